What follows belongs to an exercise in optimizing a design on an open flow for small area, a short achievable clock period and few clock cycles; a production flow would make more cautious choices. At most, simulation tests tie the RTL to the original design; equivalence was not proved. Runs are listed by start time; runs that overlapped did not see each other's results, and the first one shown may already differ from the original design. Not every run is shown, and edits may drop behaviour that the tests do not exercise. The RTL of runs 2 to 6 was laid out without a check of its function. Power and IR drop assume default switching activity.

`config.mk`:
```
export PLATFORM = sky130hd
export DESIGN_NAME = pipeline_6
export DESIGN_NICKNAME = pipeline_6
export VERILOG_FILES = /design/flow/design.v
export SDC_FILE = /design/flow/constraint.sdc
export NUM_CORES = 4
export LEC_CHECK = 0
export CAP_MARGIN = 20
export CORE_MARGIN = 2
export CORE_UTILIZATION = 40
export PLACE_DENSITY = 0.6
export SLEW_MARGIN = 20
```
`constraint.sdc`:
```
create_clock -name core_clock -period 10.0 [get_ports {clk}]
set_input_delay 2.0000 -clock core_clock [delete_from_list [all_inputs] [get_ports {clk}]]
set_output_delay 2.0000 -clock core_clock [all_outputs]
set_load 0.01 [all_outputs]
```
`design.v`:
```
`timescale 1ns / 1ps
module ALU(
    in1,
    in2,
    out,
    sel
    );
input [3:0] sel;
input [31:0] in1, in2;
output [31:0] out;
reg [31:0] out;
parameter ADD = 4'd0;
parameter SUB = 4'd1;
parameter XOR = 4'd2;
parameter OR  = 4'd3;
parameter AND = 4'd4;
parameter SLL = 4'd5;
parameter SRL = 4'd6;
parameter SRA = 4'd7;
parameter USLT= 4'd8;
parameter SLT = 4'd9;
parameter COPYB = 4'd10;
always @(*) 
begin
    out <= 32'd0;
    case (sel)
    ADD:
        out <= in1 + in2;
    SUB:
        out <= in1 - in2;
    XOR:
        out <= in1 ^ in2;
    OR:
        out <= in1 | in2;
    AND:
        out <= in1 & in2;
    SLL:
        out <= in1 << in2[4:0];
    SRL:
        out <= in1 >> in2[4:0];
    SRA:
        out <= $signed(in1) >>> in2[4:0];
    USLT:
        out <= ( in1 < in2) ? 32'd1 : 32'd0;
    SLT:
        out <= ( $signed(in1) < $signed(in2)) ? 32'd1 : 32'd0;
    COPYB:
        out <= in2;
    endcase
end
endmodule
`timescale 1ns / 1ps
module add_4(
    in,
    out
    );
input [31:0] in;
output [31:0] out;
reg [31:0] out;
always @(*)
begin
    out = in + 32'd4;
end
endmodule
`timescale 1ns / 1ps
module branch_comp(
    inA,
    inB,
    BrUn,
    BrEq,
    BrLT
    );
input [31:0] inA, inB;
input BrUn;
output BrEq, BrLT;
reg BrEq, BrLT;
always @(*)
begin
case (BrUn)
    1'b0:
        begin
            BrEq = (inA == inB) ? 1'b1 : 1'b0;
            BrLT = ($signed(inA) < $signed(inB)) ? 1'b1 : 1'b0;
        end
    1'b1:
        begin
            BrEq = (inA == inB) ? 1'b1 : 1'b0;
            BrLT = (inA <  inB) ? 1'b1 : 1'b0;
        end
endcase
end
endmodule
`timescale 1ns / 1ps
module control(
    inst,
    BrEq,
    BrLT,
    PCSel,
    ImmSel,
    RegWen,
    BrUn,
    BSel,
    ASel,
    ALUSel,
    MemRW,
    WBSel,
    RSel,
    WSel
    );
input [31:0] inst;
input BrEq, BrLT;
output reg PCSel, ASel, BSel, MemRW, BrUn, RegWen;
output reg [1:0] WSel, WBSel;
output reg [2:0] RSel, ImmSel;
output reg [3:0] ALUSel;
parameter IMM_R_TYPE = 3'd5;
parameter IMM_B_TYPE = 3'd2;
parameter IMM_I_TYPE = 3'd0;
parameter IMM_S_TYPE = 3'd1;
parameter IMM_U_TYPE = 3'd3;
parameter IMM_J_TYPE = 3'd4;
parameter BEQ = 3'b000;
parameter BNE = 3'b001;
parameter BLT = 3'b100;
parameter BGE = 3'b101;
parameter BLTU = 3'b110;
parameter BGEU = 3'b111;
parameter SB = 3'b000;
parameter SH = 3'b001;
parameter SW = 3'b010;
parameter LB = 3'b000;
parameter LH = 3'b001;
parameter LW = 3'b010;
parameter LBU = 3'b100;
parameter LHU = 3'b101;
parameter R_TYPE = 5'b01100;
parameter B_TYPE = 5'b11000;
parameter I_CAL = 5'b00100;
parameter I_LOAD = 5'b00000;
parameter S_TYPE = 5'b01000;
parameter LUI_TYPE = 5'b01101;
parameter AUIPC_TYPE = 5'b00101;
parameter JAL_TYPE = 5'b11011;
parameter JALR_TYPE = 5'b11001;
parameter ADD = 4'd0;
parameter SUB = 4'd1;
parameter XOR = 4'd2;
parameter OR  = 4'd3;
parameter AND = 4'd4;
parameter SLL = 4'd5;
parameter SRL = 4'd6;
parameter SRA = 4'd7;
parameter USLT= 4'd8;
parameter SLT = 4'd9;
parameter COPYB = 4'd10;
always @(*)
begin
PCSel <= 1'b0;
ASel <= 1'b0;
BSel <= 1'b0;
MemRW <= 1'b0;
BrUn <= 1'b0;
RegWen <= 1'b0;
WSel <= 2'd0;
WBSel <= 2'd0;
RSel <= 3'd0;
ImmSel <= 3'd0;
ALUSel <= 4'd0;
case (inst[6:2])
    R_TYPE:
    begin
        PCSel <= 1'b0; 
        ImmSel <= IMM_R_TYPE;
        RegWen <= 1'b1;
        BSel <= 1'b0;
        ASel <= 1'b0;
        MemRW <= 1'b0;
        WBSel <= 2'd1;
        case (inst[14:12])
        3'b000:  
            case (inst[30])
            1'b0: ALUSel <= ADD;  
            1'b1: ALUSel <= SUB;  
            endcase
        3'b001: ALUSel <= SLL;  
        3'b010: ALUSel <= SLT;  
        3'b011: ALUSel <= USLT;  
        3'b100: ALUSel <= XOR;  
        3'b101: 
            case(inst[30])
            1'b0: ALUSel <= SRL;   
            1'b1: ALUSel <= SRA;  
            endcase
        3'b110: ALUSel <= OR;  
        3'b111: ALUSel <= AND;  
        endcase
    end
    I_CAL:
    begin
        PCSel <= 1'b0;
        ImmSel <= IMM_I_TYPE;
        RegWen <= 1'b1;
        BSel <= 1'b1;
        ASel <= 1'b0;
        MemRW <= 1'b0;
        WBSel <= 2'd1;
        case (inst[14:12])
        3'b000: ALUSel <= ADD;  
        3'b010: ALUSel <= SLT;  
        3'b011: ALUSel <= USLT;  
        3'b100: ALUSel <= XOR;  
        3'b110: ALUSel <= OR;  
        3'b101: 
            case(inst[30])
            1'b0: ALUSel <= SRL;  
            1'b1: ALUSel <= SRA;  
            endcase
        3'b001: ALUSel <= SLL;  
        3'b111: ALUSel <= AND;  
        endcase
    end
    B_TYPE:
    begin
        MemRW <= 1'b0;
        ALUSel <= ADD;
        ASel <= 1'b1;
        BSel <= 1'b1;
        RegWen <= 1'b0;
        ImmSel <= IMM_B_TYPE;
        case (inst[14:12])
        BEQ:
        begin
            BrUn <= 1'b0;
            PCSel <= BrEq;
        end
        BNE:
        begin
            BrUn <= 1'b0;
            PCSel <= ~BrEq;
        end
        BLT:
        begin
            BrUn <= 1'b0;
            PCSel <= BrLT;
        end
        BGE:
        begin
            BrUn <= 1'b0;
            PCSel <= ~BrLT;
        end
        BLTU:
        begin
            BrUn <= 1'b1;
            PCSel <= BrLT;
        end
        BGEU:
        begin
            BrUn <= 1'b1;
            PCSel <= ~BrLT;
        end
        endcase
    end
    I_LOAD:
    begin
        PCSel <= 1'b0;
        ImmSel <= IMM_I_TYPE;
        RegWen <= 1'b1;
        BSel <= 1'b1;
        ASel <= 1'b0;
        MemRW <= 1'b0;
        WBSel <= 2'd0;
        ALUSel <= ADD;
        case (inst[14:12])
        LB: RSel <= 3'd2;
        LH: RSel <= 3'd1;
        LW: RSel <= 3'd0;
        LBU: RSel <= 3'd4;
        LHU: RSel <= 3'd3;
        endcase
    end
    S_TYPE:
    begin
        PCSel <= 1'b0;
        ImmSel <= IMM_S_TYPE;
        RegWen <= 1'b0;
        BSel <= 1'b1;
        ASel <= 1'b0;
        MemRW <= 1'b1;
        ALUSel <= ADD;
        case (inst[14:12])
        SB: WSel <= 2'd2;
        SH: WSel <= 2'd1;
        SW: WSel <= 2'd0;
        endcase
    end
    LUI_TYPE:
    begin
        ImmSel <= IMM_U_TYPE;
        RegWen <= 1'b1;
        BSel <= 1'b1;
        WBSel <= 2'd1;
        ALUSel <= COPYB;
    end
    AUIPC_TYPE:
    begin
        ImmSel <= IMM_U_TYPE;
        RegWen <= 1'b1;
        BSel <= 1'b1;
        ASel <= 1'b1;
        WBSel <= 2'd1;
        ALUSel <= ADD;
    end
    JAL_TYPE:
    begin
        PCSel <= 1'b1;
        ImmSel <= IMM_J_TYPE;
        RegWen <= 1'b1;
        BSel <= 1'b1;
        ASel <= 1'b1;
        MemRW <= 1'b0;
        WBSel <= 2'd2;
        ALUSel <= ADD;
    end
    JALR_TYPE:
    begin
        PCSel <= 1'b1;
        ImmSel <= IMM_I_TYPE;
        RegWen <= 1'b1;
        BSel <= 1'b1;
        ASel <= 1'b0;
        MemRW <= 1'b0;
        WBSel <= 2'd2;
        ALUSel <= ADD;
    end
    default:
    begin
        MemRW <= 1'b0;
    end
endcase
end
endmodule
`timescale 1ns / 1ps
module forwarding_pipeline6(
    instF,
    instD,
    instD2,
    instX,
    instM,
    instW,
    validF,
    validD,
    validD2,
    validX,
    validM,
    validW,
    Abypass_sel,
    Bbypass_sel,
    stallF_req
    );
input [31:0] instD, instD2, instX, instM, instW, instF;
input validF, validD, validD2, validX, validM, validW;
output reg stallF_req;
output reg [1:0] Abypass_sel, Bbypass_sel;
wire we_bypassF, we_stallF, re1F, re2F;
wire [4:0] rs1F, rs2F, wsF;
w   wF(.inst(instF), .we_bypass(we_bypassF), .we_stall(we_stallF), .ws(wsF));
r   rF(.inst(instF), .re1(re1F), .re2(re2F), .rs1(rs1F), .rs2(rs2F));
wire we_bypassD, we_stallD, re1D, re2D;
wire [4:0] rs1D, rs2D, wsD;
w   wD(.inst(instD), .we_bypass(we_bypassD), .we_stall(we_stallD), .ws(wsD));
r   rD(.inst(instD), .re1(re1D), .re2(re2D), .rs1(rs1D), .rs2(rs2D));
wire we_bypassD2, we_stallD2, re1D2, re2D2;
wire [4:0] rs1D2, rs2D2, wsD2;
w   wD2(.inst(instD2), .we_bypass(we_bypassD2), .we_stall(we_stallD2), .ws(wsD2));
r   rD2(.inst(instD2), .re1(re1D2), .re2(re2D2), .rs1(rs1D2), .rs2(rs2D2));
wire we_bypassX, we_stallX, re1X, re2X;
wire [4:0] rs1X, rs2X, wsX;
w   wX(.inst(instX), .we_bypass(we_bypassX), .we_stall(we_stallX), .ws(wsX));
r   rX(.inst(instX), .re1(re1X), .re2(re2X), .rs1(rs1X), .rs2(rs2X));
wire we_bypassM, we_stallM, re1M, re2M;
wire [4:0] rs1M, rs2M, wsM;
w   wM(.inst(instM), .we_bypass(we_bypassM), .we_stall(we_stallM), .ws(wsM));
r   rM(.inst(instM), .re1(re1M), .re2(re2M), .rs1(rs1M), .rs2(rs2M));
wire we_bypassW, we_stallW, re1W, re2W;
wire [4:0] rs1W, rs2W, wsW;
w   wW(.inst(instW), .we_bypass(we_bypassW), .we_stall(we_stallW), .ws(wsW));
r   rW(.inst(instW), .re1(re1W), .re2(re2W), .rs1(rs1W), .rs2(rs2W));
wire Abypass_XD2, Abypass_MD2, Abypass_WD2;
wire Bbypass_XD2, Bbypass_MD2, Bbypass_WD2;
assign Abypass_XD2 = (rs1D2 == wsX) && (we_bypassX == 1'b1) && (re1D2 == 1'b1) && (wsX != 5'd0) && (validX == 1'b1) && (validD2 == 1'b1);
assign Bbypass_XD2 = (rs2D2 == wsX) && (we_bypassX == 1'b1) && (re2D2 == 1'b1) && (wsX != 5'd0) && (validX == 1'b1) && (validD2 == 1'b1);
assign Abypass_MD2 = (rs1D2 == wsM) && (we_bypassM == 1'b1) && (re1D2 == 1'b1) && (wsM != 5'd0) && (validM == 1'b1) && (validD2 == 1'b1);
assign Bbypass_MD2 = (rs2D2 == wsM) && (we_bypassM == 1'b1) && (re2D2 == 1'b1) && (wsM != 5'd0) && (validM == 1'b1) && (validD2 == 1'b1);
assign Abypass_WD2 = (rs1D2 == wsW) && (we_bypassW == 1'b1) && (re1D2 == 1'b1) && (wsW != 5'd0) && (validW == 1'b1) && (validD2 == 1'b1);
assign Bbypass_WD2 = (rs2D2 == wsW) && (we_bypassW == 1'b1) && (re2D2 == 1'b1) && (wsW != 5'd0) && (validW == 1'b1) && (validD2 == 1'b1);
wire stall_load_A, stall_load_B, stall_load;
assign stall_load_B = (rs2F == wsD) && (we_stallD == 1'b1) && (re2F == 1'b1) && (wsD != 5'd0) && (validF == 1'b1) && (validD == 1'b1) ;
assign stall_load_A = (rs1F == wsD) && (we_stallD == 1'b1) && (re1F == 1'b1) && (wsD != 5'd0) && (validF == 1'b1) && (validD == 1'b1) ;
assign stall_load = stall_load_A | stall_load_B;
always @(*)
begin
    if (Abypass_XD2 == 1'b1) begin
        Abypass_sel = 2'd1;
    end else begin 
        if (Abypass_MD2 == 1'b1) begin
            Abypass_sel = 2'd2;        
        end else begin
            if (Abypass_WD2 == 1'b1) begin
                Abypass_sel = 2'd3;
            end else begin
                Abypass_sel = 2'd0;
            end
        end
    end
    if (Bbypass_XD2 == 1'b1) begin
        Bbypass_sel = 2'd1;
    end else begin 
        if (Bbypass_MD2 == 1'b1) begin
            Bbypass_sel = 2'd2;        
        end else begin
            if (Bbypass_WD2 == 1'b1) begin
                Bbypass_sel = 2'd3;
            end else begin
                Bbypass_sel = 2'd0;
            end
        end
    end
    if (stall_load == 1'b1)
    begin
        stallF_req = 1'b1;
    end else begin
        stallF_req = 1'b0;
    end
end
endmodule
`timescale 1ns / 1ps
module r(
    inst,
    re1,
    re2,
    rs1,
    rs2
    );
input [31:0] inst;
output reg [4:0] rs1, rs2;
output reg re1, re2;
parameter R_TYPE = 5'b01100;
parameter B_TYPE = 5'b11000;
parameter I_CAL = 5'b00100;
parameter I_LOAD = 5'b00000;
parameter S_TYPE = 5'b01000;
parameter LUI_TYPE = 5'b01101;
parameter AUIPC_TYPE = 5'b00101;
parameter JAL_TYPE = 5'b11011;
parameter JALR_TYPE = 5'b11001;
always @(*)
begin
    re1 = 1'b0;
    case (inst[6:2])
    R_TYPE: re1 = 1'b1; 
    I_CAL:  re1 = 1'b1;
    I_LOAD: re1 = 1'b1;
    S_TYPE: re1 = 1'b1;
    B_TYPE: re1 = 1'b1;
    LUI_TYPE: re1 = 1'b0;
    AUIPC_TYPE: re1 = 1'b0;
    JAL_TYPE: re1 = 1'b0;
    JALR_TYPE: re1 = 1'b1;
    endcase
end
always @(*)
begin
    re2 = 1'b0;
    case (inst[6:2])
    R_TYPE: re2 = 1'b1; 
    I_CAL:  re2 = 1'b0;
    I_LOAD: re2 = 1'b0;
    S_TYPE: re2 = 1'b1;
    B_TYPE: re2 = 1'b1;
    LUI_TYPE: re2 = 1'b0;
    AUIPC_TYPE: re2 = 1'b0;
    JAL_TYPE: re2 = 1'b0;
    JALR_TYPE: re2 = 1'b0;
    endcase
end
always @(*)
begin
    rs1 = inst[19:15];
    rs2 = inst[24:20];
end
endmodule
`timescale 1ns / 1ps
module w(
    inst,
    we_bypass,
    we_stall,
    ws
    );
input [31:0] inst;
output reg we_bypass, we_stall;
output reg [4:0] ws;
parameter R_TYPE = 5'b01100;
parameter B_TYPE = 5'b11000;
parameter I_CAL = 5'b00100;
parameter I_LOAD = 5'b00000;
parameter S_TYPE = 5'b01000;
parameter LUI_TYPE = 5'b01101;
parameter AUIPC_TYPE = 5'b00101;
parameter JAL_TYPE = 5'b11011;
parameter JALR_TYPE = 5'b11001;
always @(*)
begin
    we_bypass = 1'b0;
    case (inst[6:2])
    R_TYPE: we_bypass = 1'b1; 
    I_CAL:  we_bypass = 1'b1;
    I_LOAD: we_bypass = 1'b1;
    S_TYPE: we_bypass = 1'b0;
    B_TYPE: we_bypass = 1'b0;
    LUI_TYPE: we_bypass = 1'b1;  
    AUIPC_TYPE: we_bypass = 1'b1;  
    JAL_TYPE: we_bypass = 1'b1;
    JALR_TYPE: we_bypass = 1'b1;  
    endcase
end
always @(*)
begin
    we_stall = 1'b0;
    case (inst[6:2])
    R_TYPE: we_stall = 1'b0; 
    I_CAL:  we_stall = 1'b0;
    I_LOAD: we_stall = 1'b1;
    S_TYPE: we_stall = 1'b0;
    B_TYPE: we_stall = 1'b0;
    LUI_TYPE: we_stall = 1'b0;  
    AUIPC_TYPE: we_stall = 1'b0;  
    JAL_TYPE: we_stall = 1'b1; 
    JALR_TYPE: we_stall = 1'b1; 
    endcase
end
always @(*)
begin
    ws = inst[11:7];
end
endmodule
`timescale 1ns / 1ps
module imm_gen(
    ImmSel,
    inst,
    imm
    );
input [31:0] inst;
input [2:0] ImmSel;
output [31:0] imm;
reg [31:0] imm;
parameter R_TYPE = 3'd5;
parameter B_TYPE = 3'd2;
parameter I_TYPE = 3'd0;
parameter S_TYPE = 3'd1;
parameter U_TYPE = 3'd3;
parameter J_TYPE = 3'd4;
always @(*)
begin
imm = 32'd0;
case (ImmSel)
    R_TYPE: imm[31:0] = {31'd0}; 
    B_TYPE: imm[31:0] = {{20{inst[31]}}, {inst[7]}, {inst[30:25]}, {inst[11:8]}, {1'b0}};
    I_TYPE: imm[31:0] = {{20{inst[31]}}, {inst[31:20]}};
    S_TYPE: imm[31:0] = {{20{inst[31]}}, {inst[31:25]}, {inst[11:7]}};
    U_TYPE: imm[31:0] = {inst[31:12], {12'd0}};
    J_TYPE: imm[31:0] = {{12{inst[31]}}, inst[19:12], inst[20], inst[30:21], {1'b0}};
endcase
end
endmodule
`timescale 1ns / 1ps
module mux(
    in0,
    in1,
    sel,
    out
    );
input [31:0] in1, in0;
output [31:0] out;
input sel;
reg [31:0] out;
always @(*)
begin
    case (sel)
    0: out <= in0;
    1: out <= in1;
    endcase
end
endmodule
`timescale 1ns / 1ps
module mux4(
    in0,
    in1,
    in2,
    in3,
    sel,
    out
    );
input [31:0] in0, in1, in2, in3;
input [1:0] sel;
output [31:0] out;
reg [31:0] out;
always @(*)
begin
case (sel)
    2'd0: out <= in0;
    2'd1: out <= in1;
    2'd2: out <= in2;
    2'd3: out <= in3;
endcase
end
endmodule
`timescale 1ns / 1ps
module mux8(
    in0,
    in1,
    in2,
    in3,
    in4,
    in5,
    in6,
    in7,
    sel,
    out
    );
input [31:0] in0, in1, in2, in3, in4, in5, in6, in7;
input [2:0] sel;
output reg [31:0] out;
always @(*)
begin
    case (sel)
    3'd0: out <= in0;
    3'd1: out <= in1;
    3'd2: out <= in2;
    3'd3: out <= in3;
    3'd4: out <= in4;
    3'd5: out <= in5;
    3'd6: out <= in6;
    3'd7: out <= in7;
    endcase
end
endmodule
`timescale 1ns / 1ps
module pipeline6_branch(
    clk,
    rst,
    pnjD2,
    predict_not_jump,
    instF,
    instD,
    instD2,
    instX,
    validF,
    validD,
    validD2,
    validX,
    killD_req_next,
    killD2_req_next,
    killX_req_next,
    PCSel_F,
    PCSel_D2,
    PCSel_F_out
);
input [31:0] instF, instD, instD2, instX;
input validF, validD, validD2, validX, PCSel_F, PCSel_D2, clk, rst, pnjD2;
output reg killD_req_next, killD2_req_next;
output reg killX_req_next;
output reg [2:0] PCSel_F_out;
parameter R_TYPE = 5'b01100;
parameter B_TYPE = 5'b11000;
parameter I_CAL = 5'b00100;
parameter I_LOAD = 5'b00000;
parameter S_TYPE = 5'b01000;
parameter LUI_TYPE = 5'b01101;
parameter AUIPC_TYPE = 5'b00101;
parameter JAL_TYPE = 5'b11011;
parameter JALR_TYPE = 5'b11001;
reg [1:0] state;
output reg predict_not_jump;
reg return_jump;
reg return_valid;
always @(*)
begin
return_jump = 1'b0;
return_valid = 1'b0;
killD_req_next = 1'b0;
killD2_req_next = 1'b0;
killX_req_next = 1'b0;
PCSel_F_out = 3'd0;
case ({{validD2}, {validX}})
2'b00: begin
    return_valid = 1'b0;
    case (instF[6:2])
    JAL_TYPE: begin
        killD_req_next = 1'b0;
        killD2_req_next = 1'b0;
        killX_req_next = 1'b0;
        PCSel_F_out = 3'd1;  
    end
    JALR_TYPE: begin
        killD_req_next = 1'b0;
        killD2_req_next = 1'b0;
        killX_req_next = 1'b0;
        PCSel_F_out = 3'd0;  
    end
    B_TYPE: begin
        PCSel_F_out = {{2'd0}, ~predict_not_jump}; 
        killD_req_next = 1'b0;
        killD2_req_next = 1'b0;
        killX_req_next = 1'b0;
    end
    default: begin
        killD_req_next = 1'b0;
        killD2_req_next = 1'b0;
        killX_req_next = 1'b0;
        if (PCSel_F == 1'b0) begin
            PCSel_F_out = 3'd0; 
        end else begin
            PCSel_F_out = 3'd1; 
        end
    end
    endcase
end
2'b01: begin
    return_valid = 1'b0;
    case (instX[6:2])
    JALR_TYPE: begin
        killD_req_next = 1'b1;
        killD2_req_next = 1'b1;
        killX_req_next = 1'b1;
        PCSel_F_out = 3'd2;  
    end
    default: begin
        case (instF[6:2])
        JAL_TYPE: begin
            killD_req_next = 1'b0;
            killD2_req_next = 1'b0;
            killX_req_next = 1'b0;
            PCSel_F_out = 3'd1;  
        end
        JALR_TYPE: begin
            killD_req_next = 1'b0;
            killD2_req_next = 1'b0;
            killX_req_next = 1'b0;
            PCSel_F_out = 3'd0;  
        end
        B_TYPE: begin
            PCSel_F_out = {{2'd0}, ~predict_not_jump}; 
            killD_req_next = 1'b0;
            killD2_req_next = 1'b0;
            killX_req_next = 1'b0;
        end
        default: begin
            killD_req_next = 1'b0;
            killD2_req_next = 1'b0;
            killX_req_next = 1'b0;
            if (PCSel_F == 1'b0) begin
                PCSel_F_out = 3'd0; 
            end else begin
                PCSel_F_out = 3'd1; 
            end
        end
        endcase
    end
    endcase
end
2'b10: begin
    case (instD2[6:2])
    B_TYPE: begin
        return_valid = 1'b1;
        if (PCSel_D2 == 1'b1) begin  
            return_jump = 1'b1;
            if (pnjD2 == 1'b1) begin 
                killD_req_next = 1'b1;
                killD2_req_next = 1'b1;
                killX_req_next = 1'b0;
                PCSel_F_out = 3'd3;  
            end else begin
                case (instF[6:2])
                JAL_TYPE: begin
                    killD_req_next = 1'b0;
                    killD2_req_next = 1'b0;
                    killX_req_next = 1'b0;
                    PCSel_F_out = 3'd1;  
                end
                JALR_TYPE: begin
                    killD_req_next = 1'b0;
                    killD2_req_next = 1'b0;
                    killX_req_next = 1'b0;
                    PCSel_F_out = 3'd0;  
                end
                B_TYPE: begin
                    PCSel_F_out = {{2'd0}, ~predict_not_jump}; 
                    killD_req_next = 1'b0;
                    killD2_req_next = 1'b0;
                    killX_req_next = 1'b0;
                end
                default: begin
                    killD_req_next = 1'b0;
                    killD2_req_next = 1'b0;
                    killX_req_next = 1'b0;
                    if (PCSel_F == 1'b0) begin
                        PCSel_F_out = 3'd0; 
                    end else begin
                        PCSel_F_out = 3'd1; 
                    end
                end
                endcase 
            end
        end else begin  
            return_jump = 1'b0;
            if (pnjD2 == 1'b1) begin
                case (instF[6:2])
                JAL_TYPE: begin
                    killD_req_next = 1'b0;
                    killD2_req_next = 1'b0;
                    killX_req_next = 1'b0;
                    PCSel_F_out = 3'd1;  
                end
                JALR_TYPE: begin
                    killD_req_next = 1'b0;
                    killD2_req_next = 1'b0;
                    killX_req_next = 1'b0;
                    PCSel_F_out = 3'd0;  
                end
                B_TYPE: begin
                    PCSel_F_out = {{2'd0}, ~predict_not_jump}; 
                    killD_req_next = 1'b0;
                    killD2_req_next = 1'b0;
                    killX_req_next = 1'b0;
                end
                default: begin
                    killD_req_next = 1'b0;
                    killD2_req_next = 1'b0;
                    killX_req_next = 1'b0;
                    if (PCSel_F == 1'b0) begin
                        PCSel_F_out = 3'd0; 
                    end else begin
                        PCSel_F_out = 3'd1; 
                    end
                end
                endcase
            end else begin  
                killD_req_next = 1'b1;
                killD2_req_next = 1'b1;
                killX_req_next = 1'b0;
                PCSel_F_out = 3'd4;  
            end
        end
    end
    default: begin
        return_valid = 1'b0;
        case (instF[6:2])
        JAL_TYPE: begin
            killD_req_next = 1'b0;
            killD2_req_next = 1'b0;
            killX_req_next = 1'b0;
            PCSel_F_out = 3'd1;  
        end
        JALR_TYPE: begin
            killD_req_next = 1'b0;
            killD2_req_next = 1'b0;
            killX_req_next = 1'b0;
            PCSel_F_out = 3'd0;  
        end
        B_TYPE: begin
            PCSel_F_out = {{2'd0}, ~predict_not_jump}; 
            killD_req_next = 1'b0;
            killD2_req_next = 1'b0;
            killX_req_next = 1'b0;
        end
        default: begin
            killD_req_next = 1'b0;
            killD2_req_next = 1'b0;
            killX_req_next = 1'b0;
            if (PCSel_F == 1'b0) begin
                PCSel_F_out = 3'd0; 
            end else begin
                PCSel_F_out = 3'd1; 
            end
        end
        endcase
    end
    endcase
end
2'b11: begin
case (instX[6:2])
    JALR_TYPE: begin
        return_valid = 1'b0;
        killD_req_next = 1'b1;
        killD2_req_next = 1'b1;
        killX_req_next = 1'b1;
        PCSel_F_out = 3'd2;  
    end
    default: begin
        case (instD2[6:2])
        B_TYPE: begin
            return_valid = 1'b1;
            if (PCSel_D2 == 1'b1) begin  
                return_jump = 1'b1;
                if (pnjD2 == 1'b1) begin
                    killD_req_next = 1'b1;
                    killD2_req_next = 1'b1;
                    killX_req_next = 1'b0;
                    PCSel_F_out = 3'd3;  
                end else begin
                    case (instF[6:2])
                    JAL_TYPE: begin
                        killD_req_next = 1'b0;
                        killD2_req_next = 1'b0;
                        killX_req_next = 1'b0;
                        PCSel_F_out = 3'd1;  
                    end
                    JALR_TYPE: begin
                        killD_req_next = 1'b0;
                        killD2_req_next = 1'b0;
                        killX_req_next = 1'b0;
                        PCSel_F_out = 3'd0;  
                    end
                    B_TYPE: begin
                        PCSel_F_out = {{2'd0}, ~predict_not_jump}; 
                        killD_req_next = 1'b0;
                        killD2_req_next = 1'b0;
                        killX_req_next = 1'b0;
                    end
                    default: begin
                        killD_req_next = 1'b0;
                        killD2_req_next = 1'b0;
                        killX_req_next = 1'b0;
                        if (PCSel_F == 1'b0) begin
                            PCSel_F_out = 3'd0; 
                        end else begin
                            PCSel_F_out = 3'd1; 
                        end
                    end
                    endcase
                end
            end else begin  
                return_jump = 1'b0;
                if (pnjD2 == 1'b1) begin
                    case (instF[6:2])
                    JAL_TYPE: begin
                        killD_req_next = 1'b0;
                        killD2_req_next = 1'b0;
                        killX_req_next = 1'b0;
                        PCSel_F_out = 3'd1;  
                    end
                    JALR_TYPE: begin
                        killD_req_next = 1'b0;
                        killD2_req_next = 1'b0;
                        killX_req_next = 1'b0;
                        PCSel_F_out = 3'd0;  
                    end
                    B_TYPE: begin
                        PCSel_F_out = {{2'd0}, ~predict_not_jump}; 
                        killD_req_next = 1'b0;
                        killD2_req_next = 1'b0;
                        killX_req_next = 1'b0;
                    end
                    default: begin
                        killD_req_next = 1'b0;
                        killD2_req_next = 1'b0;
                        killX_req_next = 1'b0;
                        if (PCSel_F == 1'b0) begin
                            PCSel_F_out = 3'd0; 
                        end else begin
                            PCSel_F_out = 3'd1; 
                        end
                    end
                    endcase
                end else begin
                    killD_req_next = 1'b1;
                    killD2_req_next = 1'b1;
                    killX_req_next = 1'b0;
                    PCSel_F_out = 3'd4;  
                end
            end
        end
        default: begin
            return_valid = 1'b0;
            case (instF[6:2])
            JAL_TYPE: begin
                killD_req_next = 1'b0;
                killD2_req_next = 1'b0;
                killX_req_next = 1'b0;
                PCSel_F_out = 3'd1;  
            end
            JALR_TYPE: begin
                killD_req_next = 1'b0;
                killD2_req_next = 1'b0;
                killX_req_next = 1'b0;
                PCSel_F_out = 3'd0;  
            end
            B_TYPE: begin
                PCSel_F_out = {{2'd0}, ~predict_not_jump}; 
                killD_req_next = 1'b0;
                killD2_req_next = 1'b0;
                killX_req_next = 1'b0;
            end
            default: begin
                killD_req_next = 1'b0;
                killD2_req_next = 1'b0;
                killX_req_next = 1'b0;
                if (PCSel_F == 1'b0) begin
                    PCSel_F_out = 3'd0; 
                end else begin
                    PCSel_F_out = 3'd1; 
                end
            end
            endcase
        end
        endcase
    end
endcase
end
endcase
end
always @(posedge clk)
begin
if (rst == 1'b1) begin
    state <= 2'd0;
    predict_not_jump <= 1'b0;
end else if (return_valid == 1'b1) begin
    case (state)
    2'd0: begin
        if (return_jump == 1'b1) begin
            state <= 2'd0;
            predict_not_jump <= 0;
        end else begin
            state <= 2'd1;
            predict_not_jump <= 0;
        end
    end
    2'd1: begin
        if (return_jump == 1'b1) begin
            state <= 2'd0;
            predict_not_jump <= 0;
        end else begin
            state <= 2'd2;
            predict_not_jump <= 1;
        end    
    end
    2'd2: begin
        if (return_jump == 1'b1) begin
            state <= 2'd3;
            predict_not_jump <= 1;
        end else begin
            state <= 2'd2;
            predict_not_jump <= 1;
        end    
    end
    2'd3: begin
        if (return_jump == 1'b1) begin
            state <= 2'd0;
            predict_not_jump <= 0;
        end else begin
            state <= 2'd2;
            predict_not_jump <= 1;
        end    
    end
    endcase
end
end
endmodule
`timescale 1ns / 1ps
module pipeline_reg(
    clk,
    rst,
    in,
    out,
    stall
    );
input clk, rst, stall;
input [31:0] in;
output reg [31:0] out;
always @(posedge clk)
begin
    if (rst == 1'b1)
    out <= 32'd0;
    else if (stall == 1'b0)
    out <= in;
end
endmodule
`timescale 1ns / 1ps
module regs(
    data_D,
    addr_D,
    addr_A,
    addr_B,
    Wen,
    clk,
    data_A,
    data_B
    );
input [31:0] data_D;
input [4:0] addr_D, addr_A, addr_B;
input Wen, clk;
output [31:0] data_A, data_B;
reg [31:0] rd_A, rd_B;
reg [31:0] reg_file [31:0];
integer i;
always @(*)
begin
    case (addr_A)
        5'd00: rd_A <= reg_file[00];
        5'd01: rd_A <= reg_file[01];
        5'd02: rd_A <= reg_file[02];
        5'd03: rd_A <= reg_file[03];
        5'd04: rd_A <= reg_file[04];
        5'd05: rd_A <= reg_file[05];
        5'd06: rd_A <= reg_file[06];
        5'd07: rd_A <= reg_file[07];
        5'd08: rd_A <= reg_file[08];
        5'd09: rd_A <= reg_file[09];
        5'd10: rd_A <= reg_file[10];
        5'd11: rd_A <= reg_file[11];
        5'd12: rd_A <= reg_file[12];
        5'd13: rd_A <= reg_file[13];
        5'd14: rd_A <= reg_file[14];
        5'd15: rd_A <= reg_file[15];
        5'd16: rd_A <= reg_file[16];
        5'd17: rd_A <= reg_file[17];
        5'd18: rd_A <= reg_file[18];
        5'd19: rd_A <= reg_file[19];
        5'd20: rd_A <= reg_file[20];
        5'd21: rd_A <= reg_file[21];
        5'd22: rd_A <= reg_file[22];
        5'd23: rd_A <= reg_file[23];
        5'd24: rd_A <= reg_file[24];
        5'd25: rd_A <= reg_file[25];
        5'd26: rd_A <= reg_file[26];
        5'd27: rd_A <= reg_file[27];
        5'd28: rd_A <= reg_file[28];
        5'd29: rd_A <= reg_file[29];
        5'd30: rd_A <= reg_file[30];
        5'd31: rd_A <= reg_file[31];
    endcase
    case (addr_B)
        5'd00: rd_B <= reg_file[00];
        5'd01: rd_B <= reg_file[01];
        5'd02: rd_B <= reg_file[02];
        5'd03: rd_B <= reg_file[03];
        5'd04: rd_B <= reg_file[04];
        5'd05: rd_B <= reg_file[05];
        5'd06: rd_B <= reg_file[06];
        5'd07: rd_B <= reg_file[07];
        5'd08: rd_B <= reg_file[08];
        5'd09: rd_B <= reg_file[09];
        5'd10: rd_B <= reg_file[10];
        5'd11: rd_B <= reg_file[11];
        5'd12: rd_B <= reg_file[12];
        5'd13: rd_B <= reg_file[13];
        5'd14: rd_B <= reg_file[14];
        5'd15: rd_B <= reg_file[15];
        5'd16: rd_B <= reg_file[16];
        5'd17: rd_B <= reg_file[17];
        5'd18: rd_B <= reg_file[18];
        5'd19: rd_B <= reg_file[19];
        5'd20: rd_B <= reg_file[20];
        5'd21: rd_B <= reg_file[21];
        5'd22: rd_B <= reg_file[22];
        5'd23: rd_B <= reg_file[23];
        5'd24: rd_B <= reg_file[24];
        5'd25: rd_B <= reg_file[25];
        5'd26: rd_B <= reg_file[26];
        5'd27: rd_B <= reg_file[27];
        5'd28: rd_B <= reg_file[28];
        5'd29: rd_B <= reg_file[29];
        5'd30: rd_B <= reg_file[30];
        5'd31: rd_B <= reg_file[31];
    endcase
end
assign data_A = (addr_A == 5'd0) ? 32'd0 : ((Wen == 1'b1) && (addr_D == addr_A)) ? data_D : rd_A;
assign data_B = (addr_B == 5'd0) ? 32'd0 : ((Wen == 1'b1) && (addr_D == addr_B)) ? data_D : rd_B;
always @(posedge clk)
begin
    if (Wen == 1'b1)
        begin
            case (addr_D)
                5'd00: ; 
                5'd01: reg_file[01]  <= data_D[31:0]; 
                5'd02: reg_file[02]  <= data_D[31:0]; 
                5'd03: reg_file[03]  <= data_D[31:0]; 
                5'd04: reg_file[04]  <= data_D[31:0]; 
                5'd05: reg_file[05]  <= data_D[31:0]; 
                5'd06: reg_file[06]  <= data_D[31:0]; 
                5'd07: reg_file[07]  <= data_D[31:0]; 
                5'd08: reg_file[08]  <= data_D[31:0]; 
                5'd09: reg_file[09]  <= data_D[31:0]; 
                5'd10: reg_file[10]  <= data_D[31:0]; 
                5'd11: reg_file[11]  <= data_D[31:0]; 
                5'd12: reg_file[12]  <= data_D[31:0]; 
                5'd13: reg_file[13]  <= data_D[31:0]; 
                5'd14: reg_file[14]  <= data_D[31:0]; 
                5'd15: reg_file[15]  <= data_D[31:0]; 
                5'd16: reg_file[16]  <= data_D[31:0]; 
                5'd17: reg_file[17]  <= data_D[31:0]; 
                5'd18: reg_file[18]  <= data_D[31:0]; 
                5'd19: reg_file[19]  <= data_D[31:0]; 
                5'd20: reg_file[20]  <= data_D[31:0]; 
                5'd21: reg_file[21]  <= data_D[31:0]; 
                5'd22: reg_file[22]  <= data_D[31:0]; 
                5'd23: reg_file[23]  <= data_D[31:0]; 
                5'd24: reg_file[24]  <= data_D[31:0]; 
                5'd25: reg_file[25]  <= data_D[31:0]; 
                5'd26: reg_file[26]  <= data_D[31:0]; 
                5'd27: reg_file[27]  <= data_D[31:0]; 
                5'd28: reg_file[28]  <= data_D[31:0]; 
                5'd29: reg_file[29]  <= data_D[31:0]; 
                5'd30: reg_file[30]  <= data_D[31:0]; 
                5'd31: reg_file[31]  <= data_D[31:0]; 
            endcase
        end
end
endmodule
`timescale 1ps / 1ps
module pipeline_6(
    clk,
    rst,
    imem_addr,
    imem_rdata,
    dmem_addr,
    dmem_wdata,
    dmem_wmask,
    dmem_we,
    dmem_rdata
);
input clk, rst;
output [31:0] imem_addr;
input  [31:0] imem_rdata;
output [31:0] dmem_addr;
output [31:0] dmem_wdata;
output [3:0]  dmem_wmask;
output        dmem_we;
input  [31:0] dmem_rdata;
wire [31:0] instF, instD, instD2, instX, instM, instW;
wire [31:0] pc_in, pcF, pcD, pcD2, pcX, pcM, pcW;
parameter ADD = 4'd0;
wire stallF_req, PCSel_F;
wire [31:0] pc_plus4_out, immF, PC_Imm_F;
wire [2:0] imm_sel;
wire [2:0] PCSel_F_out;
wire [4:0] rsAD, rsBD;
wire [31:0] rsA_out, rsB_out, PC_Imm_D, pcD_4, immD;
wire stallD = 1'b0;
wire br_eq_D2, br_lt_D2, br_un_D2, BSel, ASel, PCSel_D2;
wire stallD2 = 1'b0;
wire [31:0] Bout_D2, Aout_D2, Bbypass_out, Abypass_out, PC_Imm_D2, immD2, rsB_out_D2, rsA_out_D2, pcD2_4;
wire [1:0] Abypass_sel, Bbypass_sel;
wire [31:0] Aout_X, Bout_X, ALUout_X, Bbypass_out_X, pcX_4;
wire [3:0] ALUSel;
wire stallX = 1'b0;
wire [31:0] wbout_M, dmem_out_M, Bbypass_out_M, ALUout_M, pcM_4;
wire [1:0] WBSel, WSel;
wire DMEM_Wen;
wire [2:0] RSel ;
wire stallM = 1'b0;
wire [31:0] wbout_W;
wire [4:0] rdW;
wire RegWen;
wire stallW = 1'b0;
wire predict_not_jump;
reg pnjD, pnjD2;
reg validF, validD, validD2, validX, validM, validW;
wire killD_req_next, killD2_req_next, killX_req_next;
mux8 PCmux(
    .in0(pc_plus4_out),
    .in1(PC_Imm_F),
    .in2(ALUout_X),
    .in3(PC_Imm_D2),
    .in4(pcD2_4),
    .in5(32'd0),
    .in6(32'd0),
    .in7(32'd0),
    .sel(PCSel_F_out),
    .out(pc_in)
);
wire stallF = stallF_req & ~killD_req_next;
pipeline_reg   PCF   (.clk(clk), .rst(rst), .in(pc_in), .out(pcF), .stall(stallF));   
add_4          PC_F4(.in(pcF), .out(pc_plus4_out));
assign imem_addr = pcF;
assign instF = imem_rdata;
imm_gen        IMM_G( .ImmSel(imm_sel), .inst(instF), .imm(immF));
ALU            ALU_J(.in1(pcF), .in2(immF), .out(PC_Imm_F), .sel(ADD)); 
pipeline_reg   branchD_reg(.clk(clk), .rst(rst), .in(PC_Imm_F),      .out(PC_Imm_D),  .stall(stallD));
pipeline_reg   ImmD_reg   (.clk(clk), .rst(rst), .in(pc_plus4_out),  .out(pcD_4),     .stall(stallD));
pipeline_reg   PCD_reg    (.clk(clk), .rst(rst), .in(pcF),           .out(pcD),       .stall(stallD));   
pipeline_reg   instD_reg  (.clk(clk), .rst(rst), .in(instF),         .out(instD),     .stall(stallD));   
pipeline_reg   immD_reg   (.clk(clk), .rst(rst), .in(immF),          .out(immD),      .stall(stallD));   
assign rsAD = instD[19:15];
assign rsBD = instD[24:20];
regs      REG_FILES (.addr_D(rdW), .data_D(wbout_W),  
                    .addr_A(rsAD), .data_A(rsA_out),
                    .addr_B(rsBD), .data_B(rsB_out),
                    .Wen(RegWen & validW), 
                    .clk(clk) );
pipeline_reg   branch_reg(.clk(clk), .rst(rst), .in(PC_Imm_D),  .out(PC_Imm_D2),   .stall(stallD2));
pipeline_reg   Imm_reg_D2(.clk(clk), .rst(rst), .in(pcD_4),     .out(pcD2_4),      .stall(stallD2));
pipeline_reg   rsA_outD2 (.clk(clk), .rst(rst), .in(rsA_out),   .out(rsA_out_D2),  .stall(stallD2));
pipeline_reg   rsB_outD2 (.clk(clk), .rst(rst), .in(rsB_out),   .out(rsB_out_D2),  .stall(stallD2));
pipeline_reg   ImmD2_reg (.clk(clk), .rst(rst), .in(immD),      .out(immD2),       .stall(stallD2));   
pipeline_reg   PCD2_reg  (.clk(clk), .rst(rst), .in(pcD),       .out(pcD2),        .stall(stallD2));   
pipeline_reg   instD2_reg(.clk(clk), .rst(rst), .in(instD),     .out(instD2),      .stall(stallD2));   
mux4 Abypass_mux (
    .in0(rsA_out_D2),
    .in1(ALUout_X),
    .in2(wbout_M),
    .in3(wbout_W),
    .sel(Abypass_sel),
    .out(Abypass_out)
);
mux4 Bbypass_mux (
    .in0(rsB_out_D2),
    .in1(ALUout_X),
    .in2(wbout_M),
    .in3(wbout_W),
    .sel(Bbypass_sel),
    .out(Bbypass_out)
);
mux Aout(
    .in0(Abypass_out),
    .in1(pcD2),
    .sel(ASel),
    .out(Aout_D2)
);
mux Bout(
    .in0(Bbypass_out),
    .in1(immD2),
    .sel(BSel),
    .out(Bout_D2)
);
branch_comp branch_comp(.inA(Abypass_out), .inB(Bbypass_out), 
                        .BrEq(br_eq_D2), .BrLT(br_lt_D2), .BrUn(br_un_D2));
pipeline_reg   PCX_4_reg (.clk(clk), .rst(rst), .in(pcD2_4),        .out(pcX_4),          .stall(stallX));  
pipeline_reg   Aout_X_reg(.clk(clk), .rst(rst), .in(Aout_D2),       .out(Aout_X),         .stall(stallX));
pipeline_reg   Bout_X_reg(.clk(clk), .rst(rst), .in(Bout_D2),       .out(Bout_X),         .stall(stallX));
pipeline_reg   rsB_outX  (.clk(clk), .rst(rst), .in(Bbypass_out),   .out(Bbypass_out_X),  .stall(stallX));
pipeline_reg   PCX_reg   (.clk(clk), .rst(rst), .in(pcD2),          .out(pcX),            .stall(stallX));   
pipeline_reg   instX_reg (.clk(clk), .rst(rst), .in(instD2),        .out(instX),          .stall(stallX));   
ALU            ALU(.in1(Aout_X), .in2(Bout_X), .out(ALUout_X), .sel(ALUSel));
pipeline_reg   Imm_reg_M (.clk(clk), .rst(rst), .in(pcX_4),         .out(pcM_4),          .stall(stallM));
pipeline_reg   rsA_outM  (.clk(clk), .rst(rst), .in(ALUout_X),      .out(ALUout_M),       .stall(stallM));
pipeline_reg   rsB_outM  (.clk(clk), .rst(rst), .in(Bbypass_out_X), .out(Bbypass_out_M),  .stall(stallM));
pipeline_reg   PCM_reg   (.clk(clk), .rst(rst), .in(pcX),           .out(pcM),            .stall(stallM));   
pipeline_reg   instM_reg (.clk(clk), .rst(rst), .in(instX),         .out(instM),          .stall(stallM));   
assign dmem_addr  = ALUout_M;
assign dmem_we    = DMEM_Wen & validM;
assign dmem_wdata = (WSel == 2'd2) ? {4{Bbypass_out_M[7:0]}} :
                    (WSel == 2'd1) ? {2{Bbypass_out_M[15:0]}} : Bbypass_out_M;
assign dmem_wmask = (WSel == 2'd2) ? (4'b0001 << ALUout_M[1:0]) :
                    (WSel == 2'd1) ? (ALUout_M[1] ? 4'b1100 : 4'b0011) : 4'b1111;
wire [15:0] ld_half = ALUout_M[1] ? dmem_rdata[31:16] : dmem_rdata[15:0];
wire [7:0]  ld_byte = ALUout_M[1] ? (ALUout_M[0] ? dmem_rdata[31:24] : dmem_rdata[23:16])
                                  : (ALUout_M[0] ? dmem_rdata[15:8]  : dmem_rdata[7:0]);
assign dmem_out_M = (RSel == 3'd1) ? {{16{ld_half[15]}}, ld_half} :
                    (RSel == 3'd2) ? {{24{ld_byte[7]}}, ld_byte} :
                    (RSel == 3'd3) ? {16'd0, ld_half} :
                    (RSel == 3'd4) ? {24'd0, ld_byte} : dmem_rdata;
mux4      Wbmux(.in0(dmem_out_M), .in1(ALUout_M), .in2(pcM_4), .in3(32'd0), .out(wbout_M), .sel(WBSel));
pipeline_reg   instW_reg (.clk(clk), .rst(rst), .in(wbout_M),       .out(wbout_W),          .stall(stallW));   
pipeline_reg   rsB_outW  (.clk(clk), .rst(rst), .in(instM),         .out(instW),            .stall(stallW));
assign rdW = instW[11:7];
control   ControlF(
    .BrEq(1'b0),
    .BrLT(1'b0),
    .PCSel(PCSel_F),  
    .inst(instF),
    .ImmSel(imm_sel)
    );
control   ControlD2(
    .PCSel(PCSel_D2),
    .inst(instD2),
    .BrEq(br_eq_D2),
    .BrLT(br_lt_D2),
    .BrUn(br_un_D2),
    .BSel(BSel),
    .ASel(ASel)
    );
control   ControlX(
    .BrEq(1'b0),
    .BrLT(1'b0),
    .inst(instX),
    .ALUSel(ALUSel)
    );
control   ControlM(
    .BrEq(1'b0),
    .BrLT(1'b0),
    .inst(instM),
    .MemRW(DMEM_Wen),
    .RSel(RSel),
    .WSel(WSel),
    .WBSel(WBSel)
    );
control   ControlW(
    .BrEq(1'b0),
    .BrLT(1'b0),
    .inst(instW),
    .RegWen(RegWen)
    );
pipeline6_branch pipeline_branch(
    .clk(clk),
    .rst(rst),
    .pnjD2(pnjD2),
    .predict_not_jump(predict_not_jump),
    .instF(instF),
    .instD(instD),
    .instD2(instD2),
    .instX(instX),
    .validF(validF),
    .validD(validD),
    .validD2(validD2),
    .validX(validX),
    .killD_req_next(killD_req_next),
    .killD2_req_next(killD2_req_next),
    .killX_req_next(killX_req_next),
    .PCSel_F(PCSel_F),
    .PCSel_D2(PCSel_D2),
    .PCSel_F_out(PCSel_F_out)
    );
forwarding_pipeline6 forwarding_pipeline6(
    .instF(instF),
    .instD(instD),
    .instD2(instD2),
    .instX(instX),
    .instM(instM),
    .instW(instW),
    .validF(validF),
    .validD(validD),
    .validD2(validD2),
    .validX(validX),
    .validM(validM),
    .validW(validW),
    .Abypass_sel(Abypass_sel),
    .Bbypass_sel(Bbypass_sel),
    .stallF_req(stallF_req)
    );
always @(posedge clk) begin
  if (rst == 1'b1) begin
    pnjD  <= 1'b0;
    pnjD2 <= 1'b0;
  end else begin
    pnjD  <= predict_not_jump;
    pnjD2 <= pnjD;
  end
end
always @(posedge clk) begin
  if (rst == 1'b1) begin
    validF <= 1'b1;
    validD <= 1'b0;
    validD2 <= 1'b0;
    validX <= 1'b0;
    validM <= 1'b0;
    validW <= 1'b0;
  end else begin
    validF <= 1'b1;
    if ((stallF == 1'b1) || (killD_req_next == 1'b1))
    begin
        validD <= 1'b0;
    end else begin
        validD <= validF;
    end
    if (killD2_req_next == 1'b1) begin
        validD2 <= 1'b0;
    end else begin
        validD2 <= validD;
    end
    if (killX_req_next == 1'b1) begin
        validX <= 1'b0;
    end else begin
        validX <= validD2;
    end
    validM <= validX;
    validW <= validM;
  end
end
endmodule
```
`run.sh`:
```
#!/bin/bash
# synth_recipe.tcl (not shown) runs the flow's synth.tcl, then flattens the netlist and writes it again
# the make line also repeats each setting of config.mk as NAME=value (left out here)
make -C /OpenROAD-flow-scripts/flow DESIGN_CONFIG=/design/flow/config.mk WORK_HOME=/design/flow/orfs CLKGATE_MAP_FILE= SYNTH_SCRIPT=/design/flow/synth_recipe.tcl finish
```
==> results of run 1 <==
==> kinds of logic after synthesis <==
family,count (synthesis)
xor+xnor,119
flops,1696
compound gates,2116
simple gates,2216
mux,251
buf+inv,673
fa+ha+maj,166
==> path summary, 6_finish.rpt <==
| kind | endpoint | slack [ns] |
|---|---|---|
| worst max-delay path | PCF.out[2]$_SDFFE_PP0N_ | 0.67 |
| worst min-delay path | Imm_reg_D2.out[17]$_SDFF_PP0_ | 0.43 |
| worst max register to register | PCF.out[2]$_SDFFE_PP0N_ | 0.67 |
| worst min register to register | Imm_reg_D2.out[17]$_SDFF_PP0_ | 0.43 |
==> worst max-delay path, delay by kind of cell (launching register included) <==
family	cells	cell delay [ns]
buffers and inverters	5	1.27
flip-flops	1	0.84
AND/OR/NAND/NOR	12	2.75
AO/OA/AOI/OAI	9	3.16
adder cells (fa/ha/maj)	3	1.18
==> power by group <==
group | switching, mW | internal (mW)
combinational | 1.31 | 0.615
sequential | 0.214 | 7.60
clock | 2.96 | 3.84
total | 4.48 | 12.1
==> placed cells by master, fill, tap and decap left out, types with 23 or more instances in the layout <==
cell             count
clkbuf_16          173
clkdlybuf4s50_1    163
nand2_1            437
a22oi_1            463
a221oi_1           256
xor2_1              55
nand2b_1            39
o31ai_1             23
buf_4              266
or3_1               23
ha_1               163
o32a_1              43
o211ai_1            64
and3_1              57
a21oi_1            295
edfxtp_1           992
clkinv_2            27
mux2_2              42
a211oi_1            75
and2_1              96
dfxtp_1            688
nor4_1              26
nor2b_1            365
a21o_1              54
mux4_2              53
o21a_1              34
xnor2_1             64
o21ai_0            173
clkbuf_1            27
a222oi_1            72
a31oi_1             63
a22o_1             198
inv_1              124
nor2_1             537
nand3_1            175
nor2_4              83
nand4_1            167
o22ai_1             57
nor3_1              93
mux2i_1            156
==> routing by layer <==
| metal | vias up | share of wire, % |
|---|---|---|
| li1 | 28100 | - |
| met1 | 34500 | 37 |
| met2 | 6700 | 40 |
| met3 | 1667 | 16 |
| met4 | 16 | 7.4 |
| met5 | - | 0.055 |
==> cells in the mapped netlist, types with 35 or more instances <==
cell / instances / share of area (%)
edfxtp_1: 992 / 37
dfxtp_1: 704 / 18
nor2_1: 621 / 2.9
a22oi_1: 464 / 4.4
clkbuf_1: 437 / 2.1
nand2_1: 437 / 2.1
nor2b_1: 365 / 2.9
a21oi_1: 296 / 1.9
a221oi_1: 256 / 2.8
a22o_1: 198 / 2.2
nand3_1: 175 / 1.1
o21ai_0: 173 / 1.1
nand4_1: 167 / 1.3
ha_1: 163 / 2.6
mux2i_1: 156 / 2.0
inv_1: 126 / 0.59
nor3_1: 103 / 0.65
and2_1: 96 / 0.75
a211oi_1: 75 / 0.70
a222oi_1: 72 / 0.90
o211ai_1: 64 / 0.60
xnor2_1: 64 / 0.70
a31oi_1: 63 / 0.49
and3_1: 57 / 0.45
o22ai_1: 57 / 0.45
xor2_1: 55 / 0.60
a21o_1: 54 / 0.51
mux4_2: 53 / 1.5
buf_1: 45 / 0.21
o32a_1: 43 / 0.54
mux2_2: 42 / 0.59
nand2b_1: 40 / 0.31
buf_2: 35 / 0.22
==> layout make-up <==
class / instances / share of cell area (%)
Antenna cell: 19 / 0.0519
Multi-Input combinational cell: 4868 / 37.2
Timing Repair Buffer: 436 / 4.10
Sequential cell: 1696 / 48.0
Clock buffer: 217 / 5.09
Clock inverter: 102 / 1.42
Inverter: 128 / 0.525
Tap cell: 2656 / 3.63
==> results.toml, run 1 <==
[logic_synthesis]
post_synth.cell_area_avg_um2 = 11.0
synth_cells = 7237
synth_edf_count = 992
ys_seq_area_share_pct = 54.9
async_reset_ff_share_pct = 0
yosys.cell_types.count = 113
synth_warnings = 48
synth-simple-area-share_pct = 13.8
synth-compound-area-share_pct = 19.9
yosys_most_used_dff = "edfxtp_1"
synth_adder_area_share_pct = 2.63
synth_xor_area_share_pct = 1.30
yosys-mux-area-fraction_pct = 4.04
synth_top_family_by_area = "compound AO/OA/AOI/OAI gates"
netlist_area_um2 = 79900
ys_ff_latch = 1696

[power]
total_power_mw = 16.5
ir_drop_mv = 0.183
powerDensity_nw_per_um2 = 181
p_leak_nw = 31.9

[worst_setup_path]
critPathMostFrequentCell = "buf_4"
cp-start-kind = "flop"
worstPathRequired_ns = 10.73
path_class = "flop to flop"
cp_max_fo = 13
arrival_ns = 10.07
r2r_cells = 29
crit_start = "Aout_X_reg.out[11]$_SDFF_PP0_"
slowest_delay_ns = 0.84
cp-end-kind = "flop"
slowest_stage = "dfxtp_1"
r2r-start = "Aout_X_reg.out[11]$_SDFF_PP0_"

[cts]
postCtsSetupBuffers = 0
clock_latency_ns = 0.88
htreeDepth = 4
cts_hold_repair.buffers = 0
ctsRootBufferMaster = "clkbuf_16"
cts_buffers = 171
clock_path_buffers = 3
cts_tree = "done"
clock_sinks = 1696
ctsResizeCount = 0
clkSlewWorstSetupHoldPaths_ns = 0.07

[detailed_routing]
firstDrtPassIters = 12
num_vias = 71000
postRouteAntennaNets = 0
wl_per_cell_um = 38.3
via_per_inst = 7.01
drc_errors = 0
drtIter0Drc = 14200
drt_wl_total_mm = 387

[layout]
seqCellArea_um2 = 43900
max_flop_register = "REG_FILES.reg_file"
layout-drive-gt1-share_pct = 11.4
area_growth_pct = 14.6
stdcell_area_um2 = 91600
utilization_pct = 46.0
largest_reg_flops = 992
nNetsFinal = 7533
num-fill-cells = 18100
instances_no_fill = 10100
multi_input_area_um2 = 34100

[floorplan]
rows = 164
start_util_pct = 40.1
die_h_um = 451
die_area_um2 = 203000
core_um2 = 199000
chipWidth_um = 451
num_io_pins = 167

[sta]
hold_viol_final = 0
rsz0062_at_grt = "false"
worst_pin_slew_ns = 1.32
maxSlewHeadroom_pct = 11.6
setup_tns_ns = 0
report.final.slew_viol_count = 0
setup_violations = 0
holdWs_ns = 0.428
finalWorstSetupSlack_ns = 0.665
min_period_ns = 9.33
min_period_over_period_pct = 93.3
max_freq_mhz = 107
clock_skew_ns = 0.0784

[global_route]
grt_pass1_wl_mm = 528
grt.busiest_layer = "met2"
grt_overflow = 0
met3_usage_pct = 13.7
grt_use_met2_pct = 50.9
grtUsageTotal_pct = 36.6
grtUsageMet1_pct = 48.9
grt_start_max_net_pins = 94
grt_antenna_before_repair = 25
grt_pass1_vias = 66000

[place]
port_buffers = 164
place_hpwl_mm = 236
dp.cells = 9782
globalplace.congestion = 1.04
dpl_worst_slack_ns = 0.678
place_area_um2 = 85500

[worst_hold_path]
min_from = "ImmD_reg.out[17]$_SDFF_PP0_"
hold_depth = 1
hold_class = "flop to flop"

[run_status]
status = "finished clean"

[job]
cap_violations = 0
Testbench counts, summed over its fixed seeds: cycles 181,673.
==> inputs of run 2 (changes only) <==
==> design.v (replaced) <==
`timescale 1ns / 1ps
module pipeline_6(
    clk,
    rst,
    imem_addr,
    imem_rdata,
    dmem_addr,
    dmem_wdata,
    dmem_wmask,
    dmem_we,
    dmem_rdata
);
input clk, rst;
output [31:0] imem_addr;
input  [31:0] imem_rdata;
output [31:0] dmem_addr;
output [31:0] dmem_wdata;
output [3:0]  dmem_wmask;
output        dmem_we;
input  [31:0] dmem_rdata;
reg  [31:2] pcF;
reg         vD;
reg  [31:0] iD;
reg  [31:2] pcD;
reg         vE;
reg  [31:0] aE, bE, sE;
reg  [31:2] altE;
reg  [2:0]  f3E;
reg         subE, opE, brE, jlE, jrE, ldE, stE, wE, predE;
reg  [4:0]  rdE;
reg         wenM, stM, ldM;
reg  [31:0] resM, sdM;
reg  [3:0]  wmM;
reg  [2:0]  f3M;
reg  [4:0]  rdM;
reg  [31:0] rf [1:31];
wire [4:0] op = iD[6:2];
wire dJ    = op[4] &  op[1];                       
wire dJR   = op[4] & ~op[1] &  op[0];              
wire dBR   = op[4] & ~op[0];                       
wire dU    = ~op[4] & op[2] & op[0];               
wire dLUI  = dU & op[3];
wire dLD   = ~op[4] & ~op[2] & ~op[3];             
wire dST   = ~op[4] & ~op[2] &  op[3];             
wire dOPI  = ~op[4] &  op[2] & ~op[0] & ~op[3];    
wire dOP   = ~op[4] &  op[2] & ~op[0] &  op[3];    
wire [2:0] f3 = iD[14:12];
wire [4:0] rs1 = iD[19:15];
wire [4:0] rs2 = iD[24:20];
wire [4:0] rd  = iD[11:7];
wire use1 = ~dJ & ~dU;
wire use2 = dBR | dST | dOP;
wire dW   = ~dBR & ~dST & (rd != 5'd0);
wire [31:0] immI = {{20{iD[31]}}, iD[31:20]};
wire [31:0] immS = {{20{iD[31]}}, iD[31:25], iD[11:7]};
wire [31:0] immU = {iD[31:12], 12'd0};
wire [31:2] immB = {{20{iD[31]}}, iD[7], iD[30:25], iD[11:9]};
wire [31:2] immJ = {{12{iD[31]}}, iD[19:12], iD[20], iD[30:22]};
wire [31:2] tgtD  = pcD + (dJ ? immJ : immB);
wire        predD = dJ | (dBR & iD[31]);
wire stallD = vD & vE & ldE & wE &
              ((use1 & (rdE == rs1)) | (use2 & (rdE == rs2)));
wire [31:0] resE;
wire [31:0] wbM;
wire [31:0] rf1 = (rs1 == 5'd0) ? 32'd0 : rf[rs1];
wire [31:0] rf2 = (rs2 == 5'd0) ? 32'd0 : rf[rs2];
wire fE1 = vE & wE & (rdE == rs1);
wire fE2 = vE & wE & (rdE == rs2);
wire fM1 = wenM & (rdM == rs1);
wire fM2 = wenM & (rdM == rs2);
wire [31:0] r1 = fE1 ? resE : fM1 ? wbM : rf1;
wire [31:0] r2 = fE2 ? resE : fM2 ? wbM : rf2;
wire [31:0] aD = dU ? (dLUI ? 32'd0 : {pcD, 2'b00}) : r1;
wire [31:0] bD = (dOP | dBR) ? r2 : dST ? immS : dU ? immU : immI;
wire [31:0] bx   = bE ^ {32{subE}};
wire [32:0] sum  = {1'b0, aE} + {1'b0, bx} + {32'd0, subE};
wire        ltu  = ~sum[32];
wire        lt   = (aE[31] ^ bE[31]) ? aE[31] : sum[31];
wire        eq   = (aE == bE);
wire [31:0] sra  = $signed(aE) >>> bE[4:0];
wire [31:0] srl  = aE >> bE[4:0];
wire [31:0] sll  = aE << bE[4:0];
reg [31:0] alu;
always @(*) begin
    case (opE ? f3E : 3'd0)
    3'd0: alu = sum[31:0];
    3'd1: alu = sll;
    3'd2: alu = {31'd0, lt};
    3'd3: alu = {31'd0, ltu};
    3'd4: alu = aE ^ bE;
    3'd5: alu = subE ? sra : srl;
    3'd6: alu = aE | bE;
    default: alu = aE & bE;
    endcase
end
assign resE = jlE ? {altE, 2'b00} : alu;
wire taken = (f3E[2] ? (f3E[1] ? ltu : lt) : eq) ^ f3E[0];
wire redirE = vE & ((brE & (taken ^ predE)) | jrE);
wire [31:2] tgtE = jrE ? sum[31:2] : altE;
wire redirD = vD & predD & ~stallD & ~redirE;
wire [3:0] wm = f3E[1] ? 4'b1111 :
                f3E[0] ? (sum[1] ? 4'b1100 : 4'b0011) :
                         (4'b0001 << sum[1:0]);
wire [31:0] sd = f3E[1] ? sE : f3E[0] ? {2{sE[15:0]}} : {4{sE[7:0]}};
assign dmem_addr  = resM;
assign dmem_we    = stM;
assign dmem_wdata = sdM;
assign dmem_wmask = wmM;
wire [15:0] ldh = resM[1] ? dmem_rdata[31:16] : dmem_rdata[15:0];
wire [7:0]  ldb = resM[0] ? ldh[15:8] : ldh[7:0];
wire [31:0] ldv = f3M[1] ? dmem_rdata :
                  f3M[0] ? {{16{ldh[15] & ~f3M[2]}}, ldh} :
                           {{24{ldb[7] & ~f3M[2]}}, ldb};
assign wbM = ldM ? ldv : resM;
assign imem_addr = {pcF, 2'b00};
always @(posedge clk) begin
    if (rst)
        pcF <= 30'd0;
    else if (redirE)
        pcF <= tgtE;
    else if (stallD)
        pcF <= pcF;
    else if (redirD)
        pcF <= tgtD;
    else
        pcF <= pcF + 30'd1;
end
always @(posedge clk) begin
    if (rst)
        vD <= 1'b0;
    else if (!stallD)
        vD <= ~redirE & ~redirD;
    if (!stallD) begin
        iD  <= imem_rdata;
        pcD <= pcF;
    end
end
always @(posedge clk) begin
    if (rst)
        vE <= 1'b0;
    else
        vE <= vD & ~stallD & ~redirE;
    aE    <= aD;
    bE    <= bD;
    sE    <= r2;
    altE  <= (dBR & ~iD[31]) ? tgtD : pcF;
    f3E   <= dBR ? f3 : (dOP | dOPI) ? f3 : (dLD | dST) ? f3 : 3'd0;
    subE  <= dBR | (dOP & iD[30] & (f3 == 3'd0)) | ((dOP | dOPI) & iD[30] & (f3 == 3'd5)) |
             ((dOP | dOPI) & (f3[2:1] == 2'b01));
    opE   <= dOP | dOPI;
    brE   <= dBR;
    jlE   <= dJ | dJR;
    jrE   <= dJR;
    ldE   <= dLD;
    stE   <= dST;
    wE    <= dW;
    predE <= iD[31];
    rdE   <= rd;
end
always @(posedge clk) begin
    if (rst) begin
        wenM <= 1'b0;
        stM  <= 1'b0;
    end else begin
        wenM <= vE & wE;
        stM  <= vE & stE;
    end
    ldM  <= ldE;
    f3M  <= f3E;
    rdM  <= rdE;
    resM <= resE;
    sdM  <= sd;
    wmM  <= wm;
end
always @(posedge clk) begin
    if (wenM)
        rf[rdM] <= wbM;
end
endmodule
--- a/config.mk
+++ b/config.mk
@@ -6,4 +6,5 @@
 export NUM_CORES = 4
 export LEC_CHECK = 0
+export ABC_CLOCK_PERIOD_IN_PS = 3000
 export CAP_MARGIN = 20
 export CORE_MARGIN = 2
==> results.toml, run 2 <==
[logic_synthesis]
netlist_area_um2 = 68400
post_synth.cell_area_avg_um2 = 14.0
synth_cells = 4888
synth_top_area_share_pct = 46.2
synthTopCellsByArea = "edfxtp_1 46%, mux4_2 20%, dfxtp_1 7.7%, mux2i_1 2.7%, a21oi_1 2.5%"
async_reset_ff_share_pct = 0
yosysMostFrequentCell = "edfxtp_1"
yosys_most_used_dff = "edfxtp_1"
ys_ff_latch = 1316
synth_warnings = 1
synth.top_cells.by_count = "1052 x edfxtp_1, 604 x mux4_2, 386 x nor2_1"
synth_top_cell_by_area = "edfxtp_1"
synth_edf_count = 1052
yosys.cell_types.count = 94
ys_seq_area_share_pct = 53.9

[worst_setup_path]
arrival_ns = 6.16
worstPathRequired_ns = 10.67
cp-end-kind = "flop"
r2r_slack_ns = 4.51
cp_max_fo = 44
r2r-start = "bE[1]$_DFF_P_"
r2r_cells = 15
reg2reg_to = "aE[28]$_DFF_P_"
crit_start = "bE[1]$_DFF_P_"
path_class = "flop to flop"
cp-start-kind = "flop"

[sta]
worst_pin_slew_ns = 1.27
report.final.slew_viol_count = 0
rsz0062_at_grt = "false"
hold_viol_final = 0
min_period_over_period_pct = 54.9
clock_skew_ns = 0.0730
setup_tns_ns = 0
max_freq_mhz = 182
min_period_ns = 5.49
maxSlewHeadroom_pct = 14.4
setup_violations = 0

[global_route]
met3_usage_pct = 5.92
grt_overflow = 0
grt_pass1_vias = 46000
grt_use_met2_pct = 44.2
grt_start_max_net_pins = 134
grt.busiest_layer = "met2"
grtUsageTotal_pct = 28.5
grtUsageMet1_pct = 36.0
grt_antenna_before_repair = 10
grt_pass1_wl_mm = 351

[layout]
largest_reg_flops = 992
nNetsFinal = 5165
area_growth_pct = 14.0
layout-drive-gt1-share_pct = 22.5
final_common_cell = "edfxtp_1"
max_flop_register = "rf"
final_cell_mix = "1052 x edfxtp_1, 604 x mux4_2, 355 x nor2_1"

[place]
place_hpwl_mm = 159
port_buffers = 162
globalplace.congestion = 1.05

[cts]
cts_hold_repair.buffers = 0
clock_path_buffers = 3
postCtsSetupBuffers = 0
clock_sinks = 1316
clock_latency_ns = 0.80
htreeDepth = 4
ctsRootBufferMaster = "clkbuf_16"
cts_buffers = 146
cts_tree = "done"
ctsResizeCount = 0
clkSlewWorstSetupHoldPaths_ns = 0.06

[power]
total_power_mw = 15.9
ir_drop_mv = 0.153
p_leak_nw = 26.4
powerDensity_nw_per_um2 = 204

[detailed_routing]
drt_wl_total_mm = 252
via_per_inst = 6.51
drc_errors = 0
wl_per_cell_um = 34.4
firstDrtPassIters = 9
postRouteAntennaNets = 0
num_vias = 47600
drtIter0Drc = 6354

[floorplan]
rows = 151
core_um2 = 170000
start_util_pct = 40.3
die_h_um = 417
die_area_um2 = 174000
num_io_pins = 167
chipWidth_um = 417

[worst_hold_path]
holdPathEnd = "ldM$_DFF_P_"
hold_class = "flop to flop"
hold_depth = 0
min_from = "ldE$_DFF_P_"

[job]
cap_violations = 0

[run_status]
status = "finished clean"
[run 2: changes by cell type after synthesis, sizes merged, moves of 170 or more]
cell,previous run,this run
a221oi,258,30
a22o,198,3
a22oi,464,8
clkbuf,437,257
dfxtp,704,264
mux4,53,604
nand2,438,268
nor2,624,386
nor2b,365,23
[run 2: stage by stage]
| step | cell area [um^2] | cells | hold WS (ns) | utilization, % | setup slack, ns |
|---|---|---|---|---|---|
| after CTS | 77800 | 7306 | 0.346 | 45.9 | 4.62 |
| final | 77900 | 7313 | 0.349 | 45.9 | 4.51 |
| after detailed placement | 73000 | 7040 | 0.338 | 43.0 | 4.60 |
| after global routing | 77900 | 7308 | 0.352 | 45.9 | 4.29 |
| after floorplan | 68400 | 4889 | 0.331 | - | 5.83 |
| after global placement | 72900 | 7040 | 0.335 | 43.0 | 4.67 |
[run 2: power by group]
part | internal [mW] | switching (mW)
clock network | 3.13 | 2.31
logic | 1.22 | 2.28
registers | 6.56 | 0.410
total | 10.9 | 5.00
[run 2: kinds of logic after synthesis]
logic type               synth area share [%]
AND/OR/NAND/NOR                          6.10
buffers and inverters                    2.80
AO/OA/AOI/OAI                            10.2
flip-flops                               53.9
adder cells (fa/ha/maj)                  2.36
XOR/XNOR                                 1.40
multiplexers                             23.2
other                                 0.00548
[run 2: worst max-delay path: stages, from the launching register on]
cell	delay, ns
dfxtp_2	0.31
buf_4	0.38
buf_4	0.59
xor2_1	0.20
fa_1	0.49
a211oi_1	0.26
o21a_1	0.22
a21oi_1	0.16
a31o_2	0.31
a21oi_1	0.61
o21bai_1	0.12
a21oi_1	0.20
xnor2_1	0.17
a221oi_1	0.86
o31ai_1	0.18
a22o_1	0.27
[run 2: cell type report]
cell class / count / area [um^2]
diodes: 6 / 15.0
clock buffers: 184 / 3970
clock inverters: 82 / 923
fillers: 14800 / 91700
inverters: 109 / 413
multi-input cells: 3087 / 30100
flip-flops and latches: 1316 / 36900
well taps: 2218 / 2780
repair buffers: 311 / 2840
[run 2: layer usage]
| layer | share of wire (%) | routed length [um] | vias to the layer above |
|---|---|---|---|
| met3 | 9.4 | 23600 | 695 |
| met5 | 0 | 0 | - |
| met2 | 46 | 115000 | 2800 |
| li1 | - | - | 19700 |
| met4 | 8.3 | 20900 | 0 |
| met1 | 36 | 91600 | 24400 |
[run 2: worst max path at each step]
| stage | endpoint | slack, ns |
|---|---|---|
| 6_report | aE[28]$_DFF_P_ | 4.51 |
| 5_1_grt | aE[26]$_DFF_P_ | 4.29 |
| 4_1_cts | aE[28]$_DFF_P_ | 4.62 |
| 3_5_place_dp | aE[28]$_DFF_P_ | 4.60 |
| 3_3_place_gp | bE[13]$_DFF_P_ | 4.67 |
| 2_1_floorplan | bE[27]$_DFF_P_ | 5.83 |
==> inputs of run 3 (changes only) <==
--- a/config.mk
+++ b/config.mk
@@ -11,3 +11,4 @@
 export CORE_UTILIZATION = 40
 export PLACE_DENSITY = 0.6
+export SETUP_SLACK_MARGIN = 5
 export SLEW_MARGIN = 20
==> results.toml, run 3 <==
[worst_hold_path]
hold_class = "flop to flop"

[floorplan]
die_area_um2 = 174000
core_um2 = 170000
num_io_pins = 167
rows = 151
chipWidth_um = 417
die_h_um = 417
start_util_pct = 40.3

[worst_setup_path]
arrival_ns = 5.75
worstPathRequired_ns = 10.73
cp_max_fo = 44
slowest_stage = "o21ai_0"
cp-end-kind = "flop"
path_cells = "buf_4 -> buf_12 -> xor2_1 -> fa_1 -> a211oi_1 -> o21a_1 -> a21oi_1 -> a31o_2 -> xor2_1 -> a221o_1 -> o21ai_0 -> o21ai_0 -> o21a_1 -> a21o_1"
slowest_delay_ns = 0.93
cp-start-kind = "flop"
path_class = "flop to flop"

[place]
globalplace.congestion = 1.05
place_hpwl_mm = 159
port_buffers = 162

[logic_synthesis]
post_synth.cell_area_avg_um2 = 14.0
yosysMostFrequentCell = "edfxtp_1"
synth_warnings = 1
ys_ff_latch = 1316
netlist_area_um2 = 68400
yosys_most_used_dff = "edfxtp_1"
synth_cells = 4888
yosys.cell_types.count = 94
synthTopCellsByArea = "edfxtp_1 46%, mux4_2 20%, dfxtp_1 7.7%, mux2i_1 2.7%, a21oi_1 2.5%"
synth.top_cells.by_count = "1052 x edfxtp_1, 604 x mux4_2, 386 x nor2_1"
synth_edf_count = 1052
synth_top_area_share_pct = 46.2
ys_seq_area_share_pct = 53.9
async_reset_ff_share_pct = 0
synth_top_cell_by_area = "edfxtp_1"

[cts]
cts_buffers = 146
clock_latency_ns = 0.80
htreeDepth = 4
cts_tree = "done"
ctsRootBufferMaster = "clkbuf_16"
clock_path_buffers = 3
clkSlewWorstSetupHoldPaths_ns = 0.06
clock_sinks = 1316

[detailed_routing]
firstDrtPassIters = 9
wl_per_cell_um = 34.4
postRouteAntennaNets = 0
num_vias = 47500
drt_wl_total_mm = 252
drc_errors = 0
drtIter0Drc = 6277
via_per_inst = 6.50

[global_route]
grtUsageTotal_pct = 28.5
grt_pass1_wl_mm = 351
grtUsageMet1_pct = 36.0
grt_antenna_before_repair = 11
grt_use_met2_pct = 44.1
met3_usage_pct = 5.95
grt.busiest_layer = "met2"
grt_start_max_net_pins = 134
grt_pass1_vias = 46000
grt_overflow = 0

[layout]
num-fill-cells = 14800
nNetsFinal = 5170
max_flop_register = "rf"
largest_reg_flops = 992
final_common_cell = "edfxtp_1"
layout-drive-gt1-share_pct = 22.8
seqCellArea_um2 = 36900
area_growth_pct = 14.1
final_cell_mix = "1052 x edfxtp_1, 604 x mux4_2, 355 x nor2_1"
multi_input_area_um2 = 30100

[sta]
setup_tns_ns = 0
maxSlewHeadroom_pct = 17.4
min_period_over_period_pct = 50.2
rsz0062_at_grt = "true"
hold_viol_final = 0
worst_pin_slew_ns = 1.23
holdWs_ns = 0.349
max_freq_mhz = 199
clock_skew_ns = 0.0739
setup_violations = 0
report.final.slew_viol_count = 0
min_period_ns = 5.02

[power]
total_power_mw = 15.9
ir_drop_mv = 0.153
powerDensity_nw_per_um2 = 204
p_leak_nw = 26.5

[job]
cap_violations = 0

[run_status]
status = "finished clean"
[run 3: cell counts after synthesis]
No cell type changed its count.
[run 3: worst max-delay path: cells and delay by family, from the launching register on]
family,cells,cell delay [ns]
flip-flops,1,0.31
adder cells (fa/ha/maj),1,0.47
AO/OA/AOI/OAI,9,2.71
XOR/XNOR,2,0.73
buffers and inverters,2,0.72
[run 3: worst paths after layout]
check,from,to,slack [ns],cells past startpoint
setup / recovery,bE[1]$_DFF_P_,bE[14]$_DFF_P_,4.98,14
hold / removal,ldE$_DFF_P_,ldM$_DFF_P_,0.35,0
setup reg to reg,bE[1]$_DFF_P_,bE[14]$_DFF_P_,4.98,14
hold reg to reg,ldE$_DFF_P_,ldM$_DFF_P_,0.35,0
[run 3: layout make-up]
cell class	instances	share of cell area (%)
Multi-Input combinational cell	3087	38.6
Clock buffer	184	5.09
Sequential cell	1316	47.3
Inverter	109	0.529
Clock inverter	82	1.18
Timing Repair Buffer	316	3.73
Tap cell	2218	3.56
Antenna cell	5	0.0160
[run 3: cells by family (layout without fill, tap and decap cells)]
group / count (synthesis) / count (layout) / share of synthesized area, %
and+or+nand+nor: 931 / 931 / 6.10
muxes: 827 / 827 / 23.2
DFF: 1316 / 1316 / 53.9
AOI/OAI and AO/OA: 1090 / 1090 / 10.2
adders and majority gates: 128 / 128 / 2.36
buffers and inverters: 486 / 691 / 2.80
other: 1 / 7 / 0.00548
xor gates and xnor gates: 109 / 109 / 1.40
[run 3: metal layers]
metal  part of all wire, %  vias up
li1                      -    19700
met5                     0        -
met1                    37    24400
met4                   8.5        0
met2                    46     2779
met3                   9.2      679
[run 3: repair_timing]
| action | in CTS | in global routing |
|---|---|---|
| hold buffers | 0 | 0 |
| setup buffers | 0 | 4 |
| setup endpoints to repair | 47 | 47 |
| resized for setup | 8 | 13 |
[run 3: where the power goes]
part	internal, mW	switching (mW)
sequential	6.56	0.407
combinational	1.23	2.28
clock	3.13	2.31
[run 3: stage by stage]
step	setup WS [ns]	cell area, um^2	util (%)	cells
after floorplan	5.83	68400	-	4889
after global placement	4.67	72900	43.0	7040
after detailed placement	4.60	73000	43.0	7040
after CTS	5.00	77900	45.9	7306
after global routing	4.94	78000	46.0	7313
final	4.98	78000	46.0	7317
==> inputs of run 4 (changes only) <==
--- a/design.v
+++ b/design.v
@@ -20,12 +20,15 @@
 input  [31:0] dmem_rdata;
 reg  [31:2] pcF;
-reg         vD;
+reg         vD, bD;
 reg  [31:0] iD;
 reg  [31:2] pcD;
+reg         btbV;
+reg  [13:2] btbTag;
+reg  [12:2] btbImm;
 reg         vE;
 reg  [31:0] aE, bE, sE;
 reg  [31:2] altE;
 reg  [2:0]  f3E;
-reg         subE, opE, brE, jlE, jrE, ldE, stE, wE, predE;
+reg         subE, opE, brE, jlE, jrE, ldE, stE, wE, predE, o4E, o8E;
 reg  [4:0]  rdE;
 reg         wenM, stM, ldM;
@@ -58,11 +61,24 @@
 wire [31:2] immJ = {{12{iD[31]}}, iD[19:12], iD[20], iD[30:22]};
 wire [31:2] tgtD  = pcD + (dJ ? immJ : immB);
-wire        predD = dJ | (dBR & iD[31]);
+wire [31:2] pcD1  = pcD + 30'd1;
+wire        bo4   = (iD[31:25] == 7'd0) & (iD[11:7] == 5'b00100);
+wire        bo8   = (iD[31:25] == 7'd0) & (iD[11:7] == 5'b01000);
+wire        jo4   = (iD[31:12] == 20'h00400);
+wire        predD = (dJ & ~jo4) | (dBR & iD[31]);
+wire        btbOK = dBR & iD[31] & ({iD[7], iD[30:25], iD[11:9]} == btbImm[11:2]);
 wire stallD = vD & vE & ldE & wE &
               ((use1 & (rdE == rs1)) | (use2 & (rdE == rs2)));
 wire [31:0] resE;
 wire [31:0] wbM;
-wire [31:0] rf1 = (rs1 == 5'd0) ? 32'd0 : rf[rs1];
-wire [31:0] rf2 = (rs2 == 5'd0) ? 32'd0 : rf[rs2];
+reg  [31:0] rf1, rf2;
+integer k;
+always @(*) begin
+    rf1 = 32'd0;
+    rf2 = 32'd0;
+    for (k = 1; k < 32; k = k + 1) begin
+        rf1 = rf1 | ({32{rs1 == k}} & rf[k]);
+        rf2 = rf2 | ({32{rs2 == k}} & rf[k]);
+    end
+end
 wire fE1 = vE & wE & (rdE == rs1);
 wire fE2 = vE & wE & (rdE == rs2);
@@ -71,6 +87,6 @@
 wire [31:0] r1 = fE1 ? resE : fM1 ? wbM : rf1;
 wire [31:0] r2 = fE2 ? resE : fM2 ? wbM : rf2;
-wire [31:0] aD = dU ? (dLUI ? 32'd0 : {pcD, 2'b00}) : r1;
-wire [31:0] bD = (dOP | dBR) ? r2 : dST ? immS : dU ? immU : immI;
+wire [31:0] opA = dU ? (dLUI ? 32'd0 : {pcD, 2'b00}) : r1;
+wire [31:0] opB = (dOP | dBR) ? r2 : dST ? immS : dU ? immU : immI;
 wire [31:0] bx   = bE ^ {32{subE}};
 wire [32:0] sum  = {1'b0, aE} + {1'b0, bx} + {32'd0, subE};
@@ -78,16 +94,25 @@
 wire        lt   = (aE[31] ^ bE[31]) ? aE[31] : sum[31];
 wire        eq   = (aE == bE);
-wire [31:0] sra  = $signed(aE) >>> bE[4:0];
-wire [31:0] srl  = aE >> bE[4:0];
-wire [31:0] sll  = aE << bE[4:0];
+wire [31:0] aRev, shRev;
+genvar gi;
+generate
+    for (gi = 0; gi < 32; gi = gi + 1) begin : g_rev
+        assign aRev[gi] = aE[31 - gi];
+        assign shRev[gi] = shr[31 - gi];
+    end
+endgenerate
+wire [31:0] shIn = f3E[2] ? aE : aRev;
+wire [32:0] shX  = {subE & shIn[31], shIn};
+wire [32:0] shO  = $signed(shX) >>> bE[4:0];
+wire [31:0] shr  = shO[31:0];
 reg [31:0] alu;
 always @(*) begin
     case (opE ? f3E : 3'd0)
     3'd0: alu = sum[31:0];
-    3'd1: alu = sll;
+    3'd1: alu = shRev;
     3'd2: alu = {31'd0, lt};
     3'd3: alu = {31'd0, ltu};
     3'd4: alu = aE ^ bE;
-    3'd5: alu = subE ? sra : srl;
+    3'd5: alu = shr;
     3'd6: alu = aE | bE;
     default: alu = aE & bE;
@@ -96,7 +121,13 @@
 assign resE = jlE ? {altE, 2'b00} : alu;
 wire taken = (f3E[2] ? (f3E[1] ? ltu : lt) : eq) ^ f3E[0];
-wire redirE = vE & ((brE & (taken ^ predE)) | jrE);
+wire redirE = vE & ((brE & (predE ? ~taken : (taken & ~o4E & ~o8E))) | (brE & ~predE & taken & o8E & ~(vD & ~bD)) | jrE);
 wire [31:2] tgtE = jrE ? sum[31:2] : altE;
-wire redirD = vD & predD & ~stallD & ~redirE;
+wire kill8  = vE & brE & ~predE & taken & o8E & vD & ~bD;
+wire killD  = redirE | kill8;
+wire redirD = vD & ~stallD & ~killD & (bD ? ~btbOK : predD);
+wire [31:2] tgtR = (bD & ~predD) ? pcD1 : tgtD;
+wire btbW   = vD & ~stallD & ~killD & dBR & iD[31] & ~(bD & btbOK);
+wire        hitF = btbV & (pcF[13:2] == btbTag);
+wire [31:2] tgtF = pcF + {{19{btbImm[12]}}, btbImm};
 wire [3:0] wm = f3E[1] ? 4'b1111 :
                 f3E[0] ? (sum[1] ? 4'b1100 : 4'b0011) :
@@ -122,7 +153,19 @@
         pcF <= pcF;
     else if (redirD)
-        pcF <= tgtD;
+        pcF <= tgtR;
+    else if (hitF)
+        pcF <= tgtF;
     else
         pcF <= pcF + 30'd1;
+end
+always @(posedge clk) begin
+    if (rst)
+        btbV <= 1'b0;
+    else if (btbW)
+        btbV <= 1'b1;
+    if (btbW) begin
+        btbTag <= pcD[13:2];
+        btbImm <= {iD[31], iD[7], iD[30:25], iD[11:9]};
+    end
 end
 always @(posedge clk) begin
@@ -134,4 +177,5 @@
         iD  <= imem_rdata;
         pcD <= pcF;
+        bD  <= hitF;
     end
 end
@@ -140,9 +184,9 @@
         vE <= 1'b0;
     else
-        vE <= vD & ~stallD & ~redirE;
-    aE    <= aD;
-    bE    <= bD;
+        vE <= vD & ~stallD & ~killD;
+    aE    <= opA;
+    bE    <= opB;
     sE    <= r2;
-    altE  <= (dBR & ~iD[31]) ? tgtD : pcF;
+    altE  <= (dBR & ~iD[31]) ? tgtD : pcD1;
     f3E   <= dBR ? f3 : (dOP | dOPI) ? f3 : (dLD | dST) ? f3 : 3'd0;
     subE  <= dBR | (dOP & iD[30] & (f3 == 3'd0)) | ((dOP | dOPI) & iD[30] & (f3 == 3'd5)) |
@@ -156,4 +200,6 @@
     wE    <= dW;
     predE <= iD[31];
+    o4E   <= bo4;
+    o8E   <= bo8;
     rdE   <= rd;
 end
==> flow/run.sh (new file) <==
#!/bin/bash
bash standard.sh SETUP_SLACK_MARGIN=6.5 finish > standard.log 2>&1
==> standard.sh (new file) <==
#!/bin/bash
# synth_recipe.tcl (not shown) runs the flow's synth.tcl, then flattens the netlist and writes it again
# the make line also repeats each setting of config.mk as NAME=value (left out here)
make -C /OpenROAD-flow-scripts/flow DESIGN_CONFIG=/design/flow/config.mk WORK_HOME=/design/flow/orfs CLKGATE_MAP_FILE= SYNTH_SCRIPT=/design/flow/synth_recipe.tcl "${@:-finish}"
removed: run.sh
==> results.toml, run 4 <==
[run_status]
status = "finished clean"

[layout]
instances_no_fill = 8220
utilization_pct = 51.0
max_flop_register = "rf"
stdcell_area_um2 = 82100
area_growth_pct = 26.4
final_cell_mix = "1076 x edfxtp_1, 577 x a22oi_1, 362 x buf_4"
nNetsFinal = 6143
final_common_cell = "edfxtp_1"
num-fill-cells = 13800
largest_reg_flops = 992
layout-drive-gt1-share_pct = 25.2

[logic_synthesis]
synth-simple-area-share_pct = 9.03
synth_edf_count = 1076
synth_warnings = 1
async_reset_ff_share_pct = 0
synth-compound-area-share_pct = 20.7
synth_cells = 5435
synth.top_cells.by_count = "1076 x edfxtp_1, 581 x a22oi_1, 364 x nor2_1"
synth_xor_area_share_pct = 2.37
yosys.cell_types.count = 86
yosys_most_used_dff = "edfxtp_1"
synth_adder_area_share_pct = 3.06
synthTopCellsByArea = "edfxtp_1 50%, dfxtp_1 7.9%, a22oi_1 6.7%, ha_1 3.0%, a22o_1 2.3%"
netlist_area_um2 = 64900
ys_seq_area_share_pct = 57.7
synth_top_cell_by_area = "edfxtp_1"
yosys-mux-area-fraction_pct = 4.11
yosysMostFrequentCell = "edfxtp_1"
synth_top_area_share_pct = 49.8
post_synth.cell_area_avg_um2 = 11.9
synth_top_family_by_area = "compound AO/OA/AOI/OAI gates"
ys_ff_latch = 1333

[place]
dpl_worst_slack_ns = 4.20
globalplace.congestion = 1.04
place_area_um2 = 70500
dp.cells = 7575
port_buffers = 162
place_hpwl_mm = 203

[floorplan]
num_io_pins = 167
start_util_pct = 40.3
chipWidth_um = 407
die_area_um2 = 166000
die_h_um = 407
core_um2 = 161000
rows = 147

[detailed_routing]
wl_per_cell_um = 43.1
drt_wl_total_mm = 354
firstDrtPassIters = 13
drtIter0Drc = 14100
via_per_inst = 7.43
postRouteAntennaNets = 0
drc_errors = 0
num_vias = 61100

[cts]
cts_tree = "done"
ctsRootBufferMaster = "clkbuf_16"
htreeDepth = 4
clkSlewWorstSetupHoldPaths_ns = 0.06
cts_buffers = 142
clock_path_buffers = 3
clock_sinks = 1333
clock_latency_ns = 0.84

[global_route]
grt_pass1_vias = 56000
grt_pass1_wl_mm = 467
grtUsageTotal_pct = 41.4
grt_start_max_net_pins = 75
grt_antenna_before_repair = 24
grt_overflow = 0

[power]
ir_drop_mv = 0.208
powerDensity_nw_per_um2 = 212
p_leak_nw = 28.8

[worst_setup_path]
cp_max_fo = 7
worstPathRequired_ns = 10.69
arrival_ns = 5.25
cp-start-kind = "flop"
path_class = "flop to flop"
cp-end-kind = "flop"

[sta]
min_period_over_period_pct = 45.6
setup_tns_ns = 0
maxSlewHeadroom_pct = 4.43
min_period_ns = 4.56
hold_viol_final = 0
finalWorstSetupSlack_ns = 5.44
clock_skew_ns = 0.0613
rsz0062_at_grt = "true"
setup_violations = 0
report.final.slew_viol_count = 0
worst_pin_slew_ns = 1.43
max_freq_mhz = 219

[worst_hold_path]
hold_class = "flop to flop"

[job]
cap_violations = 0
run 4: cell count changes in the layout (fill, tap and decap cells not counted), sizes merged, moves of 83 or more:
cell / previous run / this run
nand4: 19 / 129
a22o: 3 / 172
buf: 154 / 545
a211oi: 146 / 46
clkdlybuf4s50: 162 / 55
mux2i: 184 / 101
a221oi: 30 / 142
mux4: 604 / 44
nand3: 39 / 132
a21oi: 343 / 251
a22oi: 8 / 581
run 4: power breakdown:
part	total (mW)	internal (mW)	switching, mW
clock	5.56	3.15	2.41
sequential	7.04	6.70	0.342
combinational	4.82	1.78	3.03
total	17.4	11.6	5.79
run 4: layout make-up:
cell class,instances,area (um^2),share of cell area [%]
Tap cell,2160,2700,3.29
Antenna cell,22,55.1,0.0671
Clock inverter,73,978,1.19
Inverter,134,514,0.627
Clock buffer,189,3890,4.74
Sequential cell,1333,37600,45.8
Timing Repair Buffer,696,6750,8.23
Multi-Input combinational cell,3613,29600,36.0
run 4: routing by layer:
metal | global-route usage (%) | vias up | routed length, um
met1 | 50.5 | 29500 | 120000
met2 | 55.8 | 6761 | 137000
met4 | 28.9 | 24 | 33400
met3 | 21.1 | 2014 | 63600
met5 | 1.46 | - | 513
li1 | - | 22800 | -
run 4: critical path: stages (launching register included):
cell and delay (ns):
dfxtp_4 0.40, buf_12 0.15, buf_12 0.12, buf_16 0.15, xor2_1 0.14, ha_2 0.41, nand4_1 0.21, nor2_4 0.22
nand2_1 0.17, a2111oi_4 0.45, o31ai_4 0.10, buf_4 0.15, buf_6 0.10, buf_6 0.12, a31oi_4 0.25, buf_6 0.14
buf_6 0.09, o21ai_4 0.05, a31oi_4 0.21, nor3_2 0.07, buf_4 0.21, mux2_4 0.33, o21a_1 0.18
run 4: metrics by stage:
step / hold WS [ns] / power, mW
2_1_floorplan: 0.331 / 8.78
3_3_place_gp: 0.354 / 10.4
3_5_place_dp: 0.353 / 10.4
4_1_cts: 0.364 / 16.7
5_1_grt: 0.366 / 17.7
6_report: 0.365 / 17.4
run 4: what timing repair did:
action	4_1_cts	5_1_grt
cloned	31	3
gates resized for setup	766	284
setup buffers	228	99
setup endpoints to repair	856	305
pin swaps	171	151
hold buffers	0	0
run 4: logic make-up (layout without fill, tap and decap cells):
family / count (synthesis) / in the layout
adder cells (fa/ha/maj): 157 / 157
other: 1 / 24
flip-flops: 1333 / 1333
buffers and inverters: 512 / 1092
AO/OA/AOI/OAI: 1830 / 1848
XOR/XNOR: 176 / 176
AND/OR/NAND/NOR: 1222 / 1226
multiplexers: 204 / 204
run 4: path summary, 6_finish.rpt:
path	cells after the start	slack, ns	from	endpoint
setup / recovery	22	5.44	subE$_DFF_P_	bE[0]$_DFF_P_
hold / removal	0	0.37	ldE$_DFF_P_	ldM$_DFF_P_
setup reg to reg	22	5.44	subE$_DFF_P_	bE[0]$_DFF_P_
hold reg to reg	0	0.37	ldE$_DFF_P_	ldM$_DFF_P_
==> inputs of run 5 (changes only) <==
--- a/design.v
+++ b/design.v
@@ -20,15 +20,12 @@
 input  [31:0] dmem_rdata;
 reg  [31:2] pcF;
-reg         vD, bD;
+reg         vD;
 reg  [31:0] iD;
 reg  [31:2] pcD;
-reg         btbV;
-reg  [13:2] btbTag;
-reg  [12:2] btbImm;
 reg         vE;
 reg  [31:0] aE, bE, sE;
 reg  [31:2] altE;
 reg  [2:0]  f3E;
-reg         subE, opE, brE, jlE, jrE, ldE, stE, wE, predE, o4E, o8E;
+reg         subE, sraE, opE, brE, jlE, jrE, ldE, stE, wE, predE, o4E, o8E;
 reg  [4:0]  rdE;
 reg         wenM, stM, ldM;
@@ -60,11 +57,9 @@
 wire [31:2] immB = {{20{iD[31]}}, iD[7], iD[30:25], iD[11:9]};
 wire [31:2] immJ = {{12{iD[31]}}, iD[19:12], iD[20], iD[30:22]};
-wire [31:2] tgtD  = pcD + (dJ ? immJ : immB);
+wire [31:2] tgtD  = pcD + immB;
 wire [31:2] pcD1  = pcD + 30'd1;
 wire        bo4   = (iD[31:25] == 7'd0) & (iD[11:7] == 5'b00100);
 wire        bo8   = (iD[31:25] == 7'd0) & (iD[11:7] == 5'b01000);
-wire        jo4   = (iD[31:12] == 20'h00400);
-wire        predD = (dJ & ~jo4) | (dBR & iD[31]);
-wire        btbOK = dBR & iD[31] & ({iD[7], iD[30:25], iD[11:9]} == btbImm[11:2]);
+wire        predD = dJ | (dBR & iD[31]);
 wire stallD = vD & vE & ldE & wE &
               ((use1 & (rdE == rs1)) | (use2 & (rdE == rs2)));
@@ -89,9 +84,9 @@
 wire [31:0] opA = dU ? (dLUI ? 32'd0 : {pcD, 2'b00}) : r1;
 wire [31:0] opB = (dOP | dBR) ? r2 : dST ? immS : dU ? immU : immI;
-wire [31:0] bx   = bE ^ {32{subE}};
-wire [32:0] sum  = {1'b0, aE} + {1'b0, bx} + {32'd0, subE};
+wire        subD = dBR | (dOP & iD[30] & (f3 == 3'd0)) | ((dOP | dOPI) & (f3[2:1] == 2'b01));
+wire [32:0] sum  = {1'b0, aE} + {1'b0, bE} + {32'd0, subE};
 wire        ltu  = ~sum[32];
-wire        lt   = (aE[31] ^ bE[31]) ? aE[31] : sum[31];
-wire        eq   = (aE == bE);
+wire        lt   = (aE[31] ^ bE[31]) ? sum[31] : aE[31];
+wire        eq   = &(aE ^ bE);
 wire [31:0] aRev, shRev;
 genvar gi;
@@ -103,5 +98,5 @@
 endgenerate
 wire [31:0] shIn = f3E[2] ? aE : aRev;
-wire [32:0] shX  = {subE & shIn[31], shIn};
+wire [32:0] shX  = {sraE & shIn[31], shIn};
 wire [32:0] shO  = $signed(shX) >>> bE[4:0];
 wire [31:0] shr  = shO[31:0];
@@ -121,13 +116,16 @@
 assign resE = jlE ? {altE, 2'b00} : alu;
 wire taken = (f3E[2] ? (f3E[1] ? ltu : lt) : eq) ^ f3E[0];
-wire redirE = vE & ((brE & (predE ? ~taken : (taken & ~o4E & ~o8E))) | (brE & ~predE & taken & o8E & ~(vD & ~bD)) | jrE);
+wire redirE = vE & ((brE & (predE ? ~taken : (taken & ~o4E & ~o8E))) | (brE & ~predE & taken & o8E & ~(vD & ~predD)) | jrE);
 wire [31:2] tgtE = jrE ? sum[31:2] : altE;
-wire kill8  = vE & brE & ~predE & taken & o8E & vD & ~bD;
+wire kill8  = vE & brE & ~predE & taken & o8E & vD & ~predD;
 wire killD  = redirE | kill8;
-wire redirD = vD & ~stallD & ~killD & (bD ? ~btbOK : predD);
-wire [31:2] tgtR = (bD & ~predD) ? pcD1 : tgtD;
-wire btbW   = vD & ~stallD & ~killD & dBR & iD[31] & ~(bD & btbOK);
-wire        hitF = btbV & (pcF[13:2] == btbTag);
-wire [31:2] tgtF = pcF + {{19{btbImm[12]}}, btbImm};
+wire [31:0] iF    = imem_rdata;
+wire        fJ    = iF[6] & iF[3];
+wire        predF = fJ | (iF[6] & ~iF[2] & iF[31]);
+wire [31:2] immF  = fJ ? {{12{iF[31]}}, iF[19:12], iF[20], iF[30:22]}
+                       : {{20{iF[31]}}, iF[7], iF[30:25], iF[11:9]};
+wire [31:2] tgtF  = pcF + immF;
+wire [31:2] pcO   = rst ? 30'd0 : redirE ? tgtE : stallD ? pcF : pcF + 30'd1;
+wire        selF  = ~rst & ~redirE & ~stallD & predF;
 wire [3:0] wm = f3E[1] ? 4'b1111 :
                 f3E[0] ? (sum[1] ? 4'b1100 : 4'b0011) :
@@ -146,26 +144,5 @@
 assign imem_addr = {pcF, 2'b00};
 always @(posedge clk) begin
-    if (rst)
-        pcF <= 30'd0;
-    else if (redirE)
-        pcF <= tgtE;
-    else if (stallD)
-        pcF <= pcF;
-    else if (redirD)
-        pcF <= tgtR;
-    else if (hitF)
-        pcF <= tgtF;
-    else
-        pcF <= pcF + 30'd1;
-end
-always @(posedge clk) begin
-    if (rst)
-        btbV <= 1'b0;
-    else if (btbW)
-        btbV <= 1'b1;
-    if (btbW) begin
-        btbTag <= pcD[13:2];
-        btbImm <= {iD[31], iD[7], iD[30:25], iD[11:9]};
-    end
+    pcF <= selF ? tgtF : pcO;
 end
 always @(posedge clk) begin
@@ -173,9 +150,8 @@
         vD <= 1'b0;
     else if (!stallD)
-        vD <= ~redirE & ~redirD;
+        vD <= ~redirE;
     if (!stallD) begin
         iD  <= imem_rdata;
         pcD <= pcF;
-        bD  <= hitF;
     end
 end
@@ -186,10 +162,10 @@
         vE <= vD & ~stallD & ~killD;
     aE    <= opA;
-    bE    <= opB;
+    bE    <= opB ^ {32{subD}};
     sE    <= r2;
     altE  <= (dBR & ~iD[31]) ? tgtD : pcD1;
     f3E   <= dBR ? f3 : (dOP | dOPI) ? f3 : (dLD | dST) ? f3 : 3'd0;
-    subE  <= dBR | (dOP & iD[30] & (f3 == 3'd0)) | ((dOP | dOPI) & iD[30] & (f3 == 3'd5)) |
-             ((dOP | dOPI) & (f3[2:1] == 2'b01));
+    subE  <= subD;
+    sraE  <= iD[30];
     opE   <= dOP | dOPI;
     brE   <= dBR;
==> results.toml, run 5 <==
[run_status]
status = "finished clean"

[worst_setup_path]
arrival_ns = 5.24
slowest_delay_ns = 0.37
path_class = "primary input to flop"
worst-path-buf-inv = 1
cp_max_fo = 4
cp_top_family = "compound AO/OA/AOI/OAI gates"
slowest_stage = "a221o_1"
cp-start-kind = "primary input"
path_cells = "buf_12 -> nand2_8 -> mux2_4 -> ha_4 -> fa_2 -> a211oi_4 -> o21ai_2 -> a21oi_2 -> or4b_4 -> o21ai_4 -> a221o_1 -> a211o_1 -> a21oi_2 -> xor2_2 -> a2111oi_2 -> a31o_1"
worstPathRequired_ns = 10.55
cp-end-kind = "flop"
critPathMostFrequentCell = "a21oi_2"

[place]
port_buffers = 162
place_hpwl_mm = 199
dpl_worst_slack_ns = 3.52
globalplace.congestion = 0.996

[floorplan]
die_area_um2 = 163000
rows = 146
die_h_um = 403
core_um2 = 158000
start_util_pct = 40.2
num_io_pins = 167
chipWidth_um = 403

[logic_synthesis]
async_reset_ff_share_pct = 0
ys_seq_area_share_pct = 58.1
synth_top_cell_by_area = "edfxtp_1"
synth_top_area_share_pct = 51.0
synth_edf_count = 1082
ys_ff_latch = 1309
netlist_area_um2 = 63700
synth_warnings = 1
yosys.cell_types.count = 100
yosys_most_used_dff = "edfxtp_1"
synth_cells = 5232
synth.top_cells.by_count = "1082 x edfxtp_1, 615 x a22oi_1, 327 x nor2_1"
post_synth.cell_area_avg_um2 = 12.2
yosysMostFrequentCell = "edfxtp_1"
synthTopCellsByArea = "edfxtp_1 51%, a22oi_1 7.2%, dfxtp_1 7.1%, ha_1 2.4%, a221oi_1 2.2%"

[cts]
htreeDepth = 4
cts_tree = "done"
clock_sinks = 1309
clkSlewWorstSetupHoldPaths_ns = 0.06
clock_latency_ns = 0.84
ctsRootBufferMaster = "clkbuf_16"
clock_path_buffers = 3
cts_buffers = 141
cts_hold_repair.buffers = 0

[detailed_routing]
via_per_inst = 7.69
num_vias = 61700
drtIter0Drc = 16000
firstDrtPassIters = 17
postRouteAntennaNets = 0
wl_per_cell_um = 44.9
drt_wl_total_mm = 360
drc_errors = 0

[layout]
utilization_pct = 51.8
multi_input_area_um2 = 29100
num-fill-cells = 13300
final_cell_mix = "1082 x edfxtp_1, 612 x a22oi_1, 400 x buf_4"
layout-drive-gt1-share_pct = 28.8
area_growth_pct = 28.7
max_flop_register = "rf"
largest_reg_flops = 992
final_common_cell = "edfxtp_1"
nNetsFinal = 6008
seqCellArea_um2 = 37200

[global_route]
grt_antenna_before_repair = 28
grt_pass1_wl_mm = 471
grt_start_max_net_pins = 62
grtUsageTotal_pct = 42.4
grt_overflow = 0
grt_pass1_vias = 55400

[sta]
min_period_over_period_pct = 47.0
setup_violations = 0
min_period_ns = 4.70
setup_tns_ns = 0
maxSlewHeadroom_pct = 7.71
clock_skew_ns = 0.0700
rsz0062_at_grt = "true"
finalWorstSetupSlack_ns = 5.30
hold_viol_final = 0
report.final.slew_viol_count = 0
worst_pin_slew_ns = 1.37
max_freq_mhz = 213

[power]
powerDensity_nw_per_um2 = 216
ir_drop_mv = 0.209
p_leak_nw = 28.8
total_power_mw = 17.7

[worst_hold_path]
hold_class = "flop to flop"

[job]
cap_violations = 0
run 5: changes by cell type after synthesis, moves of 26 or more:
cell / change
a21oi_1: -63
nand2_1: -62
xor2_1: -48
o21ai_0: -46
a221o_1: -45
mux2i_1: -41
a211oi_2: +40
nor2_1: -37
a22oi_1: +34
nor3_1: +34
ha_1: -31
nor2b_1: +31
dfxtp_1: -30
xnor2_1: +26
run 5: final cells by class:
| type | instances | area share (%) |
|---|---|---|
| Multi-Input combinational cell | 3447 | 35.5 |
| Antenna cell | 26 | 0.0793 |
| Timing Repair inverter | 9 | 0.117 |
| Clock buffer | 176 | 4.64 |
| Tap cell | 2072 | 3.16 |
| Sequential cell | 1309 | 45.4 |
| Timing Repair Buffer | 751 | 8.96 |
| Clock inverter | 83 | 1.23 |
| Inverter | 156 | 0.945 |
run 5: what timing repair did:
action | in CTS | in global routing
hold endpoints to repair | 0 | 0
pin swaps | 215 | 198
cloned | 43 | 7
resized for setup | 906 | 302
endpoints found under the setup margin | 1023 | 446
buffers inserted | 308 | 115
run 5: metrics by stage:
stage | hold WS [ns] | instance area [um^2] | instances
after floorplan | 0.326 | 64800 | 5252
final | 0.389 | 82000 | 8029
after global routing | 0.381 | 81900 | 8009
after global placement | 0.370 | 69200 | 7270
after detailed placement | 0.370 | 69200 | 7270
after CTS | 0.382 | 79600 | 7880
run 5: where the power goes:
part | leakage (nW) | internal, mW | switching (mW)
Clock | 2.34 | 3.05 | 2.46
Combinational | 14.5 | 1.98 | 3.27
Sequential | 11.9 | 6.61 | 0.370
Total | 28.8 | 11.6 | 6.09
run 5: cell families after synthesis:
kind of cell	count (synthesis)	synth area share, %
AOI/OAI and AO/OA	1752	20.8
xor gates and xnor gates	155	2.16
adders and majority gates	127	2.54
buffers and inverters	524	3.26
DFF	1309	58.1
muxes	167	3.83
other	1	0.00588
and+or+nand+nor	1197	9.25
run 5: worst register-to-register path: stages (launching register included):
cell        delay [ns]
dfxtp_4           0.45
clkinvlp_4        0.15
ha_4              0.30
a211oi_4          0.07
o211a_1           0.29
or3_4             0.40
a21oi_4           0.16
buf_12            0.14
o21bai_4          0.07
o311ai_4          0.31
a21boi_4          0.15
mux2i_4           0.22
or3_4             0.43
buf_12            0.18
or3_4             0.47
run 5: path summary, 6_finish.rpt:
kind / start / end / slack, ns / cells after the start
min: ldE$_DFF_P_ / ldM$_DFF_P_ / 0.39 / 0
max reg2reg: aE[1]$_SDFF_PP0_ / pcF[16]$_DFFE_PP_ / 5.90 / 14
min reg2reg: ldE$_DFF_P_ / ldM$_DFF_P_ / 0.39 / 0
max: imem_rdata[6] / pcF[30]$_DFFE_PP_ / 5.30 / 16
run 5: per-layer routing:
| layer | part of all wire (%) | GRT usage, % |
|---|---|---|
| met5 | 0.34 | 3.18 |
| met4 | 10 | 29.9 |
| met3 | 20 | 25.3 |
| met2 | 37 | 55.5 |
| met1 | 33 | 50.8 |
==> inputs of run 6 (changes only) <==
--- a/design.v
+++ b/design.v
@@ -20,12 +20,15 @@
 input  [31:0] dmem_rdata;
 reg  [31:2] pcF;
-reg         vD;
+reg         vD, hD;
 reg  [31:0] iD;
 reg  [31:2] pcD;
+reg         btbV;
+reg  [13:2] btbTag;
+reg  [12:2] btbImm;
 reg         vE;
 reg  [31:0] aE, bE, sE;
 reg  [31:2] altE;
 reg  [2:0]  f3E;
-reg         subE, sraE, opE, brE, jlE, jrE, ldE, stE, wE, predE, o4E, o8E;
+reg         subE, sgnE, sraE, opE, brE, jlE, jrE, ldE, stE, wE, predE, o4E, o8E;
 reg  [4:0]  rdE;
 reg         wenM, stM, ldM;
@@ -57,9 +60,12 @@
 wire [31:2] immB = {{20{iD[31]}}, iD[7], iD[30:25], iD[11:9]};
 wire [31:2] immJ = {{12{iD[31]}}, iD[19:12], iD[20], iD[30:22]};
-wire [31:2] tgtD  = pcD + immB;
+wire [31:2] tgtD;
+ks_add #(.W(30)) u_addD (.a(pcD), .b(dJ ? immJ : immB), .ci(1'b0), .s(tgtD), .co());
 wire [31:2] pcD1  = pcD + 30'd1;
 wire        bo4   = (iD[31:25] == 7'd0) & (iD[11:7] == 5'b00100);
 wire        bo8   = (iD[31:25] == 7'd0) & (iD[11:7] == 5'b01000);
-wire        predD = dJ | (dBR & iD[31]);
+wire        jo4   = (iD[31:12] == 20'h00400);
+wire        predD = (dJ & ~jo4) | (dBR & iD[31]);
+wire        btbOK = dBR & iD[31] & ({iD[7], iD[30:25], iD[11:9]} == btbImm[11:2]);
 wire stallD = vD & vE & ldE & wE &
               ((use1 & (rdE == rs1)) | (use2 & (rdE == rs2)));
@@ -84,11 +90,38 @@
 wire [31:0] opA = dU ? (dLUI ? 32'd0 : {pcD, 2'b00}) : r1;
 wire [31:0] opB = (dOP | dBR) ? r2 : dST ? immS : dU ? immU : immI;
-wire        subD = dBR | (dOP & iD[30] & (f3 == 3'd0)) | ((dOP | dOPI) & (f3[2:1] == 2'b01));
-wire [32:0] sum  = {1'b0, aE} + {1'b0, bE} + {32'd0, subE};
-wire        ltu  = ~sum[32];
-wire        lt   = (aE[31] ^ bE[31]) ? sum[31] : aE[31];
-wire        eq   = &(aE ^ bE);
+wire        subD = dOP & iD[30] & (f3 == 3'd0);
+wire        sgnD = dBR ? ~f3[1] : ~f3[0];
+genvar gi;
+wire [32:0] sum;
+ks_add #(.W(32)) u_addE (.a(aE), .b(bE), .ci(subE), .s(sum[31:0]), .co(sum[32]));
+wire [31:0] cA = {aE[31] ^ sgnE, aE[30:0]};
+wire [31:0] cB = {bE[31] ^ sgnE, bE[30:0]};
+wire [31:0] cl0 = ~cA & cB;
+wire [31:0] ce0 = ~(cA ^ cB);
+wire [15:0] cl1, ce1;
+wire [7:0]  cl2, ce2;
+wire [3:0]  cl3, ce3;
+wire [1:0]  cl4, ce4;
+generate
+    for (gi = 0; gi < 16; gi = gi + 1) begin : g_c1
+        assign cl1[gi] = cl0[2*gi+1] | (ce0[2*gi+1] & cl0[2*gi]);
+        assign ce1[gi] = ce0[2*gi+1] & ce0[2*gi];
+    end
+    for (gi = 0; gi < 8; gi = gi + 1) begin : g_c2
+        assign cl2[gi] = cl1[2*gi+1] | (ce1[2*gi+1] & cl1[2*gi]);
+        assign ce2[gi] = ce1[2*gi+1] & ce1[2*gi];
+    end
+    for (gi = 0; gi < 4; gi = gi + 1) begin : g_c3
+        assign cl3[gi] = cl2[2*gi+1] | (ce2[2*gi+1] & cl2[2*gi]);
+        assign ce3[gi] = ce2[2*gi+1] & ce2[2*gi];
+    end
+    for (gi = 0; gi < 2; gi = gi + 1) begin : g_c4
+        assign cl4[gi] = cl3[2*gi+1] | (ce3[2*gi+1] & cl3[2*gi]);
+        assign ce4[gi] = ce3[2*gi+1] & ce3[2*gi];
+    end
+endgenerate
+wire        lt   = cl4[1] | (ce4[1] & cl4[0]);
+wire        eq   = ce4[1] & ce4[0];
 wire [31:0] aRev, shRev;
-genvar gi;
 generate
     for (gi = 0; gi < 32; gi = gi + 1) begin : g_rev
@@ -107,5 +140,5 @@
     3'd1: alu = shRev;
     3'd2: alu = {31'd0, lt};
-    3'd3: alu = {31'd0, ltu};
+    3'd3: alu = {31'd0, lt};
     3'd4: alu = aE ^ bE;
     3'd5: alu = shr;
@@ -115,17 +148,17 @@
 end
 assign resE = jlE ? {altE, 2'b00} : alu;
-wire taken = (f3E[2] ? (f3E[1] ? ltu : lt) : eq) ^ f3E[0];
-wire redirE = vE & ((brE & (predE ? ~taken : (taken & ~o4E & ~o8E))) | (brE & ~predE & taken & o8E & ~(vD & ~predD)) | jrE);
+wire taken = (f3E[2] ? lt : eq) ^ f3E[0];
+wire redirE = vE & ((brE & (predE ? ~taken : (taken & ~o4E & ~o8E))) | (brE & ~predE & taken & o8E & ~(vD & ~hD)) | jrE);
 wire [31:2] tgtE = jrE ? sum[31:2] : altE;
-wire kill8  = vE & brE & ~predE & taken & o8E & vD & ~predD;
+wire kill8  = vE & brE & ~predE & taken & o8E & vD & ~hD;
 wire killD  = redirE | kill8;
-wire [31:0] iF    = imem_rdata;
-wire        fJ    = iF[6] & iF[3];
-wire        predF = fJ | (iF[6] & ~iF[2] & iF[31]);
-wire [31:2] immF  = fJ ? {{12{iF[31]}}, iF[19:12], iF[20], iF[30:22]}
-                       : {{20{iF[31]}}, iF[7], iF[30:25], iF[11:9]};
-wire [31:2] tgtF  = pcF + immF;
-wire [31:2] pcO   = rst ? 30'd0 : redirE ? tgtE : stallD ? pcF : pcF + 30'd1;
-wire        selF  = ~rst & ~redirE & ~stallD & predF;
+wire redirD0 = vD & (hD ? ~btbOK : predD);
+wire redirD  = redirD0 & ~stallD & ~killD;
+wire [31:2] tgtR = (hD & ~predD) ? pcD1 : tgtD;
+wire btbW    = vD & ~stallD & ~killD & dBR & iD[31] & ~(hD & btbOK);
+wire        hitF = btbV & (pcF[13:2] == btbTag);
+wire [31:2] tgtF;
+ks_add #(.W(30)) u_addF (.a(pcF), .b({{19{btbImm[12]}}, btbImm}), .ci(1'b0), .s(tgtF), .co());
+wire [31:2] pcO  = rst ? 30'd0 : stallD ? pcF : (redirD0 & ~kill8) ? tgtR : hitF ? tgtF : pcF + 30'd1;
 wire [3:0] wm = f3E[1] ? 4'b1111 :
                 f3E[0] ? (sum[1] ? 4'b1100 : 4'b0011) :
@@ -144,5 +177,5 @@
 assign imem_addr = {pcF, 2'b00};
 always @(posedge clk) begin
-    pcF <= selF ? tgtF : pcO;
+    pcF <= (redirE & ~rst) ? tgtE : pcO;
 end
 always @(posedge clk) begin
@@ -150,8 +183,19 @@
         vD <= 1'b0;
     else if (!stallD)
-        vD <= ~redirE;
+        vD <= ~redirE & ~redirD;
     if (!stallD) begin
         iD  <= imem_rdata;
         pcD <= pcF;
+        hD  <= hitF;
+    end
+end
+always @(posedge clk) begin
+    if (rst)
+        btbV <= 1'b0;
+    else if (btbW)
+        btbV <= 1'b1;
+    if (btbW) begin
+        btbTag <= pcD[13:2];
+        btbImm <= {iD[31], iD[7], iD[30:25], iD[11:9]};
     end
 end
@@ -167,4 +211,5 @@
     f3E   <= dBR ? f3 : (dOP | dOPI) ? f3 : (dLD | dST) ? f3 : 3'd0;
     subE  <= subD;
+    sgnE  <= sgnD;
     sraE  <= iD[30];
     opE   <= dOP | dOPI;
@@ -200,2 +245,31 @@
 end
 endmodule
+module ks_add #(parameter W = 32) (
+    input  [W-1:0] a,
+    input  [W-1:0] b,
+    input          ci,
+    output [W-1:0] s,
+    output         co
+);
+localparam L = $clog2(W);
+wire [W-1:0] g [0:L];
+wire [W-1:0] p [0:L];
+assign g[0] = (a & b) | {{(W-1){1'b0}}, ci & (a[0] | b[0])};
+assign p[0] = a ^ b;
+genvar i, j;
+generate
+    for (i = 0; i < L; i = i + 1) begin : g_lvl
+        for (j = 0; j < W; j = j + 1) begin : g_bit
+            if (j >= (1 << i)) begin : g_op
+                assign g[i+1][j] = g[i][j] | (p[i][j] & g[i][j - (1 << i)]);
+                assign p[i+1][j] = p[i][j] & p[i][j - (1 << i)];
+            end else begin : g_pass
+                assign g[i+1][j] = g[i][j];
+                assign p[i+1][j] = p[i][j];
+            end
+        end
+    end
+endgenerate
+assign s  = p[0] ^ {g[L][W-2:0], ci};
+assign co = g[L][W-1];
+endmodule
==> results.toml, run 6 <==
[detailed_routing]
via_per_inst = 7.39
num_vias = 64400
drc_errors = 0
drt_wl_total_mm = 370
postRouteAntennaNets = 0
drtIter0Drc = 13600
firstDrtPassIters = 13
wl_per_cell_um = 42.5

[sta]
min_period_over_period_pct = 40.8
setup_violations = 0
max_freq_mhz = 245
setup_tns_ns = 0
min_period_ns = 4.08
hold_viol_final = 0
worst_pin_slew_ns = 1.33
rsz0062_at_grt = "true"
clock_skew_ns = 0.124
report.final.slew_viol_count = 0
maxSlewHeadroom_pct = 11.2

[cts]
cts_tree = "done"
clock_path_buffers = 3
cts_hold_repair.buffers = 0
clock_sinks = 1335
ctsRootBufferMaster = "clkbuf_16"
clock_latency_ns = 0.86
htreeDepth = 4
cts_buffers = 146
clkSlewWorstSetupHoldPaths_ns = 0.06

[worst_hold_path]
hold_class = "flop to flop"
hold_depth = 0
min_from = "ldE$_DFF_P_"
holdPathEnd = "ldM$_DFF_P_"

[logic_synthesis]
yosysMostFrequentCell = "edfxtp_1"
post_synth.cell_area_avg_um2 = 11.4
synth_warnings = 3
synth_edf_count = 1106
synth_cells = 5900
synth.top_cells.by_count = "1106 x edfxtp_1, 864 x a22oi_1, 465 x nand2_1"
netlist_area_um2 = 67600
ys_seq_area_share_pct = 56.0
synth_top_area_share_pct = 49.2
ys_ff_latch = 1335
async_reset_ff_share_pct = 0
synth_top_cell_by_area = "edfxtp_1"
yosys.cell_types.count = 93
synthTopCellsByArea = "edfxtp_1 49%, a22oi_1 9.6%, dfxtp_1 6.8%, ha_1 2.9%, nand2_1 2.6%"
yosys_most_used_dff = "edfxtp_1"

[global_route]
grt_start_max_net_pins = 51
grtUsageTotal_pct = 41.0
grt_overflow = 0
grt_antenna_before_repair = 25
grt_pass1_vias = 59200
grt_pass1_wl_mm = 489

[power]
p_leak_nw = 30.0
ir_drop_mv = 0.170
powerDensity_nw_per_um2 = 199

[layout]
num-fill-cells = 14600
utilization_pct = 50.7
largest_reg_flops = 992
final_cell_mix = "1106 x edfxtp_1, 863 x a22oi_1, 454 x nand2_1"
nNetsFinal = 6598
area_growth_pct = 25.7
final_common_cell = "edfxtp_1"
instances_no_fill = 8715
layout-drive-gt1-share_pct = 24.0
max_flop_register = "rf"

[worst_setup_path]
cp_max_fo = 10
r2r-start = "aE[28]$_DFF_P_"
worstPathRequired_ns = 10.58
reg2reg_to = "btbTag[7]$_DFFE_PP_"
cp-start-kind = "flop"
r2r_slack_ns = 5.92
r2r_cells = 16
path_class = "flop to flop"
cp-end-kind = "flop"
arrival_ns = 4.66

[floorplan]
chipWidth_um = 415
core_um2 = 167000
num_io_pins = 167
die_h_um = 415
die_area_um2 = 172000
start_util_pct = 40.4
rows = 150

[place]
port_buffers = 162
globalplace.congestion = 1.01
place_hpwl_mm = 208
dp.cells = 8023

[run_status]
status = "finished clean"

[job]
cap_violations = 0
[run 6: cell types whose count changed after synthesis, sizes merged, moves of 29 or more]
cell / before / now
clkbuf: 309 / 341
o211ai: 50 / 82
ha: 123 / 155
nor4: 14 / 43
nand4: 132 / 103
a21oi: 173 / 211
nand2: 227 / 465
a22o: 149 / 24
a221oi: 166 / 44
nand3: 143 / 186
a22oi: 617 / 864
[run 6: metrics by stage]
step                setup WS [ns]  hold slack (ns)  power [mW]  instance area, um^2
floorplan                    5.70            0.331        8.66                68300
global placement             4.60            0.339        10.1                72800
detailed placement           4.65            0.340        10.2                72800
CTS                          6.06            0.336        16.2                82500
global route                 5.92            0.347        17.1                84900
finish                       5.92            0.324        16.9                84900
[run 6: final cells by class]
class	instances	area [um^2]	share of cell area, %
Clock buffer	188	4040	4.76
Multi-Input combinational cell	4005	31500	37.1
Antenna cell	17	42.5	0.0501
Timing Repair inverter	4	30.0	0.0354
Inverter	168	703	0.828
Tap cell	2204	2760	3.25
Clock inverter	81	926	1.09
Timing Repair Buffer	713	6960	8.19
Sequential cell	1335	38000	44.7
[run 6: where the power goes]
part           switching [mW]  internal [mW]
combinational            2.73           1.53
clock                    2.43           3.23
sequential              0.399           6.59
[run 6: cells by family after synthesis]
family / share of synthesized area (%)
compound gates: 20.6
simple gates: 10.7
flops: 56.0
buf+inv: 3.39
xor+xnor: 2.40
mux: 3.93
fa+ha+maj: 2.99
other cells: 0.00555
[run 6: layer usage]
layer,wire (um),track usage [%],share of wire [%]
met3,61700,20.4,17
met4,39000,33.3,11
met1,119000,46.7,32
met5,1780,3.14,0.48
met2,149000,57.5,40
[run 6: timing repair]
action,4_1_cts,5_1_grt
gates cloned,45,8
pin swaps,141,162
endpoints found under the setup margin,955,279
resized for setup,747,314
endpoints found under the hold margin,0,0
setup buffers,244,108
[run 6: worst max-delay path by stage]
stage	from	endpoint	slack [ns]	cells after the start
after floorplan	bE[1]$_DFF_P_	btbImm[10]$_DFFE_PP_	5.70	14
after global placement	dmem_rdata[23]	bE[16]$_DFF_P_	4.60	12
after detailed placement	dmem_rdata[23]	bE[25]$_DFF_P_	4.65	12
after CTS	bE[1]$_DFF_P_	btbTag[2]$_DFFE_PP_	6.06	14
after global routing	aE[17]$_DFF_P_	btbTag[2]$_DFFE_PP_	5.92	15
final	aE[28]$_DFF_P_	btbTag[7]$_DFFE_PP_	5.92	16
[run 6: worst max-delay path: stages, from the launching register on]
cell and delay [ns]:
dfxtp_2 0.51, inv_1 0.12, ha_2 0.40, nor4_1 0.28, buf_4 0.19, nand4_1 0.10, buf_4 0.19, nor3_4 0.24
mux2i_1 0.25, o21ai_2 0.17, o31ai_2 0.32, nand3b_1 0.14, buf_6 0.17, nor4_4 0.26, buf_6 0.22, buf_12 0.12
buf_16 0.10
==> inputs of run 7 (changes only) <==
--- a/design.v
+++ b/design.v
@@ -30,5 +30,9 @@
 reg  [31:2] altE;
 reg  [2:0]  f3E;
-reg         subE, sgnE, sraE, opE, brE, jlE, jrE, ldE, stE, wE, predE, o4E, o8E;
+reg         subE, sgnE, sraE, jrE, ldE, stE, wE;
+reg         xAdd, xSll, xSlt, xXor, xSr, xOr, xAnd, xLnk;
+reg         tEq, tNe, tLt, tGe;
+reg  [4:0]  shE;
+reg         mT, mN, k8;
 reg  [4:0]  rdE;
 reg         wenM, stM, ldM;
@@ -86,8 +90,17 @@
 wire fM1 = wenM & (rdM == rs1);
 wire fM2 = wenM & (rdM == rs2);
-wire [31:0] r1 = fE1 ? resE : fM1 ? wbM : rf1;
-wire [31:0] r2 = fE2 ? resE : fM2 ? wbM : rf2;
-wire [31:0] opA = dU ? (dLUI ? 32'd0 : {pcD, 2'b00}) : r1;
-wire [31:0] opB = (dOP | dBR) ? r2 : dST ? immS : dU ? immU : immI;
+wire sE1 = fE1;
+wire sM1 = ~fE1 & fM1;
+wire sR1 = ~fE1 & ~fM1;
+wire sE2 = fE2;
+wire sM2 = ~fE2 & fM2;
+wire sR2 = ~fE2 & ~fM2;
+wire [31:0] r2 = ({32{sE2}} & resE) | ({32{sM2}} & wbM) | ({32{sR2}} & rf2);
+wire        bReg = dOP | dBR;
+wire [31:0] immX = dST ? immS : dU ? immU : immI;
+wire [31:0] nextA = ({32{~dU & sE1}} & resE) | ({32{~dU & sM1}} & wbM) | ({32{~dU & sR1}} & rf1) |
+                    ({32{dU & ~dLUI}} & {pcD, 2'b00});
+wire [31:0] nextB = (({32{bReg & sE2}} & resE) | ({32{bReg & sM2}} & wbM) | ({32{bReg & sR2}} & rf2) |
+                     ({32{~bReg}} & immX)) ^ {32{subD}};
 wire        subD = dOP & iD[30] & (f3 == 3'd0);
 wire        sgnD = dBR ? ~f3[1] : ~f3[0];
@@ -132,33 +145,28 @@
 wire [31:0] shIn = f3E[2] ? aE : aRev;
 wire [32:0] shX  = {sraE & shIn[31], shIn};
-wire [32:0] shO  = $signed(shX) >>> bE[4:0];
+wire [32:0] shO  = $signed(shX) >>> shE;
 wire [31:0] shr  = shO[31:0];
-reg [31:0] alu;
-always @(*) begin
-    case (opE ? f3E : 3'd0)
-    3'd0: alu = sum[31:0];
-    3'd1: alu = shRev;
-    3'd2: alu = {31'd0, lt};
-    3'd3: alu = {31'd0, lt};
-    3'd4: alu = aE ^ bE;
-    3'd5: alu = shr;
-    3'd6: alu = aE | bE;
-    default: alu = aE & bE;
-    endcase
-end
-assign resE = jlE ? {altE, 2'b00} : alu;
-wire taken = (f3E[2] ? lt : eq) ^ f3E[0];
-wire redirE = vE & ((brE & (predE ? ~taken : (taken & ~o4E & ~o8E))) | (brE & ~predE & taken & o8E & ~(vD & ~hD)) | jrE);
+assign resE = ({32{xAdd}} & sum[31:0]) | ({32{xSll}} & shRev) | {31'd0, xSlt & lt} |
+              ({32{xXor}} & (aE ^ bE)) | ({32{xSr}} & shr) | ({32{xOr}} & (aE | bE)) |
+              ({32{xAnd}} & aE & bE) | ({32{xLnk}} & {altE, 2'b00});
+wire taken  = (tEq & eq) | (tNe & ~eq) | (tLt & lt) | (tGe & ~lt);
+wire o8x    = k8 & vD & ~hD;
+wire jrv    = vE & jrE;
+wire redirE = (taken & mT & ~o8x) | (~taken & mN) | jrv;
+wire kill8  = taken & o8x;
+wire killD  = redirE | kill8;
 wire [31:2] tgtE = jrE ? sum[31:2] : altE;
-wire kill8  = vE & brE & ~predE & taken & o8E & vD & ~hD;
-wire killD  = redirE | kill8;
 wire redirD0 = vD & (hD ? ~btbOK : predD);
 wire redirD  = redirD0 & ~stallD & ~killD;
 wire [31:2] tgtR = (hD & ~predD) ? pcD1 : tgtD;
-wire btbW    = vD & ~stallD & ~killD & dBR & iD[31] & ~(hD & btbOK);
+wire btbW    = vD & ~stallD & dBR & iD[31] & ~(hD & btbOK);
 wire        hitF = btbV & (pcF[13:2] == btbTag);
 wire [31:2] tgtF;
 ks_add #(.W(30)) u_addF (.a(pcF), .b({{19{btbImm[12]}}, btbImm}), .ci(1'b0), .s(tgtF), .co());
-wire [31:2] pcO  = rst ? 30'd0 : stallD ? pcF : (redirD0 & ~kill8) ? tgtR : hitF ? tgtF : pcF + 30'd1;
+wire [31:2] pcS  = hitF ? tgtF : pcF + 30'd1;
+wire [31:2] pcDN = stallD ? pcF : redirD0 ? tgtR : pcS;
+wire [31:2] pcDT = stallD ? pcF : (redirD0 & ~o8x) ? tgtR : pcS;
+wire [31:2] pcN  = rst ? 30'd0 : jrv ? sum[31:2] : mN ? altE : pcDN;
+wire [31:2] pcT  = rst ? 30'd0 : jrv ? sum[31:2] : (mT & ~o8x) ? altE : pcDT;
 wire [3:0] wm = f3E[1] ? 4'b1111 :
                 f3E[0] ? (sum[1] ? 4'b1100 : 4'b0011) :
@@ -177,5 +185,5 @@
 assign imem_addr = {pcF, 2'b00};
 always @(posedge clk) begin
-    pcF <= (redirE & ~rst) ? tgtE : pcO;
+    pcF <= taken ? pcT : pcN;
 end
 always @(posedge clk) begin
@@ -205,22 +213,32 @@
     else
         vE <= vD & ~stallD & ~killD;
-    aE    <= opA;
-    bE    <= opB ^ {32{subD}};
+    aE    <= nextA;
+    bE    <= nextB;
+    shE   <= nextB[4:0] & {5{(dOP | dOPI) & (f3[1:0] == 2'b01)}};
     sE    <= r2;
     altE  <= (dBR & ~iD[31]) ? tgtD : pcD1;
-    f3E   <= dBR ? f3 : (dOP | dOPI) ? f3 : (dLD | dST) ? f3 : 3'd0;
+    f3E   <= f3;
     subE  <= subD;
     sgnE  <= sgnD;
     sraE  <= iD[30];
-    opE   <= dOP | dOPI;
-    brE   <= dBR;
-    jlE   <= dJ | dJR;
+    xAdd  <= ~(dJ | dJR) & (~(dOP | dOPI) | (f3 == 3'd0));
+    xSll  <= (dOP | dOPI) & (f3 == 3'd1);
+    xSlt  <= (dOP | dOPI) & (f3[2:1] == 2'b01);
+    xXor  <= (dOP | dOPI) & (f3 == 3'd4);
+    xSr   <= (dOP | dOPI) & (f3 == 3'd5);
+    xOr   <= (dOP | dOPI) & (f3 == 3'd6);
+    xAnd  <= (dOP | dOPI) & (f3 == 3'd7);
+    xLnk  <= dJ | dJR;
+    tEq   <= f3 == 3'd0;
+    tNe   <= f3 == 3'd1;
+    tLt   <= f3[2] & ~f3[0];
+    tGe   <= f3[2] & f3[0];
+    mT    <= vD & ~stallD & ~killD & dBR & ~iD[31] & ~bo4;
+    mN    <= vD & ~stallD & ~killD & dBR & iD[31];
+    k8    <= vD & ~stallD & ~killD & dBR & ~iD[31] & bo8;
     jrE   <= dJR;
     ldE   <= dLD;
     stE   <= dST;
     wE    <= dW;
-    predE <= iD[31];
-    o4E   <= bo4;
-    o8E   <= bo8;
     rdE   <= rd;
 end
@@ -252,5 +270,5 @@
     output         co
 );
-localparam L = $clog2(W);
+localparam L = 5;   
 wire [W-1:0] g [0:L];
 wire [W-1:0] p [0:L];
==> flow/run.sh (replaced) <==
#!/bin/bash
bash standard.sh SETUP_SLACK_MARGIN=6.5 'BUFFER_PORTS_ARGS=-buffer_cell sky130_fd_sc_hd__buf_4' finish > standard.log 2>&1
==> results.toml, run 7 <==
[worst_hold_path]
min_from = "ldE$_DFF_P_"
hold_class = "flop to flop"

[logic_synthesis]
synth_cells = 5851
synth_edf_count = 1106
yosys_most_used_dff = "edfxtp_1"
synth_adder_area_share_pct = 2.98
yosys-mux-area-fraction_pct = 3.58
synth_xor_area_share_pct = 2.51
synth-simple-area-share_pct = 10.6
synth_top_area_share_pct = 49.6
synth_top_cell_by_area = "edfxtp_1"
ys_ff_latch = 1349
yosysMostFrequentCell = "edfxtp_1"
async_reset_ff_share_pct = 0
synth_top_family_by_area = "compound AO/OA/AOI/OAI gates"
ys_seq_area_share_pct = 56.9
post_synth.cell_area_avg_um2 = 11.4
synth.top_cells.by_count = "1106 x edfxtp_1, 894 x a22oi_1, 450 x nand2_1"
synthTopCellsByArea = "edfxtp_1 50%, a22oi_1 10%, dfxtp_1 7.3%, ha_1 2.9%, nand2_1 2.5%"
synth-compound-area-share_pct = 20.2
netlist_area_um2 = 66900
yosys.cell_types.count = 95
synth_warnings = 3

[layout]
largest_reg_flops = 992
final_common_cell = "edfxtp_1"
area_growth_pct = 24.5
max_flop_register = "rf"
final_cell_mix = "1106 x edfxtp_1, 888 x a22oi_1, 552 x buf_4"
nNetsFinal = 6561
layout-drive-gt1-share_pct = 24.9
num-fill-cells = 14500

[cts]
clkSlewWorstSetupHoldPaths_ns = 0.06
cts_tree = "done"
clock_path_buffers = 3
ctsRootBufferMaster = "clkbuf_16"
htreeDepth = 4
clock_latency_ns = 0.85
cts_buffers = 149
clock_sinks = 1349

[global_route]
grt_pass1_wl_mm = 482
grt_pass1_vias = 58500
grtUsageTotal_pct = 41.1
grt_overflow = 0
grt_antenna_before_repair = 26
grt_start_max_net_pins = 57

[detailed_routing]
drt_wl_total_mm = 368
postRouteAntennaNets = 0
firstDrtPassIters = 15
drtIter0Drc = 15100
num_vias = 64000
via_per_inst = 7.38
wl_per_cell_um = 42.4
drc_errors = 0

[sta]
maxSlewHeadroom_pct = 10.0
setup_tns_ns = 0
min_period_ns = 3.87
clock_skew_ns = 0.0482
hold_viol_final = 0
report.final.slew_viol_count = 0
max_freq_mhz = 258
worst_pin_slew_ns = 1.35
min_period_over_period_pct = 38.7
setup_violations = 0
rsz0062_at_grt = "true"

[worst_setup_path]
cp_top_family = "simple AND/OR/NAND/NOR gates"
slowest_stage = "or3b_4"
arrival_ns = 4.45
worst-path-buf-inv = 3
worstPathRequired_ns = 10.58
path_class = "flop to flop"
path_cells = "inv_1 -> ha_2 -> or4_4 -> a21oi_1 -> nor3_1 -> o2111ai_4 -> or3b_4 -> mux2i_4 -> a2bb2oi_2 -> buf_12 -> buf_4 -> a211oi_4 -> o21ai_1"
r2r-start = "aE[6]$_DFF_P_"
slowest_delay_ns = 0.49
cp-end-kind = "flop"
cp-start-kind = "flop"
crit_start = "aE[6]$_DFF_P_"
cp_max_fo = 10

[place]
globalplace.congestion = 1.05
place_hpwl_mm = 207
port_buffers = 162

[floorplan]
rows = 150
die_h_um = 413
die_area_um2 = 171000
core_um2 = 167000
num_io_pins = 167
chipWidth_um = 413
start_util_pct = 40.2

[job]
cap_violations = 0

[power]
p_leak_nw = 29.5
powerDensity_nw_per_um2 = 207
ir_drop_mv = 0.133
total_power_mw = 17.3

[run_status]
status = "finished clean"
run 7: changes by cell type after synthesis, sizes merged, moves of 18 or more:
| cell | delta |
|---|---|
| a21oi | +110 |
| a211oi | -43 |
| nand4 | +38 |
| a22oi | +31 |
| nor2 | +30 |
| and2 | -26 |
| clkbuf | -20 |
| mux2i | -18 |
| or3 | -18 |
run 7: power by group:
part	total [mW]	internal, mW	switching [mW]
logic	4.39	1.47	2.93
registers	7.13	6.74	0.394
clock network	5.72	3.22	2.51
total	17.3	11.4	5.83
run 7: logic make-up (layout without fill, tap and decap cells):
family                   count (synthesis)  in the layout
AO/OA/AOI/OAI                         1918           1941
AND/OR/NAND/NOR                       1502           1507
flip-flops                            1349           1349
buffers and inverters                  569           1144
XOR/XNOR                               192            192
multiplexers                           163            165
adder cells (fa/ha/maj)                157            157
other                                    1             11
run 7: stage by stage:
| stage | worst slack, ns | cells | hold WS [ns] | utilization, % | area (um^2) |
|---|---|---|---|---|---|
| 6_report | 6.13 | 8670 | 0.347 | 50.0 | 83300 |
| 5_1_grt | 6.06 | 8663 | 0.356 | 50.0 | 83300 |
| 4_1_cts | 6.18 | 8507 | 0.349 | 48.5 | 80800 |
| 3_5_place_dp | 4.50 | 8001 | 0.345 | 43.2 | 72000 |
| 3_3_place_gp | 4.47 | 8001 | 0.339 | 43.2 | 72000 |
| 2_1_floorplan | 5.86 | 5852 | 0.326 | - | 67600 |
run 7: path summary, 6_finish.rpt:
kind / to / slack, ns / depth (start not counted)
setup / recovery: pcF[25]$_DFFE_PP_ / 6.13 / 13
hold / removal: ldM$_DFF_P_ / 0.35 / 0
setup reg to reg: pcF[25]$_DFFE_PP_ / 6.13 / 13
hold reg to reg: ldM$_DFF_P_ / 0.35 / 0
run 7: layout make-up:
class	instances	area (um^2)	area share, %
clock inverter	87	1080	1.29
tap	2204	2760	3.31
antenna	9	22.5	0.0270
multi-input combinational	3964	30300	36.3
inverter	182	721	0.865
clock buffer	183	3950	4.74
timing repair inverter	2	12.5	0.0150
timing repair buffer	690	6260	7.51
sequential	1349	38300	45.9
run 7: repair_timing:
item	4_1_cts	5_1_grt
pin swaps	112	129
resized for setup	444	267
cloned	33	7
setup buffers	203	147
endpoints found under the setup margin	802	436
hold buffers	0	0
run 7: layer usage:
layer / track usage, % / vias to the layer above / wire length, um
met1: 46.0 / 30400 / 115000
met4: 33.7 / 48 / 41700
met3: 22.0 / 2429 / 66100
met2: 57.3 / 7020 / 144000
met5: 1.95 / - / 989
li1: - / 24100 / -
Testbench counts for the RTL of run 7, summed over its fixed seeds: cycles 169,294.
==> inputs of run 8 (changes only) <==
--- a/design.v
+++ b/design.v
@@ -27,6 +27,8 @@
 reg  [12:2] btbImm;
 reg         vE;
-reg  [31:0] aE, bE, sE;
-reg  [31:2] altE;
+reg  [31:0] aE, bE;
+reg  [31:0] xE;
+wire [31:2] altE = xE[31:2];
+wire [31:0] sE = xE;
 reg  [2:0]  f3E;
 reg         subE, sgnE, sraE, jrE, ldE, stE, wE;
@@ -40,4 +42,8 @@
 reg  [3:0]  wmM;
 reg  [2:0]  f3M;
+reg         lwM;
+reg  [1:0]  lhM;
+reg  [3:0]  lbM;
+reg  [5:0]  lsM;
 reg  [4:0]  rdM;
 reg  [31:0] rf [1:31];
@@ -177,10 +183,13 @@
 assign dmem_wdata = sdM;
 assign dmem_wmask = wmM;
-wire [15:0] ldh = resM[1] ? dmem_rdata[31:16] : dmem_rdata[15:0];
-wire [7:0]  ldb = resM[0] ? ldh[15:8] : ldh[7:0];
-wire [31:0] ldv = f3M[1] ? dmem_rdata :
-                  f3M[0] ? {{16{ldh[15] & ~f3M[2]}}, ldh} :
-                           {{24{ldb[7] & ~f3M[2]}}, ldb};
-assign wbM = ldM ? ldv : resM;
+wire [31:0] d = dmem_rdata;
+wire sgnx = (lsM[0] & d[7]) | (lsM[1] & d[15]) | (lsM[2] & d[23]) | (lsM[3] & d[31]) |
+            (lsM[4] & d[15]) | (lsM[5] & d[31]);
+wire [7:0]  w0 = ({8{lwM | lhM[0] | lbM[0]}} & d[7:0]) | ({8{lbM[1]}} & d[15:8]) |
+                 ({8{lhM[1] | lbM[2]}} & d[23:16]) | ({8{lbM[3]}} & d[31:24]);
+wire [7:0]  w1 = ({8{lwM | lhM[0]}} & d[15:8]) | ({8{lhM[1]}} & d[31:24]) |
+                 ({8{lsM[0] | lsM[1] | lsM[2] | lsM[3]}} & {8{sgnx}});
+wire [15:0] w2 = ({16{lwM}} & d[31:16]) | {16{sgnx}};
+assign wbM = {w2, w1, w0} | ({32{~ldM}} & resM);
 assign imem_addr = {pcF, 2'b00};
 always @(posedge clk) begin
@@ -209,13 +218,19 @@
 end
 always @(posedge clk) begin
-    if (rst)
+    if (rst) begin
         vE <= 1'b0;
-    else
+        mT <= 1'b0;
+        mN <= 1'b0;
+        k8 <= 1'b0;
+    end else begin
         vE <= vD & ~stallD & ~killD;
+        mT <= vD & ~stallD & ~killD & dBR & ~iD[31] & ~bo4;
+        mN <= vD & ~stallD & ~killD & dBR & iD[31];
+        k8 <= vD & ~stallD & ~killD & dBR & ~iD[31] & bo8;
+    end
     aE    <= nextA;
     bE    <= nextB;
     shE   <= nextB[4:0] & {5{(dOP | dOPI) & (f3[1:0] == 2'b01)}};
-    sE    <= r2;
-    altE  <= (dBR & ~iD[31]) ? tgtD : pcD1;
+    xE    <= dST ? r2 : {((dBR & ~iD[31]) ? tgtD : pcD1), 2'b00};
     f3E   <= f3;
     subE  <= subD;
@@ -234,7 +249,4 @@
     tLt   <= f3[2] & ~f3[0];
     tGe   <= f3[2] & f3[0];
-    mT    <= vD & ~stallD & ~killD & dBR & ~iD[31] & ~bo4;
-    mN    <= vD & ~stallD & ~killD & dBR & iD[31];
-    k8    <= vD & ~stallD & ~killD & dBR & ~iD[31] & bo8;
     jrE   <= dJR;
     ldE   <= dLD;
@@ -252,4 +264,9 @@
     end
     ldM  <= ldE;
+    lwM  <= ldE & f3E[1];
+    lhM  <= {2{ldE & ~f3E[1] & f3E[0]}} & {sum[1], ~sum[1]};
+    lbM  <= {4{ldE & ~f3E[1] & ~f3E[0]}} & (4'b0001 << sum[1:0]);
+    lsM  <= {{2{~f3E[2]}} & {2{ldE & ~f3E[1] & f3E[0]}} & {sum[1], ~sum[1]},
+             {4{~f3E[2]}} & {4{ldE & ~f3E[1] & ~f3E[0]}} & (4'b0001 << sum[1:0])};
     f3M  <= f3E;
     rdM  <= rdE;
--- a/config.mk
+++ b/config.mk
@@ -9,6 +9,8 @@
 export CAP_MARGIN = 20
 export CORE_MARGIN = 2
-export CORE_UTILIZATION = 40
-export PLACE_DENSITY = 0.6
+export CORE_UTILIZATION = 55
+export CTS_CLUSTER_DIAMETER = 60
+export CTS_CLUSTER_SIZE = 25
+export PLACE_DENSITY = 0.7
 export SETUP_SLACK_MARGIN = 5
 export SLEW_MARGIN = 20
==> results.toml, run 8 <==
[layout]
final_cell_mix = "1106 x edfxtp_1, 658 x a22oi_1, 568 x buf_4"
layout-drive-gt1-share_pct = 26.2
area_growth_pct = 21.7
num-fill-cells = 8890
instances_no_fill = 7773
largest_reg_flops = 992
stdcell_area_um2 = 80500
final_common_cell = "edfxtp_1"
max_flop_register = "rf"
nNetsFinal = 6285

[cts]
htreeDepth = 3
clock_sinks = 1329
cts_hold_repair.buffers = 0
clock_latency_ns = 0.80
cts_tree = "done"
cts_buffers = 99
ctsRootBufferMaster = "clkbuf_16"
clkSlewWorstSetupHoldPaths_ns = 0.09
clock_path_buffers = 3

[worst_setup_path]
critical_path_depth = 1
slowest_delay_ns = 0.86
slowest_stage = "dfxtp_1"
crit_start = "resM[29]$_DFF_P_"
r2r_cells = 14
reg2reg_to = "xE[18]$_DFF_P_"
worst-path-buf-inv = 1
r2r_slack_ns = 6.34
cp-end-kind = "primary output"
worstPathRequired_ns = 8.00
r2r-start = "bE[16]$_DFF_P_"
setup.worst_path.end = "dmem_addr[29]"
cp-start-kind = "flop"
cp_top_family = "flip-flops"
arrival_ns = 1.86
path_cells = "buf_4"
cp_max_fo = 3
path_class = "flop to primary output"

[detailed_routing]
firstDrtPassIters = 14
wl_met2_mm = 131
routed.top_layer = "met5"
drt_wl_total_mm = 339
drtIter0Drc = 15100
postRouteAntennaNets = 0
via_per_inst = 8.01
wl_met3_mm = 61.7
wl_met1_mm = 104
num_vias = 62300
wl_per_cell_um = 43.6
drc_errors = 0

[floorplan]
core_um2 = 120000
die_area_um2 = 123000
rows = 127
num_io_pins = 167
start_util_pct = 55.3
die_h_um = 351
chipWidth_um = 351

[sta]
setup_violations = 0
finalWorstSetupSlack_ns = 6.14
max_freq_mhz = 259
min_period_ns = 3.86
report.final.slew_viol_count = 0
maxSlewHeadroom_pct = 11.0
setup_tns_ns = 0
clock_skew_ns = 0.0682
hold_viol_final = 0
rsz0062_at_grt = "true"
worst_pin_slew_ns = 1.33
min_period_over_period_pct = 38.6

[place]
port_buffers = 162
globalplace.congestion = 1.05
place_hpwl_mm = 198
dp.cells = 7212
place_area_um2 = 70200
dpl_worst_slack_ns = 4.98

[power]
p_leak_nw = 28.7
ir_drop_mv = 0.209
powerDensity_nw_per_um2 = 199
total_power_mw = 16.1

[logic_synthesis]
yosys.cell_types.count = 88
post_synth.cell_area_avg_um2 = 11.7
ys_ff_latch = 1329
synth_edf_count = 1106
netlist_area_um2 = 66100
yosysMostFrequentCell = "edfxtp_1"
synth_top_area_share_pct = 50.2
ys_seq_area_share_pct = 57.0
synthTopCellsByArea = "edfxtp_1 50%, a22oi_1 7.5%, dfxtp_1 6.7%, ha_1 2.9%, nor2_1 2.3%"
synth_warnings = 3
async_reset_ff_share_pct = 0
synth_cells = 5667
synth.top_cells.by_count = "1106 x edfxtp_1, 661 x a22oi_1, 407 x nor2_1"
yosys_most_used_dff = "edfxtp_1"
synth_top_cell_by_area = "edfxtp_1"

[global_route]
grt_pass1_vias = 55900
grt_overflow = 0
grt_pass1_wl_mm = 449
grtUsageTotal_pct = 53.3
grt_antenna_before_repair = 21
grt_start_max_net_pins = 66

[job]
cap_violations = 0

[run_status]
status = "finished clean"

[worst_hold_path]
hold_class = "flop to flop"
## run 8: changes by cell type after synthesis, sizes merged, moves of 22 or more
cell,change
a22oi,-234
nand2,-119
a221oi,+113
a22o,+109
a21oi,-52
a222oi,+50
o211ai,-42
a211oi,+35
nor2,+27
a31oi,-24
o22ai,-22
## run 8: cells by family (layout without fill, tap and decap cells)
group,Yosys count,count (layout),synth area share [%]
other cells,1,14,0.00567
mux,161,161,3.38
xor+xnor,194,194,2.57
simple gates,1407,1416,10.2
flops,1329,1329,57.0
compound gates,1848,1850,20.6
buf+inv,570,1040,3.33
fa+ha+maj,157,157,3.02
## run 8: metrics by stage
step                      hold slack [ns]  util [%]
after floorplan                     0.346         -
after detailed placement            0.385      58.7
after global placement              0.385      58.7
after CTS                           0.401      65.1
final                               0.396      67.3
after global routing                0.403      67.3
## run 8: layer usage
layer | global-route usage (%) | up-vias
met5 | 1.14 | -
met4 | 47.4 | 29
met3 | 26.0 | 2409
met2 | 72.3 | 7282
met1 | 62.1 | 29200
li1 | - | 23400
## run 8: worst min-delay path by stage
stage                          start  slack (ns)  cells past startpoint             end
floorplan           iD[14]$_DFFE_PN_        0.35                      0  f3E[2]$_DFF_P_
global placement    xE[0]$_SDFF_PN0_        0.38                      0  sdM[0]$_DFF_P_
detailed placement    rdE[1]$_DFF_P_        0.38                      0  rdM[1]$_DFF_P_
CTS                   rdE[0]$_DFF_P_        0.40                      0  rdM[0]$_DFF_P_
global route          rdE[0]$_DFF_P_        0.40                      0  rdM[0]$_DFF_P_
finish                rdE[0]$_DFF_P_        0.40                      0  rdM[0]$_DFF_P_
## run 8: layout make-up
| class | count | area (um^2) | area share, % |
|---|---|---|---|
| Antenna cell | 12 | 30.0 | 0.0373 |
| Clock buffer | 107 | 2590 | 3.22 |
| Clock inverter | 81 | 1100 | 1.37 |
| Inverter | 175 | 703 | 0.873 |
| Multi-Input combinational cell | 3780 | 30400 | 37.8 |
| Sequential cell | 1329 | 37900 | 47.0 |
| Tap cell | 1612 | 2020 | 2.51 |
| Timing Repair Buffer | 672 | 5730 | 7.12 |
| Timing Repair inverter | 5 | 30.0 | 0.0373 |
## run 8: repair_timing
item,in CTS,in global routing
pin swaps,124,120
gates cloned,10,9
endpoints found under the hold margin,0,0
resized for setup,515,311
setup endpoints to repair,309,200
setup buffers,205,133
## run 8: report_power, final
| group | internal, mW | switching (mW) | total, mW |
|---|---|---|---|
| logic | 1.55 | 2.85 | 4.40 |
| registers | 6.66 | 0.473 | 7.14 |
| clock network | 2.15 | 2.38 | 4.52 |
Testbench counts for the RTL of run 8, summed over its fixed seeds: cycles 169,294.
==> inputs of run 9 (changes only) <==
--- a/config.mk
+++ b/config.mk
@@ -15,2 +15,3 @@
 export SETUP_SLACK_MARGIN = 5
 export SLEW_MARGIN = 20
+export TNS_END_PERCENT = 30
==> results.toml, run 9 <==
[run_status]
status = "complete, but fails checks"
so.violations = "capacitance limit, slew limit"

[worst_setup_path]
cp-start-kind = "flop"
slowest_delay_ns = 0.94
cp-end-kind = "primary output"
worst-path-buf-inv = 1
cp_top_family = "flip-flops"
worstPathRequired_ns = 8.00
path_cells = "buf_4"
slowest_stage = "dfxtp_1"
arrival_ns = 1.98
critical_path_depth = 1
r2r_cells = 19
path_class = "flop to primary output"
r2r_slack_ns = 6.17
cp_max_fo = 3

[place]
place_hpwl_mm = 190
port_buffers = 162
globalplace.congestion = 1.03
dpl_worst_slack_ns = 5.08

[logic_synthesis]
yosys_most_used_dff = "edfxtp_1"
synth_warnings = 3
synth_top_cell_by_area = "edfxtp_1"
post_synth.cell_area_avg_um2 = 11.7
async_reset_ff_share_pct = 0
netlist_area_um2 = 66100
ys_ff_latch = 1329
synthTopCellsByArea = "edfxtp_1 50%, a22oi_1 7.5%, dfxtp_1 6.7%, ha_1 2.9%, nor2_1 2.3%"
ys_seq_area_share_pct = 57.0
synth_cells = 5667
synth_top_area_share_pct = 50.2
synth_edf_count = 1106
synth.top_cells.by_count = "1106 x edfxtp_1, 661 x a22oi_1, 407 x nor2_1"
yosysMostFrequentCell = "edfxtp_1"
yosys.cell_types.count = 88

[layout]
largest_reg_flops = 992
final_common_cell = "edfxtp_1"
nNetsFinal = 6183
area_growth_pct = 20.4
num-fill-cells = 8919
layout-drive-gt1-share_pct = 24.4
final_cell_mix = "1106 x edfxtp_1, 660 x a22oi_1, 482 x buf_4"
max_flop_register = "rf"

[worst_hold_path]
hold_depth = 0
hold_class = "flop to flop"

[job]
cap_violations = 2

[sta]
setup_tns_ns = 0
setup_violations = 0
worst_pin_slew_ns = 1.72
hold_viol_final = 0
report.final.slew_viol_count = 32
clock_skew_ns = 0.121
max_freq_mhz = 251
maxSlewHeadroom_pct = -14.8
min_period_over_period_pct = 39.8
finalWorstSetupSlack_ns = 6.02
min_period_ns = 3.98
rsz0062_at_grt = "true"

[cts]
cts_buffers = 99
clock_path_buffers = 3
clock_sinks = 1329
cts_tree = "done"
clock_latency_ns = 0.82
ctsRootBufferMaster = "clkbuf_16"
clkSlewWorstSetupHoldPaths_ns = 0.10
htreeDepth = 3
cts_hold_repair.buffers = 0

[detailed_routing]
drtIter0Drc = 14000
via_per_inst = 8.03
drt_wl_total_mm = 334
firstDrtPassIters = 13
num_vias = 61700
wl_per_cell_um = 43.5
postRouteAntennaNets = 0
drc_errors = 0

[floorplan]
die_area_um2 = 123000
chipWidth_um = 351
core_um2 = 120000
num_io_pins = 167
die_h_um = 351
start_util_pct = 55.3
rows = 127

[global_route]
grt_start_max_net_pins = 65
grt_pass1_vias = 56300
grt_antenna_before_repair = 25
grt_overflow = 0
grt_pass1_wl_mm = 444
grtUsageTotal_pct = 52.6

[power]
total_power_mw = 16.0
p_leak_nw = 28.0
powerDensity_nw_per_um2 = 202
ir_drop_mv = 0.195
[run 9: cell types whose count changed in the layout (fill, tap and decap cells not counted), sizes merged]
cell	delta
buf	-101
bufinv	+3
clkbuf	-1
clkinv	-2
diode	+8
inv	+2
nand2	-1
nand3	-4
nand3b	+1
nor3	-1
[run 9: kinds of logic (layout without fill, tap and decap cells)]
| kind of cell | count (synthesis) | count (layout) | synth area share (%) |
|---|---|---|---|
| mux | 161 | 161 | 3.38 |
| other cells | 1 | 22 | 0.00567 |
| compound gates | 1848 | 1850 | 20.6 |
| simple gates | 1407 | 1411 | 10.2 |
| fa+ha+maj | 157 | 157 | 3.02 |
| xor+xnor | 194 | 194 | 2.57 |
| buf+inv | 570 | 941 | 3.33 |
| flops | 1329 | 1329 | 57.0 |
[run 9: power by group]
| part | switching [mW] | total [mW] | internal, mW |
|---|---|---|---|
| registers | 0.473 | 7.14 | 6.66 |
| clock network | 2.40 | 4.59 | 2.19 |
| logic | 2.84 | 4.32 | 1.48 |
| total | 5.71 | 16.0 | 10.3 |
[run 9: path summary, 6_finish.rpt]
kind / to / start
setup / recovery: dmem_addr[17] / resM[17]$_DFF_P_
hold / removal: rdM[4]$_DFF_P_ / rdE[4]$_DFF_P_
setup reg to reg: pcF[30]$_DFFE_PP_ / iD[3]$_DFFE_PN_
hold reg to reg: rdM[4]$_DFF_P_ / rdE[4]$_DFF_P_
[run 9: layout make-up]
cell class | count | area [um^2] | share of cell area, %
Timing Repair inverter | 4 | 22.5 | 0.0283
Sequential cell | 1329 | 37900 | 47.5
Inverter | 175 | 691 | 0.867
Timing Repair Buffer | 576 | 4980 | 6.26
Multi-Input combinational cell | 3775 | 30200 | 38.0
Clock buffer | 101 | 2510 | 3.15
Tap cell | 1612 | 2020 | 2.53
Clock inverter | 85 | 1260 | 1.58
Antenna cell | 20 | 50.0 | 0.0629
[run 9: through the flow]
| step | area (um^2) | hold slack, ns | cells | util [%] |
|---|---|---|---|---|
| 3_5_place_dp | 70000 | 0.387 | 7201 | 58.5 |
| 3_3_place_gp | 70000 | 0.385 | 7201 | 58.5 |
| 2_1_floorplan | 66400 | 0.346 | 5668 | - |
| 5_1_grt | 79600 | 0.411 | 7660 | 66.5 |
| 6_report | 79600 | 0.412 | 7677 | 66.5 |
| 4_1_cts | 77400 | 0.407 | 7557 | 64.7 |
[run 9: layer usage]
layer / part of all wire (%) / global-route usage, % / routed length [um] / vias up
met5: 0.20 / 2.86 / 659 / -
li1: - / - / - / 23200
met2: 40 / 72.9 / 132000 / 6890
met4: 12 / 46.8 / 41000 / 30
met3: 17 / 25.8 / 57700 / 2424
met1: 31 / 59.6 / 102000 / 29100
[run 9: repair_timing]
| item | 4_1_cts | 5_1_grt |
|---|---|---|
| pin swaps | 115 | 146 |
| cloned | 9 | 6 |
| gates resized for setup | 506 | 275 |
| buffers inserted | 161 | 90 |
| endpoints found under the hold margin | 0 | 0 |
| endpoints found under the setup margin | 308 | 291 |
==> inputs of run 10 (changes only) <==
==> flow/run.sh (replaced) <==
#!/bin/bash
bash standard.sh SETUP_SLACK_MARGIN=7.0 'BUFFER_PORTS_ARGS=-buffer_cell sky130_fd_sc_hd__buf_4' finish > standard.log 2>&1
==> results.toml, run 10 <==
[run_status]
status = "complete, but fails checks"
so.violations = "capacitance limit, slew limit"

[cts]
clock_latency_ns = 0.84
cts_tree = "done"
clkSlewWorstSetupHoldPaths_ns = 0.09
cts_hold_repair.buffers = 0
cts_buffers = 99
clock_sinks = 1329
clock_path_buffers = 3
ctsRootBufferMaster = "clkbuf_16"
htreeDepth = 3

[floorplan]
num_io_pins = 167
core_um2 = 120000
die_h_um = 351
chipWidth_um = 351
rows = 127
start_util_pct = 55.3
die_area_um2 = 123000

[worst_setup_path]
setup.worst_path.end = "pcF[31]$_DFFE_PP_"
worstPathRequired_ns = 10.53
cp_top_family = "compound AO/OA/AOI/OAI gates"
r2r_cells = 15
r2r-start = "iD[31]$_DFFE_PN_"
path_cells = "buf_12 -> and2_4 -> a21o_1 -> ha_4 -> a21oi_4 -> o221ai_4 -> a31o_4 -> a211o_1 -> o221ai_4 -> a21oi_4 -> or4_4 -> nand3_4 -> nand3b_1 -> o211ai_1 -> o22ai_1"
cp-end-kind = "flop"
worst-path-buf-inv = 1
slowest_delay_ns = 0.50
slowest_stage = "or4_4"
path_class = "flop to flop"
reg2reg_to = "pcF[31]$_DFFE_PP_"
critical_path_depth = 15
arrival_ns = 4.31
cp-start-kind = "flop"
r2r_slack_ns = 6.23
cp_max_fo = 10
crit_start = "iD[31]$_DFFE_PN_"

[logic_synthesis]
ys_ff_latch = 1329
synth_cells = 5667
synth.top_cells.by_count = "1106 x edfxtp_1, 661 x a22oi_1, 407 x nor2_1"
async_reset_ff_share_pct = 0
yosysMostFrequentCell = "edfxtp_1"
synth_top_area_share_pct = 50.2
netlist_area_um2 = 66100
post_synth.cell_area_avg_um2 = 11.7
yosys_most_used_dff = "edfxtp_1"
synth_edf_count = 1106
synth_warnings = 3
synthTopCellsByArea = "edfxtp_1 50%, a22oi_1 7.5%, dfxtp_1 6.7%, ha_1 2.9%, nor2_1 2.3%"
synth_top_cell_by_area = "edfxtp_1"
yosys.cell_types.count = 88
ys_seq_area_share_pct = 57.0

[detailed_routing]
wl_per_cell_um = 44.6
drt_wl_total_mm = 359
num_vias = 66300
firstDrtPassIters = 20
drtIter0Drc = 18200
drc_errors = 0
postRouteAntennaNets = 0
via_per_inst = 8.22

[sta]
max_freq_mhz = 265
finalWorstSetupSlack_ns = 6.23
worst_pin_slew_ns = 1.61
hold_viol_final = 0
setup_tns_ns = 0
clock_skew_ns = 0.0646
report.final.slew_viol_count = 2
setup_violations = 0
maxSlewHeadroom_pct = -8.49
holdWs_ns = 0.414
min_period_over_period_pct = 37.7
rsz0062_at_grt = "true"
min_period_ns = 3.77

[layout]
area_growth_pct = 29.8
final_common_cell = "edfxtp_1"
max_flop_register = "rf"
instances_no_fill = 8061
utilization_pct = 71.7
largest_reg_flops = 992
layout-drive-gt1-share_pct = 32.4
final_cell_mix = "1106 x edfxtp_1, 657 x a22oi_1, 615 x buf_4"
nNetsFinal = 6555

[worst_hold_path]
hold_class = "flop to flop"
min_from = "rdE[2]$_DFF_P_"

[place]
globalplace.congestion = 1.09
dpl_worst_slack_ns = 5.03
port_buffers = 162
dp.cells = 7218
place_hpwl_mm = 197

[power]
sw_frac_of_total_pct = 36.2
ir_drop_mv = 0.172
powerDensity_nw_per_um2 = 196
intPower_mw = 10.7
p_comb_share_pct = 30.7
switchingPower_mw = 6.10
seqPwrFrac_pct = 42.5
p_leak_nw = 30.8
clkPwrFrac_pct = 26.8

[global_route]
grt_antenna_before_repair = 33
grt_pass1_vias = 59600
grt_pass1_wl_mm = 475
grt_overflow = 0
grtUsageTotal_pct = 56.5
grt_start_max_net_pins = 67

[job]
cap_violations = 1
[run 10: worst min path at each step]
stage / cells after the start / endpoint
3_3_place_gp: 0 / rdM[4]$_DFF_P_
4_1_cts: 0 / rdM[3]$_DFF_P_
5_1_grt: 0 / rdM[2]$_DFF_P_
2_1_floorplan: 0 / f3E[2]$_DFF_P_
6_report: 0 / rdM[2]$_DFF_P_
3_5_place_dp: 0 / rdM[3]$_DFF_P_
[run 10: layout make-up]
| type | instances | area (um^2) |
|---|---|---|
| Timing Repair Buffer | 933 | 9380 |
| Inverter | 175 | 713 |
| Clock buffer | 104 | 2520 |
| Sequential cell | 1329 | 37900 |
| Tap cell | 1612 | 2020 |
| Timing Repair inverter | 5 | 32.5 |
| Antenna cell | 31 | 77.6 |
| Clock inverter | 83 | 1120 |
| Fill cell | 7978 | 33800 |
| Multi-Input combinational cell | 3789 | 32000 |
[run 10: what timing repair did]
item                       4_1_cts  5_1_grt
pin swaps                      312      212
setup endpoints to repair     1159      631
buffers inserted               463      119
cloned                          34        6
gates resized for setup       1101      280
[run 10: kinds of logic (layout without fill, tap and decap cells)]
logic type	count (synthesis)	in the layout	synth area share [%]
AO/OA/AOI/OAI	1848	1854	20.6
other	1	33	0.00567
flip-flops	1329	1329	57.0
AND/OR/NAND/NOR	1407	1421	10.2
multiplexers	161	161	3.38
XOR/XNOR	194	194	2.57
buffers and inverters	570	1300	3.33
adder cells (fa/ha/maj)	157	157	3.02
[run 10: metrics by stage]
stage               instance area [um^2]  power, mW
CTS                                83400       15.9
global route                       85800       17.0
global placement                   70300       10.4
detailed placement                 70300       10.4
floorplan                          66700       8.80
finish                             85800       16.8
[run 10: power groups by stage]
stage / Combinational (mW) / Sequential (mW) / Clock (mW)
after floorplan: 1.80 / 6.99 / 0
final: 5.17 / 7.15 / 4.52
after global placement: 3.16 / 7.24 / 0
after detailed placement: 3.19 / 7.24 / 0
after CTS: 4.38 / 7.07 / 4.44
after global routing: 5.18 / 7.12 / 4.65
[run 10: routing by layer]
metal,routed length (um),vias to the layer above,track usage [%]
li1,-,24000,-
met1,105000,30900,62.4
met2,135000,8271,74.4
met3,69400,3000,32.8
met4,47700,56,52.6
met5,1930,-,10.1

what the ideal ports hide:
How much do the figures lean on ideal ports? The routed layouts below were timed once more, with nothing changed but the port constraints.
Step 1 (the two cells are an assumption about what drives the block):
set clk [get_ports {clk}]
set_driving_cell -lib_cell sky130_fd_sc_hd__clkbuf_16 $clk
set_driving_cell -lib_cell sky130_fd_sc_hd__buf_2 [delete_from_list [all_inputs] $clk]
Step 2 also shifts input and output timing later by t, the mid clock arrival at the registers, as if the neighbouring blocks saw the same clock.
Slacks: no drivers / after step 1 / after step 2; pairs: no drivers / after step 1.
| run | t (ns) | setup slack, ns | hold WS [ns] | worst register clock-pin slew, ns | pins driven straight from the clock port |
|---|---|---|---|---|---|
| run 1 | 0.936 | 0.665 / 0.665 / 0.309 | 0.428 / 0.428 / 0.428 | 0.07 / 0.07 | 1 |
| run 2 | 0.842 | 4.514 / 4.514 / 4.433 | 0.349 / 0.349 / 0.349 | 0.07 / 0.07 | 1 |
| run 3 | 0.844 | 4.982 / 4.982 / 4.454 | 0.349 / 0.349 / 0.349 | 0.07 / 0.07 | 1 |
| run 4 | 0.887 | 5.439 / 5.439 / 5.131 | 0.365 / 0.365 / 0.365 | 0.07 / 0.07 | 1 |
| run 5 | 0.877 | 5.303 / 5.310 / 4.434 | 0.389 / 0.389 / 0.389 | 0.08 / 0.08 | 1 |
| run 6 | 0.887 | 5.924 / 5.924 / 5.469 | 0.324 / 0.324 / 0.324 | 0.07 / 0.07 | 1 |
| run 7 | 0.911 | 6.125 / 6.125 / 5.467 | 0.347 / 0.347 / 0.347 | 0.07 / 0.07 | 1 |
| run 8 | 0.843 | 6.136 / 6.057 / 5.413 | 0.396 / 0.396 / 0.396 | 0.10 / 0.10 | 1 |
| run 9 | 0.847 | 6.023 / 5.940 / 5.417 | 0.412 / 0.412 / 0.412 | 0.10 / 0.10 | 1 |
| run 10 | 0.885 | 6.227 / 6.227 / 5.608 | 0.414 / 0.414 / 0.414 | 0.10 / 0.10 | 1 |
The setup slack of run 5, which loses most, moves by +0.007 ns with the drivers and by -0.869 ns with both steps.
